Context: an optimization exercise on an open-source flow, tuned for small area. The choices shown serve that exercise and are no tape-out recipe.
Function was checked by simulation only, so behaviour that the tests miss may differ from the original.
The runs stand in the order in which they began. Some may have run side by side, so a run need not build on the results above it, and the first need not be the original design.
Some runs may be left out. An edit can pass the tests and still lose a function that they never use.

### flow/constraint.sdc
create_clock -name core_clock -period 10.0 [get_ports {PCLK}]
set_input_delay 2.0000 -clock core_clock [delete_from_list [all_inputs] [get_ports {PCLK}]]
set_output_delay 2.0000 -clock core_clock [all_outputs]
set_load 0.01 [all_outputs]
### flow/run.sh
#!/bin/bash
# synth_recipe.tcl (not shown) runs the flow's synth.tcl, then flattens the netlist and writes it again
# the make line also repeats each setting of config.mk as NAME=value (left out here)
make -C /OpenROAD-flow-scripts/flow DESIGN_CONFIG=/design/flow/config.mk WORK_HOME=/design/flow/orfs CLKGATE_MAP_FILE= SYNTH_SCRIPT=/design/flow/synth_recipe.tcl finish
### flow/design.v
module FIFO(
    input               clk,
    input               reset,
    input               rd,
    input               wr,
    input   [B-1:0]     wr_data,
    output              empty,
    output              full,
    output  [B-1:0]     rd_data
);
parameter               B = 8;
parameter               W = 4;
reg         [B-1:0]     array_reg[2**W-1:0];
reg         [W-1:0]     wr_ptr_reg, wr_ptr_next;
reg         [W-1:0]     rd_ptr_reg, rd_ptr_next;
reg                     full_reg, full_next;
reg                     empty_reg, empty_next;
always@(posedge clk or negedge reset)begin
    if(~reset)begin
        wr_ptr_reg <= 0;
        rd_ptr_reg <= 0;
        full_reg   <= 0;
        empty_reg  <= 1;
    end
    else begin
        wr_ptr_reg <= wr_ptr_next;
        rd_ptr_reg <= rd_ptr_next;
        full_reg   <= full_next;
        empty_reg  <= empty_next;
    end
end
always@(posedge clk)
    if(wr & (~full_reg))  
        array_reg[wr_ptr_reg] <= wr_data;
assign rd_data = array_reg[rd_ptr_reg];
always@(*)begin
    rd_ptr_next     = rd_ptr_reg;
    wr_ptr_next     = wr_ptr_reg;
    full_next       = full_reg;
    empty_next      = empty_reg;
    case({wr, rd})
        2'b01:  
        if(~empty_reg)begin  
            rd_ptr_next = rd_ptr_reg + 1;
            full_next   = 1'b0;  
            if(rd_ptr_next == wr_ptr_reg)  
                empty_next = 1'b1;
        end
        2'b10:  
        if(~full_reg)begin  
            wr_ptr_next = wr_ptr_reg + 1;
            empty_next  = 1'b0;  
            if(wr_ptr_next == rd_ptr_reg) 
                full_next = 1'b1;
        end
        2'b11: begin 
        rd_ptr_next = rd_ptr_reg + 1;
        wr_ptr_next = wr_ptr_reg + 1;
        end
        default: ;
    endcase
end
assign full  = full_reg;
assign empty = empty_reg;
endmodule
module clk_div(
    input        clk,
    input        reset,
    output reg   o_clk_rx,
    output reg   o_clk_tx
);
reg [9:0] r_cnt;
always@(posedge clk or negedge reset)begin
    if(~reset)
        r_cnt <= 10'd0;
    else if(r_cnt == 10'd650)
        r_cnt <= 10'd0;
    else
        r_cnt <= r_cnt + 10'd1;
end
always@(posedge clk or negedge reset)begin
    if(~reset)
        o_clk_rx <= 1'b0;
    else if(r_cnt == 10'd650)
        o_clk_rx <= 1'b1;
    else
        o_clk_rx <= 1'b0;
end
always@(posedge clk or negedge reset)begin
    if(~reset)
        o_clk_tx <= 1'b0;
    else if(r_cnt == 10'd650)
        o_clk_tx <= 1'b1;
    else
        o_clk_tx <= 1'b0;
end
endmodule
module UART_TX(
    input           clk,
    input           reset,
    input           i_clk_tx,
    input           TxStart,  
    input   [7:0]   i_switch,
    output          TxDone,
    output  reg     o_txd
);
parameter           IDLE    = 0,
                    START   = 1,
                    D0      = 2,
                    D1      = 3,
                    D2      = 4,
                    D3      = 5,
                    D4      = 6,
                    D5      = 7,
                    D6      = 8,
                    D7      = 9,
                    STOP    = 10;
reg     [3:0]       tx_state, next_tx_state, r_tx_cnt;
reg                 r_TxDone;
always@(posedge clk or negedge reset)begin
    if(~reset)
        tx_state <= IDLE;
    else if(next_tx_state == START)
        tx_state <= START;
    else if(i_clk_tx && r_tx_cnt == 4'd15)
        tx_state <= next_tx_state;
end
always@(*)begin
    o_txd = 1'b1;
    next_tx_state = tx_state;
    case(tx_state)
    IDLE    :   begin
        if(TxStart)begin
            o_txd = 1'b1;
            next_tx_state = START;
        end
        else begin
            o_txd = 1'b1;
            next_tx_state = IDLE;
        end
    end
    START   :   begin
        o_txd = 1'b0;
        next_tx_state = D0;
    end
    D0      :   begin
        o_txd = i_switch[0];
        next_tx_state = D1;
    end
    D1      :   begin
        o_txd = i_switch[1];
        next_tx_state = D2;
    end
    D2      :   begin
        o_txd = i_switch[2];
        next_tx_state = D3;
    end
    D3      :   begin
        o_txd = i_switch[3];
        next_tx_state = D4;
    end
    D4      :   begin
        o_txd = i_switch[4];
        next_tx_state = D5;
    end
    D5      :   begin
        o_txd = i_switch[5];
        next_tx_state = D6;
    end
    D6      :   begin
        o_txd = i_switch[6];
        next_tx_state = D7;
    end
    D7      :   begin
        o_txd = i_switch[7];
        next_tx_state = STOP;
    end
    STOP    :   begin
        o_txd = 1'b1;
        next_tx_state = IDLE;
    end
    endcase
end
always@(posedge clk or negedge reset)begin
    if(~reset)
        r_TxDone <= 0;
    else if(tx_state == STOP)
        r_TxDone <= 1;
    else
        r_TxDone <= 0;
end
assign TxDone =  ((tx_state == STOP) != r_TxDone) && r_TxDone;        
always@(posedge clk or negedge reset)begin
    if(~reset)
        r_tx_cnt <= 4'd0;
    else if(tx_state == IDLE)
        r_tx_cnt <= 4'd0;
    else if(i_clk_tx && (r_tx_cnt == 4'd15))
        r_tx_cnt <= 4'd0;
    else if(i_clk_tx) 
        r_tx_cnt <= r_tx_cnt + 4'd1;
end
endmodule
module UART_RX(
    input               clk,
    input               reset,
    input               i_clk_rx,
    input               i_rxd,
    output              RxDone,
    output reg          RxStopBit,
    output reg [7:0]    o_rx_data
);
parameter           IDLE    = 0,
                    START   = 1,
                    D0      = 2,
                    D1      = 3,
                    D2      = 4,
                    D3      = 5,
                    D4      = 6,
                    D5      = 7,
                    D6      = 8,
                    D7      = 9,
                    STOP    = 10;
reg                 r_before_IDLE, r_RxDone;
reg     [3:0]       rx_state, next_rx_state, r_rx_cnt, s_data;
reg     [7:0]       r_data;
always@(posedge clk or negedge reset)begin
    if(~reset)
        rx_state <= IDLE;
    else if(next_rx_state == START)
        rx_state <= START;
    else if(i_clk_rx && r_rx_cnt == 4'd15)
        rx_state <= next_rx_state;
end
always@(posedge clk or negedge reset)begin
    if(~reset)
        r_before_IDLE <= 1'b0;
    else if(i_clk_rx && (rx_state == IDLE))
        r_before_IDLE <= 1'b1;
    else if(rx_state == STOP)
        r_before_IDLE <= 1'b0;
end
always@(*)begin
    next_rx_state = rx_state;
    case(rx_state)
    IDLE    :   begin
        if(~i_rxd && reset && r_before_IDLE)begin
            next_rx_state = START;
        end
        else begin
            next_rx_state = IDLE;
        end
    end
    START   :   begin
        next_rx_state = D0;
    end
    D0      :   begin
        next_rx_state = D1;
    end
    D1      :   begin
        next_rx_state = D2;
    end
    D2      :   begin
        next_rx_state = D3;
    end
    D3      :   begin
        next_rx_state = D4;
    end
    D4      :   begin
        next_rx_state = D5;
    end
    D5      :   begin
        next_rx_state = D6;
    end
    D6      :   begin
        next_rx_state = D7;
    end
    D7      :   begin
        next_rx_state = STOP;
    end
    STOP    :   begin
        next_rx_state = IDLE;
    end
    endcase
end
always@(posedge clk or negedge reset)begin
    if(~reset)
        r_data <= 8'd0;
    else if(r_rx_cnt == 4'd15 && rx_state >= D0 && rx_state <= D7)
        r_data[rx_state[2:0] - 3'd2] <= s_data[3];
end
always@(posedge clk or negedge reset)begin
    if(~reset)
        o_rx_data <= 8'd0;
    else if(rx_state == STOP)
        o_rx_data <= r_data;
end
always@(posedge clk or negedge reset)begin
    if(~reset)
        r_RxDone <= 0;
    else if(rx_state == STOP)
        r_RxDone <= 1;
    else
        r_RxDone <= 0;
end
assign RxDone    = ((rx_state == STOP) != r_RxDone) && r_RxDone;
always@(posedge clk or negedge reset)begin
    if(~reset)
        RxStopBit <= 1'b0;
    else if(RxDone)
        RxStopBit <= i_rxd;
end
always@(posedge clk or negedge reset)begin
    if(~reset) 
        r_rx_cnt <= 4'd0;
    else if(rx_state == IDLE)
        r_rx_cnt <= 4'd0;
    else if(i_clk_rx && (r_rx_cnt == 4'd15))
        r_rx_cnt <= 4'd0;
    else if(i_clk_rx) 
        r_rx_cnt <= r_rx_cnt + 4'd1;
end
always@(posedge clk or negedge reset)begin
    if(~reset)
        s_data <= 4'd0;
    else if(r_rx_cnt == 4'd0)
        s_data <= 4'd0;
    else if(r_rx_cnt == 4'd7)
        s_data[0] <= i_rxd;
    else if(r_rx_cnt == 4'd8)
        s_data[1] <= i_rxd;
    else if(r_rx_cnt == 4'd9)
        s_data[2] <= i_rxd;
    else if(r_rx_cnt == 4'd10)
        s_data[3] <= (s_data[2] & s_data[1]) | (s_data[1] & s_data[0]);
end
endmodule
module UART_Register(
    input               PCLK,
    input               PRESETn,
    input               PSEL,
    input               PENABLE,
    input               PWRITE,  
    input       [31:0]  PWDATA,
    input       [31:0]  PADDR,
    input               TxDone,
    input               RxStopBit,
    input               RxDone,
    input       [7:0]   RxData,
    output              TxStart,
    output      [7:0]   TxData,
    output              irqreq,
    output      [31:0]  PRDATA
);
reg [7:0] TxDbuffer;     
reg [7:0] RxDbuffer;     
wire [7:0] UBRR;         
reg [7:0] ControlReg0;   
reg [7:0] ControlReg1;   
reg [7:0] StatusReg;     
reg    r_TxBWrite, r_TxEn;
reg    r_RxDone, r_RxBRead;
wire   [7:0]     Tx_FIFOtoBuffer;
wire   TxFIFO_write;
wire   TxBWrite, RxBWrite, TxBRead, RxBRead;
wire   TxEmpty, TxFull, RxEmpty, RxFull;
wire   TxEn_edge, RxStart, RxDone_edge, RxBRead_edge;
wire   [7:0]     RxB;
wire   [3:0]       UBRRH;
wire   TxEn, RxEn, TxCIE, RxCIE, CR0_en;
assign UBRR = 8'd0;
assign TxBWrite = PSEL && PENABLE && PWRITE    && (PADDR[7:0] == 8'h00);
assign TxBRead  = PSEL && PENABLE && (~PWRITE) && (PADDR[7:0] == 8'h00);
assign RxBRead  = PSEL && PENABLE && (~PWRITE) && (PADDR[7:0] == 8'h01);
FIFO                TX_FIFO(
    .clk(PCLK),
    .reset(PRESETn),
    .rd(TxStart),
    .wr(TxBWrite),
    .wr_data(PWDATA[7:0]),
    .empty(TxEmpty),  
    .full(TxFull),
    .rd_data(Tx_FIFOtoBuffer)
);
always@(posedge PCLK or negedge PRESETn)begin
    if(~PRESETn)
        TxDbuffer <= 0;
    else if(TxStart)  
        TxDbuffer <= Tx_FIFOtoBuffer;
end
assign TxStart = (TxEn_edge || TxDone) && ~TxEmpty;
assign TxData = TxDbuffer;  
always@(posedge PCLK or negedge PRESETn)begin
    if(~PRESETn)
        r_TxBWrite <= 0;
    else
        r_TxBWrite <= TxBWrite;
end
assign TxFIFO_write = (TxBWrite != r_TxBWrite) && TxBWrite;
always@(posedge PCLK or negedge PRESETn)begin
    if(~PRESETn)
        r_TxEn <= 0;
    else
        r_TxEn <= TxEn;
end
assign TxEn_edge = (TxEn != r_TxEn) && TxEn;
FIFO                RX_FIFO(
    .clk(PCLK),
    .reset(PRESETn),
    .rd(RxBRead_edge),
    .wr(RxStart),  
    .wr_data(RxDbuffer),
    .empty(RxEmpty),  
    .full(RxFull),
    .rd_data(RxB)
);
always@(posedge PCLK or negedge PRESETn)begin
    if(~PRESETn)
        RxDbuffer <= 0;
    else if(RxDone)  
        RxDbuffer <= RxData;
end
assign RxStart = RxDone_edge && ControlReg0[1];
always@(posedge PCLK or negedge PRESETn)begin
    if(~PRESETn)
        r_RxDone <= 0;
    else
        r_RxDone <= RxDone;
end
assign RxDone_edge = (RxDone != r_RxDone) && r_RxDone;
always@(posedge PCLK or negedge PRESETn)begin
    if(~PRESETn)
        r_RxBRead <= 0;
    else
        r_RxBRead <= RxBRead;
end
assign RxBRead_edge = (RxBRead != r_RxBRead) && RxBRead;
assign TxEn     = PWDATA[0] && CR0_en;            
assign RxEn     = PWDATA[1] && CR0_en;            
assign TxCIE    = PWDATA[2];           
assign RxCIE    = PWDATA[3];           
assign UBRRH    = PWDATA[7:4];         
assign CR0_en   = PSEL && PENABLE && PWRITE && (PADDR[7:0] == 8'h03);
always @(posedge PCLK or negedge PRESETn)begin
    if (~PRESETn)
        ControlReg0 <= 8'd0;
    else if(CR0_en)begin
        ControlReg0[0]      <= TxEn;
        ControlReg0[1]      <= RxEn;
        ControlReg0[2]      <= TxCIE;
        ControlReg0[3]      <= RxCIE;
        ControlReg0[7:4]    <= UBRRH;
    end
end
wire [1:0]  DLS; 
wire        STOP, PEN, EPS, CR1_en;
assign DLS      = PWDATA[1:0];  
assign STOP     = PWDATA[2];     
assign PEN      = PWDATA[3];     
assign EPS      = PWDATA[4];     
assign CR1_en   = PSEL && PENABLE && PWRITE && (PADDR[7:0] == 8'h04);
always@(posedge PCLK or negedge PRESETn)begin
    if(~PRESETn)
        ControlReg1 <= 8'd0;
    else if(CR1_en)begin
        ControlReg1[1:0] <= DLS;
        ControlReg1[2]   <= STOP;
        ControlReg1[3]   <= PEN;
        ControlReg1[4]   <= EPS;
    end
end
wire   RxC, TxC, UDRE, FE, DOR;
assign RxC  = RxDone;               
assign TxC  = TxEmpty;              
assign UDRE = TxEmpty;              
assign FE   = RxDone && ~RxStopBit;
assign DOR  = RxFull && RxEn;       
always@(posedge PCLK or negedge PRESETn)begin
    if(~PRESETn)
        StatusReg <= 8'd0;
    else begin
        StatusReg[0] <= RxC;
        StatusReg[1] <= TxC;
        StatusReg[2] <= UDRE;
        StatusReg[3] <= FE;
        StatusReg[4] <= DOR;
    end
end
wire   UBRR_Read, ControlReg0_Read, ControlReg1_Read, StatusReg_Read;
assign UBRR_Read         = PSEL && PENABLE && (~PWRITE) && (PADDR[7:0] == 8'h02);
assign ControlReg0_Read  = PSEL && PENABLE && (~PWRITE) && (PADDR[7:0] == 8'h03);
assign ControlReg1_Read  = PSEL && PENABLE && (~PWRITE) && (PADDR[7:0] == 8'h04);
assign StatusReg_Read    = PSEL && PENABLE && (~PWRITE) && (PADDR[7:0] == 8'h05);
assign PRDATA =     (TxBRead)          ? {24'd0, TxDbuffer} :
                    (RxBRead)          ? {24'd0, RxDbuffer} :
                    (UBRR_Read)        ? {24'd0, UBRR} :
                    (ControlReg0_Read) ? {24'd0, ControlReg0} :
                    (ControlReg1_Read) ? {24'd0, ControlReg1} :
                    (StatusReg_Read)   ? {24'd0, StatusReg} : 32'd0;
assign irqreq = (RxDone) ? 1'b1 : 1'b0;
endmodule
module UART_Register_Top(
    input               PCLK,
    input               PRESETn,
    output              irqreq,
    input       [31:0]  PADDR,
    input               PSEL,
    input               PENABLE,
    input               PWRITE,
    input       [31:0]  PWDATA,
    output              PREADY,  
    output      [31:0]  PRDATA,
    output              PSLVERR,  
    input               RxD,
    output              TxD
);
assign  PREADY  = 1'b1;
assign  PSLVERR = 1'b0;
wire                w_TxStart, w_clk_tx, w_clk_rx, w_RxDone, w_RxStopBit, w_TxDone;
wire    [7:0]       w_RxData, w_TxData;
UART_Register       UART_REG(
    .PCLK(PCLK),
    .PRESETn(PRESETn),
    .PSEL(PSEL),
    .PENABLE(PENABLE),
    .PWRITE(PWRITE),
    .PWDATA(PWDATA),
    .PADDR(PADDR),
    .TxDone(w_TxDone),
    .RxStopBit(w_RxStopBit),
    .RxDone(w_RxDone),
    .RxData(w_RxData),
    .TxData(w_TxData),  
    .TxStart(w_TxStart),
    .irqreq(irqreq),
    .PRDATA(PRDATA)
);
UART_TX             UART_TX(
    .clk(PCLK),
    .reset(PRESETn),
    .i_clk_tx(w_clk_tx),
    .TxStart(w_TxStart),
    .i_switch(w_TxData),
    .TxDone(w_TxDone),
    .o_txd(TxD)  
);
UART_RX             UART_RX(
    .clk(PCLK),
    .reset(PRESETn),
    .i_clk_rx(w_clk_rx),
    .i_rxd(RxD),
    .RxDone(w_RxDone),  
    .RxStopBit(w_RxStopBit),
    .o_rx_data(w_RxData)
);
clk_div             clk_gen(
    .clk(PCLK),
    .reset(PRESETn),
    .o_clk_rx(w_clk_rx),
    .o_clk_tx(w_clk_tx)  
);
endmodule
### flow/config.mk
export PLATFORM = sky130hd
export DESIGN_NAME = UART_Register_Top
export DESIGN_NICKNAME = UART_Register_Top
export VERILOG_FILES = /design/flow/design.v
export SDC_FILE = /design/flow/constraint.sdc
export NUM_CORES = 4
export LEC_CHECK = 0
export CAP_MARGIN = 20
export CORE_MARGIN = 2
export CORE_UTILIZATION = 40
export SLEW_MARGIN = 20
==> key figures, run 1 <==
Status
  • Status: complete, no violations

Drt
  • Antenna viol nets, final: 0
  • Post-DR wirelength/cell: 18.3 um
  • First drt pass iteration count: 5
  • Total Wirelength: 21500 um
  • Iteration-0 DRC Markers: 366
  • Via/cell ratio: 5.27
  • Post-route DRC violation count: 0
  • Vias: 6196

Placed design
  • Post-Place Cells: 1128
  • Placed inst area: 11100 um2
  • Port Buf Inserts: 31
  • DP HPWL: 13900 um
  • GP Congestion: 0.815

Hold path
  • Hold EP: UART_REG.StatusReg[3]
  • HP Class: reg2reg
  • HP Start: UART_RX.RxStopBit
  • Hold depth: 1

STA
  • Max_slew headroom: 18.6%
  • Pins Over Slew Limit: 0
  • Worst-case clock skew: 0.00955 ns
  • RSZ-0062 raised after global routing: no
  • Setup violations, final: 0
  • Fin crit share: 68.9%
  • Max Fclk: 0.145 GHz
  • Worst Tran Pin Value: 1.21 ns
  • Final hold violations: 0
  • Fin Setup TNS: 0 ns
  • Min Clock Period, post-route: 6.89 ns

Clocking
  • CTS root buf: clkbuf_16
  • CTS tree: built
  • Buffer count from post-CTS setup fixing: 0
  • Clock tree buffer depth: 3
  • Clock slew at reported path FFs: 0.06 ns
  • Htree depth: 1
  • Hold Buf Count CTS: 0
  • # clock sinks: 234
  • CTS Buf Count: 26
  • CTS resizes: 0
  • Clock latency on the worst-skew pair: 0.53 ns

Synth
  • Yosys warns: 5
  • Ys flop type: edfxtp_1
  • Seq/Total Area, Yosys: 61.5%
  • Syn Inst Count: 791
  • EDFF count, synth: 128
  • Cell variety after synth: 64
  • Avg Inst Size Synth: 13.4 um2
  • Netlist Area Pre-Place: 10600 um2
  • Synth Register Bits: 234
  • Asr flop ratio synth: 45.3%

Worst setup path
  • Worst Path Max Fanout: 5
  • Worst Setup End Kind: output pin
  • Crit path launch: PADDR[5]
  • CP required: 8.00 ns
  • FF-to-FF setup slack: 7.32 ns
  • Kind of critical path: in2out
  • Worst r2r path cells: 5
  • Critical Path Start Type: input port
  • R2R Path Start: UART_REG.TX_FIFO.rd_ptr_reg[0]
  • Worst r2r dst: UART_REG.TxDbuffer[4]
  • Worst EP arrival: 4.89 ns

Global route
  • Initial antenna violation count: 0
  • Number of global-route vias before repair: 6338
  • Global Route Usage Sum: 15.7%
  • Grt total ovfl: 0
  • Largest net degree at the start of global routing: 62
  • First-pass GRT wire length: 34700 um

Finish
  • Area growth syn-to-layout: 13.4%
  • Antenna fix cells: 0
  • Proportion of layout cells with a drive suffix above 1: 13.7%
  • Fin util: 46.1%
  • Max reg flops: 128
  • Final Non-Filler Cells: 1175
  • Post-route cell area: 12000 um2
  • Nets: 911

Die
  • Row count: 59
  • Initial core utilization: 40.6%
  • Core area: 26000 um2
  • Die Height: 166 um
  • I/O pin total: 106
  • Chip Width: 166 um
  • Die Area: 27700 um2

Job
  • Max-cap violations: 0
==> layout make-up <==
class                      instances  area, um2
clock inverter                    17        205
clock buffer                      30        676
tap                              335        419
inverter                          24       90.1
fill                            2337      14000
multi-input combinational        500       3740
sequential                       234       6500
timing repair buffer              35        338
==> cells in the final DEF, fill, tap and decap left out, types with 6 or more instances in the layout <==
cell	instances
inv_1	23
conb_1	26
o21ai_0	19
a22o_1	8
clkdlybuf4s50_1	30
nor3_1	12
and3_1	7
mux4_2	32
dfrtp_1	103
xor2_1	19
edfxtp_1	128
nand2_1	90
and4_1	6
a22oi_1	21
clkbuf_16	26
xnor2_1	23
and2_1	17
mux2i_1	6
a21oi_1	24
nor2b_1	11
nand2b_1	6
mux2_2	23
ha_1	20
nand3_1	15
nor2_1	38
clkinv_2	7
==> metrics by stage <==
| stage | hold WS (ns) | setup WS, ns |
|---|---|---|
| global route | 0.444 | 2.98 |
| finish | 0.430 | 3.11 |
| detailed placement | 0.424 | 3.22 |
| CTS | 0.427 | 3.21 |
| global placement | 0.416 | 3.22 |
| floorplan | 0.398 | 4.56 |
==> cell usage after synthesis (all sizes together), types with 19 or more instances <==
library cell  instances  area share, %
a22oi                21            1.5
xor2                 19            1.6
o21ai                19           0.90
a21oi                25            1.2
dfrtp               104             25
xnor2                23            1.9
buf                  39            2.4
inv                  23           0.82
mux4                 32            6.8
ha                   20            2.4
edfxtp              128             36
nand2                90            3.2
mux2                 27            2.9
nor2                 38            1.4
==> kinds of logic after synthesis <==
group | Yosys count | synth area share [%]
XOR/XNOR | 42 | 3.48
buffers and inverters | 81 | 3.93
adder cells (fa/ha/maj) | 20 | 2.37
flip-flops | 234 | 61.5
other | 2 | 0.0711
AND/OR/NAND/NOR | 240 | 11.5
multiplexers | 65 | 10.3
AO/OA/AOI/OAI | 107 | 6.85
==> worst max path at each step <==
stage,end,slack (ns),cells after the start
2_1_floorplan,PRDATA[0],4.56,4
3_3_place_gp,PRDATA[1],3.22,7
3_5_place_dp,PRDATA[2],3.22,7
4_1_cts,PRDATA[2],3.21,7
5_1_grt,PRDATA[0],2.98,7
6_report,PRDATA[1],3.11,7
==> layer usage <==
metal | GRT usage (%) | part of all wire [%] | wire [um]
met1 | 22.7 | 47 | 10200
met2 | 25.0 | 47 | 10000
met3 | 2.40 | 4.5 | 960
met4 | 4.16 | 1.9 | 401
met5 | 0 | 0 | 0
==> critical path, stage by stage <==
cell             delay, ns
clkdlybuf4s50_1       0.41
nor4_1                1.02
nand3_1               0.18
nor2_1                0.37
a22oi_1               0.17
o21ai_0               0.14
clkdlybuf4s50_1       0.59
Power of run 1 is not shown: the default activity estimate is doubtful for this run.
==> run 2, diff against run 1 <==
==> flow/design.v (replaced) <==
module UART_Register_Top(
    input               PCLK,
    input               PRESETn,
    output              irqreq,
    input       [31:0]  PADDR,
    input               PSEL,
    input               PENABLE,
    input               PWRITE,
    input       [31:0]  PWDATA,
    output              PREADY,
    output      [31:0]  PRDATA,
    output              PSLVERR,
    input               RxD,
    output              TxD
);
assign PREADY  = 1'b1;
assign PSLVERR = 1'b0;
wire       acc    = PSEL & PENABLE;
wire       a_lo   = (PADDR[7:3] == 5'd0);
wire       wr_acc = acc & PWRITE & a_lo;
wire       tx_push = wr_acc & (PADDR[2:0] == 3'd0);
wire       cr0_wr  = wr_acc & (PADDR[2:0] == 3'd3);
wire       cr1_wr  = wr_acc & (PADDR[2:0] == 3'd4);
wire       rxb_rd  = acc & ~PWRITE & a_lo & (PADDR[2:0] == 3'd1);
reg  [9:0] div;
wire       tick = (div == 10'd0);
always @(posedge PCLK or negedge PRESETn)
    if (~PRESETn)  div <= 10'd651;
    else if (tick) div <= 10'd650;
    else           div <= div - 10'd1;
reg  [127:0] mem;
reg  [4:0]   tidx;
wire         tx_empty = tidx[4];
wire         tx_full  = (tidx == 5'd15);
wire [7:0]   head     = mem[tidx[3:0]*8 +: 8];
wire         tx_done;
wire         tx_pop   = ((cr0_wr & PWDATA[0]) | tx_done) & ~tx_empty;
wire         tx_shift = tx_push & (~tx_full | tx_pop);
wire [7:0]   tx_din   = tx_full ? mem[127:120] : PWDATA[7:0];
always @(posedge PCLK)
    if (tx_shift) mem <= {mem[119:0], tx_din};
always @(posedge PCLK or negedge PRESETn)
    if (~PRESETn)                          tidx <= 5'h1f;
    else if (tx_push & ~tx_pop & ~tx_full) tidx <= tidx + 5'd1;
    else if (tx_pop & ~tx_push)            tidx <= tidx - 5'd1;
reg  [7:0] txbuf;
always @(posedge PCLK or negedge PRESETn)
    if (~PRESETn)    txbuf <= 8'd0;
    else if (tx_pop) txbuf <= head;
reg  [3:0] ts, tc;
assign     tx_done = (ts == 4'd1);
wire       t_wait  = (ts == 4'd2) | tx_done;
wire       t_run   = ts[3] | (ts == 4'd7) | (ts == 4'd0);
always @(posedge PCLK or negedge PRESETn)
    if (~PRESETn)            begin ts <= 4'd2; tc <= 4'd0; end
    else if (t_wait)         ts <= tx_pop ? 4'd7 : 4'd2;
    else if (t_run & tick)   {ts, tc} <= {ts, tc} + 8'd1;
assign TxD = ts[3] ? txbuf[ts[2:0]] : (ts != 4'd7);
reg  [3:0] rs, rc;
wire       r_done = (rs == 4'd1);
wire       r_run  = rs[3] | (rs == 4'd7) | (rs == 4'd0);
always @(posedge PCLK or negedge PRESETn)
    if (~PRESETn)                       begin rs <= 4'd2; rc <= 4'd0; end
    else if (r_run) begin
        if (tick)                       {rs, rc} <= {rs, rc} + 8'd1;
    end
    else if (rs == 4'd3) begin
        if (~RxD)                       rs <= 4'd7;
    end
    else if (r_done | tick)             rs <= rs + 4'd1;
reg        s0, s1;
reg  [7:0] rdata;
wire       rbit = s1 & (RxD | s0);
always @(posedge PCLK) begin
    if (tick & (rc == 4'd7)) s0 <= RxD;
    if (tick & (rc == 4'd8)) s1 <= RxD;
    if (tick & (rc == 4'd9) & rs[3]) rdata <= {rbit, rdata[7:1]};
end
reg  [7:0] rxbuf;
reg        stopb;
always @(posedge PCLK or negedge PRESETn)
    if (~PRESETn)    begin rxbuf <= 8'd0; stopb <= 1'b0; end
    else if (r_done) begin rxbuf <= rdata; stopb <= RxD; end
assign irqreq = r_done;
reg  [7:0] cr0;
reg  [4:0] cr1;
always @(posedge PCLK or negedge PRESETn)
    if (~PRESETn)    cr0 <= 8'd0;
    else if (cr0_wr) cr0 <= PWDATA[7:0];
always @(posedge PCLK or negedge PRESETn)
    if (~PRESETn)    cr1 <= 5'd0;
    else if (cr1_wr) cr1 <= PWDATA[4:0];
reg  [4:0] rcnt;
wire       rx_full  = rcnt[4];
wire       rx_empty = (rcnt == 5'd0);
reg        st0, st1, st3, st4;
wire       rx_wr = st0 & cr0[1];
always @(posedge PCLK or negedge PRESETn)
    if (~PRESETn)                           rcnt <= 5'd0;
    else if (rx_wr & ~rxb_rd & ~rx_full)    rcnt <= rcnt + 5'd1;
    else if (rxb_rd & ~rx_wr & ~rx_empty)   rcnt <= rcnt - 5'd1;
always @(posedge PCLK or negedge PRESETn)
    if (~PRESETn) begin
        st0 <= 1'b0; st1 <= 1'b0; st3 <= 1'b0; st4 <= 1'b0;
    end else begin
        st0 <= r_done;
        st1 <= tx_empty;
        st3 <= r_done & ~stopb;
        st4 <= rx_full & cr0_wr & PWDATA[1];
    end
reg  [7:0] rd8;
always @(*)
    case (PADDR[7:0])
        8'h00:   rd8 = txbuf;
        8'h01:   rd8 = rxbuf;
        8'h03:   rd8 = cr0;
        8'h04:   rd8 = {3'd0, cr1};
        8'h05:   rd8 = {3'd0, st4, st3, st1, st1, st0};
        default: rd8 = 8'd0;
    endcase
assign PRDATA = {24'd0, rd8};
endmodule
==> key figures, run 2 <==
Status
  • Status: complete, no violations

Finish
  • Area growth syn-to-layout: 13.2%
  • Most frequent cells in the layout: 138 x edfxtp_1, 66 x nand2_1, 58 x dfrtp_1
  • Antenna fix cells: 0
  • Fin util: 46.2%
  • Nets: 727
  • Proportion of layout cells with a drive suffix above 1: 19.6%
  • Fillers: 1975
  • Commonest non-fill, non-tap cell in the layout: edfxtp_1
  • Max reg flops: 128
  • Final Non-Filler Cells: 943

Worst setup path
  • Worst Path Buf+Inv: 3
  • Worst Path Max Fanout: 10
  • Worst EP arrival: 5.13 ns
  • CP required: 8.00 ns
  • Worst Setup End Kind: output pin
  • Crit-path slowest cell: nor4_1
  • Critical Path Start Type: input port
  • Crit-path cells: clkdlybuf4s50_1, or4b_1, nor4_1, a222oi_1, inv_1, clkdlybuf4s50_1
  • Most used cell, CP: clkdlybuf4s50_1
  • Kind of critical path: in2out
  • CP peak stage delay: 0.86 ns
  • Crit-path leading delay family: simple AND/OR/NAND/NOR gates

Placed design
  • Post-Place Cells: 901
  • GP Congestion: 0.777
  • Pre-CTS worst setup slack: 2.81 ns
  • DP HPWL: 11300 um
  • Port Buf Inserts: 31

Synth
  • Netlist Area Pre-Place: 9230 um2
  • Cell variety after synth: 59
  • Avg Inst Size Synth: 15.2 um2
  • Synth Register Bits: 208
  • Post-synth top area share: 44.9%
  • Ys flop type: edfxtp_1
  • EDFF count, synth: 138
  • Most frequent cell after synthesis: edfxtp_1
  • Dominant cells by area after synthesis: edfxtp_1 45%, dfrtp_1 16%, mux4_2 8.8%
  • Yosys warns: 1
  • Seq/Total Area, Yosys: 64.0%
  • Asr flop ratio synth: 33.7%
  • Syn Inst Count: 606
  • Area leader, netlist: edfxtp_1
  • Synth top cells by count: 138 x edfxtp_1, 66 x nand2_1, 58 x dfrtp_1

Global route
  • First-pass GRT wire length: 27800 um
  • Global Route Usage Sum: 14.5%
  • Largest net degree at the start of global routing: 81
  • Number of global-route vias before repair: 5115
  • Initial antenna violation count: 0
  • Grt total ovfl: 0

Clocking
  • Clock slew at reported path FFs: 0.06 ns
  • Buffer count from post-CTS setup fixing: 0
  • Hold Buf Count CTS: 0
  • CTS root buf: clkbuf_16
  • CTS tree: built
  • CTS resizes: 0
  • CTS Buf Count: 23
  • Clock tree buffer depth: 3
  • Clock latency on the worst-skew pair: 0.52 ns
  • Htree depth: 1
  • # clock sinks: 208

Job
  • Max-cap violations: 0

Die
  • Die Height: 156 um
  • Die Area: 24300 um2
  • Row count: 55
  • Core area: 22600 um2
  • Initial core utilization: 40.8%
  • I/O pin total: 106
  • Chip Width: 156 um

Drt
  • Antenna viol nets, final: 0
  • First drt pass iteration count: 4
  • Post-DR wirelength/cell: 18.4 um
  • Total Wirelength: 17300 um
  • Vias: 5018
  • Iteration-0 DRC Markers: 330
  • Via/cell ratio: 5.32
  • Post-route DRC violation count: 0

STA
  • Setup violations, final: 0
  • Worst-case clock skew: 0.0165 ns
  • Fin crit share: 71.3%
  • RSZ-0062 raised after global routing: no
  • Final worst slack: 2.87 ns
  • Final hold violations: 0
  • Pins Over Slew Limit: 0
  • Max Fclk: 0.140 GHz
  • Min Clock Period, post-route: 7.13 ns
  • Max_slew headroom: 31.5%
  • Fin Setup TNS: 0 ns
  • Worst Tran Pin Value: 1.02 ns

Hold path
  • HP Class: reg2reg
run 2: cell types whose count changed after synthesis, sizes merged, moves of 11 or more:
cell	delta
mux2i	+13
nor2	-21
inv	-11
a22oi	-19
and2	-15
dfrtp	-46
nand2	-24
a21oi	-15
xor2	-13
run 2: final cells by class:
cell class	count	area, um2	area share, %
multi-input cells	360	3080	29.4
inverters	12	45.0	0.431
flip-flops and latches	208	5910	56.5
clock inverters	8	103	0.982
repair buffers	36	343	3.28
well taps	285	357	3.41
clock buffers	34	617	5.90
run 2: kinds of logic (layout without fill, tap and decap cells):
logic type	count (synthesis)	in the layout	share of synthesized area, %
adders and majority gates	16	16	2.33
AOI/OAI and AO/OA	59	59	3.97
and+or+nand+nor	145	145	8.15
DFF	208	208	64.0
buffers and inverters	62	90	3.77
muxes	91	91	15.5
xor gates and xnor gates	23	23	2.18
other	2	26	0.0814
run 2: per-layer routing:
| metal | vias to the layer above | GRT usage, % | routed length (um) |
|---|---|---|---|
| li1 | 2321 | - | - |
| met1 | 2576 | 20.6 | 7990 |
| met2 | 92 | 23.3 | 8290 |
| met3 | 29 | 2.61 | 732 |
| met4 | 0 | 3.23 | 315 |
| met5 | - | 0 | 0 |
run 2: worst paths after layout:
kind,start,to,slack (ns),cells after the start
max,PADDR[0],PRDATA[6],2.87,6
min,stopb,st3,0.43,1
max reg2reg,tidx[2],mem[60],6.57,4
min reg2reg,stopb,st3,0.43,1
max in group asynchronous,PRESETn,cr1[4],7.70,2
min in group asynchronous,PRESETn,rc[2],1.70,2
run 2: through the flow:
step	instance area, um2	hold slack, ns
3_3_place_gp	9730	0.408
5_1_grt	10500	0.448
4_1_cts	10500	0.432
6_report	10500	0.426
2_1_floorplan	9330	0.398
3_5_place_dp	9730	0.422
Power of run 2 is not shown: the default activity estimate is doubtful for this run.
==> run 3, diff against run 2 <==
--- a/flow/design.v
+++ b/flow/design.v
@@ -24,9 +24,10 @@
 wire       rxb_rd  = acc & ~PWRITE & a_lo & (PADDR[2:0] == 3'd1);
 reg  [9:0] div;
-wire       tick = (div == 10'd0);
+wire       tick = div[9] & ~div[8] & ~div[7] & ~div[6] & div[5] & div[4] &
+                  ~div[3] & div[0];
 always @(posedge PCLK or negedge PRESETn)
-    if (~PRESETn)  div <= 10'd651;
-    else if (tick) div <= 10'd650;
-    else           div <= div - 10'd1;
+    if (~PRESETn) div <= 10'd627;
+    else          div <= {div[8], div[7], div[6] | tick, div[5:0],
+                          div[9] ^ div[2]};
 reg  [127:0] mem;
 reg  [4:0]   tidx;
@@ -61,12 +62,12 @@
 wire       r_run  = rs[3] | (rs == 4'd7) | (rs == 4'd0);
 always @(posedge PCLK or negedge PRESETn)
-    if (~PRESETn)                       begin rs <= 4'd2; rc <= 4'd0; end
+    if (~PRESETn)                       begin rs <= 4'd3; rc <= 4'd0; end
     else if (r_run) begin
         if (tick)                       {rs, rc} <= {rs, rc} + 8'd1;
     end
-    else if (rs == 4'd3) begin
+    else if (rs == 4'd4) begin
         if (~RxD)                       rs <= 4'd7;
     end
-    else if (r_done | tick)             rs <= rs + 4'd1;
+    else if ((rs != 4'd3) | tick)       rs <= rs + 4'd1;
 reg        s0, s1;
 reg  [7:0] rdata;
@@ -94,5 +95,6 @@
 wire       rx_full  = rcnt[4];
 wire       rx_empty = (rcnt == 5'd0);
-reg        st0, st1, st3, st4;
+wire       st0 = (rs == 4'd2);
+reg        st1, st3, st4;
 wire       rx_wr = st0 & cr0[1];
 always @(posedge PCLK or negedge PRESETn)
@@ -102,7 +104,6 @@
 always @(posedge PCLK or negedge PRESETn)
     if (~PRESETn) begin
-        st0 <= 1'b0; st1 <= 1'b0; st3 <= 1'b0; st4 <= 1'b0;
+        st1 <= 1'b0; st3 <= 1'b0; st4 <= 1'b0;
     end else begin
-        st0 <= r_done;
         st1 <= tx_empty;
         st3 <= r_done & ~stopb;
--- a/flow/config.mk
+++ b/flow/config.mk
@@ -8,4 +8,7 @@
 export CAP_MARGIN = 20
 export CORE_MARGIN = 2
-export CORE_UTILIZATION = 40
+export CORE_UTILIZATION = 60
+export CTS_BUF_LIST = sky130_fd_sc_hd__clkbuf_8
+export CTS_CLUSTER_DIAMETER = 60
+export CTS_CLUSTER_SIZE = 20
 export SLEW_MARGIN = 20
==> key figures, run 3 <==
Synth
  • Post-synthesis mux area share: 17.0%
  • Post-Synth Adder-Cell Area: 2.38%
  • Area leader, netlist: edfxtp_1
  • Synth Area in Compound Gates: 4.07%
  • Yosys warns: 1
  • EDFF count, synth: 138
  • Post-Synth XOR/XNOR Area: 1.84%
  • Post-synth top area share: 45.8%
  • Netlist Area Pre-Place: 9040 um2
  • Cell variety after synth: 61
  • Syn Inst Count: 531
  • Seq/Total Area, Yosys: 65.1%
  • Synth Register Bits: 207
  • Avg Inst Size Synth: 17.0 um2
  • Synth Area in Simple Gates: 5.94%
  • Ys flop type: edfxtp_1
  • Most frequent cell after synthesis: edfxtp_1
  • Dominant cells by area after synthesis: edfxtp_1 46%, dfrtp_1 15%, mux4_2 10%
  • Asr flop ratio synth: 33.3%
  • Main combinational cell family by area after synthesis: multiplexers
  • Synth top cells by count: 138 x edfxtp_1, 55 x dfrtp_1, 47 x mux2_2

Worst setup path
  • Worst Path Max Fanout: 12
  • Worst EP arrival: 4.62 ns
  • CP required: 8.00 ns
  • Kind of critical path: in2out
  • Critical Path Start Type: input port
  • Worst Setup End Kind: output pin

STA
  • Max Fclk: 0.151 GHz
  • Min Clock Period, post-route: 6.62 ns
  • RSZ-0062 raised after global routing: no
  • Max_slew headroom: 36.6%
  • Fin crit share: 66.2%
  • Worst Tran Pin Value: 0.950 ns
  • Worst-case clock skew: 0.0340 ns
  • Pins Over Slew Limit: 0
  • Fin Setup TNS: 0 ns
  • Setup violations, final: 0
  • Final hold violations: 0

Die
  • Initial core utilization: 61.8%
  • Chip Width: 127 um
  • Die Area: 16100 um2
  • I/O pin total: 106
  • Row count: 44
  • Die Height: 127 um
  • Core area: 14600 um2

Drt
  • Vias: 4602
  • Post-DR wirelength/cell: 21.0 um
  • Total Wirelength: 15900 um
  • Via/cell ratio: 6.10
  • Antenna viol nets, final: 0
  • First drt pass iteration count: 4
  • Post-route DRC violation count: 0
  • Iteration-0 DRC Markers: 371

Global route
  • Grt total ovfl: 0
  • Number of global-route vias before repair: 4787
  • First-pass GRT wire length: 25800 um
  • Largest net degree at the start of global routing: 81
  • Initial antenna violation count: 0
  • Global Route Usage Sum: 20.4%

Clocking
  • Buffer count from post-CTS setup fixing: 0
  • CTS tree: built
  • # clock sinks: 207
  • CTS resizes: 0
  • Clock tree buffer depth: 3
  • CTS root buf: clkbuf_8
  • CTS Buf Count: 15
  • Clock slew at reported path FFs: 0.11 ns
  • Htree depth: 1
  • Hold Buf Count CTS: 0
  • Clock latency on the worst-skew pair: 0.52 ns

Job
  • Max-cap violations: 0

Finish
  • Post-route cell area: 9680 um2
  • Most frequent cells in the layout: 138 x edfxtp_1, 55 x dfrtp_1, 47 x mux2_2
  • Commonest non-fill, non-tap cell in the layout: edfxtp_1
  • Proportion of layout cells with a drive suffix above 1: 24.3%
  • Fillers: 1028
  • Nets: 648
  • Area growth syn-to-layout: 7.08%
  • Antenna fix cells: 0
  • Fin util: 66.1%
  • Max reg flops: 128

Hold path
  • HP Class: reg2reg

Placed design
  • DP HPWL: 10300 um
  • Port Buf Inserts: 31
  • Placed inst area: 9410 um2
  • GP Congestion: 0.786

Status
  • Status: complete, no violations
-- run 3: cell count changes in the layout (fill, tap and decap cells not counted), sizes merged, moves of 5 or more --
| cell | previous run | this run |
|---|---|---|
| o21ai | 23 | 11 |
| nand3 | 5 | 11 |
| nand2 | 66 | 18 |
| nor3 | 10 | 4 |
| and4 | 6 | 1 |
| mux4 | 36 | 42 |
| a31oi | 8 | 2 |
| mux2i | 19 | 6 |
| and3 | 2 | 8 |
| xnor2 | 17 | 11 |
| clkbuf | 34 | 16 |
| mux2 | 36 | 47 |
-- run 3: logic make-up (layout without fill, tap and decap cells) --
logic type | after synthesis | in the layout
DFF | 207 | 207
muxes | 95 | 95
AOI/OAI and AO/OA | 51 | 51
xor gates and xnor gates | 19 | 19
buffers and inverters | 51 | 67
adders and majority gates | 16 | 16
and+or+nand+nor | 90 | 90
other | 2 | 26
-- run 3: final timing paths --
check	cells after the start	endpoint	start	slack (ns)
min reg2reg	0	div[1]	div[0]	0.37
min	0	div[1]	div[0]	0.37
max reg2reg	6	mem[2]	tidx[2]	6.37
min in group asynchronous	2	rs[3]	PRESETn	1.68
max in group asynchronous	2	div[2]	PRESETn	7.73
max	6	PRDATA[3]	PADDR[0]	3.38
-- run 3: final cells by class --
cell class | count | area [um2] | area share, %
sequential | 207 | 5890 | 60.8
inverter | 6 | 22.5 | 0.233
tap | 184 | 230 | 2.38
multi-input combinational | 297 | 2930 | 30.3
clock buffer | 16 | 220 | 2.27
timing repair buffer | 35 | 335 | 3.46
clock inverter | 10 | 57.6 | 0.594
-- run 3: routing by layer --
layer | GRT usage (%) | up-vias | share of wire [%]
met4 | 4.07 | 0 | 1.6
met3 | 3.63 | 18 | 4.6
met5 | 0 | - | 0
met1 | 30.3 | 2390 | 46
met2 | 32.6 | 120 | 48
li1 | - | 2074 | -
-- run 3: per-stage QoR --
stage / hold WS [ns] / instances / setup slack [ns]
5_1_grt: 0.373 / 755 / 3.25
3_5_place_dp: 0.357 / 729 / 3.38
6_report: 0.367 / 755 / 3.38
2_1_floorplan: 0.348 / 555 / 1.19
4_1_cts: 0.366 / 755 / 3.38
3_3_place_gp: 0.356 / 729 / 3.43
-- run 3: critical path, cell delays in order --
cell,delay [ns]
clkdlybuf4s50_1,0.77
or4b_1,0.56
nor2_1,0.41
a22oi_1,0.16
o21ai_0,0.12
clkdlybuf4s50_1,0.60
Power of run 3 is not shown: the default activity estimate is doubtful for this run.
==> run 4, diff against run 3 <==
--- a/flow/config.mk
+++ b/flow/config.mk
@@ -9,6 +9,6 @@
 export CORE_MARGIN = 2
 export CORE_UTILIZATION = 60
-export CTS_BUF_LIST = sky130_fd_sc_hd__clkbuf_8
-export CTS_CLUSTER_DIAMETER = 60
-export CTS_CLUSTER_SIZE = 20
+export CTS_BUF_LIST = sky130_fd_sc_hd__clkbuf_16
+export CTS_CLUSTER_DIAMETER = 80
+export CTS_CLUSTER_SIZE = 35
 export SLEW_MARGIN = 20
==> key figures, run 4 <==
STA
  • Min Clock Period, post-route: 6.63 ns
  • Worst Tran Pin Value: 0.967 ns
  • RSZ-0062 raised after global routing: no
  • Max Fclk: 0.151 GHz
  • Final worst slack: 3.37 ns
  • Worst-case clock skew: 0.0196 ns
  • Fin crit share: 66.3%
  • Final hold violations: 0
  • Fin Setup TNS: 0 ns
  • Setup violations, final: 0
  • Max_slew headroom: 35.5%
  • Pins Over Slew Limit: 0

Worst setup path
  • Crit-path slowest cell: clkdlybuf4s50_1
  • CP required: 8.00 ns
  • Kind of critical path: in2out
  • Worst r2r path cells: 6
  • Most used cell, CP: clkdlybuf4s50_1
  • Worst EP arrival: 4.63 ns
  • Worst Path Max Fanout: 12
  • Worst Setup End Kind: output pin
  • R2R Path Start: tidx[2]
  • FF-to-FF setup slack: 6.37 ns
  • Critical Path Start Type: input port
  • Crit-path cells: clkdlybuf4s50_1, or4b_1, nor2_1, a22oi_1, o21ai_0, clkdlybuf4s50_1
  • Worst r2r dst: mem[43]
  • CP peak stage delay: 0.78 ns

Die
  • Die Height: 127 um
  • I/O pin total: 106
  • Row count: 44
  • Initial core utilization: 61.8%
  • Die Area: 16100 um2
  • Chip Width: 127 um
  • Core area: 14600 um2

Global route
  • First-pass GRT wire length: 25600 um
  • Number of global-route vias before repair: 4739
  • Global Route Usage Sum: 20.1%
  • Initial antenna violation count: 0
  • Grt total ovfl: 0
  • Largest net degree at the start of global routing: 81

Synth
  • Yosys warns: 1
  • Most frequent cell after synthesis: edfxtp_1
  • Synth top cells by count: 138 x edfxtp_1, 55 x dfrtp_1, 47 x mux2_2
  • Ys flop type: edfxtp_1
  • Dominant cells by area after synthesis: edfxtp_1 46%, dfrtp_1 15%, mux4_2 10%
  • Post-synthesis mux area share: 17.0%
  • Synth Register Bits: 207
  • Main combinational cell family by area after synthesis: multiplexers
  • Netlist Area Pre-Place: 9040 um2
  • Seq/Total Area, Yosys: 65.1%
  • Asr flop ratio synth: 33.3%
  • Post-Synth XOR/XNOR Area: 1.84%
  • Cell variety after synth: 61
  • Area leader, netlist: edfxtp_1
  • Post-synth top area share: 45.8%
  • Avg Inst Size Synth: 17.0 um2
  • Synth Area in Compound Gates: 4.07%
  • Synth Area in Simple Gates: 5.94%
  • Post-Synth Adder-Cell Area: 2.38%
  • Syn Inst Count: 531
  • EDFF count, synth: 138

Clocking
  • Buffer count from post-CTS setup fixing: 0
  • CTS root buf: clkbuf_16
  • Htree depth: 1
  • Clock tree buffer depth: 3
  • Hold Buf Count CTS: 0
  • CTS Buf Count: 11
  • CTS resizes: 0
  • Clock slew at reported path FFs: 0.11 ns
  • Clock latency on the worst-skew pair: 0.46 ns
  • # clock sinks: 207
  • CTS tree: built

Finish
  • Proportion of layout cells with a drive suffix above 1: 24.0%
  • Nets: 644
  • Area growth syn-to-layout: 7.82%
  • Max reg flops: 128
  • Antenna fix cells: 0
  • Commonest non-fill, non-tap cell in the layout: edfxtp_1
  • Most frequent cells in the layout: 138 x edfxtp_1, 55 x dfrtp_1, 47 x mux2_2

Hold path
  • Hold EP: div[5]
  • HP Class: reg2reg
  • HP Start: div[4]
  • Hold depth: 0

Drt
  • First drt pass iteration count: 6
  • Total Wirelength: 15800 um
  • Antenna viol nets, final: 0
  • Post-route DRC violation count: 0
  • Vias: 4582
  • Via/cell ratio: 6.14
  • Iteration-0 DRC Markers: 376
  • Post-DR wirelength/cell: 21.2 um

Placed design
  • GP Congestion: 0.786
  • Pre-CTS worst setup slack: 3.38 ns
  • Port Buf Inserts: 31
  • DP HPWL: 10300 um

Job
  • Max-cap violations: 0

Status
  • Status: complete, no violations
run 4: cell counts after synthesis:
Identical to the previous run, type by type.
run 4: worst max-delay path: cells and delay by family:
family	cells	cell delay [ns]
buffers and inverters	2	1.37
and+or+nand+nor	2	0.98
AOI/OAI and AO/OA	2	0.28
run 4: stage by stage:
| stage | cell area (um2) | hold WS (ns) | cells | utilization (%) |
|---|---|---|---|---|
| after floorplan | 9130 | 0.348 | 555 | - |
| after global placement | 9410 | 0.356 | 729 | 64.2 |
| after detailed placement | 9410 | 0.357 | 729 | 64.2 |
| after CTS | 9750 | 0.373 | 746 | 66.6 |
| after global routing | 9750 | 0.380 | 746 | 66.6 |
| final | 9750 | 0.372 | 746 | 66.6 |
run 4: final cells by class:
type | count | area (um2)
Clock buffer | 11 | 275
Fill cell | 1003 | 4890
Multi-Input combinational cell | 297 | 2930
Sequential cell | 207 | 5890
Clock inverter | 6 | 68.8
Inverter | 6 | 22.5
Tap cell | 184 | 230
Timing Repair Buffer | 35 | 335
run 4: kinds of logic after synthesis:
group / count (synthesis)
other: 2
multiplexers: 95
adder cells (fa/ha/maj): 16
XOR/XNOR: 19
AO/OA/AOI/OAI: 51
AND/OR/NAND/NOR: 90
buffers and inverters: 51
flip-flops: 207
run 4: how the worst max path moves through the flow:
stage | startpoint | to | slack (ns) | cells past startpoint
global route | PADDR[0] | PRDATA[3] | 3.25 | 6
CTS | PADDR[0] | PRDATA[3] | 3.38 | 6
global placement | PADDR[0] | PRDATA[3] | 3.43 | 6
detailed placement | PADDR[0] | PRDATA[3] | 3.38 | 6
floorplan | PADDR[3] | mem[0] | 1.19 | 6
finish | PADDR[0] | PRDATA[3] | 3.37 | 6
run 4: metal layers:
metal | vias to the layer above | GRT usage [%] | part of all wire [%]
li1 | 2070 | - | -
met1 | 2399 | 30.2 | 47
met2 | 98 | 32.7 | 48
met3 | 15 | 2.91 | 3.9
met4 | 0 | 3.30 | 1.2
met5 | - | 0 | 0
Power of run 4 is not shown: the default activity estimate is doubtful for this run.
==> run 5, diff against run 4 <==
==> flow/flow/run.sh (new file) <==
#!/bin/bash
# Own layout flow: the standard flow (standard synthesis unchanged),
# with smaller port buffers and a clock tree of clkbuf_8 cells without
# dummy loads. make's full output goes to flow_make.log here; ORFS keeps
# each step's log under orfs/logs/.
set -euo pipefail
CTS="-sink_clustering_enable -repair_clock_nets -dont_use_dummy_load"
CTS="$CTS -buf_list sky130_fd_sc_hd__clkbuf_8"
CTS="$CTS -sink_clustering_size 20 -sink_clustering_max_diameter 60"
bash standard.sh \
    "BUFFER_PORTS_ARGS=-buffer_cell sky130_fd_sc_hd__buf_1" \
    "CTS_ARGS=$CTS" \
    finish > flow_make.log 2>&1
test -f out/final.def
==> flow/standard.sh (new file) <==
#!/bin/bash
# synth_recipe.tcl (not shown) runs the flow's synth.tcl, then flattens the netlist and writes it again
# the make line also repeats each setting of config.mk as NAME=value (left out here)
make -C /OpenROAD-flow-scripts/flow DESIGN_CONFIG=/design/flow/config.mk WORK_HOME=/design/flow/orfs CLKGATE_MAP_FILE= SYNTH_SCRIPT=/design/flow/synth_recipe.tcl "${@:-finish}"
--- a/flow/config.mk
+++ b/flow/config.mk
@@ -9,6 +9,3 @@
 export CORE_MARGIN = 2
 export CORE_UTILIZATION = 60
-export CTS_BUF_LIST = sky130_fd_sc_hd__clkbuf_16
-export CTS_CLUSTER_DIAMETER = 80
-export CTS_CLUSTER_SIZE = 35
 export SLEW_MARGIN = 20
removed: flow/run.sh
==> key figures, run 5 <==
Global route
  • Initial antenna violation count: 0
  • Number of global-route vias before repair: 4765
  • Global Route Usage Sum: 20.1%
  • Grt total ovfl: 0
  • Largest net degree at the start of global routing: 70
  • First-pass GRT wire length: 25400 um

Synth
  • Most frequent cell after synthesis: edfxtp_1
  • Avg Inst Size Synth: 17.0 um2
  • Synth Register Bits: 207
  • EDFF count, synth: 138
  • Netlist Area Pre-Place: 9040 um2
  • Area leader, netlist: edfxtp_1
  • Dominant cells by area after synthesis: edfxtp_1 46%, dfrtp_1 15%, mux4_2 10%
  • Cell variety after synth: 61
  • Synth top cells by count: 138 x edfxtp_1, 55 x dfrtp_1, 47 x mux2_2
  • Yosys warns: 1
  • Asr flop ratio synth: 33.3%
  • Syn Inst Count: 531
  • Ys flop type: edfxtp_1
  • Post-synth top area share: 45.8%
  • Seq/Total Area, Yosys: 65.1%

Drt
  • Post-DR wirelength/cell: 21.0 um
  • Total Wirelength: 15600 um
  • Vias: 4558
  • Post-route DRC violation count: 0
  • Antenna viol nets, final: 0
  • Metal-1 WL: 7310 um
  • Iteration-0 DRC Markers: 425
  • Via/cell ratio: 6.12
  • Routed met2 length: 7310 um
  • DR top layer: met4
  • Routed wl met3: 745 um
  • First drt pass iteration count: 4

Hold path
  • HP Class: reg2reg
  • HP Start: div[4]

Die
  • Core area: 14600 um2
  • Die Area: 16100 um2
  • Chip Width: 127 um
  • Row count: 44
  • Die Height: 127 um
  • Initial core utilization: 61.8%
  • I/O pin total: 106

Worst setup path
  • Worst Setup End Kind: output pin
  • Crit-path slowest cell: or4b_1
  • Worst EP arrival: 3.86 ns
  • Kind of critical path: in2out
  • Crit path launch: PADDR[0]
  • Critical Path Start Type: input port
  • Crit-path cells: buf_1, or4b_1, nor2_1, a22oi_1, o21ai_0, buf_1
  • CP required: 8.00 ns
  • Worst Path Max Fanout: 12
  • Crit-path leading delay family: simple AND/OR/NAND/NOR gates
  • R2R Path Start: tidx[2]
  • Most used cell, CP: buf_1
  • Worst Path Buf+Inv: 2
  • CP peak stage delay: 0.57 ns

Clocking
  • CTS root buf: clkbuf_8
  • Htree depth: 1
  • # clock sinks: 207
  • Buffer count from post-CTS setup fixing: 0
  • CTS Buf Count: 16
  • Clock latency on the worst-skew pair: 0.52 ns
  • CTS tree: built
  • Hold Buf Count CTS: 0
  • Clock slew at reported path FFs: 0.10 ns
  • CTS resizes: 0
  • Clock tree buffer depth: 3

Finish
  • Area growth syn-to-layout: 4.37%
  • Max reg flops: 128
  • Commonest non-fill, non-tap cell in the layout: edfxtp_1
  • Proportion of layout cells with a drive suffix above 1: 23.9%
  • Antenna fix cells: 0
  • Fillers: 1048
  • Post-route cell area: 9440 um2
  • Most frequent cells in the layout: 138 x edfxtp_1, 55 x dfrtp_1, 47 x mux2_2
  • Nets: 649

STA
  • Final hold violations: 0
  • Fin Setup TNS: 0 ns
  • Min Clock Period, post-route: 5.86 ns
  • Setup violations, final: 0
  • Fin crit share: 58.6%
  • Worst Tran Pin Value: 0.897 ns
  • Max Fclk: 0.171 GHz
  • Worst-case clock skew: 0.0671 ns
  • Max_slew headroom: 40.2%
  • Pins Over Slew Limit: 0
  • RSZ-0062 raised after global routing: no

Placed design
  • DP HPWL: 10100 um
  • Placed inst area: 9220 um2
  • GP Congestion: 0.828
  • Port Buf Inserts: 31

Job
  • Max-cap violations: 0

Status
  • Status: complete, no violations
## run 5: logic make-up (layout without fill, tap and decap cells)
group,count (synthesis),count (layout),share of synthesized area [%]
other,2,26,0.0830
AND/OR/NAND/NOR,90,90,5.94
AO/OA/AOI/OAI,51,51,4.07
buffers and inverters,51,57,3.57
adder cells (fa/ha/maj),16,16,2.38
multiplexers,95,95,17.0
flip-flops,207,207,65.1
XOR/XNOR,19,19,1.84
## run 5: final timing paths
kind | slack [ns] | cells after the start | endpoint
min in group asynchronous | 1.68 | 2 | txbuf[2]
worst max register to register | 6.38 | 6 | mem[96]
worst max-delay path | 4.14 | 6 | PRDATA[3]
worst min register to register | 0.37 | 0 | div[5]
max in group asynchronous | 7.69 | 2 | rcnt[1]
worst min-delay path | 0.37 | 0 | div[5]
## run 5: layout make-up
| cell class | count | area [um2] | share of cell area [%] |
|---|---|---|---|
| Multi-Input combinational cell | 297 | 2930 | 31.0 |
| Inverter | 6 | 22.5 | 0.239 |
| Tap cell | 184 | 230 | 2.44 |
| Clock buffer | 16 | 220 | 2.33 |
| Timing Repair Buffer | 35 | 148 | 1.56 |
| Sequential cell | 207 | 5890 | 62.4 |
## run 5: layer usage
layer / vias up / GRT usage [%]
met5: - / 0
met4: 0 / 3.88
met3: 19 / 3.21
li1: 2066 / -
met2: 119 / 32.1
met1: 2354 / 30.4
## run 5: per-stage QoR
stage	cells	hold WS, ns	setup slack, ns	utilization (%)
CTS	745	0.373	4.17	64.5
finish	745	0.372	4.14	64.5
floorplan	555	0.348	1.19	-
global route	745	0.379	4.02	64.5
global placement	729	0.355	4.17	63.0
detailed placement	729	0.358	4.17	63.0
Power of run 5 is not shown: the default activity estimate is doubtful for this run.
==> run 6, diff against run 5 <==
--- a/flow/design.v
+++ b/flow/design.v
@@ -93,13 +93,13 @@
     else if (cr1_wr) cr1 <= PWDATA[4:0];
 reg  [4:0] rcnt;
-wire       rx_full  = rcnt[4];
-wire       rx_empty = (rcnt == 5'd0);
+wire       rx_full  =  rcnt[4] & ~rcnt[2] &  rcnt[0];
+wire       rx_empty = ~rcnt[3] &  rcnt[1] & ~rcnt[0];
 wire       st0 = (rs == 4'd2);
 reg        st1, st3, st4;
 wire       rx_wr = st0 & cr0[1];
 always @(posedge PCLK or negedge PRESETn)
-    if (~PRESETn)                           rcnt <= 5'd0;
-    else if (rx_wr & ~rxb_rd & ~rx_full)    rcnt <= rcnt + 5'd1;
-    else if (rxb_rd & ~rx_wr & ~rx_empty)   rcnt <= rcnt - 5'd1;
+    if (~PRESETn)                           rcnt <= 5'd2;
+    else if (rx_wr & ~rxb_rd & ~rx_full)    rcnt <= {rcnt[3:0], rcnt[4] ^ rcnt[0]};
+    else if (rxb_rd & ~rx_wr & ~rx_empty)   rcnt <= {rcnt[0] ^ rcnt[1], rcnt[4:1]};
 always @(posedge PCLK or negedge PRESETn)
     if (~PRESETn) begin
--- a/flow/flow/run.sh
+++ b/flow/flow/run.sh
@@ -6,9 +6,10 @@
 set -euo pipefail
 CTS="-sink_clustering_enable -repair_clock_nets -dont_use_dummy_load"
-CTS="$CTS -buf_list sky130_fd_sc_hd__clkbuf_8"
-CTS="$CTS -sink_clustering_size 20 -sink_clustering_max_diameter 60"
+CTS="$CTS -buf_list sky130_fd_sc_hd__clkbuf_16"
+CTS="$CTS -sink_clustering_size 40 -sink_clustering_max_diameter 80"
 bash standard.sh \
     "BUFFER_PORTS_ARGS=-buffer_cell sky130_fd_sc_hd__buf_1" \
     "CTS_ARGS=$CTS" \
+    SKIP_REPAIR_TIE_FANOUT=1 \
     finish > flow_make.log 2>&1
 test -f out/final.def
==> key figures, run 6 <==
Placed design
  • Pre-CTS worst setup slack: 4.29 ns
  • Placed inst area: 9090 um2
  • DP HPWL: 10200 um
  • GP Congestion: 0.814
  • Port Buf Inserts: 31

Synth
  • Post-Synth Adder-Cell Area: 1.75%
  • Synth Area in Simple Gates: 5.26%
  • EDFF count, synth: 138
  • Yosys warns: 1
  • Synth Area in Compound Gates: 3.44%
  • Netlist Area Pre-Place: 9010 um2
  • Post-synthesis mux area share: 18.3%
  • Post-Synth XOR/XNOR Area: 1.75%
  • Dominant cells by area after synthesis: edfxtp_1 46%, dfrtp_1 15%, mux4_2 7.8%
  • Synth top cells by count: 138 x edfxtp_1, 54 x dfrtp_1, 41 x mux2_2
  • Ys flop type: edfxtp_1
  • Avg Inst Size Synth: 17.5 um2
  • Most frequent cell after synthesis: edfxtp_1
  • Main combinational cell family by area after synthesis: multiplexers
  • Cell variety after synth: 60
  • Syn Inst Count: 515
  • Synth Register Bits: 207
  • Post-synth top area share: 46.0%
  • Asr flop ratio synth: 33.3%
  • Area leader, netlist: edfxtp_1
  • Seq/Total Area, Yosys: 65.4%

Worst setup path
  • CP peak stage delay: 0.54 ns
  • Worst r2r dst: tidx[4]
  • Crit-path slowest cell: buf_1
  • Critical Path Start Type: input port
  • Worst Setup End Kind: output pin
  • Most used cell, CP: buf_1
  • FF-to-FF setup slack: 6.49 ns
  • Kind of critical path: in2out
  • R2R Path Start: tidx[2]
  • Worst EP arrival: 3.71 ns
  • Crit path launch: PADDR[0]
  • CP required: 8.00 ns
  • Worst Path Max Fanout: 11
  • Crit path capture: PRDATA[5]
  • Crit-path cells: buf_1, nor4b_2, and2_1, a22o_1, buf_1
  • Worst r2r path cells: 9

Die
  • Row count: 44
  • Die Height: 127 um
  • Die Area: 16000 um2
  • Initial core utilization: 61.7%
  • Chip Width: 127 um
  • Core area: 14600 um2
  • I/O pin total: 106

STA
  • RSZ-0062 raised after global routing: no
  • Final hold violations: 0
  • Fin Setup TNS: 0 ns
  • Final worst slack: 4.29 ns
  • Worst Tran Pin Value: 0.876 ns
  • Min Clock Period, post-route: 5.71 ns
  • Fin crit share: 57.1%
  • Setup violations, final: 0
  • Pins Over Slew Limit: 0
  • Worst-case clock skew: 0.0367 ns
  • Max_slew headroom: 41.6%
  • Max Fclk: 0.175 GHz

Global route
  • Grt total ovfl: 0
  • Number of global-route vias before repair: 4550
  • Initial antenna violation count: 0
  • First-pass GRT wire length: 25000 um
  • Largest net degree at the start of global routing: 91
  • Global Route Usage Sum: 19.6%

Clocking
  • Clock slew at reported path FFs: 0.10 ns
  • CTS resizes: 0
  • CTS tree: built
  • # clock sinks: 207
  • Buffer count from post-CTS setup fixing: 0
  • Clock tree buffer depth: 3
  • Htree depth: 1
  • CTS Buf Count: 11
  • Hold Buf Count CTS: 0
  • CTS root buf: clkbuf_16
  • Clock latency on the worst-skew pair: 0.46 ns

Finish
  • Antenna fix cells: 0
  • Proportion of layout cells with a drive suffix above 1: 21.7%
  • Fin util: 64.2%
  • Post-route cell area: 9370 um2
  • Nets: 600
  • Max reg flops: 128
  • Commonest non-fill, non-tap cell in the layout: edfxtp_1
  • Most frequent cells in the layout: 138 x edfxtp_1, 54 x dfrtp_1, 41 x mux2_2
  • Area growth syn-to-layout: 3.99%

Drt
  • Post-DR wirelength/cell: 21.9 um
  • Antenna viol nets, final: 0
  • Via/cell ratio: 6.21
  • First drt pass iteration count: 4
  • Post-route DRC violation count: 0
  • Vias: 4346
  • Iteration-0 DRC Markers: 335
  • Total Wirelength: 15400 um

Job
  • Max-cap violations: 0

Hold path
  • HP Start: div[0]
  • HP Class: reg2reg

Status
  • Status: complete, no violations
-- run 6: cell count changes after synthesis, moves of 4 or more --
cell     delta
nand3_1     -7
mux4_1     +16
nand2_1     +4
inv_1       +4
mux4_2     -11
a22oi_1     -4
buf_2       -4
mux2_2      -6
-- run 6: cell families after synthesis --
kind of cell | Yosys count
AOI/OAI and AO/OA | 43
xor gates and xnor gates | 18
adders and majority gates | 12
buffers and inverters | 56
DFF | 207
muxes | 95
other | 2
and+or+nand+nor | 82
-- run 6: per-stage QoR --
stage,hold WS (ns),std cells
floorplan,0.346,515
global placement,0.353,689
detailed placement,0.361,689
CTS,0.373,700
global route,0.383,700
finish,0.375,700
-- run 6: per-layer routing --
layer	GRT usage, %	share of wire [%]	vias up	routed length [um]
met3	2.87	3.8	21	583
met1	30.0	47	2264	7260
met5	0	0	-	0
li1	-	-	1977	-
met4	4.65	2.2	0	336
met2	30.6	47	84	7170
-- run 6: layout make-up --
| type | count | area [um2] |
|---|---|---|
| repair buffers | 36 | 159 |
| flip-flops and latches | 207 | 5890 |
| inverters | 10 | 37.5 |
| well taps | 184 | 230 |
| fillers | 1044 | 5220 |
| multi-input cells | 252 | 2780 |
| clock buffers | 11 | 275 |
-- run 6: critical path: cells and delay by family --
family | cells | cell delay [ns]
AOI/OAI and AO/OA | 1 | 0.23
buffers and inverters | 2 | 0.71
and+or+nand+nor | 2 | 0.75
-- run 6: worst min-delay path by stage --
stage	end	slack (ns)	depth (start not counted)
5_1_grt	div[1]	0.38	0
3_3_place_gp	div[4]	0.35	0
2_1_floorplan	div[4]	0.35	0
6_report	div[1]	0.38	0
4_1_cts	div[1]	0.37	0
3_5_place_dp	div[6]	0.36	0
Power of run 6 is not shown: the default activity estimate is doubtful for this run.
==> run 7, diff against run 6 <==
--- a/flow/flow/run.sh
+++ b/flow/flow/run.sh
@@ -6,6 +6,6 @@
 set -euo pipefail
 CTS="-sink_clustering_enable -repair_clock_nets -dont_use_dummy_load"
-CTS="$CTS -buf_list sky130_fd_sc_hd__clkbuf_16"
-CTS="$CTS -sink_clustering_size 40 -sink_clustering_max_diameter 80"
+CTS="$CTS -buf_list sky130_fd_sc_hd__clkbuf_8"
+CTS="$CTS -sink_clustering_size 20 -sink_clustering_max_diameter 60"
 bash standard.sh \
     "BUFFER_PORTS_ARGS=-buffer_cell sky130_fd_sc_hd__buf_1" \
==> key figures, run 7 <==
STA
  • RSZ-0062 raised after global routing: no
  • Final hold violations: 0
  • Max_slew headroom: 42.3%
  • Min Hold Slack: 0.373 ns
  • Fin crit share: 56.9%
  • Worst Tran Pin Value: 0.866 ns
  • Min Clock Period, post-route: 5.69 ns
  • Worst-case clock skew: 0.0417 ns
  • Pins Over Slew Limit: 0
  • Max Fclk: 0.176 GHz
  • Fin Setup TNS: 0 ns
  • Setup violations, final: 0

Drt
  • Total Wirelength: 15500 um
  • First drt pass iteration count: 5
  • Post-route DRC violation count: 0
  • Iteration-0 DRC Markers: 372
  • Post-DR wirelength/cell: 22.0 um
  • Via/cell ratio: 6.21
  • Vias: 4375
  • Antenna viol nets, final: 0

Synth
  • Avg Inst Size Synth: 17.5 um2
  • Area leader, netlist: edfxtp_1
  • Seq/Total Area, Yosys: 65.4%
  • Asr flop ratio synth: 33.3%
  • Cell variety after synth: 60
  • Post-synth top area share: 46.0%
  • Synth top cells by count: 138 x edfxtp_1, 54 x dfrtp_1, 41 x mux2_2
  • Netlist Area Pre-Place: 9010 um2
  • EDFF count, synth: 138
  • Dominant cells by area after synthesis: edfxtp_1 46%, dfrtp_1 15%, mux4_2 7.8%
  • Most frequent cell after synthesis: edfxtp_1
  • Syn Inst Count: 515
  • Yosys warns: 1
  • Synth Register Bits: 207
  • Ys flop type: edfxtp_1

Die
  • Die Area: 16000 um2
  • Row count: 44
  • Chip Width: 127 um
  • Core area: 14600 um2
  • Die Height: 127 um
  • Initial core utilization: 61.7%
  • I/O pin total: 106

Worst setup path
  • Most used cell, CP: buf_1
  • Kind of critical path: in2out
  • Worst Setup End Kind: output pin
  • Worst Path Max Fanout: 11
  • Worst EP arrival: 3.69 ns
  • CP peak stage delay: 0.54 ns
  • Crit-path cells: buf_1, nor4b_2, and2_1, a22o_1, buf_1
  • Crit-path slowest cell: buf_1
  • CP required: 8.00 ns
  • Critical Path Start Type: input port

Finish
  • Commonest non-fill, non-tap cell in the layout: edfxtp_1
  • Proportion of layout cells with a drive suffix above 1: 22.5%
  • Fillers: 1053
  • Antenna fix cells: 0
  • Area growth syn-to-layout: 3.37%
  • Max reg flops: 128
  • Nets: 605
  • Most frequent cells in the layout: 138 x edfxtp_1, 54 x dfrtp_1, 41 x mux2_2

Hold path
  • HP Class: reg2reg

Placed design
  • Port Buf Inserts: 31
  • DP HPWL: 10200 um
  • GP Congestion: 0.814

Clocking
  • Buffer count from post-CTS setup fixing: 0
  • Clock slew at reported path FFs: 0.10 ns
  • CTS tree: built
  • Clock tree buffer depth: 3
  • Htree depth: 1
  • Hold Buf Count CTS: 0
  • CTS root buf: clkbuf_8
  • Clock latency on the worst-skew pair: 0.51 ns
  • CTS Buf Count: 16
  • # clock sinks: 207
  • CTS resizes: 0

Job
  • Max-cap violations: 0

Status
  • Status: complete, no violations

Global route
  • Initial antenna violation count: 0
  • Global Route Usage Sum: 20.0%
  • Grt total ovfl: 0
  • Number of global-route vias before repair: 4553
  • First-pass GRT wire length: 25200 um
  • Largest net degree at the start of global routing: 91
==> run 7: routing by layer <==
layer	vias to the layer above	routed length (um)	track usage (%)	share of wire [%]
met5	-	0	0	0
met4	0	265	4.65	1.7
met3	23	706	3.63	4.6
met2	93	7280	30.8	47
met1	2281	7240	30.4	47
li1	1978	-	-	-
==> run 7: cell type report <==
type / instances / area (um2) / area share [%]
timing repair buffer: 36 / 159 / 1.71
tap: 184 / 230 / 2.47
multi-input combinational: 252 / 2780 / 29.8
clock buffer: 16 / 220 / 2.36
inverter: 10 / 37.5 / 0.403
sequential: 207 / 5890 / 63.2
==> run 7: per-stage QoR <==
| stage | setup slack, ns | instance area (um2) | utilization (%) | std cells |
|---|---|---|---|---|
| 6_report | 4.31 | 9310 | 63.8 | 705 |
| 5_1_grt | 4.07 | 9310 | 63.8 | 705 |
| 4_1_cts | 4.29 | 9310 | 63.8 | 705 |
| 3_5_place_dp | 4.29 | 9090 | 62.3 | 689 |
| 3_3_place_gp | 4.32 | 9090 | 62.3 | 689 |
| 2_1_floorplan | 3.05 | 9020 | - | 515 |
==> run 7: cells by family after synthesis <==
group	Yosys count	share of synthesized area, %
buffers and inverters	56	4.01
DFF	207	65.4
xor gates and xnor gates	18	1.75
other	2	0.0834
adders and majority gates	12	1.75
AOI/OAI and AO/OA	43	3.44
and+or+nand+nor	82	5.26
muxes	95	18.3
==> run 7: worst paths after layout <==
path	from	to	slack [ns]	cells after the start
worst max-delay path	PADDR[0]	PRDATA[5]	4.31	5
worst min-delay path	div[5]	div[6]	0.37	0
worst max register to register	tidx[2]	tidx[4]	6.49	9
worst min register to register	div[5]	div[6]	0.37	0
max in group asynchronous	PRESETn	rxbuf[1]	7.71	2
min in group asynchronous	PRESETn	rs[2]	1.68	2
==> run 7: critical path: cells and delay by family <==
family,cells,cell delay [ns]
AND/OR/NAND/NOR,2,0.75
buffers and inverters,2,0.71
AO/OA/AOI/OAI,1,0.23
Power of run 7 is not shown: the default activity estimate is doubtful for this run.
==> run 8, diff against run 7 <==
--- a/flow/flow/run.sh
+++ b/flow/flow/run.sh
@@ -6,6 +6,6 @@
 set -euo pipefail
 CTS="-sink_clustering_enable -repair_clock_nets -dont_use_dummy_load"
-CTS="$CTS -buf_list sky130_fd_sc_hd__clkbuf_8"
-CTS="$CTS -sink_clustering_size 20 -sink_clustering_max_diameter 60"
+CTS="$CTS -buf_list sky130_fd_sc_hd__clkbuf_4"
+CTS="$CTS -sink_clustering_size 10 -sink_clustering_max_diameter 50"
 bash standard.sh \
     "BUFFER_PORTS_ARGS=-buffer_cell sky130_fd_sc_hd__buf_1" \
==> key figures, run 8 <==
Die
  • Die Area: 16000 um2
  • Die Height: 127 um
  • Row count: 44
  • I/O pin total: 106
  • Initial core utilization: 61.7%
  • Core area: 14600 um2
  • Chip Width: 127 um

Placed design
  • DP HPWL: 10200 um
  • Placed inst area: 9090 um2
  • Post-Place Cells: 689
  • Port Buf Inserts: 31
  • GP Congestion: 0.814

Clocking
  • Htree depth: 1
  • Clock tree buffer depth: 3
  • CTS resizes: 0
  • CTS tree: built
  • Hold Buf Count CTS: 0
  • Clock latency on the worst-skew pair: 0.65 ns
  • Buffer count from post-CTS setup fixing: 0
  • CTS Buf Count: 25
  • # clock sinks: 207
  • CTS root buf: clkbuf_4
  • Clock slew at reported path FFs: 0.11 ns

Synth
  • EDFF count, synth: 138
  • Dominant cells by area after synthesis: edfxtp_1 46%, dfrtp_1 15%, mux4_2 7.8%
  • Post-synth top area share: 46.0%
  • Cell variety after synth: 60
  • Synth top cells by count: 138 x edfxtp_1, 54 x dfrtp_1, 41 x mux2_2
  • Asr flop ratio synth: 33.3%
  • Most frequent cell after synthesis: edfxtp_1
  • Netlist Area Pre-Place: 9010 um2
  • Synth Register Bits: 207
  • Syn Inst Count: 515
  • Yosys warns: 1
  • Seq/Total Area, Yosys: 65.4%
  • Avg Inst Size Synth: 17.5 um2
  • Area leader, netlist: edfxtp_1
  • Ys flop type: edfxtp_1

Drt
  • Post-DR wirelength/cell: 21.8 um
  • DR top layer: met4
  • Post-route DRC violation count: 0
  • Total Wirelength: 15600 um
  • Via/cell ratio: 6.18
  • Antenna viol nets, final: 0
  • Routed wl met3: 798 um
  • Iteration-0 DRC Markers: 359
  • Vias: 4412
  • Routed met2 length: 7320 um
  • First drt pass iteration count: 4
  • Metal-1 WL: 7180 um

Finish
  • Area growth syn-to-layout: 3.01%
  • Antenna fix cells: 0
  • Final Non-Filler Cells: 714
  • Most frequent cells in the layout: 138 x edfxtp_1, 54 x dfrtp_1, 41 x mux2_2
  • Max reg flops: 128
  • Proportion of layout cells with a drive suffix above 1: 23.8%
  • Commonest non-fill, non-tap cell in the layout: edfxtp_1
  • Fillers: 1050
  • Post-route cell area: 9280 um2
  • Nets: 614

Worst setup path
  • Kind of critical path: in2out
  • Worst Path Max Fanout: 11
  • CP required: 8.00 ns
  • Worst EP arrival: 3.69 ns
  • Critical Path Start Type: input port
  • Worst Setup End Kind: output pin

STA
  • RSZ-0062 raised after global routing: no
  • Fin Setup TNS: 0 ns
  • Max_slew headroom: 42.2%
  • Worst Tran Pin Value: 0.867 ns
  • Max Fclk: 0.176 GHz
  • Min Clock Period, post-route: 5.69 ns
  • Pins Over Slew Limit: 0
  • Fin crit share: 56.9%
  • Worst-case clock skew: 0.0751 ns
  • Setup violations, final: 0
  • Final hold violations: 0

Global route
  • Grt total ovfl: 0
  • Global Route Usage Sum: 20.2%
  • First-pass GRT wire length: 25600 um
  • Largest net degree at the start of global routing: 91
  • Initial antenna violation count: 0
  • Number of global-route vias before repair: 4630

Status
  • Status: complete, no violations

Job
  • Max-cap violations: 0

Hold path
  • HP Class: reg2reg
-- run 8: per-layer routing --
metal  vias up  global-route usage (%)
met2        97                    30.8
met3        22                    3.84
met4         0                    4.65
li1       2010                       -
met5         -                   0.310
met1      2283                    31.1
-- run 8: cell type report --
type | count | area (um2) | share of cell area (%)
clock buffer | 25 | 188 | 2.02
inverter | 10 | 37.5 | 0.404
timing repair buffer | 36 | 159 | 1.71
tap | 184 | 230 | 2.48
sequential | 207 | 5890 | 63.5
multi-input combinational | 252 | 2780 | 29.9
-- run 8: kinds of logic after synthesis --
group	Yosys count	synth area share [%]
fa+ha+maj	12	1.75
mux	95	18.3
other cells	2	0.0834
compound gates	43	3.44
buf+inv	56	4.01
simple gates	82	5.26
flops	207	65.4
xor+xnor	18	1.75
-- run 8: critical path, stage by stage --
cell and delay, ns:
buf_1 0.53, nor4b_2 0.35, and2_1 0.41, a22o_1 0.23, buf_1 0.17
-- run 8: stage by stage --
stage / utilization (%) / hold WS, ns / worst slack [ns]
6_report: 63.6 / 0.312 / 4.31
4_1_cts: 63.6 / 0.340 / 4.29
3_5_place_dp: 62.3 / 0.361 / 4.29
3_3_place_gp: 62.3 / 0.353 / 4.32
5_1_grt: 63.6 / 0.351 / 4.07
2_1_floorplan: - / 0.346 / 3.05
-- run 8: final timing paths --
path,slack (ns),start,end,cells after the start
min in group asynchronous,1.59,PRESETn,txbuf[1],2
setup / recovery,4.31,PADDR[0],PRDATA[5],5
hold reg to reg,0.31,div[0],div[1],0
setup reg to reg,6.57,tidx[2],tidx[4],9
hold / removal,0.31,div[0],div[1],0
max in group asynchronous,7.82,PRESETn,rs[3],2
Power of run 8 is not shown: the default activity estimate is doubtful for this run.
==> run 9, diff against run 8 <==
--- a/flow/design.v
+++ b/flow/design.v
@@ -22,5 +22,4 @@
 wire       cr0_wr  = wr_acc & (PADDR[2:0] == 3'd3);
 wire       cr1_wr  = wr_acc & (PADDR[2:0] == 3'd4);
-wire       rxb_rd  = acc & ~PWRITE & a_lo & (PADDR[2:0] == 3'd1);
 reg  [9:0] div;
 wire       tick = div[9] & ~div[8] & ~div[7] & ~div[6] & div[5] & div[4] &
@@ -92,21 +91,12 @@
     if (~PRESETn)    cr1 <= 5'd0;
     else if (cr1_wr) cr1 <= PWDATA[4:0];
-reg  [4:0] rcnt;
-wire       rx_full  =  rcnt[4] & ~rcnt[2] &  rcnt[0];
-wire       rx_empty = ~rcnt[3] &  rcnt[1] & ~rcnt[0];
 wire       st0 = (rs == 4'd2);
-reg        st1, st3, st4;
-wire       rx_wr = st0 & cr0[1];
-always @(posedge PCLK or negedge PRESETn)
-    if (~PRESETn)                           rcnt <= 5'd2;
-    else if (rx_wr & ~rxb_rd & ~rx_full)    rcnt <= {rcnt[3:0], rcnt[4] ^ rcnt[0]};
-    else if (rxb_rd & ~rx_wr & ~rx_empty)   rcnt <= {rcnt[0] ^ rcnt[1], rcnt[4:1]};
+reg        st1, st3;
 always @(posedge PCLK or negedge PRESETn)
     if (~PRESETn) begin
-        st1 <= 1'b0; st3 <= 1'b0; st4 <= 1'b0;
+        st1 <= 1'b0; st3 <= 1'b0;
     end else begin
         st1 <= tx_empty;
         st3 <= r_done & ~stopb;
-        st4 <= rx_full & cr0_wr & PWDATA[1];
     end
 reg  [7:0] rd8;
@@ -117,5 +107,5 @@
         8'h03:   rd8 = cr0;
         8'h04:   rd8 = {3'd0, cr1};
-        8'h05:   rd8 = {3'd0, st4, st3, st1, st1, st0};
+        8'h05:   rd8 = {4'd0, st3, st1, st1, st0};
         default: rd8 = 8'd0;
     endcase
==> key figures, run 9 <==
STA
  • Pins Over Slew Limit: 0
  • Min Clock Period, post-route: 5.96 ns
  • Max_slew headroom: 29.7%
  • Worst Tran Pin Value: 1.06 ns
  • Worst-case clock skew: 0.0215 ns
  • Fin Setup TNS: 0 ns
  • RSZ-0062 raised after global routing: no
  • Final hold violations: 0
  • Setup violations, final: 0
  • Fin crit share: 59.6%
  • Max Fclk: 0.168 GHz

Finish
  • Area growth syn-to-layout: 3.05%
  • Max reg flops: 128
  • Proportion of layout cells with a drive suffix above 1: 22.4%
  • Commonest non-fill, non-tap cell in the layout: edfxtp_1
  • Most frequent cells in the layout: 138 x edfxtp_1, 49 x dfrtp_1, 45 x nand2_1
  • Area of the multi-input gates: 2570 um2
  • Nets: 610
  • Fillers: 1032
  • Reg area: 5740 um2

Clocking
  • Clock tree buffer depth: 3
  • CTS resizes: 0
  • Clock latency on the worst-skew pair: 0.61 ns
  • # clock sinks: 201
  • CTS tree: built
  • CTS Buf Count: 24
  • CTS root buf: clkbuf_4
  • Buffer count from post-CTS setup fixing: 0
  • Clock slew at reported path FFs: 0.10 ns
  • Htree depth: 1
  • Hold Buf Count CTS: 0

Drt
  • Antenna viol nets, final: 0
  • Post-DR wirelength/cell: 21.4 um
  • Total Wirelength: 15100 um
  • Via/cell ratio: 6.13
  • First drt pass iteration count: 4
  • Post-route DRC violation count: 0
  • Iteration-0 DRC Markers: 437
  • Vias: 4331

Synth
  • Synth top cells by count: 138 x edfxtp_1, 49 x dfrtp_1, 45 x nand2_1
  • Ys flop type: edfxtp_1
  • Post-synth top area share: 47.9%
  • Syn Inst Count: 511
  • Synth Register Bits: 201
  • Asr flop ratio synth: 31.3%
  • Yosys warns: 1
  • Dominant cells by area after synthesis: edfxtp_1 48%, dfrtp_1 14%, mux4_2 10%
  • Most frequent cell after synthesis: edfxtp_1
  • Area leader, netlist: edfxtp_1
  • EDFF count, synth: 138
  • Seq/Total Area, Yosys: 66.4%
  • Avg Inst Size Synth: 16.9 um2
  • Netlist Area Pre-Place: 8650 um2
  • Cell variety after synth: 58

Die
  • I/O pin total: 106
  • Die Height: 124 um
  • Core area: 14000 um2
  • Initial core utilization: 61.8%
  • Die Area: 15400 um2
  • Row count: 43
  • Chip Width: 124 um

Placed design
  • Port Buf Inserts: 31
  • DP HPWL: 9590 um
  • GP Congestion: 0.829

Global route
  • Largest net degree at the start of global routing: 85
  • Number of global-route vias before repair: 4489
  • Global Route Usage Sum: 20.6%
  • First-pass GRT wire length: 24100 um
  • Grt total ovfl: 0
  • Initial antenna violation count: 1

Status
  • Status: complete, no violations

Worst setup path
  • Kind of critical path: in2out
  • Worst Setup End Kind: output pin
  • Critical Path Start Type: input port
  • Worst Path Max Fanout: 8
  • Worst EP arrival: 3.96 ns
  • CP required: 8.00 ns

Hold path
  • HP Class: reg2reg

Job
  • Max-cap violations: 0
==> run 9: cell types whose count changed in the layout (fill, tap and decap cells not counted), moves of 5 or more <==
cell     before  now
dfrtp_1      54   49
mux4_2       31   40
mux4_1       16    2
a22o_1        7    1
o21ai_0      11    5
nand2_1      21   45
mux2_2       41   24
mux2_1        0    7
==> run 9: final timing paths <==
kind                       slack [ns]  startpoint  cells after the start   endpoint
min in group asynchronous        1.54     PRESETn                      2      rs[2]
min reg2reg                      0.35      div[4]                      0     div[5]
max                              4.04    PADDR[5]                      7  PRDATA[0]
max in group asynchronous        7.91     PRESETn                      2     cr1[4]
max reg2reg                      6.49     tidx[2]                      9    tidx[4]
min                              0.35      div[4]                      0     div[5]
==> run 9: cell type report <==
class                           count  area share (%)
Tap cell                          180            2.53
Inverter                           10           0.421
Sequential cell                   201            64.4
Clock buffer                       24            2.02
Antenna cell                        1          0.0281
Timing Repair Buffer               36            1.74
Multi-Input combinational cell    255            28.9
==> run 9: metal layers <==
metal  GRT usage, %  share of wire, %  routed length [um]  vias up
met4           7.09               2.3                 345        0
li1               -                 -                   -     1964
met5              0                 0                   0        -
met1           30.3                46                6910     2207
met2           31.6                46                6910      129
met3           3.71               6.4                 972       31
==> run 9: worst max-delay path, stage by stage <==
cell and delay (ns):
buf_1 0.08, nor4_2 0.48, nand3b_1 0.27, nor3_1 0.71
nand2_1 0.12, o221ai_1 0.11, buf_1 0.19
==> run 9: kinds of logic after synthesis <==
family	count (synthesis)	synth area share, %
flip-flops	201	66.4
multiplexers	84	16.5
buffers and inverters	55	4.07
adder cells (fa/ha/maj)	12	1.82
AO/OA/AOI/OAI	41	3.47
AND/OR/NAND/NOR	99	5.93
other	2	0.0869
XOR/XNOR	17	1.72
==> run 9: stage by stage <==
| step | cell area (um2) | worst slack (ns) | utilization [%] | instances | hold slack (ns) |
|---|---|---|---|---|---|
| 2_1_floorplan | 8650 | 2.32 | - | 511 | 0.348 |
| 3_3_place_gp | 8730 | 4.06 | 62.4 | 682 | 0.355 |
| 3_5_place_dp | 8730 | 4.01 | 62.4 | 682 | 0.355 |
| 4_1_cts | 8910 | 4.01 | 63.7 | 706 | 0.351 |
| 5_1_grt | 8910 | 3.79 | 63.7 | 707 | 0.354 |
| 6_report | 8910 | 4.04 | 63.7 | 707 | 0.351 |
Power of run 9 is not shown: the default activity estimate is doubtful for this run.
==> run 10, diff against run 9 <==
--- a/flow/config.mk
+++ b/flow/config.mk
@@ -8,4 +8,4 @@
 export CAP_MARGIN = 20
 export CORE_MARGIN = 2
-export CORE_UTILIZATION = 60
+export CORE_UTILIZATION = 75
 export SLEW_MARGIN = 20
==> key figures, run 10 <==
Global route
  • Number of global-route vias before repair: 4535
  • Largest net degree at the start of global routing: 90
  • Global Route Usage Sum: 24.5%
  • Grt total ovfl: 0
  • Initial antenna violation count: 0
  • First-pass GRT wire length: 23800 um

Clocking
  • CTS Buf Count: 24
  • Buffer count from post-CTS setup fixing: 0
  • Clock tree buffer depth: 3
  • CTS tree: built
  • CTS root buf: clkbuf_4
  • Htree depth: 1
  • # clock sinks: 201
  • Clock slew at reported path FFs: 0.09 ns
  • Clock latency on the worst-skew pair: 0.61 ns
  • CTS resizes: 0
  • Hold Buf Count CTS: 0

Finish
  • Nets: 611
  • Reg area: 5740 um2
  • Fillers: 641
  • Area growth syn-to-layout: 2.81%
  • Antenna fix cells: 0
  • Proportion of layout cells with a drive suffix above 1: 22.6%
  • Max reg flops: 128
  • Commonest non-fill, non-tap cell in the layout: edfxtp_1
  • Most frequent cells in the layout: 138 x edfxtp_1, 49 x dfrtp_1, 45 x nand2_1
  • Area of the multi-input gates: 2570 um2
  • Fin util: 78.5%
  • Final Non-Filler Cells: 670

Worst setup path
  • Crit-path slowest cell: nor3_1
  • Crit-path cells: buf_1, nor4_2, nand3b_1, nor3_1, a221o_1, buf_1
  • Worst Path Buf+Inv: 2
  • FF-to-FF setup slack: 6.55 ns
  • Crit-path leading delay family: simple AND/OR/NAND/NOR gates
  • Worst Path Max Fanout: 8
  • Worst Setup End Kind: output pin
  • Worst r2r path cells: 9
  • R2R Path Start: tidx[2]
  • Most used cell, CP: buf_1
  • Worst r2r dst: tidx[4]
  • Worst EP arrival: 3.97 ns
  • Kind of critical path: in2out
  • CP required: 8.00 ns
  • Critical Path Start Type: input port
  • CP peak stage delay: 0.71 ns

Synth
  • Synth Register Bits: 201
  • Post-Synth Adder-Cell Area: 1.82%
  • EDFF count, synth: 138
  • Syn Inst Count: 511
  • Synth Area in Simple Gates: 5.93%
  • Cell variety after synth: 58
  • Dominant cells by area after synthesis: edfxtp_1 48%, dfrtp_1 14%, mux4_2 10%
  • Yosys warns: 1
  • Area leader, netlist: edfxtp_1
  • Ys flop type: edfxtp_1
  • Asr flop ratio synth: 31.3%
  • Seq/Total Area, Yosys: 66.4%
  • Synth Area in Compound Gates: 3.47%
  • Post-synth top area share: 47.9%
  • Post-Synth XOR/XNOR Area: 1.72%
  • Synth top cells by count: 138 x edfxtp_1, 49 x dfrtp_1, 45 x nand2_1
  • Netlist Area Pre-Place: 8650 um2
  • Avg Inst Size Synth: 16.9 um2
  • Post-synthesis mux area share: 16.5%
  • Most frequent cell after synthesis: edfxtp_1
  • Main combinational cell family by area after synthesis: multiplexers

Drt
  • Iteration-0 DRC Markers: 417
  • Vias: 4376
  • First drt pass iteration count: 5
  • Total Wirelength: 14700 um
  • Post-DR wirelength/cell: 21.9 um
  • Post-route DRC violation count: 0
  • Antenna viol nets, final: 0
  • Via/cell ratio: 6.53

Placed design
  • GP Congestion: 0.838
  • Port Buf Inserts: 31
  • DP HPWL: 9720 um
  • Post-Place Cells: 645

STA
  • Worst Tran Pin Value: 0.886 ns
  • Pins Over Slew Limit: 0
  • Final hold violations: 0
  • Worst-case clock skew: 0.0502 ns
  • Setup violations, final: 0
  • RSZ-0062 raised after global routing: no
  • Max Fclk: 0.167 GHz
  • Fin crit share: 59.7%
  • Min Clock Period, post-route: 5.97 ns
  • Fin Setup TNS: 0 ns
  • Max_slew headroom: 40.9%

Job
  • Max-cap violations: 0

Hold path
  • HP Class: reg2reg
  • HP Start: div[5]
  • Hold depth: 0
  • Hold EP: div[6]

Die
  • Chip Width: 111 um
  • I/O pin total: 106
  • Die Height: 111 um
  • Die Area: 12400 um2
  • Initial core utilization: 76.4%
  • Core area: 11300 um2
  • Row count: 39

Status
  • Status: complete, no violations
==> run 10: cell counts after synthesis <==
Identical to the previous run, type by type.
==> run 10: cell families (layout without fill, tap and decap cells) <==
logic type | after synthesis | count (layout)
multiplexers | 84 | 84
flip-flops | 201 | 201
AO/OA/AOI/OAI | 41 | 41
buffers and inverters | 55 | 71
XOR/XNOR | 17 | 17
other | 2 | 2
AND/OR/NAND/NOR | 99 | 99
adder cells (fa/ha/maj) | 12 | 12
==> run 10: cell type report <==
| type | instances | share of cell area, % |
|---|---|---|
| Sequential cell | 201 | 64.5 |
| Clock buffer | 24 | 2.03 |
| Tap cell | 143 | 2.01 |
| Inverter | 10 | 0.422 |
| Multi-Input combinational cell | 255 | 28.9 |
| Timing Repair Buffer | 37 | 2.05 |
==> run 10: stage by stage <==
| step | instance area, um2 | setup WS (ns) | hold WS, ns |
|---|---|---|---|
| CTS | 8860 | 4.04 | 0.371 |
| floorplan | 8650 | 2.32 | 0.348 |
| detailed placement | 8680 | 4.04 | 0.355 |
| global placement | 8680 | 4.06 | 0.354 |
| finish | 8890 | 4.03 | 0.371 |
| global route | 8890 | 3.81 | 0.375 |
==> run 10: worst max path at each step <==
stage / cells after the start / endpoint / startpoint / slack [ns]
finish: 6 / PRDATA[4] / PADDR[5] / 4.03
global route: 7 / PRDATA[0] / PADDR[5] / 3.81
CTS: 6 / PRDATA[4] / PADDR[5] / 4.04
detailed placement: 6 / PRDATA[4] / PADDR[5] / 4.04
global placement: 6 / PRDATA[4] / PADDR[5] / 4.06
floorplan: 5 / mem[0] / PADDR[5] / 2.32
==> run 10: metal layers <==
metal / up-vias / GRT usage, % / part of all wire [%]
li1: 1961 / - / -
met1: 2229 / 37.9 / 44
met2: 157 / 37.8 / 48
met3: 29 / 3.92 / 5.8
met4: 0 / 7.16 / 2.4
met5: - / 0 / 0
Power of run 10 is not shown: the default activity estimate is doubtful for this run.
==> run 11, diff against run 10 <==
--- a/flow/design.v
+++ b/flow/design.v
@@ -22,4 +22,5 @@
 wire       cr0_wr  = wr_acc & (PADDR[2:0] == 3'd3);
 wire       cr1_wr  = wr_acc & (PADDR[2:0] == 3'd4);
+wire       rxb_rd  = acc & ~PWRITE & a_lo & (PADDR[2:0] == 3'd1);
 reg  [9:0] div;
 wire       tick = div[9] & ~div[8] & ~div[7] & ~div[6] & div[5] & div[4] &
@@ -37,4 +38,6 @@
 wire         tx_pop   = ((cr0_wr & PWDATA[0]) | tx_done) & ~tx_empty;
 wire         tx_shift = tx_push & (~tx_full | tx_pop);
+wire         t_up     = tx_push & ~tx_pop & ~tx_full;
+wire         t_dn     = tx_pop & ~tx_push;
 wire [7:0]   tx_din   = tx_full ? mem[127:120] : PWDATA[7:0];
 always @(posedge PCLK)
@@ -42,6 +45,5 @@
 always @(posedge PCLK or negedge PRESETn)
     if (~PRESETn)                          tidx <= 5'h1f;
-    else if (tx_push & ~tx_pop & ~tx_full) tidx <= tidx + 5'd1;
-    else if (tx_pop & ~tx_push)            tidx <= tidx - 5'd1;
+    else                                   tidx <= tidx + {{4{t_dn}}, t_up | t_dn};
 reg  [7:0] txbuf;
 always @(posedge PCLK or negedge PRESETn)
@@ -52,21 +54,28 @@
 wire       t_wait  = (ts == 4'd2) | tx_done;
 wire       t_run   = ts[3] | (ts == 4'd7) | (ts == 4'd0);
+wire [7:0] tsc = {ts, tc} + {7'd0, t_run & tick};
 always @(posedge PCLK or negedge PRESETn)
-    if (~PRESETn)            begin ts <= 4'd2; tc <= 4'd0; end
-    else if (t_wait)         ts <= tx_pop ? 4'd7 : 4'd2;
-    else if (t_run & tick)   {ts, tc} <= {ts, tc} + 8'd1;
+    if (~PRESETn) begin
+        ts <= 4'd2; tc <= 4'd0;
+    end else begin
+        tc <= tsc[3:0];
+        ts <= t_wait ? (tx_pop ? 4'd7 : 4'd2) : tsc[7:4];
+    end
 assign TxD = ts[3] ? txbuf[ts[2:0]] : (ts != 4'd7);
 reg  [3:0] rs, rc;
 wire       r_done = (rs == 4'd1);
 wire       r_run  = rs[3] | (rs == 4'd7) | (rs == 4'd0);
+wire [7:0] rsc = {rs, rc} + {7'd0, r_run & tick};
 always @(posedge PCLK or negedge PRESETn)
-    if (~PRESETn)                       begin rs <= 4'd3; rc <= 4'd0; end
-    else if (r_run) begin
-        if (tick)                       {rs, rc} <= {rs, rc} + 8'd1;
+    if (~PRESETn) begin
+        rs <= 4'd3; rc <= 4'd0;
+    end else begin
+        rc <= rsc[3:0];
+        if (r_run)                      rs <= rsc[7:4];
+        else if (rs == 4'd4) begin
+            if (~RxD)                   rs <= 4'd7;
+        end
+        else if ((rs != 4'd3) | tick)   rs <= rs + 4'd1;
     end
-    else if (rs == 4'd4) begin
-        if (~RxD)                       rs <= 4'd7;
-    end
-    else if ((rs != 4'd3) | tick)       rs <= rs + 4'd1;
 reg        s0, s1;
 reg  [7:0] rdata;
@@ -91,12 +100,21 @@
     if (~PRESETn)    cr1 <= 5'd0;
     else if (cr1_wr) cr1 <= PWDATA[4:0];
+reg  [4:0] rcnt;
+wire       rx_full  =  rcnt[4] & ~rcnt[2] &  rcnt[0];
+wire       rx_empty = ~rcnt[3] &  rcnt[1] & ~rcnt[0];
 wire       st0 = (rs == 4'd2);
-reg        st1, st3;
+reg        st1, st3, st4;
+wire       rx_wr = st0 & cr0[1];
+always @(posedge PCLK or negedge PRESETn)
+    if (~PRESETn)                           rcnt <= 5'd2;
+    else if (rx_wr & ~rxb_rd & ~rx_full)    rcnt <= {rcnt[3:0], rcnt[4] ^ rcnt[0]};
+    else if (rxb_rd & ~rx_wr & ~rx_empty)   rcnt <= {rcnt[0] ^ rcnt[1], rcnt[4:1]};
 always @(posedge PCLK or negedge PRESETn)
     if (~PRESETn) begin
-        st1 <= 1'b0; st3 <= 1'b0;
+        st1 <= 1'b0; st3 <= 1'b0; st4 <= 1'b0;
     end else begin
         st1 <= tx_empty;
         st3 <= r_done & ~stopb;
+        st4 <= rx_full & cr0_wr & PWDATA[1];
     end
 reg  [7:0] rd8;
@@ -107,5 +125,5 @@
         8'h03:   rd8 = cr0;
         8'h04:   rd8 = {3'd0, cr1};
-        8'h05:   rd8 = {4'd0, st3, st1, st1, st0};
+        8'h05:   rd8 = {3'd0, st4, st3, st1, st1, st0};
         default: rd8 = 8'd0;
     endcase
--- a/flow/flow/run.sh
+++ b/flow/flow/run.sh
@@ -1,7 +1,8 @@
 #!/bin/bash
 # Own layout flow: the standard flow (standard synthesis unchanged),
-# with smaller port buffers and a clock tree of clkbuf_8 cells without
-# dummy loads. make's full output goes to flow_make.log here; ORFS keeps
-# each step's log under orfs/logs/.
+# with buf_1 port buffers, one tie cell per constant instead of one per
+# constant output, and a clock tree of clkbuf_4 cells (clusters of at most
+# 10 flip-flops) without dummy loads. make's full output goes to
+# flow_make.log here; ORFS keeps each step's log under orfs/logs/.
 set -euo pipefail
 CTS="-sink_clustering_enable -repair_clock_nets -dont_use_dummy_load"
--- a/flow/config.mk
+++ b/flow/config.mk
@@ -8,4 +8,4 @@
 export CAP_MARGIN = 20
 export CORE_MARGIN = 2
-export CORE_UTILIZATION = 75
+export CORE_UTILIZATION = 60
 export SLEW_MARGIN = 20
==> key figures, run 11 <==
Status
  • Status: complete, no violations

Worst setup path
  • FF-to-FF setup slack: 6.48 ns
  • R2R Path Start: tidx[2]
  • Critical Path Start Type: input port
  • Worst r2r path cells: 5
  • Worst EP arrival: 3.61 ns
  • CP required: 8.00 ns
  • Crit path capture: PRDATA[5]
  • Worst Path Max Fanout: 6
  • Worst r2r dst: mem[23]
  • Crit path launch: PADDR[5]
  • Worst Setup End Kind: output pin
  • Kind of critical path: in2out

STA
  • Fin crit share: 56.1%
  • Max_slew headroom: 36.8%
  • Final hold violations: 0
  • Min Clock Period, post-route: 5.61 ns
  • Worst-case clock skew: 0.120 ns
  • Setup violations, final: 0
  • Fin Setup TNS: 0 ns
  • Worst Tran Pin Value: 0.946 ns
  • RSZ-0062 raised after global routing: no
  • Max Fclk: 0.178 GHz
  • Pins Over Slew Limit: 0
  • Final worst slack: 4.39 ns

Finish
  • Max reg flops: 128
  • Commonest non-fill, non-tap cell in the layout: edfxtp_1
  • Proportion of layout cells with a drive suffix above 1: 23.0%
  • Nets: 655
  • Most frequent cells in the layout: 138 x edfxtp_1, 54 x dfrtp_1, 38 x mux2_2
  • Post-route cell area: 9210 um2
  • Reg area: 5890 um2
  • Fillers: 1050
  • Area of the multi-input gates: 2650 um2
  • Area growth syn-to-layout: 4.00%

Die
  • I/O pin total: 106
  • Die Height: 126 um
  • Chip Width: 126 um
  • Row count: 44
  • Core area: 14500 um2
  • Initial core utilization: 61.2%
  • Die Area: 15800 um2

Clocking
  • CTS Buf Count: 25
  • Clock latency on the worst-skew pair: 0.68 ns
  • Htree depth: 1
  • CTS root buf: clkbuf_4
  • # clock sinks: 207
  • Clock slew at reported path FFs: 0.10 ns
  • Buffer count from post-CTS setup fixing: 0
  • Hold Buf Count CTS: 0
  • Clock tree buffer depth: 3
  • CTS resizes: 0
  • CTS tree: built

Placed design
  • Placed inst area: 8980 um2
  • GP Congestion: 0.749
  • DP HPWL: 9750 um
  • Pre-CTS worst setup slack: 3.83 ns
  • Port Buf Inserts: 31

Synth
  • Syn Inst Count: 554
  • Cell variety after synth: 53
  • Area leader, netlist: edfxtp_1
  • Dominant cells by area after synthesis: edfxtp_1 47%, dfrtp_1 15%, mux4_2 8.6%
  • Avg Inst Size Synth: 16.0 um2
  • Seq/Total Area, Yosys: 66.5%
  • Ys flop type: edfxtp_1
  • Yosys warns: 1
  • EDFF count, synth: 138
  • Netlist Area Pre-Place: 8860 um2
  • Asr flop ratio synth: 33.3%
  • Most frequent cell after synthesis: edfxtp_1
  • Post-synth top area share: 46.8%
  • Synth Register Bits: 207
  • Synth top cells by count: 138 x edfxtp_1, 54 x dfrtp_1, 38 x mux2_2

Drt
  • Antenna viol nets, final: 0
  • Iteration-0 DRC Markers: 405
  • Total Wirelength: 15700 um
  • Via/cell ratio: 6.14
  • Post-DR wirelength/cell: 20.8 um
  • First drt pass iteration count: 5
  • Vias: 4635
  • Post-route DRC violation count: 0

Global route
  • Initial antenna violation count: 1
  • GR Layer Usage met3: 3.72%
  • Global Route Usage Sum: 20.4%
  • GRT met1 Usage: 32.5%
  • Met2 Resource Use GR: 30.0%
  • Largest net degree at the start of global routing: 90
  • First-pass GRT wire length: 25400 um
  • Grt total ovfl: 0
  • Most used routing layer: met1
  • Number of global-route vias before repair: 4598

Hold path
  • HP Class: reg2reg

Job
  • Max-cap violations: 0
run 11: cell count changes in the layout (fill, tap and decap cells not counted), moves of 5 or more:
cell,before,now
inv_1,9,14
dfrtp_1,49,54
nand2_1,45,18
o21ai_0,5,11
a21oi_1,5,16
mux2_2,24,38
mux4_2,40,34
mux2i_1,9,14
xnor2_1,11,5
a22oi_1,4,19
nor2_1,15,27
mux2_1,7,0
run 11: layout make-up:
cell class	instances	area share, %
Antenna cell	1	0.0272
Timing Repair Buffer	38	2.12
Inverter	14	0.570
Clock buffer	25	2.04
Multi-Input combinational cell	286	28.8
Tap cell	184	2.50
Sequential cell	207	63.9
run 11: metrics by stage:
stage	hold WS [ns]	std cells	utilization [%]
2_1_floorplan	0.351	554	-
3_3_place_gp	0.358	727	62.0
3_5_place_dp	0.358	727	62.0
4_1_cts	0.362	752	63.3
5_1_grt	0.374	755	63.6
6_report	0.361	755	63.6
run 11: logic make-up (layout without fill, tap and decap cells):
group / after synthesis / count (layout) / synth area share (%)
fa+ha+maj: 13 / 13 / 1.92
flops: 207 / 207 / 66.5
mux: 86 / 86 / 15.1
other cells: 2 / 3 / 0.0848
compound gates: 75 / 75 / 5.69
xor+xnor: 12 / 12 / 1.19
buf+inv: 61 / 77 / 3.76
simple gates: 98 / 98 / 5.81
run 11: worst min path at each step:
| stage | startpoint | to | slack [ns] | cells past startpoint |
|---|---|---|---|---|
| 2_1_floorplan | div[0] | div[1] | 0.35 | 0 |
| 3_3_place_gp | div[0] | div[1] | 0.36 | 0 |
| 3_5_place_dp | div[0] | div[1] | 0.36 | 0 |
| 4_1_cts | div[0] | div[1] | 0.36 | 0 |
| 5_1_grt | div[0] | div[1] | 0.37 | 0 |
| 6_report | div[0] | div[1] | 0.36 | 0 |
run 11: metal layers:
metal,up-vias,wire length [um]
met2,137,7150
met5,-,0
met1,2346,7430
li1,2129,-
met4,0,201
met3,23,945
run 11: critical path, cell delays in order:
cell and delay, ns:
buf_1 0.07, or4_4 0.56, or2_2 0.36, nor2_1 0.27, nand2_1 0.09, o21ai_0 0.09
buf_1 0.18
Power of run 11 is not shown: the default activity estimate is doubtful for this run.
==> run 12, diff against run 11 <==
--- a/flow/design.v
+++ b/flow/design.v
@@ -22,5 +22,4 @@
 wire       cr0_wr  = wr_acc & (PADDR[2:0] == 3'd3);
 wire       cr1_wr  = wr_acc & (PADDR[2:0] == 3'd4);
-wire       rxb_rd  = acc & ~PWRITE & a_lo & (PADDR[2:0] == 3'd1);
 reg  [9:0] div;
 wire       tick = div[9] & ~div[8] & ~div[7] & ~div[6] & div[5] & div[4] &
@@ -100,21 +99,12 @@
     if (~PRESETn)    cr1 <= 5'd0;
     else if (cr1_wr) cr1 <= PWDATA[4:0];
-reg  [4:0] rcnt;
-wire       rx_full  =  rcnt[4] & ~rcnt[2] &  rcnt[0];
-wire       rx_empty = ~rcnt[3] &  rcnt[1] & ~rcnt[0];
 wire       st0 = (rs == 4'd2);
-reg        st1, st3, st4;
-wire       rx_wr = st0 & cr0[1];
-always @(posedge PCLK or negedge PRESETn)
-    if (~PRESETn)                           rcnt <= 5'd2;
-    else if (rx_wr & ~rxb_rd & ~rx_full)    rcnt <= {rcnt[3:0], rcnt[4] ^ rcnt[0]};
-    else if (rxb_rd & ~rx_wr & ~rx_empty)   rcnt <= {rcnt[0] ^ rcnt[1], rcnt[4:1]};
+reg        st1, st3;
 always @(posedge PCLK or negedge PRESETn)
     if (~PRESETn) begin
-        st1 <= 1'b0; st3 <= 1'b0; st4 <= 1'b0;
+        st1 <= 1'b0; st3 <= 1'b0;
     end else begin
         st1 <= tx_empty;
         st3 <= r_done & ~stopb;
-        st4 <= rx_full & cr0_wr & PWDATA[1];
     end
 reg  [7:0] rd8;
@@ -125,5 +115,5 @@
         8'h03:   rd8 = cr0;
         8'h04:   rd8 = {3'd0, cr1};
-        8'h05:   rd8 = {3'd0, st4, st3, st1, st1, st0};
+        8'h05:   rd8 = {4'd0, st3, st1, st1, st0};
         default: rd8 = 8'd0;
     endcase
==> key figures, run 12 <==
Status
  • Status: complete, no violations

Synth
  • Most frequent cell after synthesis: edfxtp_1
  • Yosys warns: 1
  • Main combinational cell family by area after synthesis: multiplexers
  • Synth Area in Compound Gates: 5.14%
  • Syn Inst Count: 513
  • Post-Synth Adder-Cell Area: 1.97%
  • Area leader, netlist: edfxtp_1
  • Dominant cells by area after synthesis: edfxtp_1 48%, dfrtp_1 14%, mux4_2 7.8%
  • Asr flop ratio synth: 31.3%
  • Synth Area in Simple Gates: 5.56%
  • Post-Synth XOR/XNOR Area: 1.11%
  • Avg Inst Size Synth: 16.8 um2
  • Cell variety after synth: 63
  • Post-synthesis mux area share: 15.0%
  • Synth Register Bits: 201
  • EDFF count, synth: 138
  • Ys flop type: edfxtp_1
  • Synth top cells by count: 138 x edfxtp_1, 49 x dfrtp_1, 30 x mux2_2, 30 x mux4_2, 26 x buf_4
  • Post-synth top area share: 48.0%
  • Netlist Area Pre-Place: 8640 um2
  • Seq/Total Area, Yosys: 66.4%

Die
  • Initial core utilization: 61.8%
  • Core area: 14000 um2
  • Row count: 43
  • Die Height: 124 um
  • Chip Width: 124 um
  • I/O pin total: 106
  • Die Area: 15400 um2

Worst setup path
  • R2R Path Start: tidx[2]
  • CP required: 8.00 ns
  • Worst EP arrival: 3.66 ns
  • Kind of critical path: in2out
  • Worst Path Max Fanout: 8
  • Worst Setup End Kind: output pin
  • Critical Path Start Type: input port
  • Crit path launch: PADDR[5]

STA
  • Max_slew headroom: 36.4%
  • RSZ-0062 raised after global routing: no
  • Fin Setup TNS: 0 ns
  • Fin crit share: 56.6%
  • Final hold violations: 0
  • Min Clock Period, post-route: 5.66 ns
  • Max Fclk: 0.177 GHz
  • Final worst slack: 4.34 ns
  • Setup violations, final: 0
  • Worst Tran Pin Value: 0.953 ns
  • Pins Over Slew Limit: 0
  • Worst-case clock skew: 0.0435 ns

Clocking
  • # clock sinks: 201
  • CTS Buf Count: 24
  • Clock latency on the worst-skew pair: 0.61 ns
  • Clock slew at reported path FFs: 0.10 ns
  • CTS root buf: clkbuf_4
  • Clock tree buffer depth: 3
  • Buffer count from post-CTS setup fixing: 0
  • CTS resizes: 0
  • Hold Buf Count CTS: 0
  • CTS tree: built
  • Htree depth: 1

Drt
  • Antenna viol nets, final: 0
  • Iteration-0 DRC Markers: 336
  • Via/cell ratio: 6.16
  • Total Wirelength: 15100 um
  • First drt pass iteration count: 4
  • Post-DR wirelength/cell: 21.5 um
  • Vias: 4332
  • Post-route DRC violation count: 0

Hold path
  • HP Class: reg2reg
  • HP Start: div[0]

Global route
  • Global Route Usage Sum: 20.7%
  • First-pass GRT wire length: 23900 um
  • Initial antenna violation count: 0
  • Grt total ovfl: 0
  • Number of global-route vias before repair: 4442
  • Largest net degree at the start of global routing: 79

Finish
  • Antenna fix cells: 0
  • Commonest non-fill, non-tap cell in the layout: edfxtp_1
  • Fillers: 1013
  • Nets: 608
  • Area growth syn-to-layout: 2.48%
  • Proportion of layout cells with a drive suffix above 1: 22.4%
  • Max reg flops: 128
  • Most frequent cells in the layout: 138 x edfxtp_1, 49 x dfrtp_1, 30 x mux2_2, 30 x mux4_2, 30 x buf_1

Placed design
  • GP Congestion: 0.787
  • DP HPWL: 9580 um
  • Port Buf Inserts: 31
  • Pre-CTS worst setup slack: 4.29 ns

Job
  • Max-cap violations: 0
-- run 12: cell types whose count changed after synthesis, moves of 5 or more --
cell,change
o21ai_0,-6
a22oi_1,-8
mux4_1,+7
nor2_1,-7
clkbuf_1,-7
buf_2,+5
o211ai_1,+5
mux2_2,-8
dfrtp_1,-5
a21oi_1,-9
buf_6,+7
-- run 12: cell families after synthesis --
| logic type | count (synthesis) |
|---|---|
| flops | 201 |
| simple gates | 84 |
| mux | 77 |
| buf+inv | 65 |
| compound gates | 60 |
| fa+ha+maj | 13 |
| xor+xnor | 11 |
| other cells | 2 |
-- run 12: area by class of cell --
class,instances,area (um2),share of cell area [%]
clock buffer,24,180,2.03
inverter,15,56.3,0.636
multi-input combinational,247,2500,28.3
sequential,201,5740,64.8
tap,180,225,2.54
timing repair buffer,36,153,1.72
-- run 12: per-layer routing --
layer / vias to the layer above / wire [um] / track usage (%)
li1: 1970 / - / -
met1: 2234 / 6890 / 30.3
met2: 108 / 7090 / 32.1
met3: 20 / 825 / 3.80
met4: 0 / 311 / 6.04
met5: - / 0 / 0
-- run 12: path summary, 6_finish.rpt --
| path | endpoint | slack [ns] | depth (start not counted) |
|---|---|---|---|
| max | PRDATA[6] | 4.34 | 7 |
| min | div[1] | 0.37 | 0 |
| max reg2reg | tidx[4] | 6.82 | 10 |
| min reg2reg | div[1] | 0.37 | 0 |
| max in group asynchronous | rc[2] | 7.86 | 2 |
| min in group asynchronous | tc[2] | 1.54 | 2 |
-- run 12: per-stage QoR --
step / util (%) / hold slack (ns) / std cells / area (um2)
4_1_cts: 63.3 / 0.378 / 702 / 8850
3_3_place_gp: 62.0 / 0.360 / 678 / 8670
5_1_grt: 63.3 / 0.382 / 703 / 8860
2_1_floorplan: - / 0.351 / 513 / 8640
3_5_place_dp: 62.0 / 0.359 / 678 / 8670
6_report: 63.3 / 0.373 / 703 / 8860
-- run 12: worst max-delay path: stages --
cell      delay, ns
buf_1          0.08
nor4_2         0.33
nand2b_1       0.28
nor4b_1        0.56
a22oi_1        0.13
nand2_1        0.12
buf_1          0.15
Power of run 12 is not shown: the default activity estimate is doubtful for this run.
==> run 13, diff against run 12 <==
--- a/flow/design.v
+++ b/flow/design.v
@@ -64,16 +64,14 @@
 reg  [3:0] rs, rc;
 wire       r_done = (rs == 4'd1);
+wire       r_ad   = (rs == 4'd2);
 wire       r_run  = rs[3] | (rs == 4'd7) | (rs == 4'd0);
-wire [7:0] rsc = {rs, rc} + {7'd0, r_run & tick};
+wire [4:0] rcn    = {1'b0, rc} + {4'd0, r_run & tick};
+wire       r_step = rcn[4] | r_done | ((rs == 4'd5) & tick) | ((rs == 4'd6) & ~RxD);
 always @(posedge PCLK or negedge PRESETn)
     if (~PRESETn) begin
-        rs <= 4'd3; rc <= 4'd0;
+        rs <= 4'd5; rc <= 4'd0;
     end else begin
-        rc <= rsc[3:0];
-        if (r_run)                      rs <= rsc[7:4];
-        else if (rs == 4'd4) begin
-            if (~RxD)                   rs <= 4'd7;
-        end
-        else if ((rs != 4'd3) | tick)   rs <= rs + 4'd1;
+        rc <= rcn[3:0];
+        rs <= rs + {2'd0, r_ad, r_ad | r_step};
     end
 reg        s0, s1;
@@ -99,5 +97,5 @@
     if (~PRESETn)    cr1 <= 5'd0;
     else if (cr1_wr) cr1 <= PWDATA[4:0];
-wire       st0 = (rs == 4'd2);
+wire       st0 = r_ad;
 reg        st1, st3;
 always @(posedge PCLK or negedge PRESETn)
--- a/flow/flow/run.sh
+++ b/flow/flow/run.sh
@@ -13,4 +13,5 @@
     "CTS_ARGS=$CTS" \
     SKIP_REPAIR_TIE_FANOUT=1 \
+    RECOVER_POWER=100 \
     finish > flow_make.log 2>&1
 test -f out/final.def
==> key figures, run 13 <==
Placed design
  • DP HPWL: 9320 um
  • Post-Place Cells: 674
  • GP Congestion: 0.766
  • Port Buf Inserts: 31

Die
  • Core area: 13800 um2
  • I/O pin total: 106
  • Die Area: 15100 um2
  • Initial core utilization: 61.3%
  • Die Height: 123 um
  • Row count: 43
  • Chip Width: 123 um

Worst setup path
  • CP peak stage delay: 2.52 ns
  • Worst r2r dst: mem[38]
  • Worst Setup End Kind: register
  • Kind of critical path: in2reg
  • CP required: 10.24 ns
  • Crit-path leading delay family: buffers and inverters
  • Crit-path cells: buf_1, nor4_1, nand3b_2, or4_4, a31oi_4, clkbuf_1, buf_4
  • Worst EP arrival: 6.94 ns
  • Worst Path Buf+Inv: 3
  • Worst r2r path cells: 6
  • Worst Path Max Fanout: 67
  • R2R Path Start: tidx[2]
  • FF-to-FF setup slack: 3.62 ns
  • Critical Path Start Type: input port
  • Crit-path slowest cell: clkbuf_1
  • Instance count on the critical path: 7

Synth
  • Seq/Total Area, Yosys: 67.7%
  • EDFF count, synth: 138
  • Avg Inst Size Synth: 16.7 um2
  • Yosys warns: 1
  • Post-synth top area share: 48.9%
  • Asr flop ratio synth: 31.3%
  • Cell variety after synth: 52
  • Synth Register Bits: 201
  • Synth top cells by count: 138 x edfxtp_1, 49 x dfrtp_1, 41 x mux2_2
  • Area leader, netlist: edfxtp_1
  • Netlist Area Pre-Place: 8480 um2
  • Dominant cells by area after synthesis: edfxtp_1 49%, dfrtp_1 14%, mux4_2 9.0%
  • Syn Inst Count: 507
  • Ys flop type: edfxtp_1
  • Most frequent cell after synthesis: edfxtp_1

Drt
  • Antenna viol nets, final: 0
  • Routed wl met3: 759 um
  • Iteration-0 DRC Markers: 363
  • Metal-1 WL: 6980 um
  • Routed met2 length: 6840 um
  • Post-DR wirelength/cell: 21.3 um
  • First drt pass iteration count: 4
  • Via/cell ratio: 6.11
  • DR top layer: met4
  • Vias: 4272
  • Post-route DRC violation count: 0
  • Total Wirelength: 14900 um

STA
  • RSZ-0062 raised after global routing: no
  • Pins Over Slew Limit: 167
  • Worst-case clock skew: 0.0526 ns
  • Worst Tran Pin Value: 3.55 ns
  • Fin crit share: 67.0%
  • Max_slew headroom: -137%
  • Min Hold Slack: 0.373 ns
  • Max Fclk: 0.149 GHz
  • Final hold violations: 0
  • Fin Setup TNS: 0 ns
  • Setup violations, final: 0
  • Min Clock Period, post-route: 6.70 ns

Clocking
  • Htree depth: 1
  • Clock tree buffer depth: 3
  • CTS resizes: 0
  • Buffer count from post-CTS setup fixing: 0
  • CTS root buf: clkbuf_4
  • Clock latency on the worst-skew pair: 0.64 ns
  • CTS tree: built
  • Hold Buf Count CTS: 0
  • CTS Buf Count: 25
  • Clock slew at reported path FFs: 0.11 ns
  • # clock sinks: 201

Finish
  • Proportion of layout cells with a drive suffix above 1: 22.4%
  • Fin util: 63.1%
  • Final Non-Filler Cells: 699
  • Area growth syn-to-layout: 2.95%
  • Fillers: 980
  • Most frequent cells in the layout: 138 x edfxtp_1, 49 x dfrtp_1, 41 x mux2_2
  • Antenna fix cells: 0
  • Commonest non-fill, non-tap cell in the layout: edfxtp_1
  • Max reg flops: 128
  • Nets: 603

Hold path
  • Hold depth: 0
  • HP Class: reg2reg
  • Hold EP: div[1]
  • HP Start: div[0]

Global route
  • Number of global-route vias before repair: 4264
  • Grt total ovfl: 0
  • Initial antenna violation count: 0
  • First-pass GRT wire length: 23700 um
  • Largest net degree at the start of global routing: 68
  • Global Route Usage Sum: 20.9%

Job
  • Max-cap violations: 3

Status
  • Status: complete, but fails checks
  • Violated checks: capacitance limit, slew limit
[run 13: changes by cell type after synthesis, moves of 4 or more]
cell	change
a22oi_1	+12
mux2_2	+11
nand2_1	+11
clkbuf_1	+9
buf_6	-7
mux4_1	-7
mux2i_1	-6
buf_2	-5
inv_1	-5
o211ai_1	-5
o21a_1	-5
mux4_2	+4
nor2b_1	-4
[run 13: routing by layer]
metal,global-route usage (%),vias to the layer above
met5,0,-
met4,5.03,0
met3,3.58,22
met2,31.0,97
met1,32.6,2216
li1,-,1937
[run 13: kinds of logic (layout without fill, tap and decap cells)]
family                     Yosys count  in the layout  share of synthesized area (%)
other                                2              2                         0.0886
DFF                                201            201                           67.7
buffers and inverters               58             70                           3.93
AOI/OAI and AO/OA                   50             50                           4.15
and+or+nand+nor                     93             93                           5.99
muxes                               79             79                           15.0
adders and majority gates           12             12                           1.95
xor gates and xnor gates            12             12                           1.24
[run 13: per-stage QoR]
| stage | instance area (um2) | setup slack [ns] |
|---|---|---|
| floorplan | 8480 | 2.73 |
| global placement | 8570 | 4.30 |
| detailed placement | 8570 | 4.27 |
| CTS | 8760 | 4.26 |
| global route | 8730 | 2.83 |
| finish | 8730 | 3.30 |
[run 13: layout make-up]
type | count | area, um2 | area share, %
Multi-Input combinational cell | 248 | 2400 | 27.5
Sequential cell | 201 | 5740 | 65.8
Clock buffer | 25 | 188 | 2.15
Inverter | 9 | 33.8 | 0.387
Tap cell | 180 | 225 | 2.58
Timing Repair Buffer | 36 | 144 | 1.65
[run 13: how the worst max path moves through the flow]
| stage | startpoint | endpoint |
|---|---|---|
| final | PADDR[5] | mem[38] |
| after global routing | PADDR[5] | mem[121] |
| after CTS | PADDR[5] | PRDATA[6] |
| after detailed placement | PADDR[5] | PRDATA[6] |
| after global placement | PADDR[5] | PRDATA[5] |
| after floorplan | PADDR[5] | mem[0] |
Power of run 13 is not shown: the default activity estimate is doubtful for this run.
==> run 14, diff against run 13 <==
--- a/flow/flow/run.sh
+++ b/flow/flow/run.sh
@@ -13,5 +13,5 @@
     "CTS_ARGS=$CTS" \
     SKIP_REPAIR_TIE_FANOUT=1 \
-    RECOVER_POWER=100 \
+    "POST_RESIZE_TCL=$PWD/flow/resize_post.tcl" \
     finish > flow_make.log 2>&1
 test -f out/final.def
==> flow/flow/resize_post.tcl (new file) <==
# After the standard post-placement repair_design: downsize cells on paths
# with positive slack (all of them at this clock), then repair max slew and
# max capacitance again.
log_cmd repair_timing -recover_power 100 -verbose
log_cmd estimate_parasitics -placement
repair_design_helper
==> key figures, run 14 <==
Synth
  • Area leader, netlist: edfxtp_1
  • Synth top cells by count: 138 x edfxtp_1, 49 x dfrtp_1, 41 x mux2_2
  • Dominant cells by area after synthesis: edfxtp_1 49%, dfrtp_1 14%, mux4_2 9.0%
  • Asr flop ratio synth: 31.3%
  • Cell variety after synth: 52
  • Ys flop type: edfxtp_1
  • Syn Inst Count: 507
  • Most frequent cell after synthesis: edfxtp_1
  • Seq/Total Area, Yosys: 67.7%
  • Yosys warns: 1
  • Netlist Area Pre-Place: 8480 um2
  • Post-synth top area share: 48.9%
  • Synth Register Bits: 201
  • Avg Inst Size Synth: 16.7 um2
  • EDFF count, synth: 138

Worst setup path
  • Worst r2r path cells: 12
  • Crit-path slowest cell: nor4b_1
  • Worst Setup End Kind: output pin
  • Worst Path Buf+Inv: 2
  • Instance count on the critical path: 7
  • CP peak stage delay: 0.56 ns
  • FF-to-FF setup slack: 6.77 ns
  • Worst Path Max Fanout: 8
  • Worst r2r dst: tidx[4]
  • Critical Path Start Type: input port
  • Most used cell, CP: buf_1
  • R2R Path Start: tidx[2]
  • Crit-path cells: buf_1, nor4_1, nand2b_1, nor4b_1, a22oi_1, nand2_1, buf_1
  • Crit-path leading delay family: simple AND/OR/NAND/NOR gates
  • Kind of critical path: in2out
  • CP required: 8.00 ns
  • Worst EP arrival: 3.95 ns

Die
  • I/O pin total: 106
  • Die Height: 123 um
  • Initial core utilization: 61.3%
  • Die Area: 15100 um2
  • Chip Width: 123 um
  • Core area: 13800 um2
  • Row count: 43

Finish
  • Area of the multi-input gates: 2400 um2
  • Fillers: 980
  • Commonest non-fill, non-tap cell in the layout: edfxtp_1
  • Reg area: 5740 um2
  • Proportion of layout cells with a drive suffix above 1: 23.8%
  • Area growth syn-to-layout: 3.60%
  • Fin util: 63.5%
  • Nets: 604
  • Most frequent cells in the layout: 138 x edfxtp_1, 49 x dfrtp_1, 41 x mux2_2
  • Max reg flops: 128

Global route
  • Largest net degree at the start of global routing: 63
  • Initial antenna violation count: 1
  • Number of global-route vias before repair: 4285
  • First-pass GRT wire length: 23700 um
  • Global Route Usage Sum: 20.8%
  • Grt total ovfl: 0

Clocking
  • CTS Buf Count: 24
  • # clock sinks: 201
  • CTS resizes: 0
  • Clock tree buffer depth: 3
  • CTS root buf: clkbuf_4
  • Clock latency on the worst-skew pair: 0.63 ns
  • Buffer count from post-CTS setup fixing: 0
  • Htree depth: 1
  • Clock slew at reported path FFs: 0.11 ns
  • CTS tree: built
  • Hold Buf Count CTS: 0

STA
  • RSZ-0062 raised after global routing: no
  • Final hold violations: 0
  • Pins Over Slew Limit: 0
  • Max Fclk: 0.168 GHz
  • Max_slew headroom: 30.8%
  • Worst-case clock skew: 0.0305 ns
  • Min Hold Slack: 0.363 ns
  • Fin Setup TNS: 0 ns
  • Fin crit share: 59.5%
  • Setup violations, final: 0
  • Min Clock Period, post-route: 5.95 ns
  • Worst Tran Pin Value: 1.02 ns

Hold path
  • HP Class: reg2reg
  • Hold EP: div[6]
  • Hold depth: 0
  • HP Start: div[5]

Drt
  • First drt pass iteration count: 4
  • Vias: 4263
  • Post-DR wirelength/cell: 21.1 um
  • Post-route DRC violation count: 0
  • Iteration-0 DRC Markers: 391
  • Antenna viol nets, final: 0
  • Via/cell ratio: 6.08
  • Total Wirelength: 14800 um

Placed design
  • DP HPWL: 9530 um
  • Port Buf Inserts: 31
  • GP Congestion: 0.766

Job
  • Max-cap violations: 0

Status
  • Status: complete, no violations
run 14: cell type report:
cell class / count / share of cell area [%]
clock buffers: 24 / 2.05
diodes: 1 / 0.0285
inverters: 9 / 0.385
flip-flops and latches: 201 / 65.3
multi-input cells: 248 / 27.4
well taps: 180 / 2.56
repair buffers: 38 / 2.27
run 14: worst reg2reg max path: stages, from the launching register on:
cell and delay [ns]:
dfstp_2 1.13, nand4_1 0.15, or2_2 0.47, inv_1 0.16, or3_1 0.12, nand2_1 0.05
ha_1 0.20, inv_1 0.07, fa_1 0.21, inv_1 0.05, a21o_1 0.17, a21oi_1 0.19
xor2_1 0.18
run 14: how the worst max path moves through the flow:
stage              from   endpoint
3_3_place_gp   PADDR[5]  PRDATA[5]
5_1_grt        PADDR[5]  PRDATA[6]
2_1_floorplan  PADDR[5]     mem[0]
4_1_cts        PADDR[5]  PRDATA[6]
3_5_place_dp   PADDR[5]  PRDATA[6]
6_report       PADDR[5]  PRDATA[6]
run 14: logic make-up after synthesis:
kind of cell             Yosys count  synth area share (%)
XOR/XNOR                          12                  1.24
adder cells (fa/ha/maj)           12                  1.95
AND/OR/NAND/NOR                   93                  5.99
multiplexers                      79                  15.0
AO/OA/AOI/OAI                     50                  4.15
flip-flops                       201                  67.7
buffers and inverters             58                  3.93
other                              2                0.0886
run 14: metrics by stage:
step                      setup WS, ns  instances  instance area (um2)
final                             4.05        701                 8780
after global placement            4.30        674                 8570
after floorplan                   2.73        507                 8480
after CTS                         4.06        700                 8770
after global routing              3.81        701                 8780
after detailed placement          4.07        676                 8590
run 14: per-layer routing:
metal | vias to the layer above | track usage [%] | share of wire [%]
met5 | - | 0 | 0
met4 | 0 | 5.39 | 2.0
met3 | 23 | 3.81 | 4.9
met2 | 102 | 30.9 | 47
met1 | 2189 | 32.2 | 46
li1 | 1949 | - | -
Power of run 14 is not shown: the default activity estimate is doubtful for this run.
==> run 15, diff against run 14 <==
--- a/flow/design.v
+++ b/flow/design.v
@@ -22,4 +22,5 @@
 wire       cr0_wr  = wr_acc & (PADDR[2:0] == 3'd3);
 wire       cr1_wr  = wr_acc & (PADDR[2:0] == 3'd4);
+wire       rxb_rd  = acc & ~PWRITE & a_lo & (PADDR[2:0] == 3'd1);
 reg  [9:0] div;
 wire       tick = div[9] & ~div[8] & ~div[7] & ~div[6] & div[5] & div[4] &
@@ -97,12 +98,21 @@
     if (~PRESETn)    cr1 <= 5'd0;
     else if (cr1_wr) cr1 <= PWDATA[4:0];
+reg  [4:0] rcnt;
+wire       rx_full  =  rcnt[4] & ~rcnt[2] &  rcnt[0];
+wire       rx_empty = ~rcnt[3] &  rcnt[1] & ~rcnt[0];
 wire       st0 = r_ad;
-reg        st1, st3;
+reg        st1, st3, st4;
+wire       rx_wr = st0 & cr0[1];
+always @(posedge PCLK or negedge PRESETn)
+    if (~PRESETn)                           rcnt <= 5'd2;
+    else if (rx_wr & ~rxb_rd & ~rx_full)    rcnt <= {rcnt[3:0], rcnt[4] ^ rcnt[0]};
+    else if (rxb_rd & ~rx_wr & ~rx_empty)   rcnt <= {rcnt[0] ^ rcnt[1], rcnt[4:1]};
 always @(posedge PCLK or negedge PRESETn)
     if (~PRESETn) begin
-        st1 <= 1'b0; st3 <= 1'b0;
+        st1 <= 1'b0; st3 <= 1'b0; st4 <= 1'b0;
     end else begin
         st1 <= tx_empty;
         st3 <= r_done & ~stopb;
+        st4 <= rx_full & cr0_wr & PWDATA[1];
     end
 reg  [7:0] rd8;
@@ -113,5 +123,5 @@
         8'h03:   rd8 = cr0;
         8'h04:   rd8 = {3'd0, cr1};
-        8'h05:   rd8 = {4'd0, st3, st1, st1, st0};
+        8'h05:   rd8 = {3'd0, st4, st3, st1, st1, st0};
         default: rd8 = 8'd0;
     endcase
--- a/flow/flow/run.sh
+++ b/flow/flow/run.sh
@@ -13,5 +13,4 @@
     "CTS_ARGS=$CTS" \
     SKIP_REPAIR_TIE_FANOUT=1 \
-    "POST_RESIZE_TCL=$PWD/flow/resize_post.tcl" \
     finish > flow_make.log 2>&1
 test -f out/final.def
removed: flow/flow/resize_post.tcl
==> key figures, run 15 <==
Status
  • Status: complete, no violations

Die
  • Initial core utilization: 61.0%
  • I/O pin total: 106
  • Core area: 14400 um2
  • Chip Width: 125 um
  • Row count: 44
  • Die Area: 15700 um2
  • Die Height: 125 um

Drt
  • First drt pass iteration count: 4
  • Vias: 4680
  • Post-route DRC violation count: 0
  • Routed wl met3: 762 um
  • Iteration-0 DRC Markers: 437
  • Total Wirelength: 15800 um
  • Post-DR wirelength/cell: 21.4 um
  • Via/cell ratio: 6.34
  • Metal-1 WL: 7240 um
  • Antenna viol nets, final: 0
  • DR top layer: met4
  • Routed met2 length: 7350 um

STA
  • Setup violations, final: 0
  • Fin crit share: 58.5%
  • RSZ-0062 raised after global routing: no
  • Fin Setup TNS: 0 ns
  • Max_slew headroom: 33.8%
  • Worst Tran Pin Value: 0.980 ns
  • Max Fclk: 0.171 GHz
  • Final hold violations: 0
  • Min Clock Period, post-route: 5.85 ns
  • Worst-case clock skew: 0.0630 ns
  • Pins Over Slew Limit: 0

Synth
  • Most frequent cell after synthesis: edfxtp_1
  • Yosys warns: 1
  • Synth Register Bits: 207
  • Post-synth top area share: 47.1%
  • Avg Inst Size Synth: 16.3 um2
  • Cell variety after synth: 59
  • Dominant cells by area after synthesis: edfxtp_1 47%, dfrtp_1 15%, mux4_2 8.7%
  • Synth top cells by count: 138 x edfxtp_1, 54 x dfrtp_1, 34 x mux4_2
  • Ys flop type: edfxtp_1
  • Seq/Total Area, Yosys: 66.9%
  • EDFF count, synth: 138
  • Syn Inst Count: 539
  • Post-Synth XOR/XNOR Area: 1.19%
  • Asr flop ratio synth: 33.3%
  • Main combinational cell family by area after synthesis: multiplexers
  • Synth Area in Simple Gates: 5.67%
  • Post-synthesis mux area share: 13.6%
  • Post-Synth Adder-Cell Area: 1.88%
  • Area leader, netlist: edfxtp_1
  • Netlist Area Pre-Place: 8800 um2
  • Synth Area in Compound Gates: 6.77%

Clocking
  • # clock sinks: 207
  • Buffer count from post-CTS setup fixing: 0
  • CTS Buf Count: 25
  • CTS root buf: clkbuf_4
  • CTS resizes: 0
  • CTS tree: built
  • Clock latency on the worst-skew pair: 0.63 ns
  • Clock slew at reported path FFs: 0.10 ns
  • Hold Buf Count CTS: 0
  • Clock tree buffer depth: 3
  • Htree depth: 1

Worst setup path
  • Crit-path cells: buf_1, nor4_1, nand2b_1, nor4b_1, a21o_1, buf_1
  • CP required: 8.00 ns
  • Worst EP arrival: 3.85 ns
  • Most used cell, CP: buf_1
  • Crit-path slowest cell: nor4b_1
  • Kind of critical path: in2out
  • Worst Path Max Fanout: 5
  • Worst Setup End Kind: output pin
  • Critical Path Start Type: input port
  • CP peak stage delay: 0.86 ns

Finish
  • Commonest non-fill, non-tap cell in the layout: edfxtp_1
  • Proportion of layout cells with a drive suffix above 1: 21.7%
  • Max reg flops: 128
  • Nets: 637
  • Area growth syn-to-layout: 3.37%
  • Most frequent cells in the layout: 138 x edfxtp_1, 54 x dfrtp_1, 34 x mux4_2

Global route
  • Grt total ovfl: 0
  • Largest net degree at the start of global routing: 68
  • Number of global-route vias before repair: 4661
  • Global Route Usage Sum: 20.9%
  • First-pass GRT wire length: 25800 um
  • Initial antenna violation count: 1

Hold path
  • HP Class: reg2reg

Placed design
  • GP Congestion: 0.827
  • DP HPWL: 10000 um
  • Port Buf Inserts: 31

Job
  • Max-cap violations: 0
-- run 15: cell types whose count changed after synthesis, moves of 6 or more --
cell / previous run / this run
nand2_1: 27 / 13
o22ai_1: 1 / 7
a21o_1: 3 / 16
clkbuf_1: 14 / 8
a21oi_1: 6 / 21
mux2_2: 41 / 30
-- run 15: path summary, 6_finish.rpt --
path / start / to / slack [ns] / cells after the start
setup reg to reg: ts[0] / mem[26] / 6.60 / 6
max in group asynchronous: PRESETn / txbuf[2] / 7.74 / 2
setup / recovery: PADDR[3] / PRDATA[0] / 4.15 / 6
min in group asynchronous: PRESETn / rcnt[0] / 1.23 / 1
hold / removal: div[0] / div[1] / 0.37 / 0
hold reg to reg: div[0] / div[1] / 0.37 / 0
-- run 15: per-layer routing --
metal  vias to the layer above  track usage, %
li1                       2091               -
met1                      2414            32.1
met2                       142            31.4
met3                        33            3.77
met4                         0            6.14
met5                         -               0
-- run 15: area by class of cell --
type / instances / area (um2)
antenna: 1 / 2.50
clock buffer: 25 / 188
fill: 1060 / 5320
inverter: 12 / 45.0
multi-input combinational: 272 / 2580
sequential: 207 / 5890
tap: 184 / 230
timing repair buffer: 37 / 163
-- run 15: cell families (layout without fill, tap and decap cells) --
logic type | count (synthesis) | after routing
other | 2 | 3
muxes | 73 | 73
and+or+nand+nor | 85 | 85
xor gates and xnor gates | 12 | 12
adders and majority gates | 12 | 12
AOI/OAI and AO/OA | 88 | 88
buffers and inverters | 60 | 74
DFF | 207 | 207
-- run 15: per-stage QoR --
stage                     hold slack [ns]  utilization [%]  instances  area [um2]  worst slack [ns]
after floorplan                     0.351                -        539        8800             0.166
after global placement              0.358             61.7        712        8900              4.16
after detailed placement            0.359             61.7        712        8900              4.06
after CTS                           0.376             63.0        737        9090              4.15
after global routing                0.383             63.1        738        9100              3.97
final                               0.372             63.1        738        9100              4.15
-- run 15: critical path, delay by kind of cell --
family,cells,cell delay (ns)
and+or+nand+nor,3,1.37
AOI/OAI and AO/OA,1,0.24
buffers and inverters,2,0.23
Power of run 15 is not shown: the default activity estimate is doubtful for this run.
==> run 16, diff against run 15 <==
--- a/flow/design.v
+++ b/flow/design.v
@@ -22,5 +22,4 @@
 wire       cr0_wr  = wr_acc & (PADDR[2:0] == 3'd3);
 wire       cr1_wr  = wr_acc & (PADDR[2:0] == 3'd4);
-wire       rxb_rd  = acc & ~PWRITE & a_lo & (PADDR[2:0] == 3'd1);
 reg  [9:0] div;
 wire       tick = div[9] & ~div[8] & ~div[7] & ~div[6] & div[5] & div[4] &
@@ -98,21 +97,12 @@
     if (~PRESETn)    cr1 <= 5'd0;
     else if (cr1_wr) cr1 <= PWDATA[4:0];
-reg  [4:0] rcnt;
-wire       rx_full  =  rcnt[4] & ~rcnt[2] &  rcnt[0];
-wire       rx_empty = ~rcnt[3] &  rcnt[1] & ~rcnt[0];
 wire       st0 = r_ad;
-reg        st1, st3, st4;
-wire       rx_wr = st0 & cr0[1];
-always @(posedge PCLK or negedge PRESETn)
-    if (~PRESETn)                           rcnt <= 5'd2;
-    else if (rx_wr & ~rxb_rd & ~rx_full)    rcnt <= {rcnt[3:0], rcnt[4] ^ rcnt[0]};
-    else if (rxb_rd & ~rx_wr & ~rx_empty)   rcnt <= {rcnt[0] ^ rcnt[1], rcnt[4:1]};
+reg        st1, st3;
 always @(posedge PCLK or negedge PRESETn)
     if (~PRESETn) begin
-        st1 <= 1'b0; st3 <= 1'b0; st4 <= 1'b0;
+        st1 <= 1'b0; st3 <= 1'b0;
     end else begin
         st1 <= tx_empty;
         st3 <= r_done & ~stopb;
-        st4 <= rx_full & cr0_wr & PWDATA[1];
     end
 reg  [7:0] rd8;
@@ -123,5 +113,5 @@
         8'h03:   rd8 = cr0;
         8'h04:   rd8 = {3'd0, cr1};
-        8'h05:   rd8 = {3'd0, st4, st3, st1, st1, st0};
+        8'h05:   rd8 = {4'd0, st3, st1, st1, st0};
         default: rd8 = 8'd0;
     endcase
==> key figures, run 16 <==
Status
  • Status: complete, no violations

Worst setup path
  • R2R Path Start: tidx[2]
  • Kind of critical path: in2out
  • Worst Setup End Kind: output pin
  • FF-to-FF setup slack: 6.61 ns
  • Worst Path Buf+Inv: 2
  • Crit-path slowest cell: nor4b_1
  • Worst r2r dst: mem[38]
  • Worst r2r path cells: 6
  • Critical Path Start Type: input port
  • Crit path launch: PADDR[5]
  • Worst EP arrival: 3.75 ns
  • CP required: 8.00 ns
  • Instance count on the critical path: 7
  • CP peak stage delay: 0.57 ns
  • Most used cell, CP: buf_1
  • Crit path capture: PRDATA[5]
  • Worst Path Max Fanout: 8
  • Crit-path cells: buf_1, nor4_4, nand2b_1, nor4b_1, a22oi_1, nand2_1, buf_1
  • Crit-path leading delay family: simple AND/OR/NAND/NOR gates

Global route
  • Global Route Usage Sum: 20.9%
  • Grt total ovfl: 0
  • Number of global-route vias before repair: 4264
  • Initial antenna violation count: 0
  • First-pass GRT wire length: 23700 um
  • Largest net degree at the start of global routing: 68

Clocking
  • CTS tree: built
  • Htree depth: 1
  • Clock latency on the worst-skew pair: 0.64 ns
  • Hold Buf Count CTS: 0
  • CTS root buf: clkbuf_4
  • CTS Buf Count: 25
  • CTS resizes: 0
  • # clock sinks: 201
  • Clock tree buffer depth: 3
  • Buffer count from post-CTS setup fixing: 0
  • Clock slew at reported path FFs: 0.11 ns

Synth
  • Post-synth top area share: 48.9%
  • EDFF count, synth: 138
  • Asr flop ratio synth: 31.3%
  • Most frequent cell after synthesis: edfxtp_1
  • Area leader, netlist: edfxtp_1
  • Seq/Total Area, Yosys: 67.7%
  • Synth Register Bits: 201
  • Yosys warns: 1
  • Avg Inst Size Synth: 16.7 um2
  • Netlist Area Pre-Place: 8480 um2
  • Synth top cells by count: 138 x edfxtp_1, 49 x dfrtp_1, 41 x mux2_2
  • Dominant cells by area after synthesis: edfxtp_1 49%, dfrtp_1 14%, mux4_2 9.0%
  • Syn Inst Count: 507
  • Ys flop type: edfxtp_1
  • Cell variety after synth: 52

STA
  • Pins Over Slew Limit: 0
  • Fin Setup TNS: 0 ns
  • Worst Tran Pin Value: 1.01 ns
  • Final hold violations: 0
  • Max Fclk: 0.174 GHz
  • Worst-case clock skew: 0.0528 ns
  • RSZ-0062 raised after global routing: no
  • Setup violations, final: 0
  • Min Clock Period, post-route: 5.75 ns
  • Fin crit share: 57.5%
  • Max_slew headroom: 31.9%

Die
  • Row count: 43
  • Core area: 13800 um2
  • Die Height: 123 um
  • Initial core utilization: 61.3%
  • Die Area: 15100 um2
  • Chip Width: 123 um
  • I/O pin total: 106

Job
  • Max-cap violations: 0

Finish
  • Proportion of layout cells with a drive suffix above 1: 25.2%
  • Max reg flops: 128
  • Commonest non-fill, non-tap cell in the layout: edfxtp_1
  • Nets: 603
  • Antenna fix cells: 0
  • Most frequent cells in the layout: 138 x edfxtp_1, 49 x dfrtp_1, 41 x mux2_2
  • Area growth syn-to-layout: 3.40%

Placed design
  • DP HPWL: 9320 um
  • Port Buf Inserts: 31
  • GP Congestion: 0.766

Drt
  • Antenna viol nets, final: 0
  • Post-DR wirelength/cell: 21.3 um
  • Post-route DRC violation count: 0
  • Vias: 4294
  • Total Wirelength: 14900 um
  • First drt pass iteration count: 4
  • Iteration-0 DRC Markers: 398
  • Via/cell ratio: 6.14

Hold path
  • HP Class: reg2reg
run 16: changes by cell type after synthesis, sizes merged, moves of 3 or more:
cell,change
buf,-4
o22ai,-6
a21oi,-15
o21ai,-3
clkbuf,+5
mux2i,-5
dfrtp,-5
mux2,+11
nand2,+13
inv,-3
a21o,-13
run 16: worst register-to-register path, stage by stage, from the launching register on:
cell and delay, ns:
dfstp_2 0.67, nand4_1 0.23, or2_2 0.34, inv_1 0.14
a31oi_4 0.19, buf_4 0.68, buf_4 0.77
run 16: layout make-up:
class,count,area (um2)
tap,180,225
multi-input combinational,248,2420
inverter,9,33.8
fill,970,5060
clock buffer,25,188
sequential,201,5740
timing repair buffer,36,155
run 16: cells by family (layout without fill, tap and decap cells):
group | Yosys count | after routing | synth area share, %
AO/OA/AOI/OAI | 50 | 50 | 4.15
AND/OR/NAND/NOR | 93 | 93 | 5.99
flip-flops | 201 | 201 | 67.7
buffers and inverters | 58 | 70 | 3.93
adder cells (fa/ha/maj) | 12 | 12 | 1.95
XOR/XNOR | 12 | 12 | 1.24
other | 2 | 2 | 0.0886
multiplexers | 79 | 79 | 15.0
run 16: how the worst min path moves through the flow:
stage / start / end / slack, ns / depth (start not counted)
2_1_floorplan: div[0] / div[1] / 0.35 / 0
3_3_place_gp: div[0] / div[1] / 0.36 / 0
3_5_place_dp: div[4] / div[5] / 0.36 / 0
4_1_cts: div[0] / div[1] / 0.38 / 0
5_1_grt: div[0] / div[1] / 0.38 / 0
6_report: div[0] / div[1] / 0.37 / 0
run 16: layer usage:
layer | GRT usage [%] | vias to the layer above | share of wire [%]
met2 | 31.0 | 92 | 46
met4 | 5.03 | 0 | 1.8
met5 | 0 | - | 0
met1 | 32.6 | 2240 | 47
li1 | - | 1941 | -
met3 | 3.58 | 21 | 4.3
run 16: stage by stage:
stage	setup WS, ns	instances	hold WS [ns]	util (%)	cell area (um2)
final	4.25	699	0.373	63.4	8760
after global routing	3.99	699	0.381	63.4	8760
after CTS	4.26	699	0.376	63.4	8760
after detailed placement	4.27	674	0.360	62.0	8570
after global placement	4.30	674	0.356	62.0	8570
after floorplan	2.73	507	0.351	-	8480
Power of run 16 is not shown: the default activity estimate is doubtful for this run.
==> run 17, diff against run 16 <==
--- a/flow/design.v
+++ b/flow/design.v
@@ -75,11 +75,11 @@
         rs <= rs + {2'd0, r_ad, r_ad | r_step};
     end
-reg        s0, s1;
+reg        s1;
 reg  [7:0] rdata;
-wire       rbit = s1 & (RxD | s0);
+wire       rbit = s1 & (RxD | rdata[0]);
 always @(posedge PCLK) begin
-    if (tick & (rc == 4'd7)) s0 <= RxD;
     if (tick & (rc == 4'd8)) s1 <= RxD;
     if (tick & (rc == 4'd9) & rs[3]) rdata <= {rbit, rdata[7:1]};
+    else if (tick & (rc == 4'd7) & rs[3]) rdata[0] <= RxD;
 end
 reg  [7:0] rxbuf;
--- a/flow/flow/run.sh
+++ b/flow/flow/run.sh
@@ -7,5 +7,5 @@
 set -euo pipefail
 CTS="-sink_clustering_enable -repair_clock_nets -dont_use_dummy_load"
-CTS="$CTS -buf_list sky130_fd_sc_hd__clkbuf_4"
+CTS="$CTS -buf_list {sky130_fd_sc_hd__clkbuf_4 sky130_fd_sc_hd__clkbuf_8}"
 CTS="$CTS -sink_clustering_size 10 -sink_clustering_max_diameter 50"
 bash standard.sh \
==> key figures, run 17 <==
Synth
  • Area leader, netlist: edfxtp_1
  • Ys flop type: edfxtp_1
  • Post-synth top area share: 48.7%
  • Synth top cells by count: 137 x edfxtp_1, 49 x dfrtp_1, 42 x mux2_2
  • Synth Register Bits: 200
  • Yosys warns: 1
  • Netlist Area Pre-Place: 8450 um2
  • Seq/Total Area, Yosys: 67.6%
  • Most frequent cell after synthesis: edfxtp_1
  • Cell variety after synth: 48
  • Asr flop ratio synth: 31.5%
  • Syn Inst Count: 506
  • Avg Inst Size Synth: 16.7 um2
  • EDFF count, synth: 137
  • Dominant cells by area after synthesis: edfxtp_1 49%, dfrtp_1 15%, mux4_2 9.1%

Job
  • Max-cap violations: 0

Drt
  • Antenna viol nets, final: 0
  • Iteration-0 DRC Markers: 449
  • Total Wirelength: 14500 um
  • Post-route DRC violation count: 0
  • Via/cell ratio: 6.14
  • Vias: 4240
  • First drt pass iteration count: 5
  • Post-DR wirelength/cell: 21.0 um

Clocking
  • Buffer count from post-CTS setup fixing: 0
  • CTS resizes: 0
  • # clock sinks: 200
  • Htree depth: 4
  • CTS root buf: clkbuf_8
  • CTS tree: built
  • Hold Buf Count CTS: 0
  • CTS Buf Count: 17
  • Clock tree buffer depth: 2
  • Clock slew at reported path FFs: 0.07 ns
  • Clock latency on the worst-skew pair: 0.45 ns

Die
  • Die Height: 123 um
  • I/O pin total: 106
  • Initial core utilization: 61.1%
  • Row count: 43
  • Die Area: 15000 um2
  • Core area: 13800 um2
  • Chip Width: 123 um

STA
  • Worst Tran Pin Value: 0.912 ns
  • Setup violations, final: 0
  • RSZ-0062 raised after global routing: no
  • Min Clock Period, post-route: 5.73 ns
  • Max Fclk: 0.175 GHz
  • Fin Setup TNS: 0 ns
  • Pins Over Slew Limit: 0
  • Worst-case clock skew: 0.0231 ns
  • Max_slew headroom: 39.0%
  • Final hold violations: 0
  • Fin crit share: 57.3%

Finish
  • Antenna fix cells: 0
  • Area growth syn-to-layout: 4.00%
  • Final Non-Filler Cells: 690
  • Commonest non-fill, non-tap cell in the layout: edfxtp_1
  • Max reg flops: 128
  • Proportion of layout cells with a drive suffix above 1: 23.9%
  • Nets: 594
  • Most frequent cells in the layout: 137 x edfxtp_1, 49 x dfrtp_1, 42 x mux2_2

Worst setup path
  • Critical Path Start Type: input port
  • Worst EP arrival: 3.73 ns
  • Kind of critical path: in2out
  • CP required: 8.00 ns
  • Worst Setup End Kind: output pin
  • Worst Path Max Fanout: 8

Status
  • Status: complete, no violations

Hold path
  • HP Class: reg2reg

Global route
  • First-pass GRT wire length: 23000 um
  • Number of global-route vias before repair: 4075
  • Initial antenna violation count: 0
  • Global Route Usage Sum: 21.1%
  • Largest net degree at the start of global routing: 73
  • Grt total ovfl: 0

Placed design
  • Port Buf Inserts: 31
  • DP HPWL: 9390 um
  • Post-Place Cells: 673
  • GP Congestion: 0.735
## run 17: cell families after synthesis
group,Yosys count,synth area share (%)
AO/OA/AOI/OAI,52,4.27
flip-flops,200,67.6
adder cells (fa/ha/maj),12,1.96
multiplexers,80,15.1
buffers and inverters,57,3.87
AND/OR/NAND/NOR,90,5.75
XOR/XNOR,13,1.35
other,2,0.0889
## run 17: cell type report
cell class	count	area (um2)
Multi-Input combinational cell	249	2430
Sequential cell	200	5710
Clock buffer	17	234
Timing Repair Buffer	35	148
Inverter	9	33.8
Tap cell	180	225
Fill cell	983	5040
## run 17: worst paths after layout
check	cells past startpoint	endpoint	startpoint	slack [ns]
worst max-delay path	7	PRDATA[7]	PADDR[5]	4.27
worst min-delay path	0	div[5]	div[4]	0.37
worst max register to register	6	mem[6]	tidx[2]	6.49
worst min register to register	0	div[5]	div[4]	0.37
max in group asynchronous	2	div[8]	PRESETn	7.73
min in group asynchronous	2	ts[2]	PRESETn	1.72
## run 17: metal layers
layer / wire (um) / up-vias / global-route usage, %
met5: 0 / - / 0
met4: 148 / 0 / 6.90
met3: 534 / 11 / 4.46
met2: 6980 / 84 / 31.4
met1: 6810 / 2229 / 31.6
li1: - / 1916 / -
## run 17: metrics by stage
step	util [%]	area [um2]	hold WS (ns)	setup WS (ns)
after floorplan	-	8450	0.351	2.73
after global placement	61.8	8540	0.356	4.35
after detailed placement	61.8	8540	0.359	4.33
after CTS	63.5	8770	0.370	4.26
after global routing	63.5	8780	0.372	4.07
final	63.5	8780	0.369	4.27
## run 17: critical path, stage by stage
cell and delay (ns):
buf_1 0.10, nor4_4 0.33, nand2b_1 0.24, nor4b_1 0.60
a22oi_1 0.20, nand2_1 0.12, buf_1 0.15
Power of run 17 is not shown: the default activity estimate is doubtful for this run.
==> run 18, diff against run 17 <==
--- a/flow/flow/run.sh
+++ b/flow/flow/run.sh
@@ -7,5 +7,5 @@
 set -euo pipefail
 CTS="-sink_clustering_enable -repair_clock_nets -dont_use_dummy_load"
-CTS="$CTS -buf_list {sky130_fd_sc_hd__clkbuf_4 sky130_fd_sc_hd__clkbuf_8}"
+CTS="$CTS -buf_list sky130_fd_sc_hd__clkbuf_8"
 CTS="$CTS -sink_clustering_size 10 -sink_clustering_max_diameter 50"
 bash standard.sh \
==> key figures, run 18 <==
Status
  • Status: complete, no violations

Worst setup path
  • R2R Path Start: tidx[2]
  • Worst Setup End Kind: output pin
  • CP peak stage delay: 0.60 ns
  • Worst Path Max Fanout: 8
  • Crit-path slowest cell: nor4b_1
  • Crit path launch: PADDR[5]
  • Worst EP arrival: 3.73 ns
  • Worst r2r path cells: 6
  • Kind of critical path: in2out
  • Most used cell, CP: buf_1
  • Worst r2r dst: mem[6]
  • Crit-path cells: buf_1, nor4_4, nand2b_1, nor4b_1, a22oi_1, nand2_1, buf_1
  • Critical Path Start Type: input port
  • FF-to-FF setup slack: 6.49 ns
  • CP required: 8.00 ns

Clocking
  • Clock slew at reported path FFs: 0.07 ns
  • Clock tree buffer depth: 2
  • CTS tree: built
  • CTS resizes: 0
  • CTS Buf Count: 17
  • # clock sinks: 200
  • Htree depth: 4
  • Buffer count from post-CTS setup fixing: 0
  • CTS root buf: clkbuf_8
  • Clock latency on the worst-skew pair: 0.45 ns
  • Hold Buf Count CTS: 0

Drt
  • Iteration-0 DRC Markers: 449
  • First drt pass iteration count: 5
  • Total Wirelength: 14500 um
  • Post-route DRC violation count: 0
  • Post-DR wirelength/cell: 21.0 um
  • Antenna viol nets, final: 0
  • Via/cell ratio: 6.14
  • Vias: 4240

STA
  • Worst Tran Pin Value: 0.912 ns
  • Final hold violations: 0
  • RSZ-0062 raised after global routing: no
  • Max Fclk: 0.175 GHz
  • Min Hold Slack: 0.369 ns
  • Worst-case clock skew: 0.0231 ns
  • Max_slew headroom: 39.0%
  • Min Clock Period, post-route: 5.73 ns
  • Fin Setup TNS: 0 ns
  • Fin crit share: 57.3%
  • Setup violations, final: 0
  • Pins Over Slew Limit: 0

Die
  • Initial core utilization: 61.1%
  • I/O pin total: 106
  • Die Area: 15000 um2
  • Row count: 43
  • Die Height: 123 um
  • Chip Width: 123 um
  • Core area: 13800 um2

Synth
  • Dominant cells by area after synthesis: edfxtp_1 49%, dfrtp_1 15%, mux4_2 9.1%
  • Post-Synth Adder-Cell Area: 1.96%
  • Post-synth top area share: 48.7%
  • Most frequent cell after synthesis: edfxtp_1
  • EDFF count, synth: 137
  • Area leader, netlist: edfxtp_1
  • Cell variety after synth: 48
  • Netlist Area Pre-Place: 8450 um2
  • Main combinational cell family by area after synthesis: multiplexers
  • Syn Inst Count: 506
  • Avg Inst Size Synth: 16.7 um2
  • Synth Area in Simple Gates: 5.75%
  • Synth Register Bits: 200
  • Post-synthesis mux area share: 15.1%
  • Ys flop type: edfxtp_1
  • Seq/Total Area, Yosys: 67.6%
  • Post-Synth XOR/XNOR Area: 1.35%
  • Yosys warns: 1
  • Synth Area in Compound Gates: 4.27%
  • Synth top cells by count: 137 x edfxtp_1, 49 x dfrtp_1, 42 x mux2_2
  • Asr flop ratio synth: 31.5%

Finish
  • Antenna fix cells: 0
  • Commonest non-fill, non-tap cell in the layout: edfxtp_1
  • Proportion of layout cells with a drive suffix above 1: 23.9%
  • Fillers: 983
  • Max reg flops: 128
  • Area growth syn-to-layout: 4.00%
  • Fin util: 63.5%
  • Reg area: 5710 um2
  • Most frequent cells in the layout: 137 x edfxtp_1, 49 x dfrtp_1, 42 x mux2_2
  • Nets: 594
  • Area of the multi-input gates: 2430 um2

Job
  • Max-cap violations: 0

Hold path
  • Hold EP: div[5]
  • Hold depth: 0
  • HP Start: div[4]
  • HP Class: reg2reg

Placed design
  • Port Buf Inserts: 31
  • GP Congestion: 0.735
  • DP HPWL: 9390 um

Global route
  • Global Route Usage Sum: 21.1%
  • Number of global-route vias before repair: 4075
  • Grt total ovfl: 0
  • Largest net degree at the start of global routing: 73
  • First-pass GRT wire length: 23000 um
  • Initial antenna violation count: 0
==> run 18: cells by family after synthesis <==
| logic type | count (synthesis) |
|---|---|
| other cells | 2 |
| simple gates | 90 |
| mux | 80 |
| compound gates | 52 |
| fa+ha+maj | 12 |
| xor+xnor | 13 |
| buf+inv | 57 |
| flops | 200 |
==> run 18: final cells by class <==
class                   instances  share of cell area (%)
clock buffers                  17                    2.66
well taps                     180                    2.56
inverters                       9                   0.385
flip-flops and latches        200                    65.0
repair buffers                 35                    1.68
multi-input cells             249                    27.7
==> run 18: how the worst max path moves through the flow <==
stage	end	slack, ns	cells after the start
floorplan	mem[0]	2.73	4
global placement	PRDATA[0]	4.35	6
detailed placement	PRDATA[5]	4.33	7
CTS	PRDATA[7]	4.26	7
global route	PRDATA[7]	4.07	7
finish	PRDATA[7]	4.27	7
==> run 18: worst max-delay path: cells and delay by family <==
kind	cells	cell delay (ns)
compound gates	1	0.20
simple gates	4	1.29
buf+inv	2	0.25
==> run 18: metrics by stage <==
stage	cell area, um2	cells	setup WS, ns
5_1_grt	8780	690	4.07
3_5_place_dp	8540	673	4.33
6_report	8780	690	4.27
4_1_cts	8770	690	4.26
3_3_place_gp	8540	673	4.35
2_1_floorplan	8450	506	2.73
==> run 18: layer usage <==
layer  global-route usage (%)  up-vias  share of wire [%]
met4                     6.90        0                1.0
met5                        0        -                  0
met1                     31.6     2229                 47
met2                     31.4       84                 48
li1                         -     1916                  -
met3                     4.46       11                3.7
Power of run 18 is not shown: the default activity estimate is doubtful for this run.
==> run 19, diff against run 18 <==
--- a/flow/design.v
+++ b/flow/design.v
@@ -51,13 +51,13 @@
 reg  [3:0] ts, tc;
 assign     tx_done = (ts == 4'd1);
-wire       t_wait  = (ts == 4'd2) | tx_done;
+wire       t_wait  = (ts == 4'd6) | tx_done;
 wire       t_run   = ts[3] | (ts == 4'd7) | (ts == 4'd0);
 wire [7:0] tsc = {ts, tc} + {7'd0, t_run & tick};
 always @(posedge PCLK or negedge PRESETn)
     if (~PRESETn) begin
-        ts <= 4'd2; tc <= 4'd0;
+        ts <= 4'd6; tc <= 4'd0;
     end else begin
         tc <= tsc[3:0];
-        ts <= t_wait ? (tx_pop ? 4'd7 : 4'd2) : tsc[7:4];
+        ts <= t_wait ? {3'b011, tx_pop} : tsc[7:4];
     end
 assign TxD = ts[3] ? txbuf[ts[2:0]] : (ts != 4'd7);
@@ -75,11 +75,11 @@
         rs <= rs + {2'd0, r_ad, r_ad | r_step};
     end
-reg        s1;
+reg        s0, s1;
 reg  [7:0] rdata;
-wire       rbit = s1 & (RxD | rdata[0]);
+wire       rbit = s1 & (RxD | s0);
 always @(posedge PCLK) begin
+    if (tick & (rc == 4'd7)) s0 <= RxD;
     if (tick & (rc == 4'd8)) s1 <= RxD;
     if (tick & (rc == 4'd9) & rs[3]) rdata <= {rbit, rdata[7:1]};
-    else if (tick & (rc == 4'd7) & rs[3]) rdata[0] <= RxD;
 end
 reg  [7:0] rxbuf;
--- a/flow/flow/run.sh
+++ b/flow/flow/run.sh
@@ -7,5 +7,5 @@
 set -euo pipefail
 CTS="-sink_clustering_enable -repair_clock_nets -dont_use_dummy_load"
-CTS="$CTS -buf_list sky130_fd_sc_hd__clkbuf_8"
+CTS="$CTS -buf_list sky130_fd_sc_hd__clkbuf_4"
 CTS="$CTS -sink_clustering_size 10 -sink_clustering_max_diameter 50"
 bash standard.sh \
==> key figures, run 19 <==
Status
  • Status: complete, no violations

Synth
  • Synth top cells by count: 138 x edfxtp_1, 48 x dfrtp_1, 42 x mux2_2
  • Avg Inst Size Synth: 16.8 um2
  • Netlist Area Pre-Place: 8450 um2
  • Yosys warns: 1
  • Asr flop ratio synth: 31.3%
  • Cell variety after synth: 46
  • Post-synth top area share: 49.0%
  • EDFF count, synth: 138
  • Ys flop type: edfxtp_1
  • Area leader, netlist: edfxtp_1
  • Seq/Total Area, Yosys: 67.9%
  • Most frequent cell after synthesis: edfxtp_1
  • Synth Register Bits: 201
  • Syn Inst Count: 504
  • Dominant cells by area after synthesis: edfxtp_1 49%, dfrtp_1 14%, mux4_2 9.1%

Clocking
  • Hold Buf Count CTS: 0
  • CTS resizes: 0
  • Clock tree buffer depth: 3
  • # clock sinks: 201
  • CTS root buf: clkbuf_4
  • Clock latency on the worst-skew pair: 0.61 ns
  • CTS tree: built
  • CTS Buf Count: 24
  • Clock slew at reported path FFs: 0.10 ns
  • Buffer count from post-CTS setup fixing: 0
  • Htree depth: 1

Drt
  • Iteration-0 DRC Markers: 335
  • Via/cell ratio: 6.04
  • Antenna viol nets, final: 0
  • Post-route DRC violation count: 0
  • Vias: 4203
  • Post-DR wirelength/cell: 21.5 um
  • Total Wirelength: 15000 um
  • First drt pass iteration count: 4

Die
  • Die Height: 123 um
  • Core area: 13800 um2
  • I/O pin total: 106
  • Chip Width: 123 um
  • Die Area: 15000 um2
  • Row count: 43
  • Initial core utilization: 61.1%

Worst setup path
  • Critical Path Start Type: input port
  • Most used cell, CP: buf_1
  • Worst Path Buf+Inv: 2
  • Crit-path cells: buf_1, or4_4, or2_2, nor4b_1, a22oi_1, nand2_1, buf_1
  • Crit-path slowest cell: or4_4
  • CP peak stage delay: 0.53 ns
  • Kind of critical path: in2out
  • Worst EP arrival: 3.90 ns
  • Worst Path Max Fanout: 9
  • Worst Setup End Kind: output pin
  • Crit-path leading delay family: simple AND/OR/NAND/NOR gates
  • CP required: 8.00 ns

Placed design
  • Placed inst area: 8550 um2
  • DP HPWL: 9430 um
  • GP Congestion: 0.774
  • Port Buf Inserts: 31
  • Post-Place Cells: 671

STA
  • Worst-case clock skew: 0.0566 ns
  • Fin crit share: 59.0%
  • Worst Tran Pin Value: 1.03 ns
  • Min Clock Period, post-route: 5.90 ns
  • Fin Setup TNS: 0 ns
  • Max_slew headroom: 31.6%
  • RSZ-0062 raised after global routing: no
  • Max Fclk: 0.169 GHz
  • Setup violations, final: 0
  • Final hold violations: 0
  • Min Hold Slack: 0.373 ns
  • Pins Over Slew Limit: 0

Global route
  • Number of global-route vias before repair: 4322
  • Largest net degree at the start of global routing: 82
  • Initial antenna violation count: 1
  • Grt total ovfl: 0
  • Global Route Usage Sum: 20.7%
  • First-pass GRT wire length: 23500 um

Finish
  • Nets: 599
  • Proportion of layout cells with a drive suffix above 1: 25.2%
  • Post-route cell area: 8730 um2
  • Area growth syn-to-layout: 3.32%
  • Commonest non-fill, non-tap cell in the layout: edfxtp_1
  • Max reg flops: 128
  • Final Non-Filler Cells: 696
  • Most frequent cells in the layout: 138 x edfxtp_1, 48 x dfrtp_1, 42 x mux2_2

Hold path
  • HP Class: reg2reg

Job
  • Max-cap violations: 0
-- run 19: changes by cell type after synthesis, moves of 2 or more --
| cell | change |
|---|---|
| a31oi_1 | -3 |
| nand3_1 | +2 |
| nor2_1 | -2 |
| xnor2_1 | -2 |
| xor2_1 | +2 |
| a21oi_1 | +3 |
| buf_4 | -3 |
-- run 19: final cells by class --
class | instances | area, um2
antenna | 1 | 2.50
clock buffer | 24 | 180
fill | 997 | 5100
inverter | 9 | 33.8
multi-input combinational | 245 | 2390
sequential | 201 | 5740
tap | 180 | 225
timing repair buffer | 36 | 155
-- run 19: worst paths after layout --
kind	depth (start not counted)	endpoint	slack [ns]	from
min in group asynchronous	2	div[3]	1.55	PRESETn
worst max-delay path	7	PRDATA[5]	4.10	PADDR[5]
max in group asynchronous	2	txbuf[4]	7.84	PRESETn
worst min-delay path	0	div[1]	0.37	div[0]
worst min register to register	0	div[1]	0.37	div[0]
worst max register to register	6	mem[88]	6.68	tidx[2]
-- run 19: cell families after synthesis --
group / count (synthesis) / share of synthesized area (%)
DFF: 201 / 67.9
and+or+nand+nor: 89 / 5.61
muxes: 80 / 15.1
buffers and inverters: 58 / 3.88
AOI/OAI and AO/OA: 49 / 4.06
xor gates and xnor gates: 13 / 1.35
adders and majority gates: 12 / 1.95
other: 2 / 0.0889
-- run 19: through the flow --
step	utilization (%)	setup slack (ns)
after floorplan	-	0.130
after global placement	61.8	4.14
after detailed placement	61.8	4.09
after CTS	63.1	4.09
after global routing	63.1	3.90
final	63.1	4.10
-- run 19: worst reg2reg max path, delay by kind of cell, from the launching register on --
family | cells | cell delay, ns
buffers and inverters | 2 | 0.82
AOI/OAI and AO/OA | 1 | 0.07
DFF | 1 | 1.14
and+or+nand+nor | 3 | 0.85
-- run 19: routing by layer --
layer,global-route usage (%),routed length (um),up-vias,part of all wire [%]
met5,0,0,-,0
met4,4.45,190,0,1.3
met3,3.62,553,14,3.7
met2,32.8,7330,75,49
met1,30.8,6900,2191,46
li1,-,-,1923,-
Power of run 19 is not shown: the default activity estimate is doubtful for this run.
==> run 20, diff against run 19 <==
--- a/flow/design.v
+++ b/flow/design.v
@@ -22,4 +22,5 @@
 wire       cr0_wr  = wr_acc & (PADDR[2:0] == 3'd3);
 wire       cr1_wr  = wr_acc & (PADDR[2:0] == 3'd4);
+wire       rxb_rd  = acc & ~PWRITE & a_lo & (PADDR[2:0] == 3'd1);
 reg  [9:0] div;
 wire       tick = div[9] & ~div[8] & ~div[7] & ~div[6] & div[5] & div[4] &
@@ -97,12 +98,21 @@
     if (~PRESETn)    cr1 <= 5'd0;
     else if (cr1_wr) cr1 <= PWDATA[4:0];
+reg  [4:0] rcnt;
+wire       rx_full  =  rcnt[4] & ~rcnt[2] &  rcnt[0];
+wire       rx_empty = ~rcnt[3] &  rcnt[1] & ~rcnt[0];
 wire       st0 = r_ad;
-reg        st1, st3;
+reg        st1, st3, st4;
+wire       rx_wr = st0 & cr0[1];
+always @(posedge PCLK or negedge PRESETn)
+    if (~PRESETn)                           rcnt <= 5'd2;
+    else if (rx_wr & ~rxb_rd & ~rx_full)    rcnt <= {rcnt[3:0], rcnt[4] ^ rcnt[0]};
+    else if (rxb_rd & ~rx_wr & ~rx_empty)   rcnt <= {rcnt[0] ^ rcnt[1], rcnt[4:1]};
 always @(posedge PCLK or negedge PRESETn)
     if (~PRESETn) begin
-        st1 <= 1'b0; st3 <= 1'b0;
+        st1 <= 1'b0; st3 <= 1'b0; st4 <= 1'b0;
     end else begin
         st1 <= tx_empty;
         st3 <= r_done & ~stopb;
+        st4 <= rx_full & cr0_wr & PWDATA[1];
     end
 reg  [7:0] rd8;
@@ -113,5 +123,5 @@
         8'h03:   rd8 = cr0;
         8'h04:   rd8 = {3'd0, cr1};
-        8'h05:   rd8 = {4'd0, st3, st1, st1, st0};
+        8'h05:   rd8 = {3'd0, st4, st3, st1, st1, st0};
         default: rd8 = 8'd0;
     endcase
==> key figures, run 20 <==
Status
  • Status: complete, no violations

Worst setup path
  • Worst Setup End Kind: output pin
  • FF-to-FF setup slack: 6.63 ns
  • Kind of critical path: in2out
  • Critical Path Start Type: input port
  • CP required: 8.00 ns
  • Worst EP arrival: 3.57 ns
  • Worst Path Max Fanout: 14

STA
  • RSZ-0062 raised after global routing: no
  • Worst Tran Pin Value: 0.954 ns
  • Max_slew headroom: 36.1%
  • Final hold violations: 0
  • Fin crit share: 55.7%
  • Min Hold Slack: 0.374 ns
  • Pins Over Slew Limit: 0
  • Worst-case clock skew: 0.0207 ns
  • Fin Setup TNS: 0 ns
  • Max Fclk: 0.179 GHz
  • Min Clock Period, post-route: 5.57 ns
  • Setup violations, final: 0

Placed design
  • DP HPWL: 9950 um
  • GP Congestion: 0.798
  • Port Buf Inserts: 31
  • Placed inst area: 8940 um2

Clocking
  • Clock latency on the worst-skew pair: 0.63 ns
  • Buffer count from post-CTS setup fixing: 0
  • CTS Buf Count: 24
  • Htree depth: 1
  • CTS resizes: 0
  • # clock sinks: 207
  • Hold Buf Count CTS: 0
  • CTS root buf: clkbuf_4
  • CTS tree: built
  • Clock slew at reported path FFs: 0.09 ns
  • Clock tree buffer depth: 3

Global route
  • First-pass GRT wire length: 25600 um
  • Number of global-route vias before repair: 4694
  • Largest net degree at the start of global routing: 70
  • Grt total ovfl: 0
  • Initial antenna violation count: 1
  • Global Route Usage Sum: 20.8%

Drt
  • First drt pass iteration count: 4
  • Post-DR wirelength/cell: 21.2 um
  • Vias: 4576
  • Iteration-0 DRC Markers: 383
  • Post-route DRC violation count: 0
  • Via/cell ratio: 6.15
  • Antenna viol nets, final: 0
  • Total Wirelength: 15800 um

Die
  • I/O pin total: 106
  • Initial core utilization: 61.0%
  • Row count: 44
  • Die Height: 125 um
  • Die Area: 15700 um2
  • Core area: 14500 um2
  • Chip Width: 125 um

Synth
  • Avg Inst Size Synth: 16.2 um2
  • Yosys warns: 1
  • Seq/Total Area, Yosys: 66.7%
  • Syn Inst Count: 544
  • Synth top cells by count: 138 x edfxtp_1, 53 x dfrtp_1, 37 x mux2_2
  • Ys flop type: edfxtp_1
  • Area leader, netlist: edfxtp_1
  • Netlist Area Pre-Place: 8830 um2
  • Synth Register Bits: 207
  • Most frequent cell after synthesis: edfxtp_1
  • EDFF count, synth: 138
  • Dominant cells by area after synthesis: edfxtp_1 47%, dfrtp_1 15%, mux4_2 8.7%
  • Asr flop ratio synth: 33.3%
  • Cell variety after synth: 54
  • Post-synth top area share: 47.0%

Finish
  • Nets: 643
  • Commonest non-fill, non-tap cell in the layout: edfxtp_1
  • Post-route cell area: 9120 um2
  • Area growth syn-to-layout: 3.37%
  • Proportion of layout cells with a drive suffix above 1: 22.9%
  • Most frequent cells in the layout: 138 x edfxtp_1, 53 x dfrtp_1, 37 x mux2_2
  • Max reg flops: 128

Hold path
  • HP Class: reg2reg

Job
  • Max-cap violations: 0
-- run 20: through the flow --
stage | utilization, % | std cells | setup slack (ns)
floorplan | - | 544 | 0.178
global placement | 61.8 | 719 | 4.35
detailed placement | 61.8 | 719 | 4.27
CTS | 63.0 | 743 | 4.44
global route | 63.0 | 744 | 4.27
finish | 63.0 | 744 | 4.43
-- run 20: final timing paths --
path | end | start | cells past startpoint
setup / recovery | PRDATA[5] | PADDR[0] | 6
hold / removal | div[6] | div[5] | 0
setup reg to reg | mem[95] | tidx[2] | 5
hold reg to reg | div[6] | div[5] | 0
max in group asynchronous | rc[3] | PRESETn | 2
min in group asynchronous | cr1[3] | PRESETn | 2
-- run 20: layer usage --
layer	track usage, %	part of all wire (%)	vias to the layer above
met5	0	0	-
li1	-	-	2085
met4	5.29	1.9	0
met2	31.7	47	117
met3	3.38	4.6	22
met1	32.1	47	2352
-- run 20: cell families (layout without fill, tap and decap cells) --
| family | Yosys count | after routing | share of synthesized area, % |
|---|---|---|---|
| buffers and inverters | 61 | 76 | 3.96 |
| and+or+nand+nor | 100 | 100 | 6.14 |
| AOI/OAI and AO/OA | 70 | 70 | 5.60 |
| adders and majority gates | 12 | 12 | 1.87 |
| other | 2 | 3 | 0.0851 |
| xor gates and xnor gates | 12 | 12 | 1.19 |
| muxes | 80 | 80 | 14.4 |
| DFF | 207 | 207 | 66.7 |
-- run 20: critical path, stage by stage --
cell	delay (ns)
buf_1	0.59
nor4b_1	0.38
and2_1	0.26
nand2_1	0.06
o21ai_0	0.09
buf_1	0.18
-- run 20: final cells by class --
type	instances	area, um2
diodes	1	2.50
clock buffers	24	180
fillers	1034	5360
inverters	14	52.6
multi-input cells	276	2600
flip-flops and latches	207	5890
well taps	184	230
repair buffers	38	170
Power of run 20 is not shown: the default activity estimate is doubtful for this run.
==> run 21, diff against run 20 <==
--- a/flow/design.v
+++ b/flow/design.v
@@ -22,5 +22,4 @@
 wire       cr0_wr  = wr_acc & (PADDR[2:0] == 3'd3);
 wire       cr1_wr  = wr_acc & (PADDR[2:0] == 3'd4);
-wire       rxb_rd  = acc & ~PWRITE & a_lo & (PADDR[2:0] == 3'd1);
 reg  [9:0] div;
 wire       tick = div[9] & ~div[8] & ~div[7] & ~div[6] & div[5] & div[4] &
@@ -98,21 +97,12 @@
     if (~PRESETn)    cr1 <= 5'd0;
     else if (cr1_wr) cr1 <= PWDATA[4:0];
-reg  [4:0] rcnt;
-wire       rx_full  =  rcnt[4] & ~rcnt[2] &  rcnt[0];
-wire       rx_empty = ~rcnt[3] &  rcnt[1] & ~rcnt[0];
 wire       st0 = r_ad;
-reg        st1, st3, st4;
-wire       rx_wr = st0 & cr0[1];
-always @(posedge PCLK or negedge PRESETn)
-    if (~PRESETn)                           rcnt <= 5'd2;
-    else if (rx_wr & ~rxb_rd & ~rx_full)    rcnt <= {rcnt[3:0], rcnt[4] ^ rcnt[0]};
-    else if (rxb_rd & ~rx_wr & ~rx_empty)   rcnt <= {rcnt[0] ^ rcnt[1], rcnt[4:1]};
+reg        st1, st3;
 always @(posedge PCLK or negedge PRESETn)
     if (~PRESETn) begin
-        st1 <= 1'b0; st3 <= 1'b0; st4 <= 1'b0;
+        st1 <= 1'b0; st3 <= 1'b0;
     end else begin
         st1 <= tx_empty;
         st3 <= r_done & ~stopb;
-        st4 <= rx_full & cr0_wr & PWDATA[1];
     end
 reg  [7:0] rd8;
@@ -123,5 +113,5 @@
         8'h03:   rd8 = cr0;
         8'h04:   rd8 = {3'd0, cr1};
-        8'h05:   rd8 = {3'd0, st4, st3, st1, st1, st0};
+        8'h05:   rd8 = {4'd0, st3, st1, st1, st0};
         default: rd8 = 8'd0;
     endcase
--- a/flow/config.mk
+++ b/flow/config.mk
@@ -6,6 +6,6 @@
 export NUM_CORES = 4
 export LEC_CHECK = 0
-export CAP_MARGIN = 20
+export CAP_MARGIN = 0
 export CORE_MARGIN = 2
 export CORE_UTILIZATION = 60
-export SLEW_MARGIN = 20
+export SLEW_MARGIN = 0
==> key figures, run 21 <==
Finish
  • Area of the multi-input gates: 2390 um2
  • Reg area: 5740 um2
  • Commonest non-fill, non-tap cell in the layout: edfxtp_1
  • Area growth syn-to-layout: 3.32%
  • Nets: 599
  • Proportion of layout cells with a drive suffix above 1: 25.2%
  • Fillers: 997
  • Most frequent cells in the layout: 138 x edfxtp_1, 48 x dfrtp_1, 42 x mux2_2
  • Max reg flops: 128

Worst setup path
  • R2R Path Start: tidx[2]
  • Crit path launch: PADDR[5]
  • Kind of critical path: in2out
  • CP required: 8.00 ns
  • Worst Path Max Fanout: 9
  • Worst Setup End Kind: output pin
  • Worst EP arrival: 3.90 ns
  • Crit-path slowest cell: or4_4
  • Most used cell, CP: buf_1
  • CP peak stage delay: 0.53 ns
  • Crit-path cells: buf_1, or4_4, or2_2, nor4b_1, a22oi_1, nand2_1, buf_1
  • Critical Path Start Type: input port

Drt
  • Post-route DRC violation count: 0
  • Vias: 4203
  • First drt pass iteration count: 4
  • Post-DR wirelength/cell: 21.5 um
  • Antenna viol nets, final: 0
  • Total Wirelength: 15000 um
  • Via/cell ratio: 6.04
  • Iteration-0 DRC Markers: 335

Synth
  • Synth top cells by count: 138 x edfxtp_1, 48 x dfrtp_1, 42 x mux2_2
  • EDFF count, synth: 138
  • Dominant cells by area after synthesis: edfxtp_1 49%, dfrtp_1 14%, mux4_2 9.1%
  • Asr flop ratio synth: 31.3%
  • Syn Inst Count: 504
  • Cell variety after synth: 46
  • Most frequent cell after synthesis: edfxtp_1
  • Yosys warns: 1
  • Area leader, netlist: edfxtp_1
  • Synth Register Bits: 201
  • Ys flop type: edfxtp_1
  • Seq/Total Area, Yosys: 67.9%
  • Post-synth top area share: 49.0%
  • Avg Inst Size Synth: 16.8 um2
  • Netlist Area Pre-Place: 8450 um2

Clocking
  • CTS resizes: 0
  • Htree depth: 1
  • Clock latency on the worst-skew pair: 0.61 ns
  • Clock slew at reported path FFs: 0.10 ns
  • Clock tree buffer depth: 3
  • CTS Buf Count: 24
  • CTS root buf: clkbuf_4
  • Buffer count from post-CTS setup fixing: 0
  • # clock sinks: 201
  • CTS tree: built
  • Hold Buf Count CTS: 0

STA
  • Max Fclk: 0.169 GHz
  • Worst Tran Pin Value: 1.03 ns
  • Min Clock Period, post-route: 5.90 ns
  • Pins Over Slew Limit: 0
  • Fin crit share: 59.0%
  • RSZ-0062 raised after global routing: no
  • Worst-case clock skew: 0.0566 ns
  • Setup violations, final: 0
  • Max_slew headroom: 31.6%
  • Final hold violations: 0
  • Fin Setup TNS: 0 ns

Global route
  • Largest net degree at the start of global routing: 82
  • Grt total ovfl: 0
  • Global Route Usage Sum: 20.7%
  • First-pass GRT wire length: 23500 um
  • Initial antenna violation count: 1
  • Number of global-route vias before repair: 4322

Die
  • Die Height: 123 um
  • Row count: 43
  • Die Area: 15000 um2
  • Core area: 13800 um2
  • Chip Width: 123 um
  • I/O pin total: 106
  • Initial core utilization: 61.1%

Hold path
  • HP Class: reg2reg
  • HP Start: div[0]

Job
  • Max-cap violations: 0

Placed design
  • GP Congestion: 0.774
  • Port Buf Inserts: 31
  • DP HPWL: 9430 um

Status
  • Status: complete, no violations
run 21: final cells by class:
class	count	share of cell area, %
timing repair buffer	36	1.78
antenna	1	0.0287
tap	180	2.58
inverter	9	0.387
clock buffer	24	2.06
multi-input combinational	245	27.4
sequential	201	65.7
run 21: metrics by stage:
stage               instance area [um2]  std cells  setup slack [ns]  hold WS, ns  util (%)
global route                       8730        696              3.90        0.382      63.1
detailed placement                 8550        671              4.09        0.357      61.8
finish                             8730        696              4.10        0.373      63.1
global placement                   8550        671              4.14        0.354      61.8
CTS                                8730        695              4.09        0.372      63.1
floorplan                          8450        504             0.130        0.351         -
run 21: layer usage:
metal	wire length, um	track usage, %
met5	0	0
met4	190	4.45
met3	553	3.62
met2	7330	32.8
met1	6900	30.8
run 21: path summary, 6_finish.rpt:
| kind | endpoint | slack (ns) | depth (start not counted) |
|---|---|---|---|
| setup / recovery | PRDATA[5] | 4.10 | 7 |
| hold / removal | div[1] | 0.37 | 0 |
| setup reg to reg | mem[88] | 6.68 | 6 |
| hold reg to reg | div[1] | 0.37 | 0 |
| max in group asynchronous | txbuf[4] | 7.84 | 2 |
| min in group asynchronous | div[3] | 1.55 | 2 |
run 21: logic make-up (layout without fill, tap and decap cells):
| kind of cell | after synthesis | count (layout) | synth area share (%) |
|---|---|---|---|
| AOI/OAI and AO/OA | 49 | 49 | 4.06 |
| and+or+nand+nor | 89 | 89 | 5.61 |
| adders and majority gates | 12 | 12 | 1.95 |
| DFF | 201 | 201 | 67.9 |
| buffers and inverters | 58 | 69 | 3.88 |
| muxes | 80 | 80 | 15.1 |
| other | 2 | 3 | 0.0889 |
| xor gates and xnor gates | 13 | 13 | 1.35 |
run 21: critical path, delay by kind of cell:
family                 cells  cell delay [ns]
AOI/OAI and AO/OA          1             0.14
and+or+nand+nor            4             1.53
buffers and inverters      2             0.23
Power of run 21 is not shown: the default activity estimate is doubtful for this run.

## what the ideal ports hide
In the flow no input, the clock included, has a driving cell. The finished layouts below were timed again as built, in two steps. Step 1: set_driving_cell puts a clkbuf_16 on PCLK and a buf_2 on each other input, an assumption about the parent block. Step 2 also shifts input and output timing later by t, the mid clock arrival at the registers, as if the neighbouring blocks saw the same clock. Three values: ideal, step 1, step 2; two values: the first two.
| run | t (ns) | slack for setup (ns) | clock arrival spread, ns | worst slew at a driven data input, ns | pins driven straight from the clock port |
|---|---|---|---|---|---|
| run 1 | 0.573 | 3.106 / 3.083 / 3.083 | 0.010 / 0.010 | 0.04 | 1 |
| run 2 | 0.557 | 2.872 / 2.849 / 2.849 | 0.018 / 0.018 | 0.05 | 1 |
| run 3 | 0.541 | 3.377 / 3.345 / 3.345 | 0.034 / 0.034 | 0.05 | 1 |
| run 4 | 0.497 | 3.372 / 3.341 / 3.341 | 0.024 / 0.024 | 0.05 | 1 |
| run 5 | 0.522 | 4.137 / 4.109 / 4.109 | 0.072 / 0.072 | 0.05 | 1 |
| run 6 | 0.485 | 4.294 / 4.268 / 4.268 | 0.036 / 0.037 | 0.03 | 1 |
| run 7 | 0.525 | 4.311 / 4.285 / 4.285 | 0.046 / 0.046 | 0.03 | 1 |
| run 8 | 0.637 | 4.314 / 4.288 / 4.288 | 0.099 / 0.099 | 0.03 | 1 |
| run 9 | 0.639 | 4.036 / 4.014 / 4.014 | 0.023 / 0.023 | 0.04 | 1 |
| run 10 | 0.615 | 4.029 / 4.006 / 4.006 | 0.057 / 0.058 | 0.06 | 1 |
| run 11 | 0.658 | 4.389 / 4.367 / 4.367 | 0.125 / 0.124 | 0.03 | 1 |
| run 12 | 0.625 | 4.345 / 4.324 / 4.324 | 0.050 / 0.051 | 0.06 | 1 |
| run 13 | 0.645 | 3.297 / 3.310 / 2.664 | 0.058 / 0.059 | 0.03 | 1 |
| run 14 | 0.649 | 4.046 / 4.027 / 4.027 | 0.031 / 0.031 | 0.03 | 1 |
| run 15 | 0.641 | 4.153 / 4.133 / 4.112 | 0.063 / 0.063 | 0.03 | 1 |
| run 16 | 0.649 | 4.245 / 4.223 / 4.223 | 0.053 / 0.053 | 0.03 | 1 |
| run 17 | 0.479 | 4.273 / 4.248 / 4.248 | 0.026 / 0.025 | 0.04 | 1 |
| run 18 | 0.479 | 4.273 / 4.248 / 4.248 | 0.026 / 0.025 | 0.04 | 1 |
| run 19 | 0.625 | 4.096 / 4.076 / 4.076 | 0.056 / 0.057 | 0.04 | 1 |
| run 20 | 0.653 | 4.425 / 4.398 / 4.234 | 0.024 / 0.024 | 0.03 | 1 |
| run 21 | 0.625 | 4.096 / 4.076 / 4.076 | 0.056 / 0.057 | 0.04 | 1 |
The setup slack of run 13, which loses most, moves by +0.013 ns with the drivers and by -0.633 ns with both steps.
